Source: an optimization exercise on an open RTL-to-GDS flow (aim: small area). Production flows keep margins and buffers that such runs may drop. Where RTL was checked, it was by simulation tests only, not by an equivalence proof against the original. The runs stand in the order in which they began. Some may have run side by side, so a run need not build on the results above it, and the first need not be the original design. The series may have gaps, and a smaller design here may also do less where the tests do not look. For runs 1 to 5, 7 and 8, only the layout was checked, not whether the RTL still works.

$ cat design.v
module CPUtop (input power,reset,clk,writeI,softReset,input [31:0] dataI,TPC,output valid,
	output [4:0] wb_reg, output [31:0] wb_data,
	output mem_we, output [31:0] mem_addr, mem_wdata,
	output [31:0] pc);
	localparam MS = 21;    
	integer p;
	reg [29:0] ipc;             
	reg [31:0] instr;           
	reg [511:0] imem;           
	reg [255:0] rf;             
	reg [255:0] dm;             
	reg [31:0] d_ir;            
	reg x_M, x_D, x_ADD, x_SUB, x_SLT, x_J, x_rw, x_mr, x_mw;    
	reg [4:0] x_wr;
	reg [31:0] x_col, x_rt;
	reg [31:0] m_alu, m_sd;
	reg [MS-1:0] m_q;
	reg m_s, m_M, m_D;
	reg [4:0] m_wr;
	reg m_rw, m_mr, m_mw, m_J;
	reg [31:0] w_d;             
	reg [4:0] w_wr;
	reg w_rw;
	wire clr = reset | softReset;
	genvar j, t;
	wire [1:0] bo = TPC[1:0];
	wire [3:0] bw0 = TPC[5:2];
	wire [3:0] bw1 = TPC[5:2] + 4'd1;
	wire [31:0] rot = (bo == 2'd0) ? dataI :
	                  (bo == 2'd1) ? {dataI[7:0], dataI[31:8]} :
	                  (bo == 2'd2) ? {dataI[15:0], dataI[31:16]} :
	                                 {dataI[23:0], dataI[31:24]};
	wire [31:0] idat = rot & {32{~reset}};
	always @(posedge clk) begin
		for (p = 0; p < 64; p = p + 1)
			if (reset | (writeI & (((p/4) == bw0 && (p%4) >= bo) || ((p/4) == bw1 && (p%4) < bo))))
				imem[32*(p/4) + 24 - 8*(p%4) +: 8] <= idat[24 - 8*(p%4) +: 8];
	end
	always @(posedge clk) begin
		if (reset) instr <= 32'd0;
		else if (!writeI) instr <= imem[32*ipc[3:0] +: 32];
	end
	wire [30:0] ic;
	wire [29:0] ipc1;
	assign ic[0] = 1'b1;
	generate
		for (j = 0; j < 30; j = j + 1) begin : inc
			assign ipc1[j] = ipc[j] ^ ic[j];
			assign ic[j+1] = ipc[j] & ic[j];
		end
	endgenerate
	always @(posedge clk) begin
		if (reset) ipc <= 30'd0;
		else if (!softReset && power) ipc <= m_J ? {14'd0, m_alu[17:2]} : ipc1;
	end
	always @(negedge clk) begin
		if (clr) d_ir <= 32'd0;
		else if (power) d_ir <= instr;
	end
	wire [5:0] op = d_ir[31:26];
	wire [5:0] fn = d_ir[5:0];
	wire isR = (op == 6'b000000);
	wire isJ = (op == 6'b000010);
	wire isAddi = (op == 6'b001000);
	wire isAddiu = (op == 6'b001001);
	wire isLw = (op == 6'b100011);
	wire isSw = (op == 6'b101011);
	wire fSLL = (fn == 6'b000000), fSRL = (fn == 6'b000010), fADD = (fn == 6'b100000), fMUL = (fn == 6'b011000),
	     fDIV = (fn == 6'b011010), fSUB = (fn == 6'b100010), fSLT = (fn == 6'b101010);
	wire id_M = isR & (fMUL | fSLL);
	wire id_D = isR & (fDIV | fSRL);
	wire id_ADD = isLw | isSw | isAddi | (isR & fADD);
	wire id_SUB = isR & fSUB;
	wire id_SLT = isR & fSLT;
	wire id_rw = isR | isAddi | isAddiu | isLw;
	wire [4:0] id_wr = isR ? d_ir[15:11] : d_ir[20:16];
	wire [31:0] rs_v = rf[32*d_ir[23:21] +: 32];    
	wire [31:0] rt_v = rf[32*d_ir[18:16] +: 32];
	wire [31:0] onehot = (rt_v[31:5] == 27'd0) ? (32'd1 << rt_v[4:0]) : 32'd0;
	wire [31:0] id_rt = (isR & (fSLL | fSRL)) ? onehot : rt_v;
	wire [31:0] id_col = isR ? id_rt : {16'd0, d_ir[15:0]};
	always @(negedge clk) begin
		if (clr) begin
			x_M <= 0; x_D <= 0; x_ADD <= 0; x_SUB <= 0; x_SLT <= 0; x_J <= 0;
			x_rw <= 0; x_mr <= 0; x_mw <= 0; x_wr <= 0;
			x_col <= 0; x_rt <= 0;
		end else if (power) begin
			x_M <= id_M; x_D <= id_D; x_ADD <= id_ADD; x_SUB <= id_SUB; x_SLT <= id_SLT; x_J <= isJ;
			x_rw <= id_rw; x_mr <= isLw; x_mw <= isSw; x_wr <= id_wr;
			x_col <= id_col; x_rt <= id_rt;
		end
	end
	wire [31:0] A = rs_v;
	wire sub = x_SUB | x_SLT;
	wire [32:0] ac;
	wire [31:0] asum;
	assign ac[0] = sub;
	generate
		for (t = 0; t < 32; t = t + 1) begin : add
			wire y = x_col[t] ^ sub;
			assign asum[t] = A[t] ^ y ^ ac[t];
			assign ac[t+1] = (A[t] & y) | (A[t] & ac[t]) | (y & ac[t]);
		end
	endgenerate
	wire [31:0] res_ex = (x_ADD | x_SUB) ? asum :
	                     x_SLT ? {31'd0, ~ac[32]} :
	                     x_J ? {14'd0, x_col[15:0], 2'b00} : 32'd0;
	wire [32*32-1:0] S;         
	wire [31:0] sg, q;
	wire [32:0] zx, zm;         
	assign zx[32] = 1'b1;
	assign zm[32] = 1'b1;
	generate
		for (j = 31; j >= 0; j = j - 1) begin : zchain
			assign zx[j] = zx[j+1] & ~x_col[j];
			assign zm[j] = zm[j+1] & ~m_sd[j];
		end
		for (j = 0; j < 32; j = j + 1) begin : row
			wire rM, rD, aj, act, sp, g1, g0;
			wire [31:0] cv;
			if (j < MS) begin : exr
				assign rM = x_M;
				assign rD = x_D;
				assign aj = A[31-j];
				assign cv = x_col;
				assign act = zx[j+1];
				if (j == 0) begin : s0
					assign sp = 1'b0;
				end else begin : sn
					assign sp = sg[j-1];
				end
			end else begin : memr
				assign rM = m_M;
				assign rD = m_D;
				assign aj = m_alu[31-j];
				assign cv = m_sd;
				assign act = zm[j+1];
				if (j == MS) begin : s0
					assign sp = m_s;
				end else begin : sn
					assign sp = sg[j-1];
				end
			end
			wire da = rD & act;
			assign g1 = rM ? aj : (da & sp);
			assign g0 = da & ~sp;
			wire [j+1:0] c;
			assign c[0] = g0;
			for (t = 0; t <= j; t = t + 1) begin : fa
				wire x, y;
				if (t == 0) begin : inj
					assign x = ~rM & aj;
				end else if (j == MS) begin : fromreg
					assign x = m_alu[32-MS+t-1];
				end else begin : fromrow
					assign x = S[32*(j-1) + t - 1];
				end
				assign y = cv[t] ? g1 : g0;
				assign S[32*j + t] = x ^ y ^ c[t];
				assign c[t+1] = (x & y) | (x & c[t]) | (y & c[t]);
			end
			assign sg[j] = da & ~c[j+1];
			assign q[j] = c[j+1];
		end
	endgenerate
	wire x_arr = x_M | x_D;
	always @(negedge clk) begin
		if (clr) begin
			m_alu <= 0; m_sd <= 0; m_q <= 0; m_s <= 0; m_M <= 0; m_D <= 0;
			m_wr <= 0; m_rw <= 0; m_mr <= 0; m_mw <= 0; m_J <= 0;
		end else if (power) begin
			m_alu <= x_arr ? {S[32*(MS-1) +: MS], A[31-MS:0]} : res_ex;
			m_sd <= x_rt; m_q <= q[MS-1:0]; m_s <= sg[MS-1]; m_M <= x_M; m_D <= x_D;
			m_wr <= x_wr; m_rw <= x_rw; m_mr <= x_mr; m_mw <= x_mw; m_J <= x_J;
		end
	end
	wire [31:0] quo;
	generate
		for (j = 0; j < 32; j = j + 1) begin : qbits
			if (j < MS) begin : lo
				assign quo[31-j] = m_q[j];
			end else begin : hi
				assign quo[31-j] = q[j];
			end
		end
	endgenerate
	wire [31:0] arr = m_M ? S[32*31 +: 32] : (zm[0] ? 32'd0 : quo);
	wire [31:0] ddat = m_sd & {32{~reset}};
	always @(posedge clk) begin
		for (p = 0; p < 8; p = p + 1)
			if (reset | (m_mw & (m_alu[2:0] == p)))
				dm[32*p +: 32] <= ddat;
	end
	wire [31:0] dmq = dm[32*m_alu[2:0] +: 32];
	always @(negedge clk) begin
		if (clr) begin
			w_d <= 0; w_wr <= 0; w_rw <= 0;
		end else if (power) begin
			w_d <= m_mr ? dmq : (m_M | m_D) ? arr : m_alu;
			w_wr <= m_wr; w_rw <= m_rw;
		end
	end
	wire [31:0] rdat = w_d & {32{~reset}};
	always @(negedge clk) begin
		for (p = 0; p < 8; p = p + 1)
			if (reset | (w_rw & (w_wr[2:0] == p)))
				rf[32*p +: 32] <= rdat;
	end
	assign valid = w_rw;
	assign wb_reg = w_wr;
	assign wb_data = w_d;
	assign mem_we = m_mw;
	assign mem_addr = m_alu;
	assign mem_wdata = m_sd;
	assign pc = {ipc, 2'b00};
endmodule
$ cat run.sh
#!/bin/bash
# synth_recipe.tcl (not shown) runs the flow's synth.tcl, then flattens the netlist and writes it again
# the make line also repeats each setting of config.mk as NAME=value (left out here)
make -C /OpenROAD-flow-scripts/flow DESIGN_CONFIG=/design/flow/config.mk WORK_HOME=/design/flow/orfs CLKGATE_MAP_FILE= SYNTH_SCRIPT=/design/flow/synth_recipe.tcl finish
$ cat config.mk
export PLATFORM = sky130hd
export DESIGN_NAME = CPUtop
export DESIGN_NICKNAME = CPUtop
export VERILOG_FILES = /design/flow/design.v
export SDC_FILE = /design/flow/constraint.sdc
export NUM_CORES = 4
export LEC_CHECK = 0
export ABC_AREA = 1
export CAP_MARGIN = 20
export CORE_MARGIN = 2
export CORE_UTILIZATION = 50
export PLACE_DENSITY = 0.6
export SLEW_MARGIN = 20
$ cat constraint.sdc
create_clock -name core_clock -period 140.0 [get_ports {clk}]
set_input_delay 28.0000 -clock core_clock [delete_from_list [all_inputs] [get_ports {clk}]]
set_output_delay 28.0000 -clock core_clock [all_outputs]
set_load 0.01 [all_outputs]
==> metrics.cfg, run 1 <==
[drt]
vias=61918
firstDrtPassIters=7
drt_iter0_markers=7415
wl_mm=250
routedWlPerCell_um=24.0
antenna_left=0
drc=0
viasPerCell=5.93

[timing]
tightest_slew_ps=1220
max_freq_mhz=7.37
fin_crit_sh=0.969
slew_headroom=0.177
maxSlewViolCount=0
period_needed_ps=135620
hold_viol_final=0
skew_ps=48.6
setup_viol=0

[setup_path]
rr_endpoint=w_d[0]
path_delay_family=adder cells
crit_start=m_sd[31]
r2r_setup_slack_ps=4380
worstSetupEndpoint=w_d[0]
startpoint_type=flip-flop
critPathArrivalTime_ps=206270
slowest_delay_ps=490
worst-path-stages=388
required_ps=210640
critPathKind=flip-flop to flip-flop
endpoint_kind=flip-flop
reg2reg_from=m_sd[31]
cp_slowest_cell=fa_1
crit_fanout=29
cpMostUsedCell=fa_1
reg2regPathDepth=388
worst-path-buf-inv=53

[synth]
synth-xor-area-share=0.00359
yosysTopAreaCell=edfxtp_1
ys.flop_type=edfxtp_1
syn_area_per_cell_um2=9.52
synthMuxAreaShare=0
synthAdderAreaFrac=0.152
ys_ff_latch=1295
yosysSeqAreaShare=0.474
synth_edf_count=992
synthArstFlopShare=0
synth-simple-area-share=0.134
yosysTopAreaCellShare=0.394
synth_area_mm2=0.0757
synth_compound_area_frac=0.162
synth_cells=7955
yosys-top-cells-area=edfxtp_1 (39%), fa_1 (15%), dfxtp_1 (8.0%)
synth_top_family_by_area=compound AO/OA/AOI/OAI gates
yosys_warnings=1
ys_types=53

[grt]
grt_pass1_vias=59657
grt-ovfl-total=0
grt_max_degree=117
track_usage=0.324
grt_pass1_wl_mm=373
antenna_found_initial=5

[floorplanning]
core_mm2=0.150
die_h_um=393
die_w_um=393
rows=142
dieArea_mm2=0.155
initial_core_util=0.504
num_io_pins=204

[finish]
final_area_mm2=0.0858
fin_nets=8955
area_delta_synth_final_pct=13.4
drive_gt1_frac=0.0684

[placed_design]
place_congestion=0.952
numPortBuffers=175
hpwl_mm=168
placement.cell_area_mm2=0.0787

[clocking]
clockRootBuffer=clkbuf_16
clk_latency_ps=790
clock_sinks=1295
cts_made_buffers=144
htreeDepth=4
clockBufferDepth=3
cts_tree=done
path_clk_slew_ps=30

[job]
maxCapViolCount=0

[status]
status=no timing/DRC/antenna violations

[min_path]
hold_class=flip-flop to flip-flop

[sequential cells by signal, indices dropped and copies added, names as in the netlist, 32 cells and up]
register / count
w_d: 32
imem: 480
dm: 256
rf: 256
x_col: 32
x_rt: 32
m_alu: 32
m_sd: 32
[timing repair]
item,CTS,global route
gates resized for setup,0,82
endpoints found under the setup margin,0,11
buffers inserted,0,8
hold buffers,0,0
hold endpoints to repair,0,0
[how the worst min path moves through the flow]
stage                     startpoint       to  slack (ps)  cells after the start
after global placement       m_wr[2]  m_wr[2]         450                      2
after global routing         m_q[20]  m_q[20]         470                      2
after CTS                    m_wr[2]  m_wr[2]         460                      2
after detailed placement     m_wr[2]  m_wr[2]         450                      2
after floorplan                 x_mw     m_mw         430                      2
final                        m_wr[2]  m_wr[2]         460                      2
[worst min-delay path: stages, from the launching register on]
cell and delay [ps]:
dfxtp_1 300, nand2_1 60, a21oi_1 50
[final cells by class]
type | count | area, um2
clock inverters | 595 | 2980
flip-flops and latches | 1295 | 35900
clock buffers | 169 | 3810
diodes | 2 | 5.00
well taps | 2016 | 2520
inverters | 752 | 2850
fillers | 13171 | 64300
repair buffers | 342 | 3080
multi-input cells | 5265 | 34700
[placed cells by master, fill, tap and decap left out, types with 58 or more instances in the layout]
cell type / Yosys / final
inv_1: 714 / 1211
edfxtp_1: 992 / 992
a22oi_1: 115 / 115
clkdlybuf4s50_1: 0 / 173
o21ai_0: 1200 / 1146
nand3_1: 438 / 438
nor2_1: 629 / 617
o21ai_1: 33 / 58
buf_4: 53 / 154
clkbuf_16: 0 / 149
o211ai_1: 118 / 118
o221ai_1: 106 / 105
nand2_1: 1345 / 1343
fa_1: 559 / 527
a21oi_1: 381 / 375
dfxtp_1: 303 / 293
[kinds of logic (layout without fill, tap and decap cells)]
family	Yosys count	count (layout)
simple gates	2494	2494
compound gates	2151	2151
buf+inv	1396	1858
flops	1295	1295
fa+ha+maj	587	587
xor+xnor	31	31
other cells	1	4
[per-stage QoR]
stage	util	setup WS (ps)	TNS (ps)	instances	hold slack, ps
2_1_floorplan	-	6020	0	7956	434
3_3_place_gp	0.524	889	0	9657	446
3_5_place_dp	0.524	383	0	9659	452
4_1_cts	0.569	271	0	10422	456
5_1_grt	0.572	-151	-291	10434	469
6_report	0.572	4380	0	10436	456
[layer usage]
metal  track usage  vias up  share of wire
met5             0        -        0.00011
met4         0.119        4          0.032
met3        0.0671      415           0.10
met2         0.482     3153           0.44
met1         0.468    30512           0.42
li1              -    27834              -
[Yosys cell counts, types with 2 or more instances]
library cell and n:
ha_1 28, a41oi_1 10, buf_6 14, nor2_4 3, a21oi_1 381, a2bb2oi_1 2, o21a_1 7, a31oi_1 53
clkbuf_1 449, nand3_1 438, o221ai_1 106, fa_1 559, a22o_1 2, clkinv_1 19, buf_2 76, buf_1 46
nand4_1 35, buf_4 53, o21ai_0 1200, nand2_1 1345, clkbuf_2 5, nor3_2 4, nor2_2 8, edfxtp_1 992
a22oi_1 115, a211oi_1 13, o31ai_4 2, xor2_1 29, inv_2 20, inv_1 714, xnor2_1 2, o311ai_1 4
o22ai_1 50, o311ai_0 13, a221oi_1 21, nor4_1 4, dfxtp_1 303, o211ai_1 118, nand2_2 5, o211ai_2 5
o21ai_2 12, o21ai_1 33, nor3_1 19, nor2_1 629
Power of run 1 is not shown: the default activity estimate is doubtful for this run.
==> run 2: changes to the inputs <==
--- a/design.v
+++ b/design.v
@@ -2,7 +2,7 @@
 	output [4:0] wb_reg, output [31:0] wb_data,
 	output mem_we, output [31:0] mem_addr, mem_wdata,
 	output [31:0] pc);
-	localparam MS = 21;    
+	localparam MS = 22;    
 	integer p;
 	reg [29:0] ipc;             
 	reg [31:0] instr;           
@@ -12,7 +12,9 @@
 	reg [31:0] d_ir;            
 	reg x_M, x_D, x_ADD, x_SUB, x_SLT, x_J, x_rw, x_mr, x_mw;    
 	reg [4:0] x_wr;
-	reg [31:0] x_col, x_rt;
+	reg [15:0] x_imm;           
+	reg x_R;
+	reg [31:0] x_rt;
 	reg [31:0] m_alu, m_sd;
 	reg [MS-1:0] m_q;
 	reg m_s, m_M, m_D;
@@ -83,13 +85,14 @@
 		if (clr) begin
 			x_M <= 0; x_D <= 0; x_ADD <= 0; x_SUB <= 0; x_SLT <= 0; x_J <= 0;
 			x_rw <= 0; x_mr <= 0; x_mw <= 0; x_wr <= 0;
-			x_col <= 0; x_rt <= 0;
+			x_imm <= 0; x_R <= 0; x_rt <= 0;
 		end else if (power) begin
 			x_M <= id_M; x_D <= id_D; x_ADD <= id_ADD; x_SUB <= id_SUB; x_SLT <= id_SLT; x_J <= isJ;
 			x_rw <= id_rw; x_mr <= isLw; x_mw <= isSw; x_wr <= id_wr;
-			x_col <= id_col; x_rt <= id_rt;
-		end
-	end
+			x_imm <= id_col[15:0]; x_R <= isR; x_rt <= id_rt;
+		end
+	end
+	wire [31:0] x_col = {x_rt[31:16] & {16{x_R}}, x_imm};
 	wire [31:0] A = rs_v;
 	wire sub = x_SUB | x_SLT;
 	wire [32:0] ac;
--- a/config.mk
+++ b/config.mk
@@ -8,6 +8,7 @@
 export ABC_AREA = 1
 export CAP_MARGIN = 20
 export CORE_MARGIN = 2
-export CORE_UTILIZATION = 50
-export PLACE_DENSITY = 0.6
+export CORE_UTILIZATION = 60
+export CTS_BUF_LIST = sky130_fd_sc_hd__clkbuf_4 sky130_fd_sc_hd__clkbuf_8
+export PLACE_DENSITY = 0.7
 export SLEW_MARGIN = 20
==> run 2 against run 1 <==
Net effect:
- critical endpoint is now w_d[31]
- cell area is 3.7% lower
- highest routed layer unchanged
- count of clock-buffer cells in the layout is 95 higher
- register-to-register slack better by 2700 ps
==> metrics.cfg, run 2 <==
[finish]
largest_reg_flops=480  ; unchanged
drive_gt1_frac=0.0718  ; was 0.0684
area_delta_synth_final_pct=12.1  ; was 13.4%
final_common_cell=o21ai_0  ; was nand2_1
top_regs=imem (480), dm (256), rf (256)  ; unchanged
top_register=imem  ; unchanged
layout_common_cells=o21ai_0 (1365), nand2_1 (1148), inv_1 (1032)  ; was nand2_1 (1343), inv_1 (1211), o21ai_0 (1146)
fin_nets=8575  ; was 8955

[synth]
yosysSeqAreaShare=0.483  ; was 0.474
ys_types=47  ; was 53
synthArstFlopShare=0  ; unchanged
yosysTopAreaCellShare=0.404  ; was 0.394
synth_edf_count=992  ; unchanged
ys_ff_latch=1281  ; was 1295
yosys-top-cells-count=o21ai_0 (1414), nand2_1 (1148), edfxtp_1 (992)  ; was nand2_1 (1345), o21ai_0 (1200), edfxtp_1 (992)
synth_cells=7532  ; was 7955
synth_most_common_cell=o21ai_0  ; was nand2_1
ys.flop_type=edfxtp_1  ; unchanged
yosys-top-cells-area=edfxtp_1 (40%), fa_1 (15%), o21ai_0 (9.6%)  ; was edfxtp_1 (39%), fa_1 (15%), dfxtp_1 (8.0%)
yosys_warnings=1  ; unchanged
syn_area_per_cell_um2=9.78  ; was 9.52 um2
synth_area_mm2=0.0737  ; was 0.0757 mm2
yosysTopAreaCell=edfxtp_1  ; unchanged

[placed_design]
place_congestion=0.996  ; was 0.952
numPortBuffers=175  ; unchanged
hpwl_mm=157  ; was 168 mm
dpl_worst_slack_ps=6720  ; was 383 ps

[setup_path]
reg2reg_from=m_sd[29]  ; was m_sd[31]
critPathKind=flip-flop to flip-flop  ; unchanged
crit_start=m_sd[29]  ; was m_sd[31]
startpoint_type=flip-flop  ; unchanged
cpMostUsedCell=fa_1  ; unchanged
required_ps=210750  ; was 210640 ps
critPathArrivalTime_ps=203640  ; was 206270 ps
cp_slowest_cell=clkinv_1  ; was fa_1
slowest_delay_ps=820  ; was 490 ps
path_delay_family=adder cells  ; unchanged
crit_fanout=28  ; was 29
worst-path-buf-inv=50  ; was 53
endpoint_kind=flip-flop  ; unchanged

[timing]
hold_viol_final=0  ; unchanged
rsz0062_at_grt=false
maxSlewViolCount=0  ; unchanged
tightest_slew_ps=1160  ; was 1220 ps
max_freq_mhz=7.52  ; was 7.37 MHz
period_needed_ps=132890  ; was 135620 ps
slew_headroom=0.219  ; was 0.177
setup_tns_ps=0  ; unchanged
fin_crit_sh=0.949  ; was 0.969
skew_ps=121  ; was 48.6 ps
setup_viol=0  ; unchanged
postLayoutSetupSlackWorst_ps=7110  ; was 4380 ps

[floorplanning]
die_h_um=354  ; was 393 um
die_w_um=354  ; was 393 um
num_io_pins=204  ; unchanged
rows=128  ; was 142
initial_core_util=0.605  ; was 0.504
core_mm2=0.122  ; was 0.150 mm2
dieArea_mm2=0.126  ; was 0.155 mm2

[drt]
drt_iter0_markers=7873  ; was 7415
viasPerCell=6.22  ; was 5.93
vias=60457  ; was 61918
wl_mm=236  ; was 250 mm
antenna_left=0  ; unchanged
drc=0  ; unchanged
firstDrtPassIters=9  ; was 7
routedWlPerCell_um=24.2  ; was 24.0 um

[clocking]
cts_made_buffers=202  ; was 144
clock_sinks=1281  ; was 1295
cts_resized=0  ; unchanged
clockRootBuffer=clkbuf_8  ; was clkbuf_16
postCtsSetupBuffers=0  ; unchanged
htreeDepth=4  ; unchanged
clockBufferDepth=3  ; unchanged
clk_latency_ps=940  ; was 790 ps
path_clk_slew_ps=30  ; about the same
cts_tree=done  ; unchanged
ctsHoldBuffers=0  ; unchanged

[grt]
grt-ovfl-total=0  ; unchanged
grt_max_degree=181  ; was 117
track_usage=0.374  ; was 0.324
antenna_found_initial=12  ; was 5
grt_pass1_vias=58676  ; was 59657
grt_pass1_wl_mm=353  ; was 373 mm

[min_path]
min_from=m_wr[0]  ; was m_wr[2]
hold_class=flip-flop to flip-flop  ; unchanged

[status]
status=no timing/DRC/antenna violations  ; unchanged

[job]
maxCapViolCount=0  ; unchanged

run 2: changes by cell type after synthesis, sizes merged, moves of 28 or more:
cell | before | now
nand3 | 438 | 213
nand2 | 1350 | 1150
buf | 189 | 103
clkbuf | 454 | 535
a31oi | 53 | 81
o21ai | 1245 | 1439
inv | 734 | 528
run 2: path summary, 6_finish.rpt:
check / endpoint / slack (ps) / depth (start not counted)
worst max register to register: w_d[31] / 7110 / 363
worst min register to register: m_wr[0] / 450 / 2
worst min-delay path: m_wr[0] / 450 / 2
worst max-delay path: w_d[31] / 7110 / 363
run 2: cell families (layout without fill, tap and decap cells):
| group | count (synthesis) | count (layout) | synth area share |
|---|---|---|---|
| AOI/OAI and AO/OA | 2377 | 2377 | 0.182 |
| DFF | 1281 | 1281 | 0.483 |
| other | 1 | 11 | 0.0000509 |
| and+or+nand+nor | 2071 | 2071 | 0.112 |
| adders and majority gates | 587 | 587 | 0.157 |
| buffers and inverters | 1183 | 1739 | 0.0627 |
| xor gates and xnor gates | 32 | 32 | 0.00380 |
run 2: per-layer routing:
metal / wire length (um) / part of all wire / vias to the layer above / GRT usage
li1: - / - / 26930 / -
met1: 87500 / 0.37 / 29271 / 0.485
met2: 107000 / 0.45 / 3620 / 0.567
met3: 27000 / 0.11 / 632 / 0.100
met4: 14700 / 0.063 / 4 / 0.227
met5: 14 / 0.000059 / - / 0
run 2: final cells by class:
| type | instances | area, um2 |
|---|---|---|
| inverter | 544 | 2060 |
| sequential | 1281 | 35600 |
| fill | 9514 | 39200 |
| clock inverter | 595 | 2740 |
| clock buffer | 264 | 3340 |
| multi-input combinational | 5069 | 33800 |
| timing repair buffer | 336 | 2990 |
| antenna | 9 | 22.5 |
| tap | 1625 | 2030 |
run 2: metrics by stage:
stage | hold WS (ps) | std cells | util | cell area (um2)
2_1_floorplan | 429 | 7533 | - | 73700
3_3_place_gp | 445 | 8852 | 0.627 | 76400
3_5_place_dp | 450 | 8853 | 0.627 | 76500
4_1_cts | 455 | 9711 | 0.677 | 82500
5_1_grt | 479 | 9718 | 0.678 | 82600
6_report | 452 | 9723 | 0.678 | 82600
run 2: worst reg2reg max path, delay by kind of cell, from the launching register on:
family,cells,cell delay (ps)
and+or+nand+nor,23,3210
adders and majority gates,275,118460
DFF,1,360
buffers and inverters,50,6320
AOI/OAI and AO/OA,15,4420
Power of run 2 is not shown: the default activity estimate is doubtful for this run.
==> run 3: changes to the inputs <==
--- a/config.mk
+++ b/config.mk
@@ -9,6 +9,7 @@
 export CAP_MARGIN = 20
 export CORE_MARGIN = 2
 export CORE_UTILIZATION = 60
-export CTS_BUF_LIST = sky130_fd_sc_hd__clkbuf_4 sky130_fd_sc_hd__clkbuf_8
+export CTS_BUF_LIST = sky130_fd_sc_hd__clkbuf_8
+export CTS_CLUSTER_SIZE = 40
 export PLACE_DENSITY = 0.7
 export SLEW_MARGIN = 20
==> run 3 against run 2 <==
Net effect:
- first-iteration DRC count is 0.75% lower
- utilization fell by 0.14 points
- final cell count hardly changed
- fmax fell by 0.10%
- cell area decreased by 0.21%
- hold slack worse by 0.75 ps
- critical path depth fell by 2
- die area unchanged
- global-route usage hardly changed
- flip-flop and latch count did not move
- highest routed layer unchanged
==> metrics.cfg, run 3 <==
[setup_path]
startpoint_type=flip-flop  ; unchanged
rr_endpoint=w_d[31]  ; unchanged
r2r_setup_slack_ps=6970  ; was 7110 ps
reg2regPathDepth=361  ; was 363
worstSetupEndpoint=w_d[31]  ; unchanged
critPathKind=flip-flop to flip-flop  ; unchanged
crit_fanout=28  ; unchanged
worst-path-buf-inv=50  ; unchanged
worst-path-stages=361  ; was 363
reg2reg_from=m_sd[24]  ; was m_sd[29]
crit_start=m_sd[24]  ; was m_sd[29]
required_ps=210740  ; was 210750 ps
cpMostUsedCell=fa_1  ; unchanged
cp_slowest_cell=clkinv_1  ; unchanged
critPathArrivalTime_ps=203780  ; was 203640 ps
path_delay_family=adder cells  ; unchanged
endpoint_kind=flip-flop  ; unchanged
slowest_delay_ps=800  ; was 820 ps

[drt]
firstDrtPassIters=8  ; was 9
viasPerCell=6.22  ; about the same
vias=60445  ; was 60457
drc=0  ; unchanged
drt_iter0_markers=7814  ; was 7873
routedWlPerCell_um=24.2  ; about the same
wl_mm=236  ; about the same
antenna_left=0  ; unchanged

[synth]
yosys-top-cells-area=edfxtp_1 (40%), fa_1 (15%), o21ai_0 (9.6%)  ; unchanged
synth_edf_count=992  ; unchanged
yosysTopAreaCell=edfxtp_1  ; unchanged
synth_area_mm2=0.0737  ; unchanged
ys_ff_latch=1281  ; unchanged
yosys-top-cells-count=o21ai_0 (1414), nand2_1 (1148), edfxtp_1 (992)  ; unchanged
synthMuxAreaShare=0  ; unchanged
ys.flop_type=edfxtp_1  ; unchanged
syn_area_per_cell_um2=9.78  ; unchanged
synthAdderAreaFrac=0.157  ; unchanged
synth-xor-area-share=0.00380  ; unchanged
synthArstFlopShare=0  ; unchanged
synth_top_family_by_area=compound AO/OA/AOI/OAI gates  ; unchanged
yosys_warnings=1  ; unchanged
synth-simple-area-share=0.112  ; unchanged
yosysSeqAreaShare=0.483  ; unchanged
synth_most_common_cell=o21ai_0  ; unchanged
ys_types=47  ; unchanged
yosysTopAreaCellShare=0.404  ; unchanged
synth_cells=7532  ; unchanged
synth_compound_area_frac=0.182  ; unchanged

[job]
maxCapViolCount=0  ; unchanged

[timing]
maxSlewViolCount=0  ; unchanged
fin_crit_sh=0.950  ; was 0.949
max_freq_mhz=7.52  ; about the same
hold_viol_final=0  ; unchanged
skew_ps=119  ; was 121 ps
slew_headroom=0.217  ; was 0.219
tightest_slew_ps=1170  ; was 1160 ps
period_needed_ps=133030  ; was 132890 ps
rsz0062_at_grt=false  ; unchanged
setup_viol=0  ; unchanged
setup_tns_ps=0  ; unchanged

[clocking]
path_clk_slew_ps=30  ; about the same
clockRootBuffer=clkbuf_8  ; unchanged
ctsHoldBuffers=0  ; unchanged
htreeDepth=4  ; unchanged
cts_tree=done  ; unchanged
clockBufferDepth=3  ; unchanged
clk_latency_ps=940  ; about the same
cts_resized=0  ; unchanged
cts_made_buffers=202  ; unchanged
clock_sinks=1281  ; unchanged
postCtsSetupBuffers=0  ; unchanged

[min_path]
hold_class=flip-flop to flip-flop  ; unchanged
min_from=m_wr[1]  ; was m_wr[0]

[grt]
grt_max_degree=181  ; unchanged
track_usage=0.374  ; about the same
grt_pass1_vias=58611  ; was 58676
grt_pass1_wl_mm=352  ; was 353 mm
antenna_found_initial=12  ; unchanged
grt-ovfl-total=0  ; unchanged

[floorplanning]
num_io_pins=204  ; unchanged
rows=128  ; unchanged
die_h_um=354  ; unchanged
dieArea_mm2=0.126  ; unchanged
core_mm2=0.122  ; unchanged
die_w_um=354  ; unchanged
initial_core_util=0.605  ; unchanged

[placed_design]
place_congestion=0.996  ; unchanged
numPortBuffers=175  ; unchanged
hpwl_mm=157  ; unchanged

[status]
status=no timing/DRC/antenna violations  ; unchanged

[finish]
drive_gt1_frac=0.0661  ; was 0.0718
fin_nets=8576  ; was 8575
final_common_cell=o21ai_0  ; unchanged
area_delta_synth_final_pct=11.9  ; was 12.1%
layout_common_cells=o21ai_0 (1365), nand2_1 (1148), inv_1 (1079)  ; was o21ai_0 (1365), nand2_1 (1148), inv_1 (1032)
largest_reg_flops=480  ; unchanged
top_register=imem  ; unchanged
fillers=9534  ; was 9514
top_regs=imem (480), dm (256), rf (256)  ; unchanged

run 3: kinds of logic after synthesis:
kind of cell,Yosys count
AND/OR/NAND/NOR,2071
flip-flops,1281
AO/OA/AOI/OAI,2377
XOR/XNOR,32
adder cells (fa/ha/maj),587
buffers and inverters,1183
other,1
run 3: final cells by class:
class | count | area (um2) | share of cell area
repair buffers | 337 | 3000 | 0.0363
multi-input cells | 5069 | 33800 | 0.410
well taps | 1625 | 2030 | 0.0247
clock buffers | 217 | 2990 | 0.0362
clock inverters | 642 | 2920 | 0.0354
inverters | 544 | 2060 | 0.0249
diodes | 9 | 22.5 | 0.000273
flip-flops and latches | 1281 | 35600 | 0.432
run 3: metrics by stage:
stage,instances,setup WS [ps],utilization,hold WS [ps],instance area [um2]
2_1_floorplan,7533,15870,-,429,73700
3_3_place_gp,8852,7920,0.627,445,76400
3_5_place_dp,8853,6720,0.627,450,76500
4_1_cts,9711,6600,0.676,455,82400
5_1_grt,9719,1780,0.676,473,82400
6_report,9724,6970,0.677,451,82500
run 3: metal layers:
| metal | wire length (um) | part of all wire | GRT usage |
|---|---|---|---|
| met4 | 15100 | 0.064 | 0.227 |
| met2 | 106000 | 0.45 | 0.565 |
| met1 | 87500 | 0.37 | 0.484 |
| met3 | 26600 | 0.11 | 0.101 |
| met5 | 34 | 0.00014 | 0 |
run 3: worst min path at each step:
stage,end,slack (ps),cells past startpoint
final,w_wr[1],450,2
after global routing,m_wr[4],470,2
after CTS,m_wr[0],460,2
after detailed placement,m_wr[0],450,2
after global placement,m_wr[0],440,2
after floorplan,m_q[14],430,2
run 3: worst reg2reg max path: cells and delay by family, from the launching register on:
kind                       cells  cell delay (ps)
buffers and inverters         50             6600
and+or+nand+nor               21             2960
adders and majority gates    275           118670
AOI/OAI and AO/OA             15             4380
DFF                            1              360
Power of run 3 is not shown: the default activity estimate is doubtful for this run.
==> run 4: changes to the inputs <==
==> design.v (replaced) <==
module CPUtop (input power,reset,clk,writeI,softReset,input [31:0] dataI,TPC,output valid,
	output [4:0] wb_reg, output [31:0] wb_data,
	output mem_we, output [31:0] mem_addr, mem_wdata,
	output [31:0] pc);
	localparam MS = 22;    
	integer p;
	genvar j, t;
	reg [29:0] ipc;             
	reg [29:0] instr;           
	reg [511:0] imem;           
	reg [255:0] rf;             
	reg [255:0] dm;             
	reg rq;                     
	reg [29:0] d_ir;            
	reg x_M, x_D, x_ADD, x_SUB, x_SLT, x_AI, x_J, x_rw, x_mr, x_mw;    
	reg [4:0] x_wr;
	reg [15:0] x_imm;           
	reg x_R;
	reg [31:0] x_rt;
	reg [31:0] m_alu, m_sd;
	reg [MS-1:0] m_q;
	reg m_s, m_M, m_D, m_ADD, m_SUB, m_SLT, m_AI;
	reg [4:0] m_wr;
	reg m_rw, m_mr, m_mw, m_J;
	reg [31:0] w_d;             
	reg [4:0] w_wr;
	reg w_rw;
	wire clr = reset | softReset;
	wire eN = power & ~clr, hN = ~power & ~clr;               
	wire eI = ~writeI & ~reset, hI = writeI & ~reset;         
	wire run = power & ~softReset;
	wire eP = run & ~reset, hP = ~run & ~reset;               
	wire [1:0] bo = TPC[1:0];
	wire [3:0] bw0 = TPC[5:2];
	wire [3:0] bw1 = TPC[5:2] + 4'd1;
	wire [31:0] rot = (bo == 2'd0) ? dataI :
	                  (bo == 2'd1) ? {dataI[7:0], dataI[31:8]} :
	                  (bo == 2'd2) ? {dataI[15:0], dataI[31:16]} :
	                                 {dataI[23:0], dataI[31:24]};
	always @(posedge clk) rq <= reset;
	wire [31:0] idat = rot & {32{~(reset & rq)}};
	always @(posedge clk) begin
		for (p = 0; p < 64; p = p + 1)
			if (reset | (writeI & (((p/4) == bw0 && (p%4) >= bo) || ((p/4) == bw1 && (p%4) < bo))))
				imem[32*(p/4) + 24 - 8*(p%4) +: 8] <= idat[24 - 8*(p%4) +: 8];
	end
	wire [15:0] ohf = 16'd1 << ipc[3:0];
	wire [29:0] fw, instr_n;
	generate
		for (t = 0; t < 30; t = t + 1) begin : fetch
			localparam integer B = (t < 24) ? t : t + 2;
			wire [15:0] col;
			for (j = 0; j < 16; j = j + 1) begin : w
				assign col[j] = imem[32*j + B];
			end
			mux16oh m (.s(ohf), .d(col), .y(fw[t]));
			ao22 h (.a1(eI), .a2(fw[t]), .b1(hI), .b2(instr[t]), .y(instr_n[t]));
		end
	endgenerate
	always @(posedge clk) instr <= instr_n;
	wire [30:0] ic;
	wire [29:0] ipc1, ipc_d, ipc_n;
	assign ic[0] = 1'b1;
	generate
		for (j = 0; j < 30; j = j + 1) begin : inc
			assign ipc1[j] = ipc[j] ^ ic[j];
			assign ic[j+1] = ipc[j] & ic[j];
			ao22 h (.a1(eP), .a2(ipc_d[j]), .b1(hP), .b2(ipc[j]), .y(ipc_n[j]));
		end
	endgenerate
	assign ipc_d = m_J ? {14'd0, m_alu[17:2]} : ipc1;
	always @(posedge clk) ipc <= ipc_n;
	wire [29:0] d_ir_n;
	generate
		for (t = 0; t < 30; t = t + 1) begin : ifid
			ao22 h (.a1(eN), .a2(instr[t]), .b1(hN), .b2(d_ir[t]), .y(d_ir_n[t]));
		end
	endgenerate
	always @(negedge clk) d_ir <= d_ir_n;
	wire [31:0] ir = {d_ir[29:24], 2'b00, d_ir[23:0]};
	wire [5:0] op = ir[31:26];
	wire [5:0] fn = ir[5:0];
	wire isR = (op == 6'b000000);
	wire isJ = (op == 6'b000010);
	wire isAddi = (op == 6'b001000);
	wire isAddiu = (op == 6'b001001);
	wire isLw = (op == 6'b100011);
	wire isSw = (op == 6'b101011);
	wire fSLL = (fn == 6'b000000), fSRL = (fn == 6'b000010), fADD = (fn == 6'b100000), fMUL = (fn == 6'b011000),
	     fDIV = (fn == 6'b011010), fSUB = (fn == 6'b100010), fSLT = (fn == 6'b101010);
	wire id_M = isR & (fMUL | fSLL);
	wire id_D = isR & (fDIV | fSRL);
	wire id_ADD = isR & fADD;
	wire id_SUB = isR & fSUB;
	wire id_SLT = isR & fSLT;
	wire id_rw = isR | isAddi | isAddiu | isLw;
	wire [4:0] id_wr = isR ? ir[15:11] : ir[20:16];
	wire [7:0] ohs = 8'd1 << ir[23:21];
	wire [7:0] oht = 8'd1 << ir[18:16];
	wire [31:0] rs_v, rt_v;      
	generate
		for (t = 0; t < 32; t = t + 1) begin : rfr
			wire [7:0] col;
			for (j = 0; j < 8; j = j + 1) begin : r
				assign col[j] = rf[32*j + t];
			end
			mux8oh ms (.s(ohs), .d(col), .y(rs_v[t]));
			mux8oh mt (.s(oht), .d(col), .y(rt_v[t]));
		end
	endgenerate
	wire [31:0] onehot = (rt_v[31:5] == 27'd0) ? (32'd1 << rt_v[4:0]) : 32'd0;
	wire [31:0] id_rt = (isR & (fSLL | fSRL)) ? onehot : rt_v;
	wire [15:0] id_imm = isR ? id_rt[15:0] : ir[15:0];
	wire [63:0] xcur = {x_M, x_D, x_ADD, x_SUB, x_SLT, x_AI, x_J, x_rw, x_mr, x_mw, x_wr, x_imm, x_R, x_rt};
	wire [63:0] xnxt = {id_M, id_D, id_ADD, id_SUB, id_SLT, isAddi, isJ, id_rw, isLw, isSw, id_wr, id_imm, isR, id_rt};
	wire [63:0] x_n;
	generate
		for (t = 0; t < 64; t = t + 1) begin : idex
			ao22 h (.a1(eN), .a2(xnxt[t]), .b1(hN), .b2(xcur[t]), .y(x_n[t]));
		end
	endgenerate
	always @(negedge clk) {x_M, x_D, x_ADD, x_SUB, x_SLT, x_AI, x_J, x_rw, x_mr, x_mw, x_wr, x_imm, x_R, x_rt} <= x_n;
	wire [31:0] x_col = {x_rt[31:16] & {16{x_R}}, x_imm};
	wire [31:0] A = rs_v;
	wire [32:0] ac;
	wire [31:0] asum;
	assign ac[0] = 1'b0;
	generate
		for (t = 0; t < 32; t = t + 1) begin : add
			if (t < 16) begin : lo
				fa1 f (.a(A[t]), .b(x_imm[t]), .c(ac[t]), .s(asum[t]), .co(ac[t+1]));
			end else begin : hi
				assign asum[t] = A[t] ^ ac[t];
				assign ac[t+1] = A[t] & ac[t];
			end
		end
	endgenerate
	wire [32*32-1:0] S;         
	wire [31:0] sg, q;
	wire [32:0] zx, zm;         
	wire [31:0] xcn = ~x_col, mcn = ~m_sd;
	assign zx[32] = 1'b1;
	assign zm[32] = 1'b1;
	generate
		for (j = 31; j >= 0; j = j - 1) begin : zchain
			assign zx[j] = zx[j+1] & ~x_col[j];
			assign zm[j] = zm[j+1] & ~m_sd[j];
		end
		for (j = 0; j < 32; j = j + 1) begin : row
			wire rM, rD, aj, act, sp, g1, g0;
			wire [31:0] cv;
			if (j < MS) begin : exr
				assign rM = x_M;
				assign rD = x_D;
				assign aj = A[31-j];
				assign cv = x_col;
				assign act = zx[j+1];
				if (j == 0) begin : s0
					assign sp = 1'b0;
				end else begin : sn
					assign sp = sg[j-1];
				end
			end else begin : memr
				assign rM = m_M;
				assign rD = m_D;
				assign aj = m_alu[31-j];
				assign cv = m_sd;
				assign act = zm[j+1];
				if (j == MS) begin : s0
					assign sp = m_s;
				end else begin : sn
					assign sp = sg[j-1];
				end
			end
			wire da = rD & act;
			if (j == 31) begin : last
				assign g1 = rM ? aj : ((da & sp) | m_ADD);
				assign g0 = (da & ~sp) | m_SUB | m_SLT;
			end else begin : mid
				assign g1 = rM ? aj : (da & sp);
				assign g0 = da & ~sp;
			end
			wire g1n = ~g1, g0n = ~g0;
			wire [31:0] cvn = (j < MS) ? xcn : mcn;
			wire [j+1:0] c;
			assign c[0] = g0;
			for (t = 0; t <= j; t = t + 1) begin : fa
				wire x, y;
				if (t == 0) begin : inj
					assign x = ~rM & aj;
				end else if (j == MS) begin : fromreg
					assign x = m_alu[32-MS+t-1];
				end else begin : fromrow
					assign x = S[32*(j-1) + t - 1];
				end
				o22ai ym (.a1(cvn[t]), .a2(g1n), .b1(cv[t]), .b2(g0n), .y(y));
				fa1 f (.a(x), .b(y), .c(c[t]), .s(S[32*j + t]), .co(c[t+1]));
			end
			assign sg[j] = da & ~c[j+1];
			assign q[j] = c[j+1];
		end
	endgenerate
	wire [31:0] m_alu_d = (x_mr | x_mw | x_AI) ? asum :
	                      x_J ? {14'd0, x_col[15:0], 2'b00} :
	                      {S[32*(MS-1) +: MS], A[31-MS:0]};
	wire [101:0] mcur = {m_alu, m_sd, m_q, m_s, m_M, m_D, m_ADD, m_SUB, m_SLT, m_AI, m_wr, m_rw, m_mr, m_mw, m_J};
	wire [101:0] mnxt = {m_alu_d, x_rt, q[MS-1:0], sg[MS-1], x_M, x_D, x_ADD, x_SUB, x_SLT, x_AI, x_wr, x_rw, x_mr, x_mw, x_J};
	wire [101:0] m_n;
	generate
		for (t = 0; t < 102; t = t + 1) begin : exmem
			ao22 h (.a1(eN), .a2(mnxt[t]), .b1(hN), .b2(mcur[t]), .y(m_n[t]));
		end
	endgenerate
	always @(negedge clk) {m_alu, m_sd, m_q, m_s, m_M, m_D, m_ADD, m_SUB, m_SLT, m_AI, m_wr, m_rw, m_mr, m_mw, m_J} <= m_n;
	wire [31:0] quo;
	generate
		for (j = 0; j < 32; j = j + 1) begin : qbits
			if (j < MS) begin : lo
				assign quo[31-j] = m_q[j];
			end else begin : hi
				assign quo[31-j] = q[j];
			end
		end
	endgenerate
	wire [31:0] arr = (m_M | m_ADD | m_SUB) ? S[32*31 +: 32] :
	                  m_D ? (zm[0] ? 32'd0 : quo) :
	                  m_SLT ? {31'd0, ~q[31]} : 32'd0;
	wire [7:0] oha = 8'd1 << m_alu[2:0];
	always @(posedge clk) begin
		for (p = 0; p < 8; p = p + 1)
			if (reset | (m_mw & oha[p]))
				dm[32*p +: 32] <= m_sd;
	end
	wire [31:0] dmq;
	generate
		for (t = 0; t < 32; t = t + 1) begin : dmr
			wire [7:0] col;
			for (j = 0; j < 8; j = j + 1) begin : r
				assign col[j] = dm[32*j + t];
			end
			mux8oh m (.s(oha), .d(col), .y(dmq[t]));
		end
	endgenerate
	wire [31:0] w_d_d = m_mr ? dmq : m_AI ? m_alu : arr;
	wire [37:0] wcur = {w_d, w_wr, w_rw};
	wire [37:0] wnxt = {w_d_d, m_wr, m_rw};
	wire [37:0] w_n;
	generate
		for (t = 0; t < 38; t = t + 1) begin : memwb
			ao22 h (.a1(eN), .a2(wnxt[t]), .b1(hN), .b2(wcur[t]), .y(w_n[t]));
		end
	endgenerate
	always @(negedge clk) {w_d, w_wr, w_rw} <= w_n;
	wire [7:0] ohw = 8'd1 << w_wr[2:0];
	always @(negedge clk) begin
		for (p = 0; p < 8; p = p + 1)
			if (reset | (w_rw & ohw[p]))
				rf[32*p +: 32] <= w_d;
	end
	assign valid = w_rw;
	assign wb_reg = w_wr;
	assign wb_data = w_d;
	assign mem_we = m_mw;
	assign mem_addr = m_alu;
	assign mem_wdata = m_sd;
	assign pc = {ipc, 2'b00};
endmodule
module mux16oh (input [15:0] s, input [15:0] d, output y);
	wire [5:0] n;
	wire h0, h1;
	aoi222 u0 (.a1(d[0]), .a2(s[0]), .b1(d[1]), .b2(s[1]), .c1(d[2]), .c2(s[2]), .y(n[0]));
	aoi222 u1 (.a1(d[3]), .a2(s[3]), .b1(d[4]), .b2(s[4]), .c1(d[5]), .c2(s[5]), .y(n[1]));
	aoi222 u2 (.a1(d[6]), .a2(s[6]), .b1(d[7]), .b2(s[7]), .c1(d[8]), .c2(s[8]), .y(n[2]));
	aoi222 u3 (.a1(d[9]), .a2(s[9]), .b1(d[10]), .b2(s[10]), .c1(d[11]), .c2(s[11]), .y(n[3]));
	aoi222 u4 (.a1(d[12]), .a2(s[12]), .b1(d[13]), .b2(s[13]), .c1(d[14]), .c2(s[14]), .y(n[4]));
	nand2g u5 (.a(d[15]), .b(s[15]), .y(n[5]));
	nand3g u6 (.a(n[0]), .b(n[1]), .c(n[2]), .y(h0));
	nand3g u7 (.a(n[3]), .b(n[4]), .c(n[5]), .y(h1));
	or2g u8 (.a(h0), .b(h1), .y(y));
endmodule
module mux8oh (input [7:0] s, input [7:0] d, output y);
	wire [2:0] n;
	aoi222 u0 (.a1(d[0]), .a2(s[0]), .b1(d[1]), .b2(s[1]), .c1(d[2]), .c2(s[2]), .y(n[0]));
	aoi222 u1 (.a1(d[3]), .a2(s[3]), .b1(d[4]), .b2(s[4]), .c1(d[5]), .c2(s[5]), .y(n[1]));
	aoi22 u2 (.a1(d[6]), .a2(s[6]), .b1(d[7]), .b2(s[7]), .y(n[2]));
	nand3g u3 (.a(n[0]), .b(n[1]), .c(n[2]), .y(y));
endmodule
module fa1 (input a, b, c, output s, co);
	assign s = a ^ b ^ c;
	assign co = (a & b) | (a & c) | (b & c);
endmodule
module o22ai (input a1, a2, b1, b2, output y);
	assign y = ~((a1 | a2) & (b1 | b2));
endmodule
module ao22 (input a1, a2, b1, b2, output y);
	assign y = (a1 & a2) | (b1 & b2);
endmodule
module aoi22 (input a1, a2, b1, b2, output y);
	assign y = ~((a1 & a2) | (b1 & b2));
endmodule
module aoi222 (input a1, a2, b1, b2, c1, c2, output y);
	assign y = ~((a1 & a2) | (b1 & b2) | (c1 & c2));
endmodule
module nand2g (input a, b, output y);
	assign y = ~(a & b);
endmodule
module nand3g (input a, b, c, output y);
	assign y = ~(a & b & c);
endmodule
module or2g (input a, b, output y);
	assign y = a | b;
endmodule
==> flow/run.sh (new file) <==
#!/bin/bash
# Own layout flow: the standard ORFS flow (standard.sh) with these changes:
#  - port buffers use the smallest buffer cell;
#  - clock tree synthesis options (flow/cts_args.txt).
# Registers, floorplan, power grid, placement, routing and reports are ORFS's
# own steps, run by standard.sh. Each step's full log is in orfs/logs/, and
# make's own output in flow_make.log.
set -euo pipefail
W=$(pwd)
rm -rf "$W/scripts_own"
cp -r "$FLOW_HOME/scripts" "$W/scripts_own"
cp "$W/flow/abc_area.script" "$W/scripts_own/abc_area.script"
export SCRIPTS_DIR="$W/scripts_own"
export CTS_ARGS="$(cat "$W/flow/cts_args.txt")"
export BUFFER_PORTS_ARGS="-buffer_cell sky130_fd_sc_hd__buf_1"
bash "$W/standard.sh" "SCRIPTS_DIR=$SCRIPTS_DIR" finish > "$W/flow_make.log" 2>&1
==> flow/abc_area.script (new file) <==
strash
dch
amap
&get -n
&st
&dch
&put
amap
topo
stime -c
==> flow/cts_args.txt (new file) <==
-sink_clustering_enable -repair_clock_nets -dont_use_dummy_load -buf_list {sky130_fd_sc_hd__clkbuf_8}
==> standard.sh (new file) <==
#!/bin/bash
# synth_recipe.tcl (not shown) runs the flow's synth.tcl, then flattens the netlist and writes it again
# the make line also repeats each setting of config.mk as NAME=value (left out here)
make -C /OpenROAD-flow-scripts/flow DESIGN_CONFIG=/design/flow/config.mk WORK_HOME=/design/flow/orfs CLKGATE_MAP_FILE= SYNTH_SCRIPT=/design/flow/synth_recipe.tcl "${@:-finish}"
--- a/config.mk
+++ b/config.mk
@@ -9,7 +9,6 @@
 export CAP_MARGIN = 20
 export CORE_MARGIN = 2
 export CORE_UTILIZATION = 60
-export CTS_BUF_LIST = sky130_fd_sc_hd__clkbuf_8
-export CTS_CLUSTER_SIZE = 40
 export PLACE_DENSITY = 0.7
 export SLEW_MARGIN = 20
+export SYNTH_HIERARCHICAL = 1
removed: run.sh
==> run 4 against run 3 <==
Net effect:
- still clean on timing, DRC and antenna
- routed wire length decreased by 13%
- global-route usage increased by 0.12 points
- count of clock-buffer cells in the layout decreased by 7
- register-to-register slack improved by 8400 ps
- hold slack improved by 5.8 ps
- highest routed layer unchanged
- die area decreased by 13%
- via count decreased by 18%
- final cell count decreased by 29%
- cell area decreased by 12%
- flip-flop and latch count increased by 6
- largest cell class unchanged
- fmax increased by 6.7%
- setup slack improved by 8400 ps
==> metrics.cfg, run 4 <==
[setup_path]
startpoint_type=flip-flop  ; unchanged
reg2reg_from=x_rt[31]  ; was m_sd[24]
critPathKind=flip-flop to flip-flop  ; unchanged
worst-path-buf-inv=23  ; was 50
critPathArrivalTime_ps=195370  ; was 203780 ps
endpoint_kind=flip-flop  ; unchanged
required_ps=210720  ; was 210740 ps
slowest_delay_ps=510  ; was 800 ps
cp_slowest_cell=or3_1  ; was clkinv_1
crit_start=x_rt[31]  ; was m_sd[24]
path_delay_family=adder cells  ; unchanged
crit_fanout=22  ; was 28
cpMostUsedCell=fa_1  ; unchanged

[floorplanning]
die_w_um=331  ; was 354 um
core_mm2=0.106  ; was 0.122 mm2
dieArea_mm2=0.109  ; was 0.126 mm2
die_h_um=331  ; was 354 um
rows=119  ; was 128
initial_core_util=0.606  ; was 0.605
num_io_pins=204  ; unchanged

[finish]
area_delta_synth_final_pct=13.9  ; was 11.9%
final_common_cell=edfxtp_1  ; was o21ai_0
top_regs=imem (480), dm (256), rf (256)  ; unchanged
layout_common_cells=edfxtp_1 (992), clkinv_1 (682), o22ai_1 (598)  ; was o21ai_0 (1365), nand2_1 (1148), inv_1 (1079)
largest_reg_flops=480  ; unchanged
drive_gt1_frac=0.0903  ; was 0.0661
fin_nets=6180  ; was 8576
fillers=7552  ; was 9534
top_register=imem  ; unchanged

[clocking]
cts_tree=done  ; unchanged
path_clk_slew_ps=40  ; was 30 ps
postCtsSetupBuffers=0  ; unchanged
htreeDepth=4  ; unchanged
clock_sinks=1287  ; was 1281
ctsHoldBuffers=0  ; unchanged
clockBufferDepth=3  ; unchanged
cts_resized=0  ; unchanged
cts_made_buffers=210  ; was 202
clockRootBuffer=clkbuf_8  ; unchanged
clk_latency_ps=900  ; was 940 ps

[grt]
grt_pass1_wl_mm=303  ; was 352 mm
antenna_found_initial=4  ; was 12
grt-ovfl-total=0  ; unchanged
grt_max_degree=219  ; was 181
track_usage=0.375  ; was 0.374
grt_pass1_vias=49351  ; was 58611

[timing]
fin_crit_sh=0.890  ; was 0.950
hold_viol_final=0  ; unchanged
skew_ps=136  ; was 119 ps
tightest_slew_ps=1210  ; was 1170 ps
slew_headroom=0.184  ; was 0.217
setup_viol=0  ; unchanged
max_freq_mhz=8.02  ; was 7.52 MHz
rsz0062_at_grt=false  ; unchanged
period_needed_ps=124650  ; was 133030 ps
maxSlewViolCount=0  ; unchanged
setup_tns_ps=0  ; unchanged

[synth]
yosysTopAreaCellShare=0.465  ; was 0.404
synthArstFlopShare=0  ; unchanged
synth_edf_count=992  ; unchanged
ys_types=34  ; was 47
syn_area_per_cell_um2=14.3  ; was 9.78 um2
synth_cells=4468  ; was 7532
ys.flop_type=edfxtp_1  ; unchanged
yosysTopAreaCell=edfxtp_1  ; unchanged
ys_ff_latch=1287  ; was 1281
yosys-top-cells-count=edfxtp_1 (992), o22ai_1 (606), fa_1 (544)  ; was o21ai_0 (1414), nand2_1 (1148), edfxtp_1 (992)
yosys_warnings=7  ; was 1
synth_area_mm2=0.0640  ; was 0.0737 mm2
yosysSeqAreaShare=0.558  ; was 0.483
synth_most_common_cell=edfxtp_1  ; was o21ai_0
yosys-top-cells-area=edfxtp_1 (47%), fa_1 (17%), dfxtp_1 (9.2%)  ; was edfxtp_1 (40%), fa_1 (15%), o21ai_0 (9.6%)

[drt]
vias=49414  ; was 60445
firstDrtPassIters=11  ; was 8
antenna_left=0  ; unchanged
drc=0  ; unchanged
routedWlPerCell_um=29.5  ; was 24.2 um
viasPerCell=7.15  ; was 6.22
drt_iter0_markers=7877  ; was 7814
wl_mm=204  ; was 236 mm

[min_path]
min_from=w_wr[3]  ; was m_wr[1]
hold_class=flip-flop to flip-flop  ; unchanged

[placed_design]
numPortBuffers=175  ; unchanged
place_congestion=1.01  ; was 0.996
hpwl_mm=134  ; was 157 mm

[job]
maxCapViolCount=0  ; unchanged

[status]
status=no timing/DRC/antenna violations  ; unchanged

[run 4: cell types whose count changed in the layout (fill, tap and decap cells not counted), moves of 173 or more]
cell / previous run / this run
o21ai_0: 1365 / 90
inv_1: 1079 / 0
nand2_1: 1148 / 157
clkinv_1: 28 / 682
o22ai_1: 53 / 598
nor2_1: 635 / 223
a222oi_1: 0 / 346
a21oi_1: 360 / 32
a22o_1: 0 / 306
buf_1: 0 / 175
clkdlybuf4s50_1: 173 / 0
[run 4: final timing paths]
| check | end | slack [ps] | cells past startpoint |
|---|---|---|---|
| setup reg to reg | m_alu[31] | 15350 | 364 |
| hold / removal | w_wr[3] | 460 | 1 |
| hold reg to reg | w_wr[3] | 460 | 1 |
| setup / recovery | m_alu[31] | 15350 | 364 |
[run 4: final cells by class]
type                            count  area, um2  share of cell area
Inverter                          192        721             0.00988
Multi-Input combinational cell   2955      27800               0.381
Antenna cell                        4       10.0            0.000137
Timing Repair Buffer              383       2260              0.0310
Clock inverter                    490       1840              0.0252
Clock buffer                      210       2890              0.0396
Tap cell                         1391       1740              0.0239
Sequential cell                  1287      35700               0.489
[run 4: kinds of logic after synthesis]
family          count (synthesis)  synth area share
other cells                     1         0.0000586
compound gates               1607             0.193
buf+inv                       228            0.0154
flops                        1287             0.558
simple gates                  753            0.0539
fa+ha+maj                     592             0.180
[run 4: modules after synthesis, one instance, submodules excluded, excerpt]
module,flip-flops and latches,area (um2),copies in the design
CPUtop,1287,42000,1
nand2g,0,3.75,30
aoi22,0,7.51,96
fa1,0,20.0,544
or2g,0,6.26,30
ao22,0,8.76,294
nand3g,0,5.00,156
aoi222,0,10.0,342
o22ai,0,6.26,528
[run 4: through the flow]
step	instances	hold slack, ps	worst slack [ps]	area, um2	utilization
floorplan	4470	439	25420	64000	-
global placement	6206	451	18500	68100	0.645
detailed placement	6207	457	16680	68100	0.645
CTS	6906	462	16850	72900	0.690
global route	6909	475	12240	72900	0.691
finish	6912	457	15350	72900	0.691
[run 4: metal layers]
metal	vias to the layer above	global-route usage	part of all wire
met5	-	0	0.00015
met4	4	0.246	0.068
met3	665	0.0941	0.12
met2	3632	0.572	0.46
met1	24458	0.481	0.36
li1	20655	-	-
Power of run 4 is not shown: the default activity estimate is doubtful for this run.
==> run 5: changes to the inputs <==
==> flow/run.sh (replaced) <==
#!/bin/bash
# Own layout flow: the standard ORFS flow (standard.sh) with these changes:
#  - port buffers use the smallest buffer cell;
#  - clock tree synthesis: the clock inverter of the falling-edge registers is
#    kept whole (not copied next to each register), so CTS builds one tree on
#    clk and one on the inverted clock; no dummy loads; options in
#    flow/cts_args.txt.
# Registers, floorplan, power grid, placement, routing and reports are ORFS's
# own steps, run by standard.sh. Each step's full log is in orfs/logs/, and
# make's own output in flow_make.log.
set -euo pipefail
W=$(pwd)
rm -rf "$W/scripts_own"
cp -r "$FLOW_HOME/scripts" "$W/scripts_own"
cp "$W/flow/abc_area.script" "$W/scripts_own/abc_area.script"
sed -i 's/^repair_clock_inverters$/# repair_clock_inverters (left out by flow\/run.sh)/' "$W/scripts_own/cts.tcl"
grep -q "left out by flow" "$W/scripts_own/cts.tcl"
export SCRIPTS_DIR="$W/scripts_own"
export CTS_ARGS="$(cat "$W/flow/cts_args.txt")"
export BUFFER_PORTS_ARGS="-buffer_cell sky130_fd_sc_hd__buf_1"
bash "$W/standard.sh" "SCRIPTS_DIR=$SCRIPTS_DIR" finish > "$W/flow_make.log" 2>&1
==> flow/cts_args.txt (replaced) <==
-sink_clustering_enable -repair_clock_nets -dont_use_dummy_load -buf_list {sky130_fd_sc_hd__clkbuf_8} -sink_clustering_size 16 -sink_clustering_max_diameter 50
==> run 5 against run 4 <==
Net effect:
- clock skew rose by 540 ps
- register-to-register slack got worse by 40 ps
- count of clock-buffer cells in the layout down 44
- sequential share of layout area is 1.7 points higher
- global-route usage is 0.51 points lower
- setup slack worse by 40 ps
- non-clock buffer count grew 1
- fmax about the same
==> metrics.cfg, run 5 <==
[setup_path]
path_delay_family=adder cells  ; unchanged
critPathKind=flip-flop to flip-flop  ; unchanged
cp_slowest_cell=fa_1  ; was or3_1
worst-path-buf-inv=23  ; unchanged
crit_start=x_rt[31]  ; unchanged
cpMostUsedCell=fa_1  ; unchanged
required_ps=211280  ; was 210720 ps
r2r_setup_slack_ps=15310  ; was 15350 ps
startpoint_type=flip-flop  ; unchanged
crit_fanout=22  ; unchanged
slowest_delay_ps=510  ; about the same
reg2reg_from=x_rt[31]  ; unchanged
endpoint_kind=flip-flop  ; unchanged
critPathArrivalTime_ps=195960  ; was 195370 ps

[floorplanning]
rows=119  ; unchanged
dieArea_mm2=0.109  ; unchanged
num_io_pins=204  ; unchanged
die_w_um=331  ; unchanged
initial_core_util=0.606  ; unchanged
die_h_um=331  ; unchanged
core_mm2=0.106  ; unchanged

[finish]
top_register=imem  ; unchanged
top_regs=imem (480), dm (256), rf (256)  ; unchanged
area_delta_synth_final_pct=10.1  ; was 13.9%
final_common_cell=edfxtp_1  ; unchanged
drive_gt1_frac=0.0913  ; was 0.0903
layout_common_cells=edfxtp_1 (992), o22ai_1 (598), fa_1 (544)  ; was edfxtp_1 (992), clkinv_1 (682), o22ai_1 (598)
largest_reg_flops=480  ; unchanged
fin_nets=5648  ; was 6180

[synth]
syn_area_per_cell_um2=14.3  ; unchanged
yosys-top-cells-area=edfxtp_1 (47%), fa_1 (17%), dfxtp_1 (9.2%)  ; unchanged
synth_area_mm2=0.0640  ; unchanged
yosysTopAreaCellShare=0.465  ; unchanged
ys.flop_type=edfxtp_1  ; unchanged
yosys_warnings=7  ; unchanged
synth_edf_count=992  ; unchanged
yosys-top-cells-count=edfxtp_1 (992), o22ai_1 (606), fa_1 (544)  ; unchanged
synthArstFlopShare=0  ; unchanged
ys_types=34  ; unchanged
synth_most_common_cell=edfxtp_1  ; unchanged
yosysTopAreaCell=edfxtp_1  ; unchanged
synth_cells=4468  ; unchanged
ys_ff_latch=1287  ; unchanged
yosysSeqAreaShare=0.558  ; unchanged

[timing]
hold_viol_final=0  ; unchanged
skew_ps=675  ; was 136 ps
period_needed_ps=124690  ; was 124650 ps
setup_tns_ps=0  ; unchanged
max_freq_mhz=8.02  ; about the same
rsz0062_at_grt=false  ; unchanged
maxSlewViolCount=0  ; unchanged
slew_headroom=0.165  ; was 0.184
fin_crit_sh=0.891  ; was 0.890
setup_viol=0  ; unchanged
tightest_slew_ps=1250  ; was 1210 ps

[drt]
antenna_left=0  ; unchanged
vias=46946  ; was 49414
wl_mm=201  ; was 204 mm
drc=0  ; unchanged
routedWlPerCell_um=31.5  ; was 29.5 um
firstDrtPassIters=13  ; was 11
drt_iter0_markers=7316  ; was 7877
viasPerCell=7.36  ; was 7.15

[clocking]
ctsHoldBuffers=0  ; unchanged
cts_resized=0  ; unchanged
clk_latency_ps=1980  ; was 900 ps
path_clk_slew_ps=90  ; was 40 ps
postCtsSetupBuffers=0  ; unchanged
cts_tree=done  ; unchanged

[placed_design]
place_congestion=1.01  ; unchanged
hpwl_mm=134  ; unchanged
numPortBuffers=175  ; unchanged

[min_path]
min_from=x_wr[3]  ; was w_wr[3]
hold_class=flip-flop to flip-flop  ; unchanged

[grt]
grt_pass1_wl_mm=297  ; was 303 mm
antenna_found_initial=5  ; was 4
grt_max_degree=219  ; unchanged
track_usage=0.370  ; was 0.375
grt_pass1_vias=46101  ; was 49351
grt-ovfl-total=0  ; unchanged

[status]
status=no timing/DRC/antenna violations  ; unchanged

[job]
maxCapViolCount=0  ; unchanged

==> run 5: cell counts after synthesis <==
Identical to the previous run, type by type.
==> run 5: path summary, 6_finish.rpt <==
check                            endpoint  cells after the start
worst max register to register  m_alu[31]                    364
worst min-delay path              m_wr[3]                      1
worst min register to register    m_wr[3]                      1
worst max-delay path            m_alu[31]                    364
==> run 5: worst register-to-register path: cells and delay by family, from the launching register on <==
family	cells	cell delay [ps]
AND/OR/NAND/NOR	63	11960
flip-flops	1	370
AO/OA/AOI/OAI	25	3740
adder cells (fa/ha/maj)	253	104470
buffers and inverters	23	4000
==> run 5: area by class of cell <==
cell class	instances	area, um2
Clock buffer	166	2280
Tap cell	1391	1740
Timing Repair Buffer	384	2250
Sequential cell	1287	35700
Fill cell	7659	35100
Inverter	193	724
Antenna cell	4	10.0
Multi-Input combinational cell	2955	27800
==> run 5: Yosys stat by module (local to each module, per instance), excerpt <==
module,flops+latches,times used
aoi22,0,96
aoi222,0,342
o22ai,0,528
nand2g,0,30
or2g,0,30
CPUtop,1287,1
nand3g,0,156
==> run 5: stage by stage <==
| step | cell area, um2 | hold slack [ps] | utilization | setup slack [ps] | cells |
|---|---|---|---|---|---|
| floorplan | 64000 | 439 | - | 25420 | 4470 |
| CTS | 70400 | 419 | 0.667 | 16820 | 6373 |
| finish | 70500 | 414 | 0.668 | 15310 | 6380 |
| detailed placement | 68100 | 457 | 0.645 | 16680 | 6207 |
| global route | 70500 | 428 | 0.668 | 12270 | 6378 |
| global placement | 68100 | 451 | 0.645 | 18500 | 6206 |
==> run 5: layer usage <==
| metal | track usage | wire, um | vias to the layer above |
|---|---|---|---|
| met5 | 0 | 24 | - |
| met4 | 0.231 | 14200 | 4 |
| met3 | 0.0830 | 22700 | 614 |
| met2 | 0.564 | 91800 | 3302 |
| met1 | 0.487 | 72500 | 23426 |
| li1 | - | - | 19600 |
==> run 5: kinds of logic (layout without fill, tap and decap cells) <==
logic type | after synthesis | in the layout | share of synthesized area
simple gates | 753 | 753 | 0.0539
flops | 1287 | 1287 | 0.558
fa+ha+maj | 592 | 592 | 0.180
other cells | 1 | 7 | 0.0000586
buf+inv | 228 | 743 | 0.0154
compound gates | 1607 | 1607 | 0.193
Power of run 5 is not shown: the default activity estimate is doubtful for this run.
==> run 6: changes to the inputs <==
==> design.v (replaced) <==
module CPUtop (input power,reset,clk,writeI,softReset,input [31:0] dataI,TPC,output valid,
	output [4:0] wb_reg, output [31:0] wb_data,
	output mem_we, output [31:0] mem_addr, mem_wdata,
	output [31:0] pc);
	localparam MS = 22;    
	integer p;
	reg [29:0] ipc;             
	reg [31:0] instr;           
	reg [511:0] imem;           
	reg [255:0] rf;             
	reg [255:0] dm;             
	reg [31:0] d_ir;            
	reg x_M, x_D, x_ADD, x_SUB, x_SLT, x_J, x_rw, x_mr, x_mw;    
	reg [4:0] x_wr;
	reg [15:0] x_imm;           
	reg x_R;
	reg [31:0] x_rt;
	reg [31:0] m_alu, m_sd;
	reg [MS-1:0] m_q;
	reg m_s, m_M, m_D;
	reg [4:0] m_wr;
	reg m_rw, m_mr, m_mw, m_J;
	reg [31:0] w_d;             
	reg [4:0] w_wr;
	reg w_rw;
	wire clr = reset | softReset;
	genvar j, t;
	wire [1:0] bo = TPC[1:0];
	wire [3:0] bw0 = TPC[5:2];
	wire [3:0] bw1 = TPC[5:2] + 4'd1;
	wire [31:0] rot = (bo == 2'd0) ? dataI :
	                  (bo == 2'd1) ? {dataI[7:0], dataI[31:8]} :
	                  (bo == 2'd2) ? {dataI[15:0], dataI[31:16]} :
	                                 {dataI[23:0], dataI[31:24]};
	reg rq;
	always @(posedge clk) rq <= reset;
	wire [31:0] idat = rot & {32{~(reset & rq)}};
	always @(posedge clk) begin
		for (p = 0; p < 64; p = p + 1)
			if (reset | (writeI & (((p/4) == bw0 && (p%4) >= bo) || ((p/4) == bw1 && (p%4) < bo))))
				imem[32*(p/4) + 24 - 8*(p%4) +: 8] <= idat[24 - 8*(p%4) +: 8];
	end
	always @(posedge clk) begin
		if (reset) instr <= 32'd0;
		else if (!writeI) instr <= imem[32*ipc[3:0] +: 32];
	end
	wire [30:0] ic;
	wire [29:0] ipc1;
	assign ic[0] = 1'b1;
	generate
		for (j = 0; j < 30; j = j + 1) begin : inc
			assign ipc1[j] = ipc[j] ^ ic[j];
			assign ic[j+1] = ipc[j] & ic[j];
		end
	endgenerate
	always @(posedge clk) begin
		if (reset) ipc <= 30'd0;
		else if (!softReset && power) ipc <= m_J ? {14'd0, m_alu[17:2]} : ipc1;
	end
	always @(negedge clk) begin
		if (clr) d_ir <= 32'd0;
		else if (power) d_ir <= instr;
	end
	wire [5:0] op = d_ir[31:26];
	wire [5:0] fn = d_ir[5:0];
	wire isR = (op == 6'b000000);
	wire isJ = (op == 6'b000010);
	wire isAddi = (op == 6'b001000);
	wire isAddiu = (op == 6'b001001);
	wire isLw = (op == 6'b100011);
	wire isSw = (op == 6'b101011);
	wire fSLL = (fn == 6'b000000), fSRL = (fn == 6'b000010), fADD = (fn == 6'b100000), fMUL = (fn == 6'b011000),
	     fDIV = (fn == 6'b011010), fSUB = (fn == 6'b100010), fSLT = (fn == 6'b101010);
	wire id_M = isR & (fMUL | fSLL);
	wire id_D = isR & (fDIV | fSRL);
	wire id_ADD = isLw | isSw | isAddi | (isR & fADD);
	wire id_SUB = isR & fSUB;
	wire id_SLT = isR & fSLT;
	wire id_rw = isR | isAddi | isAddiu | isLw;
	wire [4:0] id_wr = isR ? d_ir[15:11] : d_ir[20:16];
	wire [31:0] rs_v = rf[32*d_ir[23:21] +: 32];    
	wire [31:0] rt_v = rf[32*d_ir[18:16] +: 32];
	wire [31:0] onehot = (rt_v[31:5] == 27'd0) ? (32'd1 << rt_v[4:0]) : 32'd0;
	wire [31:0] id_rt = (isR & (fSLL | fSRL)) ? onehot : rt_v;
	wire [31:0] id_col = isR ? id_rt : {16'd0, d_ir[15:0]};
	always @(negedge clk) begin
		if (clr) begin
			x_M <= 0; x_D <= 0; x_ADD <= 0; x_SUB <= 0; x_SLT <= 0; x_J <= 0;
			x_rw <= 0; x_mr <= 0; x_mw <= 0; x_wr <= 0;
			x_imm <= 0; x_R <= 0; x_rt <= 0;
		end else if (power) begin
			x_M <= id_M; x_D <= id_D; x_ADD <= id_ADD; x_SUB <= id_SUB; x_SLT <= id_SLT; x_J <= isJ;
			x_rw <= id_rw; x_mr <= isLw; x_mw <= isSw; x_wr <= id_wr;
			x_imm <= id_col[15:0]; x_R <= isR; x_rt <= id_rt;
		end
	end
	wire [31:0] x_col = {x_rt[31:16] & {16{x_R}}, x_imm};
	wire [31:0] A = rs_v;
	wire sub = x_SUB | x_SLT;
	wire [32:0] ac;
	wire [31:0] asum;
	assign ac[0] = sub;
	generate
		for (t = 0; t < 32; t = t + 1) begin : add
			wire y = x_col[t] ^ sub;
			assign asum[t] = A[t] ^ y ^ ac[t];
			assign ac[t+1] = (A[t] & y) | (A[t] & ac[t]) | (y & ac[t]);
		end
	endgenerate
	wire [31:0] res_ex = (x_ADD | x_SUB) ? asum :
	                     x_SLT ? {31'd0, ~ac[32]} :
	                     x_J ? {14'd0, x_col[15:0], 2'b00} : 32'd0;
	wire [32*32-1:0] S;         
	wire [31:0] sg, q;
	wire [32:0] zx, zm;         
	assign zx[32] = 1'b1;
	assign zm[32] = 1'b1;
	generate
		for (j = 31; j >= 0; j = j - 1) begin : zchain
			assign zx[j] = zx[j+1] & ~x_col[j];
			assign zm[j] = zm[j+1] & ~m_sd[j];
		end
		for (j = 0; j < 32; j = j + 1) begin : row
			wire rM, rD, aj, act, sp, g1, g0;
			wire [31:0] cv;
			if (j < MS) begin : exr
				assign rM = x_M;
				assign rD = x_D;
				assign aj = A[31-j];
				assign cv = x_col;
				assign act = zx[j+1];
				if (j == 0) begin : s0
					assign sp = 1'b0;
				end else begin : sn
					assign sp = sg[j-1];
				end
			end else begin : memr
				assign rM = m_M;
				assign rD = m_D;
				assign aj = m_alu[31-j];
				assign cv = m_sd;
				assign act = zm[j+1];
				if (j == MS) begin : s0
					assign sp = m_s;
				end else begin : sn
					assign sp = sg[j-1];
				end
			end
			wire da = rD & act;
			assign g1 = rM ? aj : (da & sp);
			assign g0 = da & ~sp;
			wire [j+1:0] c;
			assign c[0] = g0;
			for (t = 0; t <= j; t = t + 1) begin : fa
				wire x, y;
				if (t == 0) begin : inj
					assign x = ~rM & aj;
				end else if (j == MS) begin : fromreg
					assign x = m_alu[32-MS+t-1];
				end else begin : fromrow
					assign x = S[32*(j-1) + t - 1];
				end
				assign y = cv[t] ? g1 : g0;
				assign S[32*j + t] = x ^ y ^ c[t];
				assign c[t+1] = (x & y) | (x & c[t]) | (y & c[t]);
			end
			assign sg[j] = da & ~c[j+1];
			assign q[j] = c[j+1];
		end
	endgenerate
	wire x_arr = x_M | x_D;
	always @(negedge clk) begin
		if (clr) begin
			m_alu <= 0; m_sd <= 0; m_q <= 0; m_s <= 0; m_M <= 0; m_D <= 0;
			m_wr <= 0; m_rw <= 0; m_mr <= 0; m_mw <= 0; m_J <= 0;
		end else if (power) begin
			m_alu <= x_arr ? {S[32*(MS-1) +: MS], A[31-MS:0]} : res_ex;
			m_sd <= x_rt; m_q <= q[MS-1:0]; m_s <= sg[MS-1]; m_M <= x_M; m_D <= x_D;
			m_wr <= x_wr; m_rw <= x_rw; m_mr <= x_mr; m_mw <= x_mw; m_J <= x_J;
		end
	end
	wire [31:0] quo;
	generate
		for (j = 0; j < 32; j = j + 1) begin : qbits
			if (j < MS) begin : lo
				assign quo[31-j] = m_q[j];
			end else begin : hi
				assign quo[31-j] = q[j];
			end
		end
	endgenerate
	wire [31:0] arr = m_M ? S[32*31 +: 32] : (zm[0] ? 32'd0 : quo);
	always @(posedge clk) begin
		for (p = 0; p < 8; p = p + 1)
			if (reset | (m_mw & (m_alu[2:0] == p)))
				dm[32*p +: 32] <= m_sd;
	end
	wire [31:0] dmq = dm[32*m_alu[2:0] +: 32];
	always @(negedge clk) begin
		if (clr) begin
			w_d <= 0; w_wr <= 0; w_rw <= 0;
		end else if (power) begin
			w_d <= m_mr ? dmq : (m_M | m_D) ? arr : m_alu;
			w_wr <= m_wr; w_rw <= m_rw;
		end
	end
	always @(negedge clk) begin
		for (p = 0; p < 8; p = p + 1)
			if (reset | (w_rw & (w_wr[2:0] == p)))
				rf[32*p +: 32] <= w_d;
	end
	assign valid = w_rw;
	assign wb_reg = w_wr;
	assign wb_data = w_d;
	assign mem_we = m_mw;
	assign mem_addr = m_alu;
	assign mem_wdata = m_sd;
	assign pc = {ipc, 2'b00};
endmodule
==> run.sh (new file) <==
#!/bin/bash
# synth_recipe.tcl (not shown) runs the flow's synth.tcl, then flattens the netlist and writes it again
# the make line also repeats each setting of config.mk as NAME=value (left out here)
make -C /OpenROAD-flow-scripts/flow DESIGN_CONFIG=/design/flow/config.mk WORK_HOME=/design/flow/orfs CLKGATE_MAP_FILE= SYNTH_SCRIPT=/design/flow/synth_recipe.tcl finish
--- a/config.mk
+++ b/config.mk
@@ -9,6 +9,7 @@
 export CAP_MARGIN = 20
 export CORE_MARGIN = 2
 export CORE_UTILIZATION = 60
+export CTS_BUF_LIST = sky130_fd_sc_hd__clkbuf_8
+export CTS_CLUSTER_SIZE = 40
 export PLACE_DENSITY = 0.7
 export SLEW_MARGIN = 20
-export SYNTH_HIERARCHICAL = 1
removed: flow/run.sh
removed: flow/abc_area.script
removed: flow/cts_args.txt
removed: standard.sh
==> run 6 against run 5 <==
Net effect:
- still clean on timing, DRC and antenna
- utilization is 1.0 points higher
- first-iteration DRC count is 16% higher
- routed wire length is 19% higher
- critical path depth is 3 higher
- fmax is 5.0% lower
- sequential share of layout area is 7.4 points lower
- area after synthesis is 14% higher
- hold slack better by 46 ps
- flip-flop and latch count is 5 lower
- clock skew is 500 ps lower
- setup slack worse by 6600 ps
- synthesized cell count is 67% higher
==> metrics.cfg, run 6 <==
[finish]
final_area_mm2=0.0824  ; was 0.0705 mm2
top_regs=imem (480), dm (256), rf (256)  ; unchanged
area_delta_synth_final_pct=12.4  ; was 10.1%
layout_common_cells=o21ai_0 (1412), nand2_1 (1126), inv_1 (1053)  ; was edfxtp_1 (992), o22ai_1 (598), fa_1 (544)
largest_reg_flops=480  ; unchanged
final_common_cell=o21ai_0  ; was edfxtp_1
final_cells=9702  ; was 6380
drive_gt1_frac=0.0722  ; was 0.0913
fillers=9592  ; was 7659
fin_nets=8566  ; was 5648
top_register=imem  ; unchanged

[grt]
grt_pass1_vias=58822  ; was 46101
grt_max_degree=170  ; was 219
antenna_found_initial=9  ; was 5
track_usage=0.380  ; was 0.370
grt-ovfl-total=0  ; unchanged
grt_pass1_wl_mm=356  ; was 297 mm

[timing]
fin_crit_sh=0.937  ; was 0.891
skew_ps=175  ; was 675 ps
hold_viol_final=0  ; unchanged
max_freq_mhz=7.62  ; was 8.02 MHz
maxSlewViolCount=0  ; unchanged
period_needed_ps=131240  ; was 124690 ps
tightest_slew_ps=1300  ; was 1250 ps
rsz0062_at_grt=false  ; unchanged
slew_headroom=0.122  ; was 0.165
setup_viol=0  ; unchanged
setup_tns_ps=0  ; unchanged

[setup_path]
cpMostUsedCell=fa_1  ; unchanged
slowest_delay_ps=580  ; was 510 ps
startpoint_type=flip-flop  ; unchanged
r2r_setup_slack_ps=8760  ; was 15310 ps
reg2reg_from=m_sd[26]  ; was x_rt[31]
critPathArrivalTime_ps=202030  ; was 195960 ps
crit_fanout=32  ; was 22
required_ps=210780  ; was 211280 ps
rr_endpoint=w_d[31]  ; was m_alu[31]
critPathKind=flip-flop to flip-flop  ; unchanged
cp_slowest_cell=fa_1  ; unchanged
reg2regPathDepth=367  ; was 364
path_delay_family=adder cells  ; unchanged
endpoint_kind=flip-flop  ; unchanged
worst-path-buf-inv=51  ; was 23

[synth]
yosysTopAreaCellShare=0.407  ; was 0.465
synthArstFlopShare=0  ; unchanged
synth_area_mm2=0.0733  ; was 0.0640 mm2
ys_ff_latch=1282  ; was 1287
ys_types=48  ; was 34
synth_edf_count=992  ; unchanged
synth_cells=7460  ; was 4468
yosys_warnings=1  ; was 7
syn_area_per_cell_um2=9.82  ; was 14.3 um2
yosys-top-cells-area=edfxtp_1 (41%), fa_1 (15%), o21ai_0 (9.9%)  ; was edfxtp_1 (47%), fa_1 (17%), dfxtp_1 (9.2%)
yosysSeqAreaShare=0.486  ; was 0.558
synth_most_common_cell=o21ai_0  ; was edfxtp_1
yosys-top-cells-count=o21ai_0 (1455), nand2_1 (1126), edfxtp_1 (992)  ; was edfxtp_1 (992), o22ai_1 (606), fa_1 (544)
ys.flop_type=edfxtp_1  ; unchanged
yosysTopAreaCell=edfxtp_1  ; unchanged

[clocking]
postCtsSetupBuffers=0  ; unchanged
clockRootBuffer=clkbuf_8
clock_sinks=1282
ctsHoldBuffers=0  ; unchanged
cts_made_buffers=206
clockBufferDepth=3
htreeDepth=4
path_clk_slew_ps=40  ; was 90 ps
cts_tree=done  ; unchanged
cts_resized=0  ; unchanged
clk_latency_ps=1000  ; was 1980 ps

[floorplanning]
dieArea_mm2=0.125  ; was 0.109 mm2
num_io_pins=204  ; unchanged
die_w_um=353  ; was 331 um
initial_core_util=0.603  ; was 0.606
die_h_um=353  ; was 331 um
core_mm2=0.122  ; was 0.106 mm2
rows=128  ; was 119

[drt]
firstDrtPassIters=7  ; was 13
drc=0  ; unchanged
viasPerCell=6.23  ; was 7.36
routedWlPerCell_um=24.6  ; was 31.5 um
vias=60474  ; was 46946
antenna_left=0  ; unchanged
drt_iter0_markers=8457  ; was 7316
wl_mm=239  ; was 201 mm

[placed_design]
placement.cell_area_mm2=0.0765  ; was 0.0681 mm2
numPortBuffers=175  ; unchanged
dp_cells=8840  ; was 6207
place_congestion=0.988  ; was 1.01
hpwl_mm=160  ; was 134 mm

[job]
maxCapViolCount=0  ; unchanged

[min_path]
hold_class=flip-flop to flip-flop  ; unchanged
min_from=d_ir[9]  ; was x_wr[3]
min_path_cells=2  ; was 1
whs_endpoint=d_ir[9]  ; was m_wr[3]

[status]
status=no timing/DRC/antenna violations  ; unchanged

run 6: cell count changes in the layout (fill, tap and decap cells not counted), sizes merged, moves of 77 or more:
| cell | change |
|---|---|
| a21oi | +327 |
| a222oi | -346 |
| a22o | -306 |
| a31oi | +77 |
| buf | -169 |
| clkdlybuf4s50 | +174 |
| clkinv | -139 |
| inv | +1078 |
| nand2 | +971 |
| nor2 | +423 |
| o211ai | +118 |
| o21ai | +1397 |
| o22ai | -519 |
run 6: how the worst max path moves through the flow:
stage | end | cells past startpoint | from
after global routing | w_d[31] | 367 | m_sd[26]
after CTS | w_d[31] | 367 | m_sd[26]
after detailed placement | w_d[31] | 367 | m_sd[26]
after floorplan | w_d[31] | 367 | m_sd[28]
final | w_d[31] | 367 | m_sd[26]
after global placement | w_d[31] | 367 | m_sd[26]
run 6: cell type report:
| type | instances | area, um2 | area share |
|---|---|---|---|
| tap | 1625 | 2030 | 0.0247 |
| multi-input combinational | 5035 | 33600 | 0.408 |
| antenna | 4 | 10.0 | 0.000122 |
| sequential | 1282 | 35600 | 0.432 |
| clock buffer | 225 | 3100 | 0.0376 |
| clock inverter | 631 | 2700 | 0.0328 |
| inverter | 511 | 1940 | 0.0235 |
| timing repair buffer | 389 | 3360 | 0.0408 |
run 6: worst reg2reg max path, delay by kind of cell, from the launching register on:
kind	cells	cell delay (ps)
and+or+nand+nor	26	3190
AOI/OAI and AO/OA	15	3120
buffers and inverters	51	6230
DFF	1	490
adders and majority gates	275	118100
run 6: stage by stage:
step,setup slack [ps],utilization,hold WS (ps)
after floorplan,16040,-,434
after global placement,9780,0.629,445
after detailed placement,8650,0.629,453
after CTS,8460,0.677,459
after global routing,3760,0.678,472
final,8760,0.678,460
run 6: cells by family after synthesis:
family / synth area share
xor+xnor: 0.00382
other cells: 0.0000512
flops: 0.486
buf+inv: 0.0608
simple gates: 0.110
fa+ha+maj: 0.158
compound gates: 0.182
run 6: per-layer routing:
metal | GRT usage | wire, um | up-vias
li1 | - | - | 26783
met2 | 0.566 | 106000 | 3689
met4 | 0.183 | 11800 | 8
met3 | 0.122 | 31600 | 638
met1 | 0.507 | 89700 | 29356
met5 | 0 | 46 | -
Power of run 6 is not shown: the default activity estimate is doubtful for this run.
==> run 7: changes to the inputs <==
==> design.v (replaced) <==
module CPUtop (input power,reset,clk,writeI,softReset,input [31:0] dataI,TPC,output valid,
	output [4:0] wb_reg, output [31:0] wb_data,
	output mem_we, output [31:0] mem_addr, mem_wdata,
	output [31:0] pc);
	localparam MS = 22;    
	integer p;
	genvar j, t;
	reg [29:0] ipc;             
	reg [29:0] instr;           
	reg [511:0] imem;           
	reg [255:0] rf;             
	reg [255:0] dm;             
	reg rq;                     
	reg [29:0] d_ir;            
	localparam [3:0] C_NONE = 4'b0000, C_ZW = 4'b0001,    
	                 C_AI = 4'b0010, C_LW = 4'b0011, C_SW = 4'b0100, C_J = 4'b0101,
	                 C_M = 4'b1000, C_D = 4'b1001,          
	                 C_ADD = 4'b1100, C_SUB = 4'b1101, C_SLT = 4'b1110;
	reg [3:0] x_c;              
	reg [4:0] x_wr;
	reg [15:0] x_imm;           
	reg [31:0] x_rt;
	reg [31:0] m_alu, m_sd;
	reg [MS-1:0] m_q;
	reg m_s;
	reg [3:0] m_c;
	reg [4:0] m_wr;
	wire x_M = (x_c == C_M), x_D = (x_c == C_D), x_AI = (x_c == C_AI), x_J = (x_c == C_J);
	wire x_mr = (x_c == C_LW), x_mw = (x_c == C_SW), x_R = x_c[3];
	wire m_M = (m_c == C_M), m_D = (m_c == C_D), m_ADD = (m_c == C_ADD), m_SUB = (m_c == C_SUB);
	wire m_SLT = (m_c == C_SLT), m_AI = (m_c == C_AI), m_J = (m_c == C_J);
	wire m_mr = (m_c == C_LW), m_mw = (m_c == C_SW);
	wire m_rw = m_c[3] | (~m_c[2] & (m_c[1] | m_c[0]));
	reg [31:0] w_d;             
	reg [4:0] w_wr;
	reg w_rw;
	wire clr = reset | softReset;
	wire eN = power & ~clr, hN = ~power & ~clr;               
	wire eI = ~writeI & ~reset, hI = writeI & ~reset;         
	wire run = power & ~softReset;
	wire eP = run & ~reset, hP = ~run & ~reset;               
	wire [1:0] bo = TPC[1:0];
	wire [3:0] bw0 = TPC[5:2];
	wire [3:0] bw1 = TPC[5:2] + 4'd1;
	wire [31:0] rot = (bo == 2'd0) ? dataI :
	                  (bo == 2'd1) ? {dataI[7:0], dataI[31:8]} :
	                  (bo == 2'd2) ? {dataI[15:0], dataI[31:16]} :
	                                 {dataI[23:0], dataI[31:24]};
	always @(posedge clk) rq <= reset;
	wire [31:0] idat = rot & {32{~(reset & rq)}};
	always @(posedge clk) begin
		for (p = 0; p < 64; p = p + 1)
			if (reset | (writeI & (((p/4) == bw0 && (p%4) >= bo) || ((p/4) == bw1 && (p%4) < bo))))
				imem[32*(p/4) + 24 - 8*(p%4) +: 8] <= idat[24 - 8*(p%4) +: 8];
	end
	wire [15:0] ohf = 16'd1 << ipc[3:0];
	wire [29:0] fw, instr_n;
	generate
		for (t = 0; t < 30; t = t + 1) begin : fetch
			localparam integer B = (t < 24) ? t : t + 2;
			wire [15:0] col;
			for (j = 0; j < 16; j = j + 1) begin : w
				assign col[j] = imem[32*j + B];
			end
			mux16oh m (.s(ohf), .d(col), .y(fw[t]));
			ao22 h (.a1(eI), .a2(fw[t]), .b1(hI), .b2(instr[t]), .y(instr_n[t]));
		end
	endgenerate
	always @(posedge clk) instr <= instr_n;
	wire [30:0] ic;
	wire [29:0] ipc1, ipc_d, ipc_n;
	assign ic[0] = 1'b1;
	generate
		for (j = 0; j < 30; j = j + 1) begin : inc
			assign ipc1[j] = ipc[j] ^ ic[j];
			assign ic[j+1] = ipc[j] & ic[j];
			ao22 h (.a1(eP), .a2(ipc_d[j]), .b1(hP), .b2(ipc[j]), .y(ipc_n[j]));
		end
	endgenerate
	assign ipc_d = m_J ? {14'd0, m_alu[17:2]} : ipc1;
	always @(posedge clk) ipc <= ipc_n;
	wire [29:0] d_ir_n;
	generate
		for (t = 0; t < 30; t = t + 1) begin : ifid
			ao22 h (.a1(eN), .a2(instr[t]), .b1(hN), .b2(d_ir[t]), .y(d_ir_n[t]));
		end
	endgenerate
	always @(negedge clk) d_ir <= d_ir_n;
	wire [31:0] ir = {d_ir[29:24], 2'b00, d_ir[23:0]};
	wire [5:0] op = ir[31:26];
	wire [5:0] fn = ir[5:0];
	wire isR = (op == 6'b000000);
	wire isJ = (op == 6'b000010);
	wire isAddi = (op == 6'b001000);
	wire isAddiu = (op == 6'b001001);
	wire isLw = (op == 6'b100011);
	wire isSw = (op == 6'b101011);
	wire fSLL = (fn == 6'b000000), fSRL = (fn == 6'b000010), fADD = (fn == 6'b100000), fMUL = (fn == 6'b011000),
	     fDIV = (fn == 6'b011010), fSUB = (fn == 6'b100010), fSLT = (fn == 6'b101010);
	wire [3:0] id_c = isR ? ((fMUL | fSLL) ? C_M : (fDIV | fSRL) ? C_D : fADD ? C_ADD :
	                         fSUB ? C_SUB : fSLT ? C_SLT : C_ZW) :
	                  isAddi ? C_AI : isAddiu ? C_ZW : isLw ? C_LW : isSw ? C_SW : isJ ? C_J : C_NONE;
	wire [4:0] id_wr = isR ? ir[15:11] : ir[20:16];
	wire [7:0] ohs = 8'd1 << ir[23:21];
	wire [7:0] oht = 8'd1 << ir[18:16];
	wire [31:0] rs_v, rt_v;      
	generate
		for (t = 0; t < 32; t = t + 1) begin : rfr
			wire [7:0] col;
			for (j = 0; j < 8; j = j + 1) begin : r
				assign col[j] = rf[32*j + t];
			end
			mux8oh ms (.s(ohs), .d(col), .y(rs_v[t]));
			mux8oh mt (.s(oht), .d(col), .y(rt_v[t]));
		end
	endgenerate
	wire [31:0] onehot = (rt_v[31:5] == 27'd0) ? (32'd1 << rt_v[4:0]) : 32'd0;
	wire [31:0] id_rt = (isR & (fSLL | fSRL)) ? onehot : rt_v;
	wire [15:0] id_imm = isR ? id_rt[15:0] : ir[15:0];
	wire [56:0] xcur = {x_c, x_wr, x_imm, x_rt};
	wire [56:0] xnxt = {id_c, id_wr, id_imm, id_rt};
	wire [56:0] x_n;
	generate
		for (t = 0; t < 57; t = t + 1) begin : idex
			ao22 h (.a1(eN), .a2(xnxt[t]), .b1(hN), .b2(xcur[t]), .y(x_n[t]));
		end
	endgenerate
	always @(negedge clk) {x_c, x_wr, x_imm, x_rt} <= x_n;
	wire [31:0] x_col = {x_rt[31:16] & {16{x_R}}, x_imm};
	wire [31:0] A = rs_v;
	wire [32:0] ac;
	wire [31:0] asum;
	assign ac[0] = 1'b0;
	generate
		for (t = 0; t < 32; t = t + 1) begin : add
			if (t < 16) begin : lo
				fa1 f (.a(A[t]), .b(x_imm[t]), .c(ac[t]), .s(asum[t]), .co(ac[t+1]));
			end else begin : hi
				assign asum[t] = A[t] ^ ac[t];
				assign ac[t+1] = A[t] & ac[t];
			end
		end
	endgenerate
	wire [32*32-1:0] S;         
	wire [31:0] sg, q;
	wire [32:0] zx, zm;         
	wire [31:0] xcn = ~x_col, mcn = ~m_sd;
	assign zx[32] = 1'b1;
	assign zm[32] = 1'b1;
	generate
		for (j = 31; j >= 0; j = j - 1) begin : zchain
			assign zx[j] = zx[j+1] & ~x_col[j];
			assign zm[j] = zm[j+1] & ~m_sd[j];
		end
		for (j = 0; j < 32; j = j + 1) begin : row
			wire rM, rD, aj, act, sp, g1, g0;
			wire [31:0] cv;
			if (j < MS) begin : exr
				assign rM = x_M;
				assign rD = x_D;
				assign aj = A[31-j];
				assign cv = x_col;
				assign act = zx[j+1];
				if (j == 0) begin : s0
					assign sp = 1'b0;
				end else begin : sn
					assign sp = sg[j-1];
				end
			end else begin : memr
				assign rM = m_M;
				assign rD = m_D;
				assign aj = m_alu[31-j];
				assign cv = m_sd;
				assign act = zm[j+1];
				if (j == MS) begin : s0
					assign sp = m_s;
				end else begin : sn
					assign sp = sg[j-1];
				end
			end
			wire da = rD & act;
			if (j == 31) begin : last
				assign g1 = rM ? aj : ((da & sp) | m_ADD);
				assign g0 = (da & ~sp) | m_SUB | m_SLT;
			end else begin : mid
				assign g1 = rM ? aj : (da & sp);
				assign g0 = da & ~sp;
			end
			wire g1n = ~g1, g0n = ~g0;
			wire [31:0] cvn = (j < MS) ? xcn : mcn;
			wire [j+1:0] c;
			assign c[0] = g0;
			for (t = 0; t <= j; t = t + 1) begin : fa
				wire x, y;
				if (t == 0) begin : inj
					assign x = ~rM & aj;
				end else if (j == MS) begin : fromreg
					assign x = m_alu[32-MS+t-1];
				end else begin : fromrow
					assign x = S[32*(j-1) + t - 1];
				end
				o22ai ym (.a1(cvn[t]), .a2(g1n), .b1(cv[t]), .b2(g0n), .y(y));
				fa1 f (.a(x), .b(y), .c(c[t]), .s(S[32*j + t]), .co(c[t+1]));
			end
			assign sg[j] = da & ~c[j+1];
			assign q[j] = c[j+1];
		end
	endgenerate
	wire [31:0] m_alu_d = (x_mr | x_mw | x_AI) ? asum :
	                      x_J ? {14'd0, x_col[15:0], 2'b00} :
	                      {S[32*(MS-1) +: MS], A[31-MS:0]};
	wire [95:0] mcur = {m_alu, m_sd, m_q, m_s, m_c, m_wr};
	wire [95:0] mnxt = {m_alu_d, x_rt, q[MS-1:0], sg[MS-1], x_c, x_wr};
	wire [95:0] m_n;
	generate
		for (t = 0; t < 96; t = t + 1) begin : exmem
			ao22 h (.a1(eN), .a2(mnxt[t]), .b1(hN), .b2(mcur[t]), .y(m_n[t]));
		end
	endgenerate
	always @(negedge clk) {m_alu, m_sd, m_q, m_s, m_c, m_wr} <= m_n;
	wire [31:0] quo;
	generate
		for (j = 0; j < 32; j = j + 1) begin : qbits
			if (j < MS) begin : lo
				assign quo[31-j] = m_q[j];
			end else begin : hi
				assign quo[31-j] = q[j];
			end
		end
	endgenerate
	wire [31:0] arr = (m_M | m_ADD | m_SUB) ? S[32*31 +: 32] :
	                  m_D ? (zm[0] ? 32'd0 : quo) :
	                  m_SLT ? {31'd0, ~q[31]} : 32'd0;
	wire [7:0] oha = 8'd1 << m_alu[2:0];
	always @(posedge clk) begin
		for (p = 0; p < 8; p = p + 1)
			if (reset | (m_mw & oha[p]))
				dm[32*p +: 32] <= m_sd;
	end
	wire [31:0] dmq;
	generate
		for (t = 0; t < 32; t = t + 1) begin : dmr
			wire [7:0] col;
			for (j = 0; j < 8; j = j + 1) begin : r
				assign col[j] = dm[32*j + t];
			end
			mux8oh m (.s(oha), .d(col), .y(dmq[t]));
		end
	endgenerate
	wire [31:0] w_d_d = m_mr ? dmq : m_AI ? m_alu : arr;
	wire [37:0] wcur = {w_d, w_wr, w_rw};
	wire [37:0] wnxt = {w_d_d, m_wr, m_rw};
	wire [37:0] w_n;
	generate
		for (t = 0; t < 38; t = t + 1) begin : memwb
			ao22 h (.a1(eN), .a2(wnxt[t]), .b1(hN), .b2(wcur[t]), .y(w_n[t]));
		end
	endgenerate
	always @(negedge clk) {w_d, w_wr, w_rw} <= w_n;
	wire [7:0] ohw = 8'd1 << w_wr[2:0];
	always @(negedge clk) begin
		for (p = 0; p < 8; p = p + 1)
			if (reset | (w_rw & ohw[p]))
				rf[32*p +: 32] <= w_d;
	end
	assign valid = w_rw;
	assign wb_reg = w_wr;
	assign wb_data = w_d;
	assign mem_we = m_mw;
	assign mem_addr = m_alu;
	assign mem_wdata = m_sd;
	assign pc = {ipc, 2'b00};
endmodule
module mux16oh (input [15:0] s, input [15:0] d, output y);
	wire [5:0] n;
	wire h0, h1;
	aoi222 u0 (.a1(d[0]), .a2(s[0]), .b1(d[1]), .b2(s[1]), .c1(d[2]), .c2(s[2]), .y(n[0]));
	aoi222 u1 (.a1(d[3]), .a2(s[3]), .b1(d[4]), .b2(s[4]), .c1(d[5]), .c2(s[5]), .y(n[1]));
	aoi222 u2 (.a1(d[6]), .a2(s[6]), .b1(d[7]), .b2(s[7]), .c1(d[8]), .c2(s[8]), .y(n[2]));
	aoi222 u3 (.a1(d[9]), .a2(s[9]), .b1(d[10]), .b2(s[10]), .c1(d[11]), .c2(s[11]), .y(n[3]));
	aoi222 u4 (.a1(d[12]), .a2(s[12]), .b1(d[13]), .b2(s[13]), .c1(d[14]), .c2(s[14]), .y(n[4]));
	nand2g u5 (.a(d[15]), .b(s[15]), .y(n[5]));
	nand3g u6 (.a(n[0]), .b(n[1]), .c(n[2]), .y(h0));
	nand3g u7 (.a(n[3]), .b(n[4]), .c(n[5]), .y(h1));
	or2g u8 (.a(h0), .b(h1), .y(y));
endmodule
module mux8oh (input [7:0] s, input [7:0] d, output y);
	wire [2:0] n;
	aoi222 u0 (.a1(d[0]), .a2(s[0]), .b1(d[1]), .b2(s[1]), .c1(d[2]), .c2(s[2]), .y(n[0]));
	aoi222 u1 (.a1(d[3]), .a2(s[3]), .b1(d[4]), .b2(s[4]), .c1(d[5]), .c2(s[5]), .y(n[1]));
	aoi22 u2 (.a1(d[6]), .a2(s[6]), .b1(d[7]), .b2(s[7]), .y(n[2]));
	nand3g u3 (.a(n[0]), .b(n[1]), .c(n[2]), .y(y));
endmodule
module fa1 (input a, b, c, output s, co);
	assign s = a ^ b ^ c;
	assign co = (a & b) | (a & c) | (b & c);
endmodule
module o22ai (input a1, a2, b1, b2, output y);
	assign y = ~((a1 | a2) & (b1 | b2));
endmodule
module ao22 (input a1, a2, b1, b2, output y);
	assign y = (a1 & a2) | (b1 & b2);
endmodule
module aoi22 (input a1, a2, b1, b2, output y);
	assign y = ~((a1 & a2) | (b1 & b2));
endmodule
module aoi222 (input a1, a2, b1, b2, c1, c2, output y);
	assign y = ~((a1 & a2) | (b1 & b2) | (c1 & c2));
endmodule
module nand2g (input a, b, output y);
	assign y = ~(a & b);
endmodule
module nand3g (input a, b, c, output y);
	assign y = ~(a & b & c);
endmodule
module or2g (input a, b, output y);
	assign y = a | b;
endmodule
==> flow/run.sh (new file) <==
#!/bin/bash
# Own layout flow: the standard ORFS flow (standard.sh) with these changes:
#  - port buffers use the smallest buffer cell;
#  - clock tree synthesis: the clock inverter of the falling-edge registers is
#    kept whole (not copied next to each register), so CTS builds one tree on
#    clk and one on the inverted clock; no dummy loads; options in
#    flow/cts_args.txt.
# Registers, floorplan, power grid, placement, routing and reports are ORFS's
# own steps, run by standard.sh. Each step's full log is in orfs/logs/, and
# make's own output in flow_make.log.
set -euo pipefail
W=$(pwd)
rm -rf "$W/scripts_own"
cp -r "$FLOW_HOME/scripts" "$W/scripts_own"
cp "$W/flow/abc_area.script" "$W/scripts_own/abc_area.script"
sed -i 's/^repair_clock_inverters$/# repair_clock_inverters (left out by flow\/run.sh)/' "$W/scripts_own/cts.tcl"
grep -q "left out by flow" "$W/scripts_own/cts.tcl"
export SCRIPTS_DIR="$W/scripts_own"
export CTS_ARGS="$(cat "$W/flow/cts_args.txt")"
export BUFFER_PORTS_ARGS="-buffer_cell sky130_fd_sc_hd__buf_1"
bash "$W/standard.sh" "SCRIPTS_DIR=$SCRIPTS_DIR" finish > "$W/flow_make.log" 2>&1
==> flow/abc_area.script (new file) <==
strash
dch
amap
&get -n
&st
&dch
&put
amap
topo
stime -c
==> flow/cts_args.txt (new file) <==
-sink_clustering_enable -repair_clock_nets -dont_use_dummy_load -buf_list {sky130_fd_sc_hd__clkbuf_8} -sink_clustering_size 16 -sink_clustering_max_diameter 50
==> standard.sh (new file) <==
#!/bin/bash
# synth_recipe.tcl (not shown) runs the flow's synth.tcl, then flattens the netlist and writes it again
# the make line also repeats each setting of config.mk as NAME=value (left out here)
make -C /OpenROAD-flow-scripts/flow DESIGN_CONFIG=/design/flow/config.mk WORK_HOME=/design/flow/orfs CLKGATE_MAP_FILE= SYNTH_SCRIPT=/design/flow/synth_recipe.tcl "${@:-finish}"
==> config.mk (replaced) <==
export PLATFORM = sky130hd
export DESIGN_NAME = CPUtop
export DESIGN_NICKNAME = CPUtop
export VERILOG_FILES = /design/flow/design.v
export SDC_FILE = /design/flow/constraint.sdc
export NUM_CORES = 4
export LEC_CHECK = 0
export ABC_AREA = 1
export CAP_MARGIN = 10
export CORE_MARGIN = 2
export CORE_UTILIZATION = 60
export PLACE_DENSITY = 0.7
export SLEW_MARGIN = 10
export SYNTH_HIERARCHICAL = 1
removed: run.sh
==> run 7 against run 6 <==
Net effect:
- global-route usage is 0.13 points lower
- routed wire length shrank 14%
- count of clock-buffer cells in the layout fell by 97
- critical endpoint is now w_d[0]
- non-clock buffer count decreased by 15
- cell area is 16% lower
- utilization shrank 1.7 points
- register-to-register slack better by 6200 ps
- critical path depth down 40
- flip-flop and latch count decreased by 8
- clock skew grew 270 ps
- first-iteration DRC count down 11%
- highest routed layer is now met4
==> metrics.cfg, run 7 <==
[timing]
fin_crit_sh=0.893  ; was 0.937
setup_tns_ps=0  ; unchanged
period_needed_ps=125030  ; was 131240 ps
slew_headroom=0.142  ; was 0.122
tightest_slew_ps=1290  ; was 1300 ps
hold_viol_final=0  ; unchanged
rsz0062_at_grt=false  ; unchanged
skew_ps=448  ; was 175 ps
maxSlewViolCount=0  ; unchanged
max_freq_mhz=8.00  ; was 7.62 MHz
setup_viol=0  ; unchanged

[setup_path]
endpoint_kind=flip-flop  ; unchanged
slowest_delay_ps=720  ; was 580 ps
required_ps=211180  ; was 210780 ps
critPathArrivalTime_ps=196210  ; was 202030 ps
worst-path-buf-inv=16  ; was 51
r2r_setup_slack_ps=14970  ; was 8760 ps
startpoint_type=flip-flop  ; unchanged
path_delay_family=adder cells  ; unchanged
reg2regPathDepth=327  ; was 367
cp_slowest_cell=dfxtp_1  ; was fa_1
worst-path-stages=327  ; was 367
crit_fanout=32  ; unchanged
cpMostUsedCell=fa_1  ; unchanged
critPathKind=flip-flop to flip-flop  ; unchanged

[finish]
fillers=7686  ; was 9592
regArea_mm2=0.0354  ; was 0.0356 mm2
largest_reg_flops=480  ; unchanged
fin_nets=5582  ; was 8566
top_regs=imem (480), dm (256), rf (256)  ; unchanged
drive_gt1_frac=0.0829  ; was 0.0722
area_delta_synth_final_pct=9.09  ; was 12.4%
final_common_cell=edfxtp_1  ; was o21ai_0
final_area_mm2=0.0695  ; was 0.0824 mm2
multi_input_area_mm2=0.0275  ; was 0.0336 mm2
layout_common_cells=edfxtp_1 (992), o22ai_1 (583), fa_1 (544)  ; was o21ai_0 (1412), nand2_1 (1126), inv_1 (1053)
top_register=imem  ; unchanged

[synth]
synth_cells=4450  ; was 7460
synthArstFlopShare=0  ; unchanged
syn_area_per_cell_um2=14.3  ; was 9.82 um2
ys.flop_type=edfxtp_1  ; unchanged
yosys-top-cells-area=edfxtp_1 (47%), fa_1 (17%), dfxtp_1 (8.9%)  ; was edfxtp_1 (41%), fa_1 (15%), o21ai_0 (9.9%)
ys_ff_latch=1274  ; was 1282
yosysSeqAreaShare=0.556  ; was 0.486
yosysTopAreaCellShare=0.467  ; was 0.407
synth_area_mm2=0.0637  ; was 0.0733 mm2
yosys_warnings=7  ; was 1
ys_types=42  ; was 48
yosys-top-cells-count=edfxtp_1 (992), o22ai_1 (585), fa_1 (544)  ; was o21ai_0 (1455), nand2_1 (1126), edfxtp_1 (992)
yosysTopAreaCell=edfxtp_1  ; unchanged
synth_most_common_cell=edfxtp_1  ; was o21ai_0
synth_edf_count=992  ; unchanged

[job]
maxCapViolCount=0  ; unchanged

[floorplanning]
rows=119  ; was 128
initial_core_util=0.606  ; was 0.603
num_io_pins=204  ; unchanged
die_h_um=330  ; was 353 um
core_mm2=0.105  ; was 0.122 mm2
dieArea_mm2=0.109  ; was 0.125 mm2
die_w_um=330  ; was 353 um

[clocking]
ctsHoldBuffers=0  ; unchanged
path_clk_slew_ps=100  ; was 40 ps
clk_latency_ps=1680  ; was 1000 ps
cts_tree=done  ; unchanged
postCtsSetupBuffers=0  ; unchanged
cts_resized=0  ; unchanged

[placed_design]
numPortBuffers=175  ; unchanged
place_congestion=0.971  ; was 0.988
placement.cell_area_mm2=0.0678  ; was 0.0765 mm2
hpwl_mm=136  ; was 160 mm

[status]
status=no timing/DRC/antenna violations  ; unchanged

[grt]
grt-ovfl-total=0  ; unchanged
grt_max_degree=222  ; was 170
grt_pass1_wl_mm=302  ; was 356 mm
grt_pass1_vias=45546  ; was 58822
antenna_found_initial=1  ; was 9
track_usage=0.379  ; was 0.380

[drt]
drc=0  ; unchanged
vias=47072  ; was 60474
antenna_left=0  ; unchanged
routedWlPerCell_um=32.8  ; was 24.6 um
wl_mm=207  ; was 239 mm
viasPerCell=7.46  ; was 6.23
drt_iter0_markers=7485  ; was 8457
firstDrtPassIters=13  ; was 7

[min_path]
hold_class=flip-flop to flip-flop  ; unchanged
min_path_cells=4  ; was 2

==> run 7: changes by cell type in the layout (fill, tap and decap cells not counted), sizes merged, moves of 76 or more <==
| cell | previous run | this run |
|---|---|---|
| o21ai | 1487 | 77 |
| inv | 1078 | 0 |
| nand2 | 1128 | 113 |
| o22ai | 87 | 585 |
| nor2 | 655 | 213 |
| a222oi | 0 | 349 |
| a21oi | 359 | 64 |
| a22o | 0 | 283 |
| clkinv | 54 | 254 |
| clkdlybuf4s50 | 174 | 0 |
| buf | 214 | 373 |
| o211ai | 118 | 0 |
| clkbuf | 226 | 129 |
| a31oi | 77 | 1 |
==> run 7: layer usage <==
layer	share of wire	up-vias	track usage
met4	0.068	0	0.228
met1	0.36	23655	0.507
met2	0.45	3473	0.572
li1	-	19376	-
met5	0	-	0
met3	0.12	568	0.0859
==> run 7: cells by family after synthesis <==
| family | Yosys count | synth area share |
|---|---|---|
| and+or+nand+nor | 683 | 0.0503 |
| other | 1 | 0.0000588 |
| adders and majority gates | 592 | 0.180 |
| buffers and inverters | 289 | 0.0190 |
| DFF | 1274 | 0.556 |
| AOI/OAI and AO/OA | 1611 | 0.195 |
==> run 7: metrics by stage <==
step | worst slack [ps] | util | instances | hold slack [ps]
finish | 14970 | 0.661 | 6312 | 403
detailed placement | 17210 | 0.644 | 6181 | 455
floorplan | 25250 | - | 4452 | 439
CTS | 17250 | 0.660 | 6309 | 396
global route | 12530 | 0.661 | 6311 | 458
global placement | 18380 | 0.644 | 6181 | 453
==> run 7: per-module statistics from Yosys (local to each module, per instance), a selection <==
module  flops+latches  cells inside  times used
aoi222              0             1         342
fa1                 0             1         544
or2g                0             1          30
o22ai               0             1         528
ao22                0             1         281
nand3g              0             1         156
aoi22               0             1          96
nand2g              0             1          30
CPUtop           1274          2443           1
==> run 7: path summary, 6_finish.rpt <==
| path | start | end |
|---|---|---|
| setup / recovery | m_sd[31] | w_d[0] |
| hold / removal | imem[496] | instr[16] |
| setup reg to reg | m_sd[31] | w_d[0] |
| hold reg to reg | imem[496] | instr[16] |
==> run 7: final cells by class <==
cell class,instances,area share
well taps,1391,0.0250
flip-flops and latches,1274,0.510
inverters,254,0.0137
repair buffers,374,0.0314
diodes,2,0.0000720
clock buffers,128,0.0253
multi-input cells,2889,0.395
==> run 7: tightest hold or removal path, cell delays in order, from the launching register on <==
cell and delay (ps):
edfxtp_1 330, nand2_1 60, nand3_1 70, or2_0 100, a22o_1 120
Power of run 7 is not shown: the default activity estimate is doubtful for this run.
==> run 8: changes to the inputs <==
--- a/config.mk
+++ b/config.mk
@@ -8,7 +8,7 @@
 export ABC_AREA = 1
 export CAP_MARGIN = 10
 export CORE_MARGIN = 2
-export CORE_UTILIZATION = 60
-export PLACE_DENSITY = 0.7
+export CORE_UTILIZATION = 72
+export PLACE_DENSITY = 0.8
 export SLEW_MARGIN = 10
 export SYNTH_HIERARCHICAL = 1
==> run 8 against run 7 <==
Net effect:
- critical endpoint unchanged
- setup slack lost 780 ps
- first-iteration DRC count is 25% higher
- flip-flop and latch count unchanged
- utilization up 12 points
- routed wire length fell by 2.7%
- die area down 16%
- highest routed layer is now met5
- hold slack improved by 63 ps
==> metrics.cfg, run 8 <==
[timing]
fin_crit_sh=0.899  ; was 0.893
period_needed_ps=125810  ; was 125030 ps
maxSlewViolCount=0  ; unchanged
hold_viol_final=0  ; unchanged
setup_tns_ps=0  ; unchanged
slew_headroom=0.100  ; was 0.142
tightest_slew_ps=1340  ; was 1290 ps
max_freq_mhz=7.95  ; was 8.00 MHz
rsz0062_at_grt=false  ; unchanged
skew_ps=396  ; was 448 ps
setup_viol=0  ; unchanged

[finish]
layout_common_cells=edfxtp_1 (992), o22ai_1 (583), fa_1 (544)  ; unchanged
largest_reg_flops=480  ; unchanged
top_regs=imem (480), dm (256), rf (256)  ; unchanged
top_register=imem  ; unchanged
final_common_cell=edfxtp_1  ; unchanged
area_delta_synth_final_pct=8.26  ; was 9.09%
fin_nets=5555  ; was 5582
drive_gt1_frac=0.0758  ; was 0.0829

[min_path]
whs_endpoint=m_sd[8]  ; was instr[16]
min_from=x_rt[8]  ; was imem[496]
hold_class=flip-flop to flip-flop  ; unchanged
min_path_cells=1  ; was 4

[setup_path]
cp_slowest_cell=dfxtp_1  ; unchanged
reg2regPathDepth=324  ; was 327
rr_endpoint=w_d[0]  ; unchanged
startpoint_type=flip-flop  ; unchanged
reg2reg_from=m_sd[30]  ; was m_sd[31]
required_ps=211140  ; was 211180 ps
critPathKind=flip-flop to flip-flop  ; unchanged
critPathArrivalTime_ps=196950  ; was 196210 ps
slowest_delay_ps=740  ; was 720 ps
r2r_setup_slack_ps=14190  ; was 14970 ps
endpoint_kind=flip-flop  ; unchanged
crit_fanout=31  ; was 32
cpMostUsedCell=fa_1  ; unchanged

[synth]
synth_edf_count=992  ; unchanged
synth_most_common_cell=edfxtp_1  ; unchanged
synthArstFlopShare=0  ; unchanged
synth_cells=4450  ; unchanged
yosysSeqAreaShare=0.556  ; unchanged
yosysTopAreaCell=edfxtp_1  ; unchanged
ys_types=42  ; unchanged
syn_area_per_cell_um2=14.3  ; unchanged
synth_area_mm2=0.0637  ; unchanged
ys_ff_latch=1274  ; unchanged
yosys-top-cells-area=edfxtp_1 (47%), fa_1 (17%), dfxtp_1 (8.9%)  ; unchanged
yosys_warnings=7  ; unchanged
yosysTopAreaCellShare=0.467  ; unchanged
yosys-top-cells-count=edfxtp_1 (992), o22ai_1 (585), fa_1 (544)  ; unchanged
ys.flop_type=edfxtp_1  ; unchanged

[placed_design]
numPortBuffers=175  ; unchanged
place_congestion=1.02  ; was 0.971
hpwl_mm=134  ; was 136 mm

[clocking]
cts_tree=done  ; unchanged
clk_latency_ps=1550  ; was 1680 ps
postCtsSetupBuffers=0  ; unchanged
cts_resized=0  ; unchanged
ctsHoldBuffers=0  ; unchanged
path_clk_slew_ps=100  ; about the same

[grt]
grt-ovfl-total=0  ; unchanged
antenna_found_initial=13  ; was 1
grt_max_degree=171  ; was 222
grt_pass1_wl_mm=294  ; was 302 mm
grt_pass1_vias=45989  ; was 45546
track_usage=0.441  ; was 0.379

[drt]
wl_mm=201  ; was 207 mm
drc=0  ; unchanged
firstDrtPassIters=14  ; was 13
viasPerCell=7.90  ; was 7.46
antenna_left=0  ; unchanged
routedWlPerCell_um=33.2  ; was 32.8 um
drt_iter0_markers=9338  ; was 7485
vias=47858  ; was 47072

[job]
maxCapViolCount=0  ; unchanged

[status]
status=no timing/DRC/antenna violations  ; unchanged

[floorplanning]
initial_core_util=0.724  ; was 0.606
core_mm2=0.0881  ; was 0.105 mm2
die_h_um=302  ; was 330 um
die_w_um=302  ; was 330 um
rows=109  ; was 119
dieArea_mm2=0.0909  ; was 0.109 mm2
num_io_pins=204  ; unchanged

[run 8: cell counts after synthesis]
Identical to the previous run, type by type.
[run 8: critical path, delay by kind of cell, from the launching register on]
kind,cells,cell delay [ps]
adder cells (fa/ha/maj),272,112460
buffers and inverters,14,4950
AND/OR/NAND/NOR,23,3770
AO/OA/AOI/OAI,15,3560
flip-flops,1,740
[run 8: worst max-delay path by stage]
stage                     startpoint   endpoint  slack, ps  cells past startpoint
after global routing          x_c[3]  m_alu[31]      11420                    364
after global placement      m_sd[30]     w_d[0]      18020                    324
after CTS                     x_c[3]  m_alu[31]      16240                    364
after floorplan             m_sd[30]     w_d[0]      25250                    323
final                       m_sd[30]     w_d[0]      14190                    324
after detailed placement      x_c[3]  m_alu[31]      16270                    364
[run 8: final cells by class]
cell class                 count  area [um2]
clock buffer                 122        1680
antenna                        2        5.00
timing repair buffer         353        2000
tap                         1165        1460
multi-input combinational   2889       27500
inverter                     254         953
sequential                  1274       35400
fill                        5198       19100
[run 8: through the flow]
| stage | hold slack, ps | cell area, um2 | util | cells | worst slack [ps] |
|---|---|---|---|---|---|
| 3_3_place_gp | 452 | 67300 | 0.764 | 5931 | 18020 |
| 2_1_floorplan | 439 | 63800 | - | 4452 | 25250 |
| 6_report | 466 | 69000 | 0.783 | 6059 | 14190 |
| 4_1_cts | 469 | 69000 | 0.783 | 6054 | 16240 |
| 3_5_place_dp | 453 | 67300 | 0.764 | 5932 | 16270 |
| 5_1_grt | 490 | 69000 | 0.783 | 6058 | 11420 |
[run 8: per-module statistics from Yosys (local to each module, per instance), excerpt]
module / times used / cells inside
CPUtop: 1 / 2443
aoi222: 342 / 1
fa1: 544 / 1
nand2g: 30 / 1
nand3g: 156 / 1
o22ai: 528 / 1
or2g: 30 / 1
[run 8: per-layer routing]
layer | part of all wire | track usage | vias up
met2 | 0.44 | 0.639 | 4567
met1 | 0.33 | 0.589 | 23248
met4 | 0.079 | 0.291 | 10
li1 | - | - | 19295
met5 | 0.00034 | 0 | -
met3 | 0.15 | 0.125 | 738
[run 8: logic make-up (layout without fill, tap and decap cells)]
group                    after synthesis  count (layout)  share of synthesized area
flip-flops                          1274            1274                      0.556
AO/OA/AOI/OAI                       1611            1611                      0.195
other                                  1               5                  0.0000588
buffers and inverters                289             729                     0.0190
adder cells (fa/ha/maj)              592             592                      0.180
AND/OR/NAND/NOR                      683             683                     0.0503
Power of run 8 is not shown: the default activity estimate is doubtful for this run.
==> run 9: changes to the inputs <==
--- a/design.v
+++ b/design.v
@@ -48,11 +48,24 @@
 	                                 {dataI[23:0], dataI[31:24]};
 	always @(posedge clk) rq <= reset;
 	wire [31:0] idat = rot & {32{~(reset & rq)}};
-	always @(posedge clk) begin
+	reg [63:0] iwe;
+	always @(*) begin
 		for (p = 0; p < 64; p = p + 1)
-			if (reset | (writeI & (((p/4) == bw0 && (p%4) >= bo) || ((p/4) == bw1 && (p%4) < bo))))
-				imem[32*(p/4) + 24 - 8*(p%4) +: 8] <= idat[24 - 8*(p%4) +: 8];
+			iwe[p] = reset | (writeI & (((p/4) == bw0 && (p%4) >= bo) || ((p/4) == bw1 && (p%4) < bo)));
 	end
+	wire [63:0] iweb = ~iwe;
+	wire [511:0] imem_n;
+	generate
+		for (j = 0; j < 512; j = j + 1) begin : imw
+			localparam integer BY = 4*(j/32) + 3 - (j%32)/8;    
+			if ((j%32) == 24 || (j%32) == 25) begin : unused
+				assign imem_n[j] = 1'b0;
+			end else begin : st
+				ao22 h (.a1(iwe[BY]), .a2(idat[j%32]), .b1(iweb[BY]), .b2(imem[j]), .y(imem_n[j]));
+			end
+		end
+	endgenerate
+	always @(posedge clk) imem <= imem_n;
 	wire [15:0] ohf = 16'd1 << ipc[3:0];
 	wire [29:0] fw, instr_n;
 	generate
@@ -232,11 +245,15 @@
 	                  m_D ? (zm[0] ? 32'd0 : quo) :
 	                  m_SLT ? {31'd0, ~q[31]} : 32'd0;
 	wire [7:0] oha = 8'd1 << m_alu[2:0];
-	always @(posedge clk) begin
-		for (p = 0; p < 8; p = p + 1)
-			if (reset | (m_mw & oha[p]))
-				dm[32*p +: 32] <= m_sd;
-	end
+	wire [7:0] dwe = {8{reset}} | ({8{m_mw}} & oha);
+	wire [7:0] dweb = ~dwe;
+	wire [255:0] dm_n;
+	generate
+		for (j = 0; j < 256; j = j + 1) begin : dmw
+			ao22 h (.a1(dwe[j/32]), .a2(m_sd[j%32]), .b1(dweb[j/32]), .b2(dm[j]), .y(dm_n[j]));
+		end
+	endgenerate
+	always @(posedge clk) dm <= dm_n;
 	wire [31:0] dmq;
 	generate
 		for (t = 0; t < 32; t = t + 1) begin : dmr
@@ -258,11 +275,15 @@
 	endgenerate
 	always @(negedge clk) {w_d, w_wr, w_rw} <= w_n;
 	wire [7:0] ohw = 8'd1 << w_wr[2:0];
-	always @(negedge clk) begin
-		for (p = 0; p < 8; p = p + 1)
-			if (reset | (w_rw & ohw[p]))
-				rf[32*p +: 32] <= w_d;
-	end
+	wire [7:0] rwe = {8{reset}} | ({8{w_rw}} & ohw);
+	wire [7:0] rweb = ~rwe;
+	wire [255:0] rf_n;
+	generate
+		for (j = 0; j < 256; j = j + 1) begin : rfw
+			ao22 h (.a1(rwe[j/32]), .a2(w_d[j%32]), .b1(rweb[j/32]), .b2(rf[j]), .y(rf_n[j]));
+		end
+	endgenerate
+	always @(negedge clk) rf <= rf_n;
 	assign valid = w_rw;
 	assign wb_reg = w_wr;
 	assign wb_data = w_d;
--- a/config.mk
+++ b/config.mk
@@ -6,9 +6,9 @@
 export NUM_CORES = 4
 export LEC_CHECK = 0
 export ABC_AREA = 1
-export CAP_MARGIN = 10
+export CAP_MARGIN = 20
 export CORE_MARGIN = 2
-export CORE_UTILIZATION = 72
-export PLACE_DENSITY = 0.8
-export SLEW_MARGIN = 10
+export CORE_UTILIZATION = 60
+export PLACE_DENSITY = 0.7
+export SLEW_MARGIN = 20
 export SYNTH_HIERARCHICAL = 1
==> run 9 against run 8 <==
Net effect:
- final cell count increased by 22%
- flip-flop and latch count unchanged
- fmax is 0.72% higher
- register-to-register slack improved by 900 ps
- non-clock buffer count increased by 29
- critical path type unchanged
- largest cell class is now multi-input gates
==> metrics.cfg, run 9 <==
[finish]
layout_common_cells=a22o_1 (1277), dfxtp_1 (1274), o22ai_1 (620)  ; was edfxtp_1 (992), o22ai_1 (583), fa_1 (544)
area_delta_synth_final_pct=9.97  ; was 8.26%
top_regs=imem (480), dm (256), rf (256)  ; unchanged
largest_reg_flops=480  ; unchanged
final_common_cell=a22o_1  ; was edfxtp_1
final_cells=7369  ; was 6059
top_register=imem  ; unchanged
drive_gt1_frac=0.0742  ; was 0.0758
final_area_mm2=0.0690  ; about the same
fin_nets=6647  ; was 5555

[synth]
syn_area_per_cell_um2=11.4  ; was 14.3 um2
yosys-top-cells-count=a22o_1 (1277), dfxtp_1 (1274), o22ai_1 (621)  ; was edfxtp_1 (992), o22ai_1 (585), fa_1 (544)
ys.flop_type=dfxtp_1  ; was edfxtp_1
yosysTopAreaCell=dfxtp_1  ; was edfxtp_1
yosys-top-cells-area=dfxtp_1 (41%), a22o_1 (18%), fa_1 (17%)  ; was edfxtp_1 (47%), fa_1 (17%), dfxtp_1 (8.9%)
yosys_warnings=7  ; unchanged
yosysSeqAreaShare=0.407  ; was 0.556
ys_types=37  ; was 42
ys_ff_latch=1274  ; unchanged
yosysTopAreaCellShare=0.407  ; was 0.467
synth_most_common_cell=a22o_1  ; was edfxtp_1
synth_cells=5499  ; was 4450
synthArstFlopShare=0  ; unchanged
synth_edf_count=0  ; was 992
synth_area_mm2=0.0627  ; was 0.0637 mm2

[clocking]
ctsHoldBuffers=0  ; unchanged
postCtsSetupBuffers=0  ; unchanged
cts_resized=0  ; unchanged
path_clk_slew_ps=100  ; about the same
clk_latency_ps=1850  ; was 1550 ps
cts_tree=done  ; unchanged

[grt]
grt_pass1_wl_mm=344  ; was 294 mm
grt_pass1_vias=53738  ; was 45989
antenna_found_initial=6  ; was 13
track_usage=0.417  ; was 0.441
grt_max_degree=100  ; was 171
grt-ovfl-total=0  ; unchanged

[setup_path]
endpoint_kind=flip-flop  ; unchanged
cpMostUsedCell=fa_1  ; unchanged
crit_fanout=21  ; was 31
slowest_delay_ps=630  ; was 740 ps
cp_slowest_cell=dfxtp_1  ; unchanged
required_ps=211260  ; was 211140 ps
critPathKind=flip-flop to flip-flop  ; unchanged
startpoint_type=flip-flop  ; unchanged
critPathArrivalTime_ps=196170  ; was 196950 ps

[drt]
drt_iter0_markers=9019  ; was 9338
viasPerCell=7.56  ; was 7.90
drc=0  ; unchanged
wl_mm=229  ; was 201 mm
vias=55731  ; was 47858
firstDrtPassIters=14  ; unchanged
antenna_left=0  ; unchanged
routedWlPerCell_um=31.0  ; was 33.2 um

[placed_design]
dp_cells=7226  ; was 5932
hpwl_mm=155  ; was 134 mm
placement.cell_area_mm2=0.0670  ; was 0.0673 mm2
numPortBuffers=175  ; unchanged
place_congestion=1.01  ; was 1.02

[timing]
period_needed_ps=124910  ; was 125810 ps
fin_crit_sh=0.892  ; was 0.899
maxSlewViolCount=0  ; unchanged
rsz0062_at_grt=false  ; unchanged
setup_tns_ps=0  ; unchanged
skew_ps=573  ; was 396 ps
hold_viol_final=0  ; unchanged
max_freq_mhz=8.01  ; was 7.95 MHz
setup_viol=0  ; unchanged
tightest_slew_ps=1170  ; was 1340 ps
slew_headroom=0.217  ; was 0.100

[floorplanning]
initial_core_util=0.605  ; was 0.724
die_h_um=327  ; was 302 um
dieArea_mm2=0.107  ; was 0.0909 mm2
die_w_um=327  ; was 302 um
rows=118  ; was 109
core_mm2=0.104  ; was 0.0881 mm2
num_io_pins=204  ; unchanged

[status]
status=no timing/DRC/antenna violations  ; unchanged

[job]
maxCapViolCount=0  ; unchanged

[min_path]
hold_class=flip-flop to flip-flop  ; unchanged

-- run 9: area by class of cell --
cell class,count,area (um2)
Tap cell,1380,1730
Timing Repair Buffer,382,2230
Inverter,344,1290
Multi-Input combinational cell,3848,36300
Clock buffer,136,1870
Sequential cell,1274,25500
Antenna cell,5,12.5
Fill cell,8304,34700
-- run 9: worst paths after layout --
path	depth (start not counted)	slack, ps	startpoint	end
hold reg to reg	4	470	imem[438]	instr[22]
setup / recovery	365	15090	x_c[3]	m_alu[31]
hold / removal	4	470	imem[438]	instr[22]
setup reg to reg	365	15090	x_c[3]	m_alu[31]
-- run 9: per-layer routing --
| metal | track usage | part of all wire | wire length (um) | up-vias |
|---|---|---|---|---|
| li1 | - | - | - | 23561 |
| met2 | 0.600 | 0.42 | 97000 | 3937 |
| met3 | 0.106 | 0.12 | 27700 | 599 |
| met1 | 0.570 | 0.39 | 88600 | 27630 |
| met4 | 0.246 | 0.067 | 15300 | 4 |
| met5 | 0 | 0.00011 | 26 | - |
-- run 9: modules after synthesis, one instance, submodules excluded, excerpt --
module	flip-flops and latches	cell area (um2)
CPUtop	1274	32200
fa1	0	20.0
aoi222	0	10.0
ao22	0	8.76
aoi22	0	7.51
nand3g	0	5.00
nand2g	0	3.75
-- run 9: stage by stage --
stage | utilization | worst slack, ps | hold slack [ps]
after detailed placement | 0.646 | 16570 | 452
after global routing | 0.665 | 11350 | 490
after floorplan | - | 25440 | 439
final | 0.665 | 15090 | 469
after CTS | 0.664 | 16610 | 473
after global placement | 0.646 | 18240 | 451
-- run 9: cells by family after synthesis --
kind of cell    count (synthesis)  synth area share
fa+ha+maj                     592             0.183
simple gates                  627            0.0477
flops                        1274             0.407
other cells                     1         0.0000598
compound gates               2626             0.338
buf+inv                       379            0.0247
-- run 9: critical path, delay by kind of cell, from the launching register on --
kind            cells  cell delay, ps
compound gates     25            3900
buf+inv            24            4660
simple gates       63           12060
flops               1             630
fa+ha+maj         253          103420
Power of run 9 is not shown: the default activity estimate is doubtful for this run.
==> run 10: changes to the inputs <==
--- a/design.v
+++ b/design.v
@@ -6,12 +6,12 @@
 	integer p;
 	genvar j, t;
 	reg [29:0] ipc;             
-	reg [29:0] instr;           
+	reg [26:0] instr;
 	reg [511:0] imem;           
 	reg [255:0] rf;             
 	reg [255:0] dm;             
 	reg rq;                     
-	reg [29:0] d_ir;            
+	reg [26:0] d_ir;            
 	localparam [3:0] C_NONE = 4'b0000, C_ZW = 4'b0001,    
 	                 C_AI = 4'b0010, C_LW = 4'b0011, C_SW = 4'b0100, C_J = 4'b0101,
 	                 C_M = 4'b1000, C_D = 4'b1001,          
@@ -67,7 +67,7 @@
 	endgenerate
 	always @(posedge clk) imem <= imem_n;
 	wire [15:0] ohf = 16'd1 << ipc[3:0];
-	wire [29:0] fw, instr_n;
+	wire [29:0] fw;
 	generate
 		for (t = 0; t < 30; t = t + 1) begin : fetch
 			localparam integer B = (t < 24) ? t : t + 2;
@@ -76,7 +76,18 @@
 				assign col[j] = imem[32*j + B];
 			end
 			mux16oh m (.s(ohf), .d(col), .y(fw[t]));
-			ao22 h (.a1(eI), .a2(fw[t]), .b1(hI), .b2(instr[t]), .y(instr_n[t]));
+		end
+	endgenerate
+	localparam [2:0] O_R = 3'd0, O_OTHER = 3'd1, O_J = 3'd2, O_ADDI = 3'd3,
+	                 O_ADDIU = 3'd4, O_LW = 3'd5, O_SW = 3'd6;
+	wire [5:0] fop = fw[29:24];
+	wire [2:0] foc = (fop == 6'b000000) ? O_R : (fop == 6'b000010) ? O_J : (fop == 6'b001000) ? O_ADDI :
+	                 (fop == 6'b001001) ? O_ADDIU : (fop == 6'b100011) ? O_LW : (fop == 6'b101011) ? O_SW : O_OTHER;
+	wire [26:0] fi = {foc, fw[23:0]};
+	wire [26:0] instr_n;
+	generate
+		for (t = 0; t < 27; t = t + 1) begin : fhold
+			ao22 h (.a1(eI), .a2(fi[t]), .b1(hI), .b2(instr[t]), .y(instr_n[t]));
 		end
 	endgenerate
 	always @(posedge clk) instr <= instr_n;
@@ -92,22 +103,22 @@
 	endgenerate
 	assign ipc_d = m_J ? {14'd0, m_alu[17:2]} : ipc1;
 	always @(posedge clk) ipc <= ipc_n;
-	wire [29:0] d_ir_n;
+	wire [26:0] d_ir_n;
 	generate
-		for (t = 0; t < 30; t = t + 1) begin : ifid
+		for (t = 0; t < 27; t = t + 1) begin : ifid
 			ao22 h (.a1(eN), .a2(instr[t]), .b1(hN), .b2(d_ir[t]), .y(d_ir_n[t]));
 		end
 	endgenerate
 	always @(negedge clk) d_ir <= d_ir_n;
-	wire [31:0] ir = {d_ir[29:24], 2'b00, d_ir[23:0]};
-	wire [5:0] op = ir[31:26];
+	wire [23:0] ir = d_ir[23:0];
+	wire [2:0] oc = d_ir[26:24];
 	wire [5:0] fn = ir[5:0];
-	wire isR = (op == 6'b000000);
-	wire isJ = (op == 6'b000010);
-	wire isAddi = (op == 6'b001000);
-	wire isAddiu = (op == 6'b001001);
-	wire isLw = (op == 6'b100011);
-	wire isSw = (op == 6'b101011);
+	wire isR = (oc == O_R);
+	wire isJ = (oc == O_J);
+	wire isAddi = (oc == O_ADDI);
+	wire isAddiu = (oc == O_ADDIU);
+	wire isLw = (oc == O_LW);
+	wire isSw = (oc == O_SW);
 	wire fSLL = (fn == 6'b000000), fSRL = (fn == 6'b000010), fADD = (fn == 6'b100000), fMUL = (fn == 6'b011000),
 	     fDIV = (fn == 6'b011010), fSUB = (fn == 6'b100010), fSLT = (fn == 6'b101010);
 	wire [3:0] id_c = isR ? ((fMUL | fSLL) ? C_M : (fDIV | fSRL) ? C_D : fADD ? C_ADD :
--- a/config.mk
+++ b/config.mk
@@ -6,9 +6,9 @@
 export NUM_CORES = 4
 export LEC_CHECK = 0
 export ABC_AREA = 1
-export CAP_MARGIN = 20
+export CAP_MARGIN = 10
 export CORE_MARGIN = 2
-export CORE_UTILIZATION = 60
-export PLACE_DENSITY = 0.7
-export SLEW_MARGIN = 20
+export CORE_UTILIZATION = 72
+export PLACE_DENSITY = 0.8
+export SLEW_MARGIN = 10
 export SYNTH_HIERARCHICAL = 1
==> run 10 against run 9 <==
Net effect:
- global-route usage is 9.1 points higher
- cell area is 0.30% lower
- fmax is 0.91% lower
- sequential share of layout area is 0.065 points lower
- utilization is 13 points higher
- hold slack worse by 2.8 ps
- via count is 4.9% higher
- flip-flop and latch count is 6 lower
- final cell count is 2.7% lower
- setup slack worse by 1100 ps
- critical path type unchanged
- highest routed layer unchanged
==> metrics.cfg, run 10 <==
[status]
status=no timing/DRC/antenna violations  ; unchanged

[drt]
drc=0  ; unchanged
viasPerCell=8.16  ; was 7.56
wl_mm=232  ; was 229 mm
vias=58488  ; was 55731
firstDrtPassIters=13  ; was 14
antenna_left=0  ; unchanged
routedWlPerCell_um=32.3  ; was 31.0 um
drt_iter0_markers=11394  ; was 9019

[grt]
track_usage=0.508  ; was 0.417
grt_max_degree=209  ; was 100
grt-ovfl-total=0  ; unchanged
antenna_found_initial=12  ; was 6
grt_pass1_vias=55684  ; was 53738
grt_pass1_wl_mm=348  ; was 344 mm

[placed_design]
place_congestion=1.05  ; was 1.01
numPortBuffers=175  ; unchanged
hpwl_mm=151  ; was 155 mm
dp_cells=7013  ; was 7226

[setup_path]
cp_slowest_cell=dfxtp_1  ; unchanged
crit_fanout=22  ; was 21
startpoint_type=flip-flop  ; unchanged
reg2reg_from=x_c[3]  ; unchanged
critPathArrivalTime_ps=197350  ; was 196170 ps
reg2regPathDepth=364  ; was 365
required_ps=211300  ; was 211260 ps
critPathKind=flip-flop to flip-flop  ; unchanged
cpMostUsedCell=fa_1  ; unchanged
crit_start=x_c[3]  ; unchanged
endpoint_kind=flip-flop  ; unchanged
slowest_delay_ps=650  ; was 630 ps

[finish]
final_cells=7170  ; was 7369
layout_common_cells=a22o_1 (1271), dfxtp_1 (1268), o22ai_1 (588)  ; was a22o_1 (1277), dfxtp_1 (1274), o22ai_1 (620)
fillers=5692  ; was 8304
fin_nets=6669  ; was 6647
area_delta_synth_final_pct=9.79  ; was 9.97%
drive_gt1_frac=0.0769  ; was 0.0742
top_regs=imem (480), dm (256), rf (256)  ; unchanged
top_register=imem  ; unchanged
final_common_cell=a22o_1  ; unchanged
largest_reg_flops=480  ; unchanged
regArea_mm2=0.0254  ; was 0.0255 mm2
fin_util=0.795  ; was 0.665
multi_input_area_mm2=0.0363  ; about the same

[floorplanning]
num_io_pins=204  ; unchanged
core_mm2=0.0865  ; was 0.104 mm2
initial_core_util=0.724  ; was 0.605
dieArea_mm2=0.0894  ; was 0.107 mm2
die_w_um=299  ; was 327 um
die_h_um=299  ; was 327 um
rows=108  ; was 118

[timing]
maxSlewViolCount=0  ; unchanged
setup_viol=0  ; unchanged
slew_headroom=0.0845  ; was 0.217
rsz0062_at_grt=false  ; unchanged
tightest_slew_ps=1370  ; was 1170 ps
period_needed_ps=126050  ; was 124910 ps
hold_viol_final=0  ; unchanged
setup_tns_ps=0  ; unchanged
skew_ps=671  ; was 573 ps
fin_crit_sh=0.900  ; was 0.892
max_freq_mhz=7.93  ; was 8.01 MHz

[synth]
synth-xor-area-share=0  ; unchanged
yosysTopAreaCell=dfxtp_1  ; unchanged
synth_most_common_cell=a22o_1  ; unchanged
ys_types=38  ; was 37
syn_area_per_cell_um2=11.4  ; about the same
yosysSeqAreaShare=0.405  ; was 0.407
synthAdderAreaFrac=0.183  ; about the same
synthMuxAreaShare=0  ; unchanged
yosys-top-cells-area=dfxtp_1 (41%), a22o_1 (18%), fa_1 (17%)  ; unchanged
synth_edf_count=0  ; unchanged
synth_cells=5502  ; was 5499
synth-simple-area-share=0.0487  ; was 0.0477
ys.flop_type=dfxtp_1  ; unchanged
yosysTopAreaCellShare=0.405  ; was 0.407
synth_area_mm2=0.0626  ; was 0.0627 mm2
yosys_warnings=7  ; unchanged
synth_top_family_by_area=compound AO/OA/AOI/OAI gates  ; unchanged
synthArstFlopShare=0  ; unchanged
ys_ff_latch=1268  ; was 1274
synth_compound_area_frac=0.338  ; about the same
yosys-top-cells-count=a22o_1 (1271), dfxtp_1 (1268), o22ai_1 (589)  ; was a22o_1 (1277), dfxtp_1 (1274), o22ai_1 (621)

[min_path]
min_from=dm[221]  ; was imem[438]
min_path_cells=1  ; was 4
hold_class=flip-flop to flip-flop  ; unchanged

[clocking]
postCtsSetupBuffers=0  ; unchanged
cts_tree=done  ; unchanged
path_clk_slew_ps=100  ; about the same
clk_latency_ps=1980  ; was 1850 ps
ctsHoldBuffers=0  ; unchanged
cts_resized=0  ; unchanged

[job]
maxCapViolCount=0  ; unchanged

-- run 10: changes by cell type in the layout (fill, tap and decap cells not counted), moves of 7 or more --
cell / previous run / this run
a221o_1: 14 / 0
o22ai_1: 620 / 588
a211oi_2: 3 / 11
clkbuf_8: 136 / 145
buf_4: 205 / 213
a21oi_4: 7 / 0
o221ai_1: 22 / 45
-- run 10: routing by layer --
layer	wire length (um)	vias up	track usage
met5	392	-	0.0164
met4	19500	18	0.341
met3	35300	1247	0.178
met2	98200	5574	0.739
met1	78200	28034	0.639
li1	-	23615	-
-- run 10: logic make-up (layout without fill, tap and decap cells) --
group	count (synthesis)	in the layout
compound gates	2622	2622
fa+ha+maj	592	592
buf+inv	383	885
flops	1268	1268
other cells	1	12
simple gates	636	636
-- run 10: worst max-delay path: cells and delay by family (launching register included) --
family / cells / cell delay [ps]
flops: 1 / 650
fa+ha+maj: 253 / 103680
compound gates: 25 / 4090
buf+inv: 23 / 5090
simple gates: 63 / 12360
-- run 10: final timing paths --
| check | to | slack, ps |
|---|---|---|
| worst max-delay path | m_alu[31] | 13950 |
| worst min-delay path | dm[221] | 470 |
| worst max register to register | m_alu[31] | 13950 |
| worst min register to register | dm[221] | 470 |
-- run 10: per-stage QoR --
step           area (um2)  worst slack [ps]  hold slack, ps
2_1_floorplan       62600             25400             439
4_1_cts             68700             16470             469
5_1_grt             68700             10830             479
3_3_place_gp        66700             18790             451
3_5_place_dp        66700             16540             452
6_report            68800             13950             466
-- run 10: layout make-up --
class / count / share of cell area
diodes: 9 / 0.000327
clock buffers: 145 / 0.0290
inverters: 348 / 0.0190
multi-input cells: 3853 / 0.527
flip-flops and latches: 1268 / 0.369
well taps: 1155 / 0.0210
repair buffers: 392 / 0.0341
-- run 10: modules after synthesis (local to each module, per instance), a selection --
module | times used | flip-flops and latches
nand2g | 30 | 0
nand3g | 156 | 0
ao22 | 1267 | 0
aoi22 | 96 | 0
aoi222 | 342 | 0
CPUtop | 1 | 1268
o22ai | 528 | 0
or2g | 30 | 0
fa1 | 544 | 0
Power of run 10 is not shown: the default activity estimate is doubtful for this run.
==> run 11: changes to the inputs <==
==> flow/cts_args.txt (replaced) <==
-sink_clustering_enable -repair_clock_nets -dont_use_dummy_load -no_insertion_delay -buf_list {sky130_fd_sc_hd__clkbuf_8} -sink_clustering_size 16 -sink_clustering_max_diameter 50
==> run 11 against run 10 <==
Net effect:
- hold slack improved by 2.4 ps
- sequential share of layout area rose by 0.26 points
- cell area fell by 0.70%
- critical path depth did not move
- final cell count fell by 0.53%
- register-to-register slack improved by 100 ps
- routed wire length fell by 2.9%
- synthesized cell count did not move
- first-iteration DRC count fell by 6.9%
- utilization fell by 0.56 points
- global-route usage fell by 2.0 points
- via count fell by 1.9%
- critical path type unchanged
- largest cell class unchanged
- highest routed layer unchanged
==> metrics.cfg, run 11 <==
[finish]
top_regs=imem (480), dm (256), rf (256)  ; unchanged
top_register=imem  ; unchanged
final_common_cell=a22o_1  ; unchanged
drive_gt1_frac=0.0713  ; was 0.0769
area_delta_synth_final_pct=9.02  ; was 9.79%
fillers=5770  ; was 5692
multi_input_area_mm2=0.0363  ; about the same
regArea_mm2=0.0254  ; unchanged
largest_reg_flops=480  ; unchanged
fin_nets=6634  ; was 6669
layout_common_cells=a22o_1 (1271), dfxtp_1 (1268), o22ai_1 (588)  ; unchanged

[setup_path]
reg2reg_from=x_c[3]  ; unchanged
crit_start=x_c[3]  ; unchanged
critPathArrivalTime_ps=197480  ; was 197350 ps
critPathKind=flip-flop to flip-flop  ; unchanged
worst-path-buf-inv=23  ; unchanged
required_ps=211530  ; was 211300 ps
slowest_delay_ps=670  ; was 650 ps
cp_slowest_cell=dfxtp_1  ; unchanged
worstSetupEndpoint=m_alu[31]  ; unchanged
worst-path-stages=364  ; unchanged
startpoint_type=flip-flop  ; unchanged
path_delay_family=adder cells  ; unchanged
rr_endpoint=m_alu[31]  ; unchanged
cpMostUsedCell=fa_1  ; unchanged
reg2regPathDepth=364  ; unchanged
crit_fanout=22  ; unchanged
r2r_setup_slack_ps=14050  ; was 13950 ps
endpoint_kind=flip-flop  ; unchanged

[synth]
syn_area_per_cell_um2=11.4  ; unchanged
ys.flop_type=dfxtp_1  ; unchanged
yosys_warnings=7  ; unchanged
synthArstFlopShare=0  ; unchanged
synth_cells=5502  ; unchanged
yosys-top-cells-count=a22o_1 (1271), dfxtp_1 (1268), o22ai_1 (589)  ; unchanged
synth_edf_count=0  ; unchanged
yosysTopAreaCellShare=0.405  ; unchanged
yosys-top-cells-area=dfxtp_1 (41%), a22o_1 (18%), fa_1 (17%)  ; unchanged
ys_types=38  ; unchanged
yosysTopAreaCell=dfxtp_1  ; unchanged
synth_area_mm2=0.0626  ; unchanged
synth_most_common_cell=a22o_1  ; unchanged
ys_ff_latch=1268  ; unchanged
yosysSeqAreaShare=0.405  ; unchanged

[placed_design]
hpwl_mm=151  ; unchanged
dpl_worst_slack_ps=16540  ; unchanged
numPortBuffers=175  ; unchanged
place_congestion=1.05  ; unchanged

[clocking]
ctsHoldBuffers=0  ; unchanged
cts_tree=done  ; unchanged
cts_resized=0  ; unchanged
clk_latency_ps=1640  ; was 1980 ps
path_clk_slew_ps=90  ; was 100 ps
postCtsSetupBuffers=0  ; unchanged

[drt]
viasPerCell=8.04  ; was 8.16
drt_iter0_markers=10606  ; was 11394
routedWlPerCell_um=31.5  ; was 32.3 um
vias=57362  ; was 58488
firstDrtPassIters=17  ; was 13
drc=0  ; unchanged
wl_mm=225  ; was 232 mm
antenna_left=0  ; unchanged

[floorplanning]
rows=108  ; unchanged
core_mm2=0.0865  ; unchanged
die_w_um=299  ; unchanged
num_io_pins=204  ; unchanged
dieArea_mm2=0.0894  ; unchanged
die_h_um=299  ; unchanged
initial_core_util=0.724  ; unchanged

[status]
status=no timing/DRC/antenna violations  ; unchanged

[grt]
grt_pass1_vias=54459  ; was 55684
grt_max_degree=209  ; unchanged
antenna_found_initial=11  ; was 12
track_usage=0.488  ; was 0.508
grt_pass1_wl_mm=337  ; was 348 mm
grt-ovfl-total=0  ; unchanged

[timing]
max_freq_mhz=7.94  ; was 7.93 MHz
maxSlewViolCount=0  ; unchanged
slew_headroom=0.152  ; was 0.0845
setup_viol=0  ; unchanged
period_needed_ps=125950  ; was 126050 ps
hold_viol_final=0  ; unchanged
setup_tns_ps=0  ; unchanged
skew_ps=1030  ; was 671 ps
postLayoutSetupSlackWorst_ps=14050  ; was 13950 ps
fin_crit_sh=0.900  ; about the same
rsz0062_at_grt=false  ; unchanged
tightest_slew_ps=1260  ; was 1370 ps

[min_path]
hold_class=flip-flop to flip-flop  ; unchanged

[job]
maxCapViolCount=0  ; unchanged

## run 11: how the worst min path moves through the flow
stage	endpoint	depth (start not counted)	startpoint
3_3_place_gp	imem[263]	1	imem[263]
6_report	dm[221]	1	dm[221]
4_1_cts	dm[221]	1	dm[221]
5_1_grt	imem[494]	1	imem[494]
3_5_place_dp	imem[68]	1	imem[68]
2_1_floorplan	imem[282]	1	imem[282]
## run 11: area by class of cell
cell class                 instances  area share
sequential                      1268       0.372
inverter                         348      0.0191
tap                             1155      0.0212
timing repair buffer             392      0.0346
antenna                            6    0.000220
clock buffer                     110      0.0222
multi-input combinational       3853       0.531
## run 11: logic make-up after synthesis
group / synth area share
simple gates: 0.0487
compound gates: 0.338
fa+ha+maj: 0.183
buf+inv: 0.0250
flops: 0.405
other cells: 0.0000599
## run 11: per-module statistics from Yosys, one instance, submodules excluded, excerpt
| module | cell area (um2) | flops+latches | cells inside | copies in the design |
|---|---|---|---|---|
| CPUtop | 32100 | 1268 | 2509 | 1 |
| ao22 | 8.76 | 0 | 1 | 1267 |
| aoi22 | 7.51 | 0 | 1 | 96 |
| aoi222 | 10.0 | 0 | 1 | 342 |
| fa1 | 20.0 | 0 | 1 | 544 |
| nand2g | 3.75 | 0 | 1 | 30 |
| nand3g | 5.00 | 0 | 1 | 156 |
| o22ai | 6.26 | 0 | 1 | 528 |
| or2g | 6.26 | 0 | 1 | 30 |
## run 11: through the flow
stage                     area, um2  hold slack (ps)   util  instances
after floorplan               62600              439      -       5504
after global placement        66700              451  0.771       7013
after detailed placement      66700              452  0.771       7013
after CTS                     68200              471  0.788       7123
after global routing          68300              481  0.789       7127
final                         68300              468  0.790       7132
## run 11: per-layer routing
| layer | part of all wire | track usage | vias up |
|---|---|---|---|
| li1 | - | - | 23547 |
| met1 | 0.34 | 0.621 | 27582 |
| met2 | 0.43 | 0.721 | 5147 |
| met3 | 0.15 | 0.151 | 1070 |
| met4 | 0.081 | 0.321 | 16 |
| met5 | 0.00081 | 0.00635 | - |
Power of run 11 is not shown: the default activity estimate is doubtful for this run.
==> run 12: changes to the inputs <==
==> flow/abc_area.script (replaced) <==
strash
dch
amap
&get -n
&st
&dch
&put
amap
&get -n
&st
&dch
&put
amap
topo
stime -c
==> run 12 against run 11 <==
Net effect:
- still clean on timing, DRC and antenna
- area after synthesis fell by 0.36%
- flip-flop and latch count did not move
- synthesized cell count fell by 0.64%
- final cell count fell by 0.62%
- largest cell class unchanged
==> metrics.cfg, run 12 <==
[grt]
grt_pass1_vias=56081  ; was 54459
grt-ovfl-total=0  ; unchanged
antenna_found_initial=3  ; was 11
grt_pass1_wl_mm=339  ; was 337 mm
grt_max_degree=95  ; was 209
track_usage=0.491  ; was 0.488

[clocking]
path_clk_slew_ps=100  ; was 90 ps
cts_resized=0  ; unchanged
cts_tree=done  ; unchanged
ctsHoldBuffers=0  ; unchanged
postCtsSetupBuffers=0  ; unchanged
clk_latency_ps=1590  ; was 1640 ps

[synth]
synth_edf_count=0  ; unchanged
yosysTopAreaCellShare=0.407  ; was 0.405
synth_area_mm2=0.0624  ; was 0.0626 mm2
ys_types=36  ; was 38
synth_most_common_cell=a22o_1  ; unchanged
yosys_warnings=7  ; unchanged
yosys-top-cells-count=a22o_1 (1277), dfxtp_1 (1268), o22ai_1 (612)  ; was a22o_1 (1271), dfxtp_1 (1268), o22ai_1 (589)
yosysSeqAreaShare=0.407  ; was 0.405
ys_ff_latch=1268  ; unchanged
ys.flop_type=dfxtp_1  ; unchanged
yosys-top-cells-area=dfxtp_1 (41%), a22o_1 (18%), fa_1 (17%)  ; unchanged
syn_area_per_cell_um2=11.4  ; about the same
synthArstFlopShare=0  ; unchanged
synth_cells=5467  ; was 5502
yosysTopAreaCell=dfxtp_1  ; unchanged

[placed_design]
numPortBuffers=175  ; unchanged
dpl_worst_slack_ps=17260  ; was 16540 ps
placement.cell_area_mm2=0.0665  ; was 0.0667 mm2
hpwl_mm=151  ; about the same
place_congestion=1.02  ; was 1.05

[finish]
final_common_cell=a22o_1  ; unchanged
top_regs=imem (480), dm (256), rf (256)  ; unchanged
final_area_mm2=0.0680  ; was 0.0683 mm2
fillers=5646  ; was 5770
layout_common_cells=a22o_1 (1277), dfxtp_1 (1268), o22ai_1 (610)  ; was a22o_1 (1271), dfxtp_1 (1268), o22ai_1 (588)
top_register=imem  ; unchanged
drive_gt1_frac=0.0746  ; was 0.0713
fin_util=0.795  ; was 0.790
largest_reg_flops=480  ; unchanged
fin_nets=6605  ; was 6634
area_delta_synth_final_pct=9.02  ; about the same

[drt]
drc=0  ; unchanged
antenna_left=0  ; unchanged
vias=57460  ; was 57362
wl_mm=224  ; was 225 mm
firstDrtPassIters=12  ; was 17
viasPerCell=8.11  ; was 8.04
drt_iter0_markers=11323  ; was 10606
routedWlPerCell_um=31.6  ; was 31.5 um

[floorplanning]
initial_core_util=0.730  ; was 0.724
die_h_um=298  ; was 299 um
core_mm2=0.0855  ; was 0.0865 mm2
num_io_pins=204  ; unchanged
rows=107  ; was 108
die_w_um=298  ; was 299 um
dieArea_mm2=0.0891  ; was 0.0894 mm2

[setup_path]
cp_slowest_cell=dfxtp_1  ; unchanged
cpMostUsedCell=fa_1  ; unchanged
critPathArrivalTime_ps=196660  ; was 197480 ps
crit_start=m_sd[29]  ; was x_c[3]
startpoint_type=flip-flop  ; unchanged
crit_fanout=33  ; was 22
reg2regPathDepth=328  ; was 364
critPathKind=flip-flop to flip-flop  ; unchanged
endpoint_kind=flip-flop  ; unchanged
slowest_delay_ps=820  ; was 670 ps
r2r_setup_slack_ps=14830  ; was 14050 ps
required_ps=211490  ; was 211530 ps
reg2reg_from=m_sd[29]  ; was x_c[3]

[timing]
setup_tns_ps=0  ; unchanged
tightest_slew_ps=1400  ; was 1260 ps
postLayoutSetupSlackWorst_ps=14830  ; was 14050 ps
rsz0062_at_grt=false  ; unchanged
setup_viol=0  ; unchanged
slew_headroom=0.0662  ; was 0.152
fin_crit_sh=0.894  ; was 0.900
maxSlewViolCount=0  ; unchanged
hold_viol_final=0  ; unchanged
max_freq_mhz=7.99  ; was 7.94 MHz
skew_ps=982  ; was 1030 ps
period_needed_ps=125170  ; was 125950 ps

[min_path]
min_from=m_wr[3]  ; was dm[221]
hold_class=flip-flop to flip-flop  ; unchanged
min_path_cells=1  ; unchanged

[status]
status=no timing/DRC/antenna violations  ; unchanged

[job]
maxCapViolCount=0  ; unchanged

run 12: cell types whose count changed in the layout (fill, tap and decap cells not counted), sizes merged, moves of 14 or more:
cell    before  now
o22ai      589  612
clkinv     348  305
nand2      102  149
a22oi      145  115
o221ai      46    9
o21ai       94   80
a21oi       59   45
a222oi     347  377
run 12: cell families (layout without fill, tap and decap cells):
| logic type | Yosys count | in the layout | synth area share |
|---|---|---|---|
| other cells | 1 | 5 | 0.0000601 |
| buf+inv | 340 | 813 | 0.0225 |
| fa+ha+maj | 592 | 592 | 0.184 |
| flops | 1268 | 1268 | 0.407 |
| simple gates | 686 | 686 | 0.0515 |
| compound gates | 2580 | 2580 | 0.335 |
run 12: per-stage QoR:
step | std cells | hold WS (ps)
CTS | 7084 | 458
finish | 7088 | 469
global route | 7087 | 492
detailed placement | 6972 | 454
floorplan | 5469 | 440
global placement | 6972 | 447
run 12: path summary, 6_finish.rpt:
check                               end
worst max register to register   w_d[0]
worst min register to register  w_wr[3]
worst min-delay path            w_wr[3]
worst max-delay path             w_d[0]
run 12: cell type report:
class	count	area, um2	share of cell area
sequential	1268	25400	0.373
clock buffer	112	1540	0.0227
multi-input combinational	3861	36200	0.532
timing repair buffer	396	2320	0.0342
tap	1144	1430	0.0210
antenna	2	5.00	0.0000736
inverter	305	1140	0.0168
run 12: layer usage:
layer / GRT usage / vias up / share of wire
li1: - / 23450 / -
met1: 0.617 / 27656 / 0.34
met2: 0.715 / 5164 / 0.42
met3: 0.167 / 1186 / 0.15
met4: 0.343 / 4 / 0.087
met5: 0.000529 / - / 0.00014
run 12: critical path, delay by kind of cell (launching register included):
kind | cells | cell delay, ps
flip-flops | 1 | 820
AO/OA/AOI/OAI | 16 | 2790
buffers and inverters | 14 | 4850
AND/OR/NAND/NOR | 23 | 3610
adder cells (fa/ha/maj) | 275 | 112920
run 12: modules after synthesis, one instance, submodules excluded, a selection:
module  flip-flops and latches  times used
aoi22                        0          96
ao22                         0        1267
fa1                          0         544
nand3g                       0         156
o22ai                        0         528
or2g                         0          30
aoi222                       0         342
CPUtop                    1268           1
nand2g                       0          30
Power of run 12 is not shown: the default activity estimate is doubtful for this run.
